From an optimization exercise on the open Yosys and OpenROAD flow, aimed at a short achievable clock period and few clock cycles; shortcuts taken in it are not production practice.
In this exercise RTL edits were held to simulation tests only and were not proved equivalent to the original.
Order is by start time. A run may have started before the one above it ended, and the first run may already hold edits.
The series may have gaps, and a smaller design here may also do less where the tests do not look.
The clock port is modelled as an ideal driver; clocking choices that lean on that would not hold on a real chip.
Power is estimated from default activity; no workload was simulated.

==> flow/design.v <==
module alu
(
  input [4:0] opcode1,  
  input [2:0] opcode2,  
  input       opcode3,  
  input [31:0] operand1,
  input [31:0] operand2,
  output reg [31:0] result
);
always @*
  casez (opcode1)
    5'b01101:    result = operand1;
    5'b00101:  result = operand1 + operand2;
    5'b11011:    result = operand1 + operand2;
    5'b11001:   result = operand1 + operand2;
    5'b0?000:    result = operand1 + operand2;
    5'b11000: result = operand1 + operand2;
    5'b0?100:
      case (opcode2)
        3'b000:  result = (opcode3 == 1'b0 || opcode1 == 5'b00100) ? (operand1 + operand2) : (operand1 - operand2);
        3'b010:  result = ($signed(operand1) < $signed(operand2));
        3'b011: result = (operand1 < operand2);
        3'b100:  result = (operand1 ^ operand2);
        3'b110:   result = (operand1 | operand2);
        3'b111:  result = (operand1 & operand2);
        3'b001:   result = (operand1 << operand2[4:0]);
        3'b101:   if (opcode3 == 1'b0)
                  result = operand1 >> operand2[4:0];
               else
                  result = $signed(operand1) >>> operand2[4:0];
      endcase
    default: result = 32'bx;
  endcase
endmodule
module program_counter
(
  input clk,
  input rst,
  input  [29:0] jump_dest,
  input         jump,
  output [29:0] pc
);
reg [29:0] counter;
always @(posedge clk)
  if (rst)
    counter <= {28'hFF00000, 2'b00};  
  else if (jump)
    counter <= jump_dest;
  else
    counter <= counter + 1;
assign pc = counter;
endmodule
module register_file
(
  input clk,
  input [4:0] read_select_1,
  output reg [31:0] read_1,
  input [4:0] read_select_2,
  output reg [31:0] read_2,
  input [4:0] write_select,  
  input [31:0] write
);
reg [31:0] registers [31:1];
always @(posedge clk)
  if (write_select != 0)
    registers[write_select] <= write;
always @*
  if (read_select_1 == 0)
    read_1 = 0;
  else
    read_1 = registers[read_select_1];
always @*
  if (read_select_2 == 0)
    read_2 = 0;
  else
    read_2 = registers[read_select_2];
endmodule
module ad100_cpu
(
  input clk,
  input rst,  
  output     [29:0] addr_1,  
  input      [31:0] read_1,
  output     [29:0] addr_2,  
  input      [31:0] read_2,
  output reg [31:0] write_2,
  output reg        write_enable_1, write_enable_2, write_enable_3, write_enable_4
);
wire [29:0] program_counter;
assign addr_1 = program_counter;
wire [31:0] alu_result;
assign addr_2 = alu_result[31:2];
wire [31:0] instruction = read_1;
wire [4:0] opcode1 = instruction[6:2];
wire [2:0] opcode2 = instruction[14:12];
wire       opcode3 = instruction[30];
wire [4:0] dest_reg  = instruction[11:7];
wire [4:0] src_reg_1 = instruction[19:15];
wire [4:0] src_reg_2 = instruction[24:20];
wire [19:0] immed1 = instruction[31:12];  
wire [11:0] immed2 = instruction[31:20];  
wire [11:0] immed3 = {instruction[31:25], instruction[11:7]};  
wire [18:0] jal_immed = {immed1[19], immed1[7:0], immed1[8], immed1[18:10]};
wire [10:0] b_immed = {instruction[31], instruction[7], instruction[30:25], instruction[11:9]};
wire [31:0] reg1;  
wire [31:0] reg2;  
reg jump;
always @*
  case (opcode1)
    5'b11011: jump = 1;  
    5'b11001: jump = 1;  
    5'b11000:  
      case (opcode2)
        3'b000:    jump = (reg1 == reg2);
        3'b001:    jump = (reg1 != reg2);
        3'b100:    jump = ($signed(reg1) <  $signed(reg2));
        3'b101:    jump = ($signed(reg1) >= $signed(reg2));
        3'b110:   jump = (reg1 <  reg2);
        3'b111:   jump = (reg1 >= reg2);
        default: jump = 0;
      endcase
    default: jump = 0;
  endcase
function [29:0] drop_bottom_2_bits(input [31:0] val32);
  drop_bottom_2_bits = val32[31:2];
endfunction
reg [29:0] jump_dest;
always @*
  case (opcode1)
    5'b11011:  
      jump_dest = program_counter + {{11{jal_immed[18]}}, jal_immed};
    5'b11001:  
      jump_dest = drop_bottom_2_bits(reg1 + {{20{immed2[11]}}, immed2});
    5'b11000:  
      jump_dest = program_counter + {{19{b_immed[10]}}, b_immed};
    default:
      jump_dest = 0;
  endcase
always @* begin
  write_enable_1 = 0;
  write_enable_2 = 0;
  write_enable_3 = 0;
  write_enable_4 = 0;
  write_2 = reg2;
  if (opcode1 == 5'b01000)  
    case (opcode2)
      3'b000:  
        case (alu_result[1:0])
          2'b00: write_enable_1 = 1;
          2'b01: write_enable_2 = 1;
          2'b10: write_enable_3 = 1;
          2'b11: write_enable_4 = 1;
        endcase
      3'b001:  
        case (alu_result[1])
          1'b0: begin write_enable_1 = 1; write_enable_2 = 1; end
          1'b1: begin write_enable_3 = 1; write_enable_4 = 1; end
        endcase
      3'b010: begin  
        write_enable_1 = 1;
        write_enable_2 = 1;
        write_enable_3 = 1;
        write_enable_4 = 1;
      end
    endcase
end
reg [4:0] write_reg;
always @*
  case (opcode1)
    5'b01101: write_reg = dest_reg;  
    5'b00101: write_reg = dest_reg;  
    5'b11011: write_reg = dest_reg;  
    5'b11001: write_reg = dest_reg;  
    5'b00000: write_reg = dest_reg;  
    5'b00100: write_reg = dest_reg;  
    5'b01100: write_reg = dest_reg;  
    default:  write_reg = 0;
  endcase
reg [31:0] write_reg_val;
always @*
  case (opcode1)
    5'b00000:  
      case (opcode2)
        3'b000:
          case (alu_result[1:0])
            2'b00: write_reg_val = {{24{read_2[7]}},  read_2[7:0]};
            2'b01: write_reg_val = {{24{read_2[15]}}, read_2[15:8]};
            2'b10: write_reg_val = {{24{read_2[23]}}, read_2[23:16]};
            2'b11: write_reg_val = {{24{read_2[31]}}, read_2[31:24]};
          endcase
        3'b001:
          case (alu_result[1])
            1'b0: write_reg_val = {{16{read_2[15]}}, read_2[15:0]};
            1'b1: write_reg_val = {{16{read_2[31]}}, read_2[31:16]};
          endcase
        3'b100:
          case (alu_result[1:0])
            2'b00: write_reg_val = {24'b0, read_2[7:0]};
            2'b01: write_reg_val = {24'b0, read_2[15:8]};
            2'b10: write_reg_val = {24'b0, read_2[23:16]};
            2'b11: write_reg_val = {24'b0, read_2[31:24]};
          endcase
        3'b101:
          case (alu_result[1])
            1'b0: write_reg_val = {16'b0, read_2[15:0]};
            1'b1: write_reg_val = {16'b0, read_2[31:16]};
          endcase
        3'b010:     write_reg_val = read_2;  
        default: write_reg_val = 0;
      endcase
    default: write_reg_val = alu_result;
  endcase
reg [31:0] operand1;
reg [31:0] operand2;
always @* begin
  operand1 = 0;
  operand2 = 0;
  case (opcode1)
    5'b01101:  
      operand1 = {immed1, 12'b0};
    5'b00101: begin  
      operand1 = {immed1, 12'b0};
      operand2 = {program_counter, 2'b00};
    end
    5'b11011: begin  
      operand1 = 4;
      operand2 = {program_counter, 2'b00};
    end
    5'b11001: begin  
      operand1 = 4;
      operand2 = {program_counter, 2'b00};
    end
    5'b00000: begin  
      operand1 = reg1;
      operand2 = {{20{immed2[11]}}, immed2};
    end
    5'b01000: begin  
      operand1 = reg1;
      operand2 = {{20{immed3[11]}}, immed3};
    end
    5'b00100: begin  
      operand1 = reg1;
      operand2 = {{20{immed2[11]}}, immed2};
    end
    5'b01100: begin  
      operand1 = reg1;
      operand2 = reg2;
    end
  endcase
end
register_file regfile(
  .clk(clk),
  .read_select_1(src_reg_1),
  .read_1(reg1),
  .read_select_2(src_reg_2),
  .read_2(reg2),
  .write_select(write_reg),
  .write(write_reg_val));
program_counter prog_cnt(
  .clk(clk),
  .rst(rst),
  .jump_dest(jump_dest),
  .jump(jump),
  .pc(program_counter));
alu alu(
  .opcode1(opcode1),
  .opcode2(opcode2),
  .opcode3(opcode3),
  .operand1(operand1),
  .operand2(operand2),
  .result(alu_result));
endmodule
==> flow/run.sh <==
#!/bin/bash
# synth_recipe.tcl (not shown) runs the flow's synth.tcl, then flattens the netlist and writes it again
# the make line also repeats each setting of config.mk as NAME=value (left out here)
make -C /OpenROAD-flow-scripts/flow DESIGN_CONFIG=/design/flow/config.mk WORK_HOME=/design/flow/orfs CLKGATE_MAP_FILE= SYNTH_SCRIPT=/design/flow/synth_recipe.tcl finish
==> flow/config.mk <==
export PLATFORM = sky130hd
export DESIGN_NAME = ad100_cpu
export DESIGN_NICKNAME = ad100_cpu
export VERILOG_FILES = /design/flow/design.v
export SDC_FILE = /design/flow/constraint.sdc
export NUM_CORES = 4
export LEC_CHECK = 0
export CAP_MARGIN = 20
export CORE_MARGIN = 2
export CORE_UTILIZATION = 40
export SLEW_MARGIN = 20
==> flow/constraint.sdc <==
create_clock -name core_clock -period 20.0 [get_ports {clk}]
set_input_delay 4.0000 -clock core_clock [delete_from_list [all_inputs] [get_ports {clk}]]
set_output_delay 4.0000 -clock core_clock [all_outputs]
set_load 0.01 [all_outputs]
==> results of run 1 <==
metal layers:
layer	global-route usage	wire, µm	vias up
met5	0	27	-
met4	0.197	19300	4
met3	0.0767	30900	799
li1	-	-	21300
met2	0.496	120000	3437
met1	0.430	105000	25900
cells by family (layout without fill, tap and decap cells):
group,count (synthesis),after routing,synth area share
AO/OA/AOI/OAI,1559,1559,0.166
XOR/XNOR,135,135,0.0185
adder cells (fa/ha/maj),192,192,0.0380
buffers and inverters,555,722,0.0411
flip-flops,1022,1022,0.476
multiplexers,855,855,0.187
other,0,2,0
AND/OR/NAND/NOR,982,982,0.0738
cell usage in the layout (no fill, tap or decap), types with 22 or more instances in the layout:
cell / instances
a22oi_1: 91
nand2b_1: 25
ha_1: 189
o22ai_1: 116
dfxtp_1: 30
nor2_4: 32
clkdlybuf4s50_1: 145
clkinv_2: 26
nand4_1: 35
nor2b_1: 41
a211o_1: 29
edfxtp_1: 992
nor2_1: 248
nand2_1: 267
nand3_1: 83
a21boi_0: 27
and3_1: 31
o221ai_1: 89
o21a_1: 38
a221oi_1: 36
o211ai_1: 49
mux2_2: 57
a22o_1: 26
a31oi_1: 34
a21o_1: 49
clkbuf_16: 108
inv_1: 144
mux4_2: 258
a21oi_1: 377
xor2_1: 47
a211oi_1: 120
xnor2_1: 88
nor3_1: 54
buf_4: 198
o21ai_0: 228
mux2i_1: 531
clkbuf_1: 25
o31ai_1: 22
and2_1: 37
path summary, 6_finish.rpt:
check | from | to | slack (ps) | cells after the start
max | read_1[20] | addr_2[26] | 3160 | 23
min | prog_cnt.counter[29]$_SDFF_PP1_ | prog_cnt.counter[29]$_SDFF_PP1_ | 670 | 2
max reg2reg | regfile.registers[21][4]$_DFFE_PP_ | regfile.registers[9][19]$_DFFE_PP_ | 11530 | 21
min reg2reg | prog_cnt.counter[29]$_SDFF_PP1_ | prog_cnt.counter[29]$_SDFF_PP1_ | 670 | 2
final cells by class:
cell class | count | area (µm²)
multi-input combinational | 3723 | 31400
tap | 2072 | 2590
antenna | 2 | 5.00
fill | 14400 | 86800
clock buffer | 133 | 2800
clock inverter | 72 | 875
timing repair buffer | 361 | 3140
sequential | 1022 | 30400
inverter | 156 | 586
critical path, cell delays in order:
cell and delay, ps:
buf_8 620, buf_4 590, mux4_2 580, a22oi_1 260
o211ai_1 140, buf_4 210, a221oi_4 230, buf_4 260
buf_4 510, ha_1 370, inv_1 110, a21oi_1 430
o21ai_0 210, and4b_1 300, o2111a_1 310, o31ai_1 370
o21ai_0 250, a221oi_1 580, nor2b_1 230, xor2_1 220
a21oi_1 100, o31ai_1 990, clkdlybuf4s50_1 720
cell usage after synthesis, types with 32 or more instances:
cell | n | area (µm²)
mux2i_1 | 531 | 5320
a21o_1 | 49 | 368
o21ai_0 | 228 | 1140
a221oi_1 | 37 | 324
xnor2_1 | 88 | 771
inv_1 | 144 | 541
nand2_1 | 276 | 1040
o32ai_1 | 32 | 280
nor3_1 | 57 | 285
nand4_1 | 35 | 219
a22oi_1 | 91 | 683
mux2_2 | 57 | 642
clkbuf_1 | 218 | 818
xor2_1 | 47 | 412
ha_1 | 189 | 2360
o21a_1 | 38 | 285
o211ai_1 | 49 | 368
mux4_2 | 258 | 5810
a21oi_1 | 378 | 1890
buf_6 | 32 | 360
o221ai_1 | 89 | 780
and2_1 | 37 | 231
nor2b_1 | 44 | 275
buf_2 | 67 | 335
nor2_1 | 282 | 1060
edfxtp_1 | 992 | 29800
o22ai_1 | 116 | 726
a211oi_1 | 120 | 901
buf_1 | 47 | 176
a31oi_1 | 35 | 219
nand3_1 | 85 | 425
power breakdown:
| group | switching [mW] | internal, mW |
|---|---|---|
| Sequential | 0.0121 | 2.37 |
| Combinational | 0.675 | 0.345 |
| Clock | 0.884 | 1.20 |
| Total | 1.57 | 3.91 |
through the flow:
stage	cell area (µm²)	util	power, mW	std cells
final	71800	0.453	5.48	7541
after detailed placement	68100	0.429	3.41	7334
after CTS	71800	0.453	5.47	7539
after global routing	71800	0.453	5.62	7539
after floorplan	63900	-	3.01	5300
after global placement	68100	0.429	3.41	7334
==> results.txt, run 1 <==
Status - timing/DRC/antenna clean
Nets - 5,630
CP max FO - 75
Initial drt markers - 7,356
Sequential area share after synthesis - 0.476
Top achievable clock speed - 59.4 MHz
Vias in the first global route - 48.7k
H-tree Lvls - 3
P_leak - 25.7 nW
Port bufs - 159
Avg WL per Cell - 36.5 µm
Via count - 51.4k
Antenna violations before repair - 9
Final worst slack - 3160 ps
RSZ-0062 raised after global routing - no
Synth unique cells - 114
Clock buffer depth - 3
Root Buffer Master - clkbuf_16
Number of synthesized register bits - 1,022
Die Area - 0.163 mm²
PD cells - 76.3 mW/mm²
TNS Setup - 0 ps
Max IR drop VDD - 0.0925 mV
Total core area - 0.159 mm²
Global route overflow - 0
Netlist Area Pre-Place - 0.0639 mm²
Pre-antenna DRT Iters - 7
Syn_area_per_cell - 12.1 µm²
Post-DP HPWL - 182 mm
Post-synth ARST share - 0
Max reg flops - 992
DRC - 0
Clk latency of the worst-skew pair - 760 ps
Area growth, synth to finish - 12.4%
CTS resizes - 0
Cells after Synth - 5,300
CP required - 16,000 ps
CP Class - input pin to primary output
Synth warnings - 4
Crit path launch type - input pin
Final WL - 275 mm
Number of routed nets with antenna violations - 0
Hold crit path type - flop to flop
Max-Cap Viols - 0
CTS sink count - 1,022
Relative slew margins - 0.125
Num rows - 146
Layout cells sized above 1 - 0.157
Dominant synthesized flop cell - edfxtp_1
Slew Limit Fails - 0
Tot GR Track Use - 0.329
Global-route wire length before repair - 378 mm
CTS tree - done
Synthesized net count - 5,558
Reg with most FFs - regfile.registers
Largest registers - regfile.registers: 992 flops, prog_cnt.counter: 30 flops
Fin crit share - 0.842
CTS buffer count - 108
Clk slew on worst S/H paths - 60 ps
# setup viols final - 0
Initial Utilization - 0.403
Final Critical Period - 16,840 ps
# hold bufs at CTS - 0
Setup WS pre-CTS - 3600 ps
CP endpoint kind - primary output
Die Ht - 404 µm
Largest net degree at the start of global routing - 93
Clock Skew - 97.8 ps
Setup bufs post-CTS - 0
Post-synth EDFFs - 992
Final hold violations - 0
DR vias/cell - 6.82
Ports - 162
Critical path arrival - 12,840 ps
Routability cong. - 1.02
Worst hold slack - 666 ps
Chip width - 404 µm
Worst-Margin Slew - 1310 ps
Testbench counts, summed over its fixed seeds: cycles 83,414.
==> inputs of run 2 (changes only) <==
==> flow/design.v (replaced) <==
module alu
(
  input  [9:0]  op,         
  input  [31:0] operand1,
  input  [31:0] operand2,
  input  [4:0]  shift,      
  output [31:0] sum,        
  output        equal,      
  output        less_s,     
  output        less_u,     
  output [31:0] result
);
assign sum = operand1 + operand2;
wire [32:0] diff = {1'b0, operand1} - {1'b0, operand2};
assign equal  = operand1 == operand2;
assign less_u = diff[32];
assign less_s = (operand1[31] != operand2[31]) ? operand1[31] : diff[32];
wire [31:0] shift_left  = operand1 << shift;
wire [31:0] shift_right = {{32{op[9] & operand1[31]}}, operand1} >> shift;
assign result =
    ({32{op[0]}}  & sum)
  | ({32{op[1]}}  & diff[31:0])
  | ({32{op[2]}}  & {31'b0, less_s})
  | ({32{op[3]}} & {31'b0, less_u})
  | ({32{op[4]}}  & (operand1 ^ operand2))
  | ({32{op[5]}}   & (operand1 | operand2))
  | ({32{op[6]}}  & (operand1 & operand2))
  | ({32{op[7]}}  & shift_left)
  | ({32{op[8] | op[9]}} & shift_right);
endmodule
module program_counter
#(parameter ENTRIES = 8)
(
  input clk,
  input rst,
  input  [29:0] jump_dest,
  input         jump,
  output [29:0] pc,
  output                predicted,
  output [ENTRIES-1:0]  predicted_entry,   
  output [29:0]         predicted_dest,
  input                 insert,            
  input  [29:0]         insert_pc,
  input  [29:0]         insert_dest,
  input  [ENTRIES-1:0]  invalidate         
);
reg [29:0] counter;
reg [ENTRIES-1:0] valid;
reg [29:0]        tag  [0:ENTRIES-1];
reg [29:0]        dest [0:ENTRIES-1];
reg [ENTRIES-1:0] next_entry;  
genvar k;
generate
  for (k = 0; k < ENTRIES; k = k + 1) begin : e
    assign predicted_entry[k] = valid[k] && tag[k] == counter;
  end
endgenerate
reg [29:0] dest_sel;
integer i;
always @* begin
  dest_sel = 0;
  for (i = 0; i < ENTRIES; i = i + 1)
    dest_sel = dest_sel | ({30{predicted_entry[i]}} & dest[i]);
end
assign predicted      = |predicted_entry;
assign predicted_dest = dest_sel;
always @(posedge clk)
  if (rst)
    counter <= {28'hFF00000, 2'b00};  
  else if (jump)
    counter <= jump_dest;
  else if (predicted)
    counter <= predicted_dest;
  else
    counter <= counter + 1;
always @(posedge clk)
  if (rst) begin
    valid      <= 0;
    next_entry <= 1;
  end else begin
    valid <= (valid & ~invalidate) | ({ENTRIES{insert}} & next_entry);
    if (insert)
      next_entry <= {next_entry[ENTRIES-2:0], next_entry[ENTRIES-1]};
  end
always @(posedge clk)
  for (i = 0; i < ENTRIES; i = i + 1)
    if (insert && next_entry[i]) begin
      tag[i]  <= insert_pc;
      dest[i] <= insert_dest;
    end
assign pc = counter;
endmodule
module register_file
(
  input clk,
  input [4:0] read_select_1,
  output [127:0] read_1,  
  input [4:0] read_select_2,
  output [127:0] read_2,
  input        write_enable,
  input [4:0]  write_select,  
  input [31:0] write
);
wire [31:0] regs [0:31];
assign regs[0] = 32'b0;
genvar i, b;
generate
  for (i = 1; i < 32; i = i + 1) begin : r
    reg [31:0] q;
    always @(posedge clk)
      if (write_enable && write_select == i)
        q <= write;
    assign regs[i] = q;
  end
  for (b = 0; b < 4; b = b + 1) begin : bank
    reg [31:0] out_1, out_2;
    integer k;
    always @* begin
      out_1 = 0;
      out_2 = 0;
      for (k = 8*b; k < 8*b + 8; k = k + 1) begin
        out_1 = out_1 | ({32{read_select_1 == k}} & regs[k]);
        out_2 = out_2 | ({32{read_select_2 == k}} & regs[k]);
      end
    end
    assign read_1[32*b +: 32] = out_1;
    assign read_2[32*b +: 32] = out_2;
  end
endgenerate
endmodule
module ad100_cpu
(
  input clk,
  input rst,  
  output     [29:0] addr_1,  
  input      [31:0] read_1,
  output     [29:0] addr_2,  
  input      [31:0] read_2,
  output reg [31:0] write_2,
  output reg        write_enable_1, write_enable_2, write_enable_3, write_enable_4
);
wire [29:0] program_counter;
assign addr_1 = program_counter;
wire [31:0] instruction = read_1;
wire [4:0] opcode1 = instruction[6:2];
wire [2:0] opcode2 = instruction[14:12];
wire       opcode3 = instruction[30];
wire [4:0] dest_reg  = instruction[11:7];
wire [4:0] src_reg_1 = instruction[19:15];
wire [4:0] src_reg_2 = instruction[24:20];
wire [31:0] immed_u = {instruction[31:12], 12'b0};                              
wire [31:0] immed_i = {{20{instruction[31]}}, instruction[31:20]};              
wire [31:0] immed_s = {{20{instruction[31]}}, instruction[31:25], instruction[11:7]};  
wire [29:0] jal_immed = {{11{instruction[31]}}, instruction[31], instruction[19:12], instruction[20], instruction[30:22]};
wire [29:0] b_immed   = {{19{instruction[31]}}, instruction[31], instruction[7], instruction[30:25], instruction[11:9]};
wire is_lui    = opcode1 == 5'b01101;
wire is_auipc  = opcode1 == 5'b00101;
wire is_jal    = opcode1 == 5'b11011;
wire is_jalr   = opcode1 == 5'b11001;
wire is_branch = opcode1 == 5'b11000;
wire is_load   = opcode1 == 5'b00000;
wire is_store  = opcode1 == 5'b01000;
wire is_opimm  = opcode1 == 5'b00100;
wire is_op     = opcode1 == 5'b01100;
wire uses_src_1 = is_jalr | is_branch | is_load | is_store | is_opimm | is_op;
wire uses_src_2 = is_branch | is_store | is_op;
wire writes_reg = (is_lui | is_auipc | is_jal | is_jalr | is_opimm | is_op) && dest_reg != 0;
wire loads_reg  = is_load && dest_reg != 0;
wire is_shift   = (is_op || is_opimm) && opcode2[1:0] == 2'b01;
reg [9:0] alu_op;
always @* begin
  alu_op = 0;
  if (is_op || is_opimm)
    case (opcode2)
      3'b000: if (is_op && opcode3) alu_op[1] = 1; else alu_op[0] = 1;  
      3'b010: alu_op[2] = 1;  
      3'b011: alu_op[3] = 1;  
      3'b100: alu_op[4] = 1;  
      3'b110: alu_op[5] = 1;  
      3'b111: alu_op[6] = 1;  
      3'b001: alu_op[7] = 1;  
      3'b101: if (opcode3) alu_op[9] = 1; else alu_op[8] = 1;  
    endcase
  else if (is_lui || is_auipc)
    alu_op[0] = 1;  
end
wire        use_immed = !(is_op || is_branch);
wire [31:0] immed = (is_lui || is_auipc) ? immed_u : is_store ? immed_s : immed_i;
wire [127:0] bank1;  
wire [127:0] bank2;  
reg        ex_valid;
reg [29:0] ex_pc;
reg [29:0] ex_link;         
reg [4:0]  ex_dest_reg;
reg        ex_writes_reg;   
reg        ex_loads_reg;
reg        ex_store;
reg        ex_jal, ex_jalr, ex_branch;
reg [2:0]  ex_funct3;
reg [9:0]  ex_alu_op;
reg [29:0] ex_jump_offset;
reg [127:0] ex_bank1, ex_bank2;
reg [31:0] ex_immed;
reg [6:0]  ex_src1;
reg [6:0]  ex_src2;
reg [6:0]  ex_srcs;         
reg [5:0]  ex_srcd;         
reg        ex_replay;       
reg        ex_predicted;    
reg [7:0]  ex_predicted_entry;
reg [29:0] ex_predicted_dest;
reg        mem_load;        
reg        wb_result;       
reg [4:0]  mem_dest_reg;
reg [2:0]  mem_load_type;
reg [1:0]  mem_byte;
reg [29:0] mem_addr;
reg [31:0] last_result;     
reg [31:0] last_write;      
wire ex_execute    = ex_valid && !ex_replay;
wire ex_writes_now = ex_execute && ex_writes_reg;
wire ex_loads_now  = ex_execute && ex_loads_reg;
wire rf_write      = wb_result || mem_load;
wire fwd_ex1 = ex_writes_now && src_reg_1 == ex_dest_reg;
wire fwd_rf1 = !fwd_ex1 && rf_write && src_reg_1 == mem_dest_reg;
wire fwd_ex2 = ex_writes_now && src_reg_2 == ex_dest_reg;
wire fwd_rf2 = !fwd_ex2 && rf_write && src_reg_2 == mem_dest_reg;
wire [3:0] bank_sel1 = 4'b1 << src_reg_1[4:3];
wire [3:0] bank_sel2 = 4'b1 << src_reg_2[4:3];
wire        redirect;
wire [29:0] redirect_dest;
wire        predicted;
wire [7:0]  predicted_entry;
wire [29:0] predicted_dest;
always @(posedge clk) begin
  ex_valid       <= !rst && !redirect;
  ex_pc          <= program_counter;
  ex_link        <= program_counter + 1;
  ex_dest_reg    <= dest_reg;
  ex_writes_reg  <= writes_reg;
  ex_loads_reg   <= loads_reg;
  ex_store       <= is_store;
  ex_jal         <= is_jal;
  ex_jalr        <= is_jalr;
  ex_branch      <= is_branch;
  ex_funct3      <= opcode2;
  ex_alu_op      <= alu_op;
  ex_jump_offset <= is_jal ? jal_immed : b_immed;
  ex_bank1       <= bank1;
  ex_bank2       <= bank2;
  ex_immed       <= immed;
  ex_predicted       <= predicted;
  ex_predicted_entry <= predicted_entry;
  ex_predicted_dest  <= predicted_dest;
  ex_src1[3:0] <= {4{uses_src_1 && !fwd_ex1 && !fwd_rf1}} & bank_sel1;
  ex_src1[4]   <= uses_src_1 && fwd_ex1;
  ex_src1[5]   <= uses_src_1 && fwd_rf1;
  ex_src1[6]   <= is_auipc;
  ex_src2[3:0] <= {4{!use_immed && !fwd_ex2 && !fwd_rf2}} & bank_sel2;
  ex_src2[4]   <= !use_immed && fwd_ex2;
  ex_src2[5]   <= !use_immed && fwd_rf2;
  ex_src2[6]   <= use_immed;
  ex_srcs[3:0] <= {4{is_shift && !use_immed && !fwd_ex2 && !fwd_rf2}} & bank_sel2;
  ex_srcs[4]   <= is_shift && !use_immed && fwd_ex2;
  ex_srcs[5]   <= is_shift && !use_immed && fwd_rf2;
  ex_srcs[6]   <= is_shift && use_immed;
  ex_srcd[3:0] <= {4{!fwd_ex2 && !fwd_rf2}} & bank_sel2;
  ex_srcd[4]   <= fwd_ex2;
  ex_srcd[5]   <= fwd_rf2;
  ex_replay <= ex_loads_now &&
    ((uses_src_1 && src_reg_1 == ex_dest_reg) || (uses_src_2 && src_reg_2 == ex_dest_reg));
end
wire        btb_insert;
wire [29:0] btb_insert_dest;
wire [7:0]  btb_invalidate;
program_counter #(.ENTRIES(8)) prog_cnt(
  .clk(clk),
  .rst(rst),
  .jump_dest(redirect_dest),
  .jump(redirect),
  .pc(program_counter),
  .predicted(predicted),
  .predicted_entry(predicted_entry),
  .predicted_dest(predicted_dest),
  .insert(btb_insert),
  .insert_pc(ex_pc),
  .insert_dest(btb_insert_dest),
  .invalidate(btb_invalidate));
wire [31:0] operand1 =
    ({32{ex_src1[0]}} & ex_bank1[31:0])
  | ({32{ex_src1[1]}} & ex_bank1[63:32])
  | ({32{ex_src1[2]}} & ex_bank1[95:64])
  | ({32{ex_src1[3]}} & ex_bank1[127:96])
  | ({32{ex_src1[4]}} & last_result)
  | ({32{ex_src1[5]}} & last_write)
  | ({32{ex_src1[6]}} & {ex_pc, 2'b00});
wire [31:0] operand2 =
    ({32{ex_src2[0]}} & ex_bank2[31:0])
  | ({32{ex_src2[1]}} & ex_bank2[63:32])
  | ({32{ex_src2[2]}} & ex_bank2[95:64])
  | ({32{ex_src2[3]}} & ex_bank2[127:96])
  | ({32{ex_src2[4]}} & last_result)
  | ({32{ex_src2[5]}} & last_write)
  | ({32{ex_src2[6]}} & ex_immed);
wire [4:0] shift =
    ({5{ex_srcs[0]}} & ex_bank2[4:0])
  | ({5{ex_srcs[1]}} & ex_bank2[36:32])
  | ({5{ex_srcs[2]}} & ex_bank2[68:64])
  | ({5{ex_srcs[3]}} & ex_bank2[100:96])
  | ({5{ex_srcs[4]}} & last_result[4:0])
  | ({5{ex_srcs[5]}} & last_write[4:0])
  | ({5{ex_srcs[6]}} & ex_immed[4:0]);
wire [31:0] store_data =
    ({32{ex_srcd[0]}} & ex_bank2[31:0])
  | ({32{ex_srcd[1]}} & ex_bank2[63:32])
  | ({32{ex_srcd[2]}} & ex_bank2[95:64])
  | ({32{ex_srcd[3]}} & ex_bank2[127:96])
  | ({32{ex_srcd[4]}} & last_result)
  | ({32{ex_srcd[5]}} & last_write);
wire [31:0] sum;
wire        equal, less_s, less_u;
wire [31:0] alu_result;
alu alu(
  .op(ex_alu_op),
  .operand1(operand1),
  .operand2(operand2),
  .shift(shift),
  .sum(sum),
  .equal(equal),
  .less_s(less_s),
  .less_u(less_u),
  .result(alu_result));
reg branch_taken;
always @*
  case (ex_funct3)
    3'b000:    branch_taken = equal;
    3'b001:    branch_taken = !equal;
    3'b100:    branch_taken = less_s;
    3'b101:    branch_taken = !less_s;
    3'b110:   branch_taken = less_u;
    3'b111:   branch_taken = !less_u;
    default: branch_taken = 0;
  endcase
wire static_jump = ex_jal || (ex_branch && branch_taken);
wire [29:0] pc_jump_dest = ex_pc + ex_jump_offset;
wire predicted_right = ex_predicted && ex_predicted_dest == pc_jump_dest;
wire mispredict = ex_jalr || (static_jump ? !predicted_right : ex_predicted);
assign redirect      = ex_valid && (ex_replay || mispredict);
assign redirect_dest = ex_replay ? ex_pc
                     : ex_jalr ? sum[31:2]
                     : static_jump ? pc_jump_dest
                     : ex_link;
assign btb_insert      = ex_execute && static_jump && !predicted_right;
assign btb_insert_dest = pc_jump_dest;
assign btb_invalidate  = {8{ex_execute && ex_predicted && !(static_jump && predicted_right)}} & ex_predicted_entry;
wire [31:0] write_reg_val =
    alu_result
  | ({32{ex_jal || ex_jalr}}  & {ex_link, 2'b00});
always @(posedge clk)
  last_result <= write_reg_val;
always @(posedge clk) begin
  mem_addr      <= sum[31:2];
  mem_byte      <= sum[1:0];
  mem_load_type <= ex_funct3;
  mem_dest_reg  <= ex_dest_reg;
  write_2       <= store_data;
  if (rst) begin
    mem_load       <= 0;
    wb_result      <= 0;
    write_enable_1 <= 0;
    write_enable_2 <= 0;
    write_enable_3 <= 0;
    write_enable_4 <= 0;
  end else begin
    mem_load       <= ex_loads_now;
    wb_result      <= ex_writes_now;
    write_enable_1 <= 0;
    write_enable_2 <= 0;
    write_enable_3 <= 0;
    write_enable_4 <= 0;
    if (ex_execute && ex_store)
      case (ex_funct3)
        3'b000:  
          case (sum[1:0])
            2'b00: write_enable_1 <= 1;
            2'b01: write_enable_2 <= 1;
            2'b10: write_enable_3 <= 1;
            2'b11: write_enable_4 <= 1;
          endcase
        3'b001:  
          case (sum[1])
            1'b0: begin write_enable_1 <= 1; write_enable_2 <= 1; end
            1'b1: begin write_enable_3 <= 1; write_enable_4 <= 1; end
          endcase
        3'b010: begin  
          write_enable_1 <= 1;
          write_enable_2 <= 1;
          write_enable_3 <= 1;
          write_enable_4 <= 1;
        end
      endcase
  end
end
assign addr_2 = mem_addr;
reg [31:0] load_val;
always @*
  case (mem_load_type)
    3'b000:
      case (mem_byte)
        2'b00: load_val = {{24{read_2[7]}},  read_2[7:0]};
        2'b01: load_val = {{24{read_2[15]}}, read_2[15:8]};
        2'b10: load_val = {{24{read_2[23]}}, read_2[23:16]};
        2'b11: load_val = {{24{read_2[31]}}, read_2[31:24]};
      endcase
    3'b001:
      case (mem_byte[1])
        1'b0: load_val = {{16{read_2[15]}}, read_2[15:0]};
        1'b1: load_val = {{16{read_2[31]}}, read_2[31:16]};
      endcase
    3'b100:
      case (mem_byte)
        2'b00: load_val = {24'b0, read_2[7:0]};
        2'b01: load_val = {24'b0, read_2[15:8]};
        2'b10: load_val = {24'b0, read_2[23:16]};
        2'b11: load_val = {24'b0, read_2[31:24]};
      endcase
    3'b101:
      case (mem_byte[1])
        1'b0: load_val = {16'b0, read_2[15:0]};
        1'b1: load_val = {16'b0, read_2[31:16]};
      endcase
    3'b010:     load_val = read_2;  
    default: load_val = 0;
  endcase
wire [31:0] write_val = mem_load ? load_val : last_result;
always @(posedge clk)
  last_write <= write_val;
register_file regfile(
  .clk(clk),
  .read_select_1(src_reg_1),
  .read_1(bank1),
  .read_select_2(src_reg_2),
  .read_2(bank2),
  .write_enable(rf_write),
  .write_select(mem_dest_reg),
  .write(write_val));
endmodule
--- a/flow/config.mk
+++ b/flow/config.mk
@@ -5,7 +5,7 @@
 export SDC_FILE = /design/flow/constraint.sdc
 export NUM_CORES = 4
 export LEC_CHECK = 0
-export CAP_MARGIN = 20
+export CAP_MARGIN = 70
 export CORE_MARGIN = 2
 export CORE_UTILIZATION = 40
-export SLEW_MARGIN = 20
+export SLEW_MARGIN = 70
==> run 2 against run 1 <==
  * Sequential share of layout area increased by 11 points
  * Critical path depth decreased by 3
  * Flip-flop and latch count increased by 1096
  * Die area increased by 42%
  * Synthesized cell count increased by 37%
  * Highest routed layer unchanged
  * Wire length increased by 45%
  * Clock skew decreased by 7.0 ps
  * Critical endpoint is now prog_cnt.dest[7][8]$_DFFE_PP_
  * Final area increased by 50%
  * Register-to-register slack improved by 1900 ps
==> results.txt, run 2 <==
Leading area contributor after synthesis - edfxtp_1
Clk slew on worst S/H paths - 60 ps (about the same)
Int Power - 7.27 mW (+86%)
Routability cong. - 1.02 (+0.29%)
Met2 usage - 0.498 (+0.00188)
Sequential area share after synthesis - 0.630 (+0.154)
DRC - 0 (unchanged)
Hold Crit Depth - 1 (-1)
Global-route wire length before repair - 543 mm (+43%)
GR met3 Demand/Resource - 0.0884 (+0.0118)
CTS tree - done
R2r worst-path depth - 20 (-4.8%)
Avg WL per Cell - 37.3 µm (+2.0%)
Root Buffer Master - clkbuf_16
Clock buffer depth - 3 (unchanged)
Max reg flops - 992 (unchanged)
R2r setup slk - 13,430 ps (+1900 ps)
Reg2reg start - ex_src2[0]$_DFF_P_
CP required - 20,590 ps (+4590 ps)
Port bufs - 159 (unchanged)
Critical path arrival - 7160 ps (-5680 ps)
Top Usage Layer GRT - met2
H-tree Lvls - 4 (+1)
Number of routed nets with antenna violations - 0 (unchanged)
Worst Setup SP - ex_src2[0]$_DFF_P_
Worst Min Path Start - prog_cnt.counter[0]$_SDFF_PP0_
Synth unique cells - 94 (-18%)
Global route overflow - 0 (unchanged)
Number of synthesized register bits - 2,118 (+110%)
Via count - 71.8k (+40%)
TNS Setup - 0 ps (unchanged)
Initial drt markers - 12.9k (+76%)
Pre-antenna DRT Iters - 12 (+5)
Area growth, synth to finish - 18.7%
Ports - 162 (unchanged)
Synth cell count leaders - 1,472 x edfxtp_1, 1,057 x a22oi_1, 646 x dfxtp_1
Final WL - 401 mm (+45%)
# setup viols final - 0 (unchanged)
Commonest non-fill, non-tap cell in the layout - edfxtp_1
Status - timing/DRC/antenna clean
Net Sw Frac - 0.244 (-0.0429)
Synth top area cells - edfxtp_1 49%, dfxtp_1 14%, a22oi_1 8.7%
Relative slew margins - 0.637 (+0.512)
Setup bufs post-CTS - 0 (unchanged)
Final hold violations - 0 (unchanged)
Hold crit path type - flop to flop
Syn_area_per_cell - 12.5 µm² (+3.4%)
CTS resizes - 0 (unchanged)
Num rows - 174 (+19%)
Yosys top cell area share - 0.487 (+0.0210)
Clock Skew - 90.8 ps (-6.95 ps)
DR vias/cell - 6.68 (-2.0%)
Nets - 7,739 (+37%)
Layout cells sized above 1 - 0.161 (+0.00418)
Most common cell in the netlist - edfxtp_1
RSZ-0062 raised after global routing - no
Commonest non-fill, non-tap cells in the layout - 1,472 x edfxtp_1, 1,055 x a22oi_1, 597 x dfxtp_1, 318 x nand2_1, 289 x nand3_1
Fin crit share - 0.328 (-0.513)
Post-DP HPWL - 264 mm (+45%)
Final Critical Period - 6570 ps (-10,270 ps)
Antenna violations before repair - 53 (+44)
Worst-Margin Slew - 545 ps (-768 ps)
Worst Hold End - ex_link[0]$_DFF_P_
Combinational fraction of design power - 0.069 (-0.117)
Max IR drop VDD - 0.108 mV (+17%)
Clk latency of the worst-skew pair - 930 ps (+170 ps)
Clock share of power - 0.426 (+0.046)
Netlist Area Pre-Place - 0.0907 mm² (+42%)
Met1 usage - 0.442 (+0.0119)
Top achievable clock speed - 152 MHz (+160%)
CP max FO - 34 (-55%)
Cells after Synth - 7,276 (+37%)
Synthesized net count - 7,471 (+34%)
Switch Pwr - 2.35 mW (+49%)
FF-to-FF End - prog_cnt.dest[7][8]$_DFFE_PP_
Post-synth ARST share - 0 (unchanged)
Sequential share of power - 0.505 (+0.071)
Max-Cap Viols - 0 (unchanged)
PD cells - 89.3 mW/mm² (+17%)
Post-synth EDFFs - 1,472 (+48%)
Design Power - 9.62 mW (+76%)
Crit path launch type - flop
Synth warnings - 5 (+1)
CP Class - flop to flop
Chip width - 480 µm (+19%)
P_leak - 36.5 nW (+42%)
CTS sink count - 2,118 (+110%)
Dominant synthesized flop cell - edfxtp_1
Die Area - 0.231 mm² (+42%)
CTS buffer count - 214 (+98%)
Initial Utilization - 0.403 (about the same)
Die Ht - 480 µm (+19%)
Slew Limit Fails - 0 (unchanged)
Largest net degree at the start of global routing - 62 (-33%)
Total core area - 0.225 mm² (+42%)
Vias in the first global route - 66.3k (+36%)
# hold bufs at CTS - 0 (unchanged)
Tot GR Track Use - 0.336 (+0.00745)
CP endpoint kind - flop
## run 2: worst max-delay path by stage
stage,to,slack [ps],depth (start not counted)
finish,prog_cnt.dest[7][8]$_DFFE_PP_,13430,20
global route,prog_cnt.dest[7][8]$_DFFE_PP_,13440,20
CTS,prog_cnt.dest[7][8]$_DFFE_PP_,13380,19
detailed placement,regfile.r[26].q[31]$_DFFE_PP_,13280,8
global placement,prog_cnt.dest[7][28]$_DFFE_PP_,11630,14
floorplan,regfile.r[10].q[21]$_DFFE_PP_,13030,6
## run 2: layer usage
layer | vias up | share of wire
met2 | 5446 | 0.43
met5 | - | 0.00047
met3 | 981 | 0.12
met4 | 30 | 0.072
met1 | 36000 | 0.37
li1 | 29400 | -
## run 2: layout make-up
class,count,area [µm²]
Multi-Input combinational cell,4469,33200
Inverter,171,661
Clock buffer,287,5900
Sequential cell,2118,57200
Tap cell,2992,3740
Antenna cell,23,57.6
Timing Repair Buffer,570,5570
Clock inverter,121,1340
Fill cell,19800,117000
## run 2: cell families (layout without fill, tap and decap cells)
| family | after synthesis | in the layout | synth area share |
|---|---|---|---|
| flip-flops | 2118 | 2118 | 0.630 |
| other | 0 | 23 | 0 |
| AND/OR/NAND/NOR | 1550 | 1550 | 0.0833 |
| multiplexers | 152 | 152 | 0.0175 |
| buffers and inverters | 689 | 1149 | 0.0295 |
| adder cells (fa/ha/maj) | 129 | 129 | 0.0180 |
| AO/OA/AOI/OAI | 2262 | 2262 | 0.184 |
| XOR/XNOR | 376 | 376 | 0.0375 |
## run 2: metrics by stage
| step | worst slack (ps) | hold WS, ps | cells | utilization | instance area [µm²] |
|---|---|---|---|---|---|
| floorplan | 13030 | 372 | 7276 | - | 90700 |
| global placement | 11630 | 363 | 10200 | 0.431 | 96900 |
| detailed placement | 13280 | 364 | 10300 | 0.443 | 99700 |
| CTS | 13380 | 382 | 10700 | 0.475 | 107000 |
| global route | 13440 | 401 | 10700 | 0.478 | 108000 |
| finish | 13430 | 385 | 10800 | 0.479 | 108000 |
## run 2: power by group through the flow
stage | sequential [mW] | clock, mW | combinational, mW
6_report | 4.85 | 4.10 | 0.663
5_1_grt | 4.85 | 4.30 | 0.682
4_1_cts | 4.85 | 4.12 | 0.629
3_5_place_dp | 4.94 | 0 | 0.626
3_3_place_gp | 4.94 | 0 | 0.586
2_1_floorplan | 4.88 | 0 | 0.292
## run 2: worst max-delay path, stage by stage (launching register included)
cell,delay [ps]
dfxtp_1,310
buf_6,220
a222oi_1,360
clkdlybuf4s50_1,600
buf_2,160
nand3_1,360
ha_2,730
inv_1,120
a21oi_1,230
o31ai_4,150
o311ai_2,400
o211ai_1,240
buf_2,220
a21o_1,210
nand3_2,80
buf_6,310
and2_1,350
nand3_1,330
inv_6,350
buf_6,240
buf_12,220
Testbench counts for the RTL of run 2, summed over its fixed seeds: cycles 92,608.
==> inputs of run 3 (changes only) <==
--- a/flow/design.v
+++ b/flow/design.v
@@ -33,9 +33,9 @@
 (
   input clk,
   input rst,
-  input  [29:0] jump_dest,
-  input         jump,
+  input  [29:0] next_pc,       
   output [29:0] pc,
+  output [29:0] fetch_next,    
   output                predicted,
   output [ENTRIES-1:0]  predicted_entry,   
   output [29:0]         predicted_dest,
@@ -64,29 +64,37 @@
 end
 assign predicted      = |predicted_entry;
 assign predicted_dest = dest_sel;
+assign fetch_next = predicted ? predicted_dest : counter + 1;
 always @(posedge clk)
   if (rst)
     counter <= {28'hFF00000, 2'b00};  
-  else if (jump)
-    counter <= jump_dest;
-  else if (predicted)
-    counter <= predicted_dest;
   else
-    counter <= counter + 1;
+    counter <= next_pc;
+reg               insert_q;
+reg [29:0]        insert_pc_q, insert_dest_q;
+reg [ENTRIES-1:0] invalidate_q;
+always @(posedge clk) begin
+  insert_pc_q   <= insert_pc;
+  insert_dest_q <= insert_dest;
+end
 always @(posedge clk)
   if (rst) begin
-    valid      <= 0;
-    next_entry <= 1;
+    insert_q     <= 0;
+    invalidate_q <= 0;
+    valid        <= 0;
+    next_entry   <= 1;
   end else begin
-    valid <= (valid & ~invalidate) | ({ENTRIES{insert}} & next_entry);
-    if (insert)
+    insert_q     <= insert;
+    invalidate_q <= invalidate;
+    valid <= (valid & ~invalidate_q) | ({ENTRIES{insert_q}} & next_entry);
+    if (insert_q)
       next_entry <= {next_entry[ENTRIES-2:0], next_entry[ENTRIES-1]};
   end
 always @(posedge clk)
   for (i = 0; i < ENTRIES; i = i + 1)
-    if (insert && next_entry[i]) begin
-      tag[i]  <= insert_pc;
-      dest[i] <= insert_dest;
+    if (insert_q && next_entry[i]) begin
+      tag[i]  <= insert_pc_q;
+      dest[i] <= insert_dest_q;
     end
 assign pc = counter;
 endmodule
@@ -228,7 +236,8 @@
 wire [3:0] bank_sel1 = 4'b1 << src_reg_1[4:3];
 wire [3:0] bank_sel2 = 4'b1 << src_reg_2[4:3];
 wire        redirect;
-wire [29:0] redirect_dest;
+reg  [29:0] next_pc;
+wire [29:0] fetch_next;
 wire        predicted;
 wire [7:0]  predicted_entry;
 wire [29:0] predicted_dest;
@@ -276,8 +285,8 @@
 program_counter #(.ENTRIES(8)) prog_cnt(
   .clk(clk),
   .rst(rst),
-  .jump_dest(redirect_dest),
-  .jump(redirect),
+  .next_pc(next_pc),
+  .fetch_next(fetch_next),
   .pc(program_counter),
   .predicted(predicted),
   .predicted_entry(predicted_entry),
@@ -345,11 +354,22 @@
 wire [29:0] pc_jump_dest = ex_pc + ex_jump_offset;
 wire predicted_right = ex_predicted && ex_predicted_dest == pc_jump_dest;
 wire mispredict = ex_jalr || (static_jump ? !predicted_right : ex_predicted);
-assign redirect      = ex_valid && (ex_replay || mispredict);
-assign redirect_dest = ex_replay ? ex_pc
-                     : ex_jalr ? sum[31:2]
-                     : static_jump ? pc_jump_dest
-                     : ex_link;
+assign redirect = ex_valid && (ex_replay || mispredict);
+wire [29:0] next_if_taken = predicted_right ? fetch_next : pc_jump_dest;
+wire [29:0] next_if_not   = ex_predicted ? ex_link : fetch_next;
+always @*
+  if (!ex_valid)
+    next_pc = fetch_next;
+  else if (ex_replay)
+    next_pc = ex_pc;
+  else if (ex_jalr)
+    next_pc = sum[31:2];
+  else if (ex_jal)
+    next_pc = next_if_taken;
+  else if (ex_branch)
+    next_pc = branch_taken ? next_if_taken : next_if_not;
+  else
+    next_pc = next_if_not;
 assign btb_insert      = ex_execute && static_jump && !predicted_right;
 assign btb_insert_dest = pc_jump_dest;
 assign btb_invalidate  = {8{ex_execute && ex_predicted && !(static_jump && predicted_right)}} & ex_predicted_entry;
==> run 3 against run 2 <==
  * Highest routed layer unchanged
  * Wire length up 0.33%
  * Via count up 1.8%
  * Non-clock buffer count decreased by 14
  * Cell count increased by 1.9%
  * Area after synthesis up 2.1%
  * Combinational power is 26% higher
  * Critical endpoint is now prog_cnt.counter[22]$_SDFF_PP1_
  * Power up 6.7%
  * Sequential power up 5.8%
==> results.txt, run 3 <==
CTS sink count - 2,187 (+3.3%)
CP required - 20,780 ps (+190 ps)
Nets - 7,900 (+2.1%)
TNS Setup - 0 ps (unchanged)
Leading area contributor after synthesis - edfxtp_1
Number of synthesized register bits - 2,187 (+3.3%)
CTS tree - done
Global-route wire length before repair - 546 mm (+0.69%)
Worst-Margin Slew - 540 ps (-4.42 ps)
Synth warnings - 5 (unchanged)
Hold crit path type - flop to flop
H-tree Lvls - 4 (unchanged)
Worst Setup SP - ex_src2[3]$_DFF_P_
Num rows - 176 (+1.1%)
R2r setup slk - 13,480 ps (+40 ps)
Multi-input gate area - 0.0335 mm² (+0.76%)
Final worst slack - 13,480 ps (+42.6 ps)
CP endpoint kind - flop
Worst hold slack - 399 ps (+14.0 ps)
Pre-antenna DRT Iters - 12 (unchanged)
Clock buffer depth - 3 (unchanged)
Synth cell count leaders - 1,472 x edfxtp_1, 1,033 x a22oi_1, 715 x dfxtp_1
DR vias/cell - 6.67 (-0.13%)
Top achievable clock speed - 153 MHz (+0.65%)
PD cells - 93.3 mW/mm² (+4.5%)
Crit path launch type - flop
Setup bufs post-CTS - 0 (unchanged)
Sequential area share after synthesis - 0.632 (+0.00187)
Fin crit share - 0.326 (-0.00213)
Cells after Synth - 7,467 (+2.6%)
# setup viols final - 0 (unchanged)
# hold bufs at CTS - 0 (unchanged)
Post-DP HPWL - 265 mm (+0.40%)
Clk slew on worst S/H paths - 60 ps (about the same)
P_leak - 37.6 nW (+3.0%)
Initial drt markers - 12.4k (-3.8%)
Global route overflow - 0 (unchanged)
Commonest non-fill, non-tap cell in the layout - edfxtp_1
Routability cong. - 1.01 (-1.1%)
Die Ht - 485 µm (+1.0%)
Layout cells sized above 1 - 0.162 (+0.00152)
Netlist Area Pre-Place - 0.0926 mm² (+2.1%)
Reg2reg start - ex_src2[3]$_DFF_P_
Relative slew margins - 0.639 (+0.00251)
Clk latency of the worst-skew pair - 940 ps (about the same)
Core Util, Final - 0.478 (-0.000647)
Synthesized net count - 7,662 (+2.6%)
Max reg flops - 992 (unchanged)
Storage element area - 0.0587 mm² (+2.5%)
CTS resizes - 0 (unchanged)
Antenna violations before repair - 61 (+15%)
Chip width - 485 µm (+1.0%)
Yosys top cell area share - 0.477 (-0.0101)
DRC - 0 (unchanged)
Synth unique cells - 92 (-2.1%)
Avg WL per Cell - 36.7 µm (-1.6%)
Final WL - 402 mm (+0.33%)
Synth top area cells - edfxtp_1 48%, dfxtp_1 15%, a22oi_1 8.4%
Critical path arrival - 7300 ps (+140 ps)
Port bufs - 159 (unchanged)
Ports - 162 (unchanged)
Area growth, synth to finish - 18.7% (about the same)
CTS buffer count - 225 (+5.1%)
CP max FO - 19 (-44%)
Tot GR Track Use - 0.329 (-0.00679)
Post-synth EDFFs - 1,472 (unchanged)
Max IR drop VDD - 0.0898 mV (-17%)
Largest net degree at the start of global routing - 63 (+1.6%)
Final hold violations - 0 (unchanged)
Dominant synthesized flop cell - edfxtp_1
Clock Skew - 101 ps (+10.5 ps)
Max-Cap Viols - 0 (unchanged)
Final Critical Period - 6520 ps (-42.6 ps)
Syn_area_per_cell - 12.4 µm² (-0.50%)
RSZ-0062 raised after global routing - no
Post-synth ARST share - 0 (unchanged)
Number of routed nets with antenna violations - 0 (unchanged)
Setup WS pre-CTS - 13,310 ps (+30.4 ps)
Status - timing/DRC/antenna clean
Total core area - 0.230 mm² (+2.2%)
Initial Utilization - 0.403 (-0.000438)
Most common cell in the netlist - edfxtp_1
Die Area - 0.235 mm² (+2.1%)
Root Buffer Master - clkbuf_16
Commonest non-fill, non-tap cells in the layout - 1,472 x edfxtp_1, 1,030 x a22oi_1, 621 x dfxtp_1, 395 x nand2_1, 297 x nand3_1
Via count - 73.1k (+1.8%)
Vias in the first global route - 68.0k (+2.5%)
Worst Min Path Start - ex_dest_reg[1]$_DFF_P_
CP Class - flop to flop
Slew Limit Fails - 0 (unchanged)
Number of fill cells - 20.1k (+1.6%)
==> run 3: critical path, cell delays in order (launching register included) <==
cell             delay, ps
dfxtp_1                310
buf_4                  220
a222oi_1               330
clkdlybuf4s50_1        590
buf_1                  170
buf_2                  160
nand3_1                290
ha_2                   530
nor4_2                 490
nand4_1                150
buf_2                  220
a31o_2                 260
a31oi_2                290
o32ai_2                140
buf_4                  220
or4_1                  590
nor4_4                 160
clkdlybuf4s18_2        310
buf_4                  320
nor2_1                 180
o221a_2                310
o21ai_1                100
==> run 3: cell type report <==
type / instances / share of cell area
Timing Repair Buffer: 556 / 0.0508
Inverter: 182 / 0.00641
Clock buffer: 315 / 0.0584
Multi-Input combinational cell: 4553 / 0.305
Clock inverter: 117 / 0.0115
Antenna cell: 23 / 0.000523
Sequential cell: 2187 / 0.533
Tap cell: 3026 / 0.0344
==> run 3: worst paths after layout <==
path                                     endpoint  depth (start not counted)
setup / recovery  prog_cnt.counter[22]$_SDFF_PP1_                         21
hold / removal            mem_dest_reg[1]$_DFF_P_                          0
setup reg to reg  prog_cnt.counter[22]$_SDFF_PP1_                         21
hold reg to reg           mem_dest_reg[1]$_DFF_P_                          0
==> run 3: cell families after synthesis <==
kind of cell    Yosys count  synth area share
compound gates         2297             0.185
flops                  2187             0.632
fa+ha+maj               129            0.0177
mux                     103            0.0115
buf+inv                 727            0.0298
simple gates           1642            0.0865
xor+xnor                382            0.0381
==> run 3: report_power, final <==
group	total [mW]	switching, mW	internal [mW]
sequential	5.13	0.176	4.95
combinational	0.837	0.560	0.277
clock	4.30	1.86	2.44
==> run 3: layer usage <==
layer	wire length, µm	up-vias	GRT usage
met4	30900	22	0.206
met3	51400	1173	0.0996
met1	145000	36400	0.416
met2	174000	5590	0.492
li1	-	29900	-
met5	414	-	0.00837
==> run 3: per-stage QoR <==
step / power [mW] / instance area (µm²) / instances
4_1_cts: 10.2 / 109000 / 10900
3_3_place_gp: 5.95 / 98700 / 10400
3_5_place_dp: 6.01 / 101000 / 10500
5_1_grt: 10.5 / 110000 / 10900
6_report: 10.3 / 110000 / 11000
2_1_floorplan: 5.50 / 92600 / 7467
Testbench counts for the RTL of run 3, summed over its fixed seeds: cycles 92,608.
==> inputs of run 4 (changes only) <==
--- a/flow/design.v
+++ b/flow/design.v
@@ -148,7 +148,8 @@
   output reg        write_enable_1, write_enable_2, write_enable_3, write_enable_4
 );
 wire [29:0] program_counter;
-assign addr_1 = program_counter;
+reg  [29:0] fetch_address;
+assign addr_1 = fetch_address;
 wire [31:0] instruction = read_1;
 wire [4:0] opcode1 = instruction[6:2];
 wire [2:0] opcode2 = instruction[14:12];
@@ -370,6 +371,22 @@
     next_pc = branch_taken ? next_if_taken : next_if_not;
   else
     next_pc = next_if_not;
+wire next_fetch    = !ex_valid;
+wire next_replay   = ex_valid && ex_replay;
+wire next_jalr     = ex_valid && !ex_replay && ex_jalr;
+wire next_taken    = ex_valid && !ex_replay && !ex_jalr && (ex_jal || (ex_branch && branch_taken));
+wire next_not      = ex_valid && !ex_replay && !ex_jalr && !(ex_jal || (ex_branch && branch_taken));
+wire [29:0] next_fetch_address =
+    ({30{next_fetch}}  & fetch_next)
+  | ({30{next_replay}} & ex_pc)
+  | ({30{next_jalr}}   & sum[31:2])
+  | ({30{next_taken}}  & next_if_taken)
+  | ({30{next_not}}    & next_if_not);
+always @(posedge clk)
+  if (rst)
+    fetch_address <= {28'hFF00000, 2'b00};  
+  else
+    fetch_address <= next_fetch_address;
 assign btb_insert      = ex_execute && static_jump && !predicted_right;
 assign btb_insert_dest = pc_jump_dest;
 assign btb_invalidate  = {8{ex_execute && ex_predicted && !(static_jump && predicted_right)}} & ex_predicted_entry;
==> run 4 against run 3 <==
  * Synthesized cell count grew 0.71%
  * Largest power group unchanged
  * Utilization shrank 0.19 points
  * Via count shrank 0.28%
  * Worst setup slack gained 300 ps
  * Count of clock-buffer cells in the layout grew 6
  * Non-clock buffer count shrank 41
  * Global-route usage shrank 0.17 points
  * Critical path type unchanged
  * Largest cell class unchanged
  * Sequential share of layout area grew 0.26 points
  * Hold slack lost 31 ps
  * Critical endpoint is now fetch_address[16]$_SDFF_PP0_
  * Critical path depth shrank 4
  * Highest routed layer unchanged
  * Final area grew 0.56%
  * Clock skew grew 27 ps
==> results.txt, run 4 <==
P_leak - 37.4 nW (-0.45%)
Largest stage delay, worst path - 660 ps (+70 ps)
CTS buffer count - 222 (-1.3%)
Commonest non-fill, non-tap cell in the layout - edfxtp_1
Antenna violations before repair - 42 (-31%)
Final WL - 402 mm (about the same)
Commonest non-fill, non-tap cells in the layout - 1,472 x edfxtp_1, 998 x a22oi_1, 643 x dfxtp_1, 346 x nand2_1, 306 x nand3_1
Crit path launch type - flop
Crit path depth - 17 (-19%)
Tot GR Track Use - 0.328 (-0.00166)
R2r setup slk - 13,780 ps (+300 ps)
Chip width - 487 µm (+0.33%)
Slew Limit Fails - 0 (unchanged)
Final Non-Filler Cells - 11.0k (+0.35%)
Final Critical Period - 6220 ps (-300 ps)
Critical path arrival - 6910 ps (-390 ps)
Clk slew on worst S/H paths - 60 ps (about the same)
Synthesized net count - 7,715 (+0.69%)
Top achievable clock speed - 161 MHz (+4.8%)
Port bufs - 159 (unchanged)
Number of synthesized register bits - 2,217 (+1.4%)
WP buf/inv - 3 (-5)
H-tree Lvls - 4 (unchanged)
Area growth, synth to finish - 18.6%
Nets - 7,915 (+0.19%)
Initial Utilization - 0.401 (-0.00115)
Total core area - 0.232 mm² (+0.95%)
Global route overflow - 0 (unchanged)
RSZ-0062 raised after global routing - no
FF-to-FF End - fetch_address[16]$_SDFF_PP0_
Post-synth ARST share - 0 (unchanged)
Reg2reg start - ex_src1[6]$_DFF_P_
Post-DP HPWL - 266 mm (+0.59%)
Status - timing/DRC/antenna clean
Met2 usage - 0.481 (-0.0111)
Die Ht - 487 µm (+0.33%)
Worst-Margin Slew - 525 ps (-15.0 ps)
CP Cell Sequence - buf_4 -> a222oi_1 -> buf_1 -> nand3_2 -> ha_1 -> or2_2 -> nor4_2 -> and4_1 -> nand4_1 -> xnor2_1 -> o41ai_2 -> clkdlybuf4s15_2 -> nor4_2 -> or3_2 -> nor2_4 -> nand2_1 -> a31oi_1
Global-route wire length before repair - 545 mm (-0.29%)
Clk latency of the worst-skew pair - 940 ps (about the same)
CP top delay family - simple AND/OR/NAND/NOR gates
Setup bufs post-CTS - 0 (unchanged)
Cells after Synth - 7,520 (+0.71%)
Placed cells - 10.5k (+0.47%)
Hold crit path type - flop to flop
Max reg flops - 992 (unchanged)
Relative slew margins - 0.649 (+0.00951)
# setup viols final - 0 (unchanged)
CP Class - flop to flop
Fin crit share - 0.311 (-0.0150)
Routability cong. - 1.02 (+1.4%)
Ports - 162 (unchanged)
Synth warnings - 5 (unchanged)
Synth cell count leaders - 1,472 x edfxtp_1, 1,006 x a22oi_1, 745 x dfxtp_1
R2r worst-path depth - 17 (-19%)
Sequential area share after synthesis - 0.634 (+0.00226)
Number of routed nets with antenna violations - 0 (unchanged)
# hold bufs at CTS - 0 (unchanged)
CP endpoint kind - flop
Max IR drop VDD - 0.0835 mV (-7.1%)
CTS tree - done
Netlist Area Pre-Place - 0.0933 mm² (+0.67%)
TNS Setup - 0 ps (unchanged)
Pre-antenna DRT Iters - 10 (-2)
Most common cell in the netlist - edfxtp_1
Max-Cap Viols - 0 (unchanged)
Leading area contributor after synthesis - edfxtp_1
Root Buffer Master - clkbuf_16
Num rows - 177 (+0.57%)
Avg WL per Cell - 36.6 µm (-0.28%)
Final hold violations - 0 (unchanged)
DR vias/cell - 6.63 (-0.62%)
Most frequent CP cell - nor4_2
Layout cells sized above 1 - 0.162 (-0.000816)
DRC - 0 (unchanged)
Largest net degree at the start of global routing - 62 (-1.6%)
Worst Setup EP - fetch_address[16]$_SDFF_PP0_
Synth unique cells - 94 (+2.2%)
Die Area - 0.237 mm² (+0.66%)
Met1 usage - 0.426 (+0.00976)
Yosys top cell area share - 0.474 (-0.00316)
Dominant synthesized flop cell - edfxtp_1
CP max FO - 25 (+6)
Initial drt markers - 13.0k (+4.2%)
Clock Skew - 128 ps (+26.5 ps)
Clock buffer depth - 3 (unchanged)
CTS sink count - 2,217 (+1.4%)
PD cells - 93.0 mW/mm² (-0.40%)
GR met3 Demand/Resource - 0.101 (+0.00132)
Vias in the first global route - 67.6k (-0.63%)
CTS resizes - 0 (unchanged)
CP required - 20,680 ps (-100 ps)
Crit path max-delay cell type - or3_2
Hold Crit Depth - 0 (unchanged)
Post-synth EDFFs - 1,472 (unchanged)
Top Usage Layer GRT - met2
Syn_area_per_cell - 12.4 µm² (about the same)
Synth top area cells - edfxtp_1 47%, dfxtp_1 16%, a22oi_1 8.1%
Worst Setup SP - ex_src1[6]$_DFF_P_
Via count - 72.9k (-0.28%)
## run 4: changes by cell type after synthesis, sizes merged, moves of 29 or more
cell / previous run / this run
dfxtp: 715 / 745
inv: 179 / 212
nor2: 375 / 345
xnor2: 292 / 261
nand2: 402 / 356
a21oi: 243 / 303
nand4: 204 / 175
o21ai: 183 / 223
xor2: 77 / 108
a222oi: 131 / 162
## run 4: routing by layer
metal	vias up	routed length (µm)
met3	965	52400
met5	-	74
li1	30000	-
met1	36400	150000
met2	5477	171000
met4	10	29000
## run 4: how the worst min path moves through the flow
stage | from | slack (ps) | endpoint
floorplan | prog_cnt.counter[21]$_SDFF_PP0_ | 330 | ex_pc[21]$_DFF_P_
global placement | prog_cnt.counter[17]$_SDFF_PP0_ | 340 | ex_pc[17]$_DFF_P_
detailed placement | prog_cnt.counter[17]$_SDFF_PP0_ | 340 | ex_pc[17]$_DFF_P_
CTS | prog_cnt.counter[17]$_SDFF_PP0_ | 370 | ex_pc[17]$_DFF_P_
global route | prog_cnt.counter[17]$_SDFF_PP0_ | 380 | ex_pc[17]$_DFF_P_
finish | prog_cnt.counter[17]$_SDFF_PP0_ | 370 | ex_pc[17]$_DFF_P_
## run 4: metrics by stage
step	utilization	setup slack, ps	hold WS, ps	total power, mW	cell area [µm²]
after floorplan	-	13030	326	5.52	93300
after global placement	0.427	12690	340	5.95	99200
after detailed placement	0.440	13220	340	6.00	102000
after CTS	0.473	13990	368	10.3	110000
after global routing	0.476	13700	381	10.5	111000
final	0.476	13780	368	10.3	111000
## run 4: worst reg2reg max path: stages, from the launching register on
cell	delay [ps]
dfxtp_1	370
buf_4	300
a222oi_1	420
buf_1	230
nand3_2	350
ha_1	600
or2_2	390
nor4_2	300
and4_1	410
nand4_1	200
xnor2_1	190
o41ai_2	300
clkdlybuf4s15_2	300
nor4_2	60
or3_2	660
nor2_4	400
nand2_1	160
a31oi_1	370
## run 4: power breakdown
group	switching, mW	total, mW	internal [mW]
registers	0.167	5.17	5.00
clock network	1.85	4.32	2.47
logic	0.535	0.789	0.254
## run 4: logic make-up after synthesis
group / synth area share
AO/OA/AOI/OAI: 0.188
flip-flops: 0.634
AND/OR/NAND/NOR: 0.0810
buffers and inverters: 0.0307
XOR/XNOR: 0.0366
adder cells (fa/ha/maj): 0.0175
multiplexers: 0.0122
## run 4: cell type report
cell class	count	area, µm²
Sequential cell	2217	59300
Tap cell	3043	3810
Multi-Input combinational cell	4550	33700
Clock inverter	102	1370
Inverter	214	803
Fill cell	20300	122000
Antenna cell	35	87.6
Timing Repair Buffer	515	5210
Clock buffer	321	6370
Testbench counts for the RTL of run 4, summed over its fixed seeds: cycles 92,608.
==> inputs of run 5 (changes only) <==
--- a/flow/design.v
+++ b/flow/design.v
@@ -216,7 +216,7 @@
 reg [5:0]  ex_srcd;         
 reg        ex_replay;       
 reg        ex_predicted;    
-reg [7:0]  ex_predicted_entry;
+reg [3:0]  ex_predicted_entry;
 reg [29:0] ex_predicted_dest;
 reg        mem_load;        
 reg        wb_result;       
@@ -240,7 +240,7 @@
 reg  [29:0] next_pc;
 wire [29:0] fetch_next;
 wire        predicted;
-wire [7:0]  predicted_entry;
+wire [3:0]  predicted_entry;
 wire [29:0] predicted_dest;
 always @(posedge clk) begin
   ex_valid       <= !rst && !redirect;
@@ -282,8 +282,8 @@
 end
 wire        btb_insert;
 wire [29:0] btb_insert_dest;
-wire [7:0]  btb_invalidate;
-program_counter #(.ENTRIES(8)) prog_cnt(
+wire [3:0]  btb_invalidate;
+program_counter #(.ENTRIES(4)) prog_cnt(
   .clk(clk),
   .rst(rst),
   .next_pc(next_pc),
@@ -389,7 +389,7 @@
     fetch_address <= next_fetch_address;
 assign btb_insert      = ex_execute && static_jump && !predicted_right;
 assign btb_insert_dest = pc_jump_dest;
-assign btb_invalidate  = {8{ex_execute && ex_predicted && !(static_jump && predicted_right)}} & ex_predicted_entry;
+assign btb_invalidate  = {4{ex_execute && ex_predicted && !(static_jump && predicted_right)}} & ex_predicted_entry;
 wire [31:0] write_reg_val =
     alu_result
   | ({32{ex_jal || ex_jalr}}  & {ex_link, 2'b00});
--- a/flow/config.mk
+++ b/flow/config.mk
@@ -7,5 +7,6 @@
 export LEC_CHECK = 0
 export CAP_MARGIN = 70
 export CORE_MARGIN = 2
-export CORE_UTILIZATION = 40
+export CORE_UTILIZATION = 45
+export PLACE_DENSITY = 0.7
 export SLEW_MARGIN = 70
==> run 5 against run 4 <==
  * Cell count down 12%
  * Flip-flop and latch count down 256
  * Die area down 21%
  * Largest power group unchanged
==> results.txt, run 5 <==
CP top delay family - buffers and inverters
CP max FO - 28 (+12%)
Switch Pwr - 2.23 mW (-13%)
GR met3 Demand/Resource - 0.138 (+0.0372)
Clk latency of the worst-skew pair - 890 ps (-50 ps)
Syn_area_per_cell - 12.1 µm² (-2.0%)
Reg with most FFs - regfile.r.q
Vias in the first global route - 62.5k (-7.5%)
Final hold violations - 0 (unchanged)
Int Power - 6.74 mW (-13%)
Most common cell in the netlist - edfxtp_1
Reg2reg start - ex_src1[3]$_DFF_P_
Relative slew margins - 0.610 (-0.0392)
Initial drt markers - 13.2k (+1.4%)
Max-Cap Viols - 0 (unchanged)
Clock buffer depth - 3 (unchanged)
Port bufs - 159 (unchanged)
Met1 usage - 0.453 (+0.0271)
Number of synthesized register bits - 1,961 (-12%)
Global route overflow - 0 (unchanged)
Worst Setup SP - ex_src1[3]$_DFF_P_
Slew Limit Fails - 0 (unchanged)
DR vias/cell - 6.98 (+5.3%)
Synth warnings - 5 (unchanged)
Crit path depth - 22 (+5)
Post-synth EDFFs - 1,232 (-16%)
Nets - 7,191 (-9.1%)
Initial Utilization - 0.453 (+0.0512)
Root Buffer Master - clkbuf_16
PD cells - 91.7 mW/mm² (-1.3%)
Crit path launch type - flop
R2r worst-path depth - 22 (+5)
TNS Setup - 0 ps (unchanged)
Avg WL per Cell - 37.1 µm (+1.5%)
Crit path max-delay cell type - clkdlybuf4s50_1
Chip width - 433 µm (-11%)
CTS resizes - 0 (unchanged)
Antenna violations before repair - 38 (-9.5%)
Yosys top cell area share - 0.446 (-0.0276)
Num rows - 157 (-11%)
Final worst slack - 13,300 ps (-481 ps)
Clock Skew - 87.5 ps (-40.4 ps)
Ports - 162 (unchanged)
Via count - 67.4k (-7.5%)
Final Non-Filler Cells - 9,657 (-12%)
Netlist Area Pre-Place - 0.0829 mm² (-11%)
Final WL - 359 mm (-11%)
CTS buffer count - 195 (-12%)
P_leak - 33.8 nW (-9.7%)
FF-to-FF End - fetch_address[4]$_SDFF_PP0_
Setup WS pre-CTS - 13,230 ps (+11.3 ps)
Area growth, synth to finish - 18.0%
WP buf/inv - 9 (+6)
# setup viols final - 0 (unchanged)
Synthesized net count - 7,017 (-9.0%)
Sequential share of power - 0.506 (+0.003)
Top achievable clock speed - 149 MHz (-7.2%)
Number of routed nets with antenna violations - 0 (unchanged)
CP endpoint kind - flop
Tot GR Track Use - 0.372 (+0.0440)
Net Sw Frac - 0.249 (+0.000393)
CTS sink count - 1,961 (-12%)
Worst-Margin Slew - 586 ps (+60.1 ps)
H-tree Lvls - 4 (unchanged)
Max reg flops - 992 (unchanged)
Sequential area share after synthesis - 0.623 (-0.0114)
Final Critical Period - 6710 ps (+481 ps)
Layout cells sized above 1 - 0.161 (-0.00113)
Fin crit share - 0.335 (+0.0241)
CP Cell Sequence - buf_4 -> buf_16 -> a222oi_1 -> clkdlybuf4s50_1 -> buf_2 -> buf_2 -> and3_2 -> inv_1 -> ha_1 -> nor2b_1 -> a2111oi_1 -> a221oi_1 -> o211ai_1 -> buf_2 -> a31oi_1 -> or3_1 -> nor2_2 -> or3_1 -> buf_4 -> nor2_2 -> buf_4 -> a311o_1
RSZ-0062 raised after global routing - no
Largest net degree at the start of global routing - 60 (-3.2%)
Combinational fraction of design power - 0.076 (about the same)
Synth unique cells - 98 (+4.3%)
Met2 usage - 0.540 (+0.0593)
Design Power - 8.97 mW (-13%)
Post-synth ARST share - 0 (unchanged)
Largest registers - regfile.r.q: 992 flops, ex_bank1: 128 flops, ex_bank2: 128 flops
Top Usage Layer GRT - met2
CTS tree - done
Status - timing/DRC/antenna clean
Largest stage delay, worst path - 590 ps (-70 ps)
Hold crit path type - flop to flop
Dominant synthesized flop cell - edfxtp_1
R2r setup slk - 13,300 ps (-480 ps)
Worst Setup EP - fetch_address[4]$_SDFF_PP0_
Leading area contributor after synthesis - edfxtp_1
CP required - 20,720 ps (+40 ps)
Placed cells - 9,245 (-12%)
Die Area - 0.188 mm² (-21%)
Critical path arrival - 7420 ps (+510 ps)
Synth top area cells - edfxtp_1 45%, dfxtp_1 18%, a22oi_1 8.9%
Clock share of power - 0.419 (-0.002)
Post-DP HPWL - 238 mm (-11%)
Global-route wire length before repair - 489 mm (-10%)
Total core area - 0.183 mm² (-21%)
Pre-antenna DRT Iters - 14 (+4)
CP Class - flop to flop
Max IR drop VDD - 0.0851 mV (+1.9%)
Routability cong. - 1.03 (+1.1%)
Die Ht - 433 µm (-11%)
Synth cell count leaders - 1,232 x edfxtp_1, 986 x a22oi_1, 729 x dfxtp_1
# hold bufs at CTS - 0 (unchanged)
Commonest non-fill, non-tap cell in the layout - edfxtp_1
Clk slew on worst S/H paths - 60 ps (about the same)
Setup bufs post-CTS - 0 (unchanged)
Cells after Synth - 6,822 (-9.3%)
DRC - 0 (unchanged)
Commonest non-fill, non-tap cells in the layout - 1,232 x edfxtp_1, 976 x a22oi_1, 631 x dfxtp_1, 359 x nand2_1, 271 x nor2_1
==> run 5: cell types whose count changed after synthesis, moves of 28 or more <==
cell,previous run,this run
inv_1,211,159
edfxtp_1,1472,1232
nand3_1,341,275
nor2_1,344,372
a21oi_1,301,253
xnor2_1,261,165
==> run 5: cell type report <==
| cell class | instances | area (µm²) |
|---|---|---|
| fill | 15300 | 85300 |
| sequential | 1961 | 51700 |
| multi-input combinational | 4174 | 30600 |
| clock buffer | 271 | 5550 |
| timing repair buffer | 503 | 5020 |
| tap | 2464 | 3080 |
| clock inverter | 101 | 1100 |
| inverter | 161 | 622 |
| antenna | 22 | 55.1 |
==> run 5: stage by stage <==
| step | area (µm²) | util | hold WS [ps] |
|---|---|---|---|
| floorplan | 82900 | - | 329 |
| global placement | 87900 | 0.480 | 396 |
| detailed placement | 90400 | 0.494 | 379 |
| CTS | 97100 | 0.530 | 392 |
| global route | 97700 | 0.534 | 397 |
| finish | 97800 | 0.534 | 391 |
==> run 5: worst register-to-register path: stages, from the launching register on <==
cell and delay [ps]:
dfxtp_2 440, buf_4 270, buf_16 190, a222oi_1 320, clkdlybuf4s50_1 590, buf_2 180, buf_2 170, and3_2 340
inv_1 200, ha_1 300, nor2b_1 170, a2111oi_1 390, a221oi_1 160, o211ai_1 380, buf_2 260, a31oi_1 90
or3_1 510, nor2_2 330, or3_1 160, buf_4 330, nor2_2 60, buf_4 250, a311o_1 480
==> run 5: kinds of logic (layout without fill, tap and decap cells) <==
| logic type | Yosys count | count (layout) | synth area share |
|---|---|---|---|
| AOI/OAI and AO/OA | 2185 | 2185 | 0.197 |
| xor gates and xnor gates | 276 | 276 | 0.0303 |
| adders and majority gates | 129 | 129 | 0.0197 |
| buffers and inverters | 687 | 1036 | 0.0316 |
| DFF | 1961 | 1961 | 0.623 |
| muxes | 111 | 111 | 0.0138 |
| other | 0 | 22 | 0 |
| and+or+nand+nor | 1473 | 1473 | 0.0854 |
==> run 5: worst min path at each step <==
| stage | from | end | slack [ps] | cells past startpoint |
|---|---|---|---|---|
| detailed placement | ex_dest_reg[2]$_DFF_P_ | mem_dest_reg[2]$_DFF_P_ | 380 | 0 |
| global route | ex_dest_reg[2]$_DFF_P_ | mem_dest_reg[2]$_DFF_P_ | 400 | 0 |
| floorplan | prog_cnt.counter[11]$_SDFF_PP0_ | ex_pc[11]$_DFF_P_ | 330 | 0 |
| finish | ex_dest_reg[2]$_DFF_P_ | mem_dest_reg[2]$_DFF_P_ | 390 | 0 |
| CTS | ex_dest_reg[2]$_DFF_P_ | mem_dest_reg[2]$_DFF_P_ | 390 | 0 |
| global placement | ex_dest_reg[2]$_DFF_P_ | mem_dest_reg[2]$_DFF_P_ | 400 | 0 |
==> run 5: power by group through the flow <==
stage | Combinational, mW | Clock (mW) | Sequential (mW)
floorplan | 0.315 | 0 | 4.52
global placement | 0.589 | 0 | 4.61
detailed placement | 0.637 | 0 | 4.61
CTS | 0.640 | 3.77 | 4.52
global route | 0.693 | 3.92 | 4.53
finish | 0.678 | 3.75 | 4.54
==> run 5: layer usage <==
layer	vias up	part of all wire
li1	27200	-
met1	33000	0.34
met2	5876	0.42
met3	1274	0.15
met4	22	0.093
met5	-	0.00080
Testbench counts for the RTL of run 5, summed over its fixed seeds: cycles 92,608.
==> inputs of run 6 (changes only) <==
==> flow/config.mk (replaced) <==
export PLATFORM = sky130hd
export DESIGN_NAME = ad100_cpu
export DESIGN_NICKNAME = ad100_cpu
export VERILOG_FILES = /design/flow/design.v
export SDC_FILE = /design/flow/constraint.sdc
export NUM_CORES = 4
export LEC_CHECK = 0
export CAP_MARGIN = 50
export CORE_MARGIN = 2
export CORE_UTILIZATION = 40
export SLEW_MARGIN = 50
==> run 6 against run 5 <==
  * Count of clock-buffer cells in the layout stayed put
  * Wire length increased by 1.0%
  * Clock skew down 13 ps
  * Die area increased by 12%
  * Clock power grew 3%
  * Global-route usage fell by 4.0 points
  * Sequential share of layout area increased by 1.2 points
  * Area after synthesis unchanged
  * Fmax shrank 2.7%
  * Largest cell class unchanged
==> results.txt, run 6 <==
Vias in the first global route - 61.0k (-2.4%)
Int Power - 6.81 mW (+1.2%)
PD cells - 94.6 mW/mm² (+3.1%)
Commonest non-fill, non-tap cells in the layout - 1,232 x edfxtp_1, 984 x a22oi_1, 715 x dfxtp_1, 367 x nand2_1, 279 x nor2_1
Die Area - 0.211 mm² (+12%)
Via count - 65.7k (-2.5%)
P_leak - 32.9 nW (-2.8%)
Crit path max-delay cell type - a222oi_1
Max IR drop VDD - 0.0904 mV (+6.3%)
Synthesized net count - 7,017 (unchanged)
Clock Skew - 75.0 ps (-12.5 ps)
Synth unique cells - 98 (unchanged)
Clock share of power - 0.428 (+0.009)
Initial drt markers - 12.2k (-7.2%)
CP endpoint kind - flop
Sequential share of power - 0.503 (-0.003)
Largest stage delay, worst path - 730 ps (+140 ps)
Largest registers - regfile.r.q: 992 flops, ex_bank1: 128 flops, ex_bank2: 128 flops
Core Util, Final - 0.462 (-0.0722)
Pre-antenna DRT Iters - 12 (-2)
Worst Hold End - mem_dest_reg[2]$_DFF_P_
Final hold violations - 0 (unchanged)
Largest net degree at the start of global routing - 65 (+8.3%)
Worst Min Path Start - ex_dest_reg[2]$_DFF_P_
Fin crit share - 0.345 (+0.00937)
Routability cong. - 1.00 (-2.8%)
# hold bufs at CTS - 0 (unchanged)
Clk latency of the worst-skew pair - 880 ps (about the same)
Netlist Area Pre-Place - 0.0829 mm² (unchanged)
Reg with most FFs - regfile.r.q
Post-DP HPWL - 239 mm (+0.40%)
Worst-Margin Slew - 855 ps (+270 ps)
Global route overflow - 0 (unchanged)
Reg2reg start - ex_src1[3]$_DFF_P_
CTS resizes - 0 (unchanged)
TNS Setup - 0 ps (unchanged)
DRC - 0 (unchanged)
CTS tree - done
Switch Pwr - 2.21 mW (-1.2%)
CP Cell Sequence - buf_4 -> a222oi_1 -> and3_1 -> inv_1 -> ha_1 -> nor4_1 -> o311a_1 -> o311ai_2 -> a31o_1 -> and4_1 -> or3_1 -> nor2_2 -> nor3_2 -> buf_4 -> nand2b_1 -> nor3_1 -> a311o_1
Global-route wire length before repair - 491 mm (+0.47%)
Critical path arrival - 7610 ps (+190 ps)
Slew Limit Fails - 0 (unchanged)
CTS buffer count - 196 (+0.51%)
# setup viols final - 0 (unchanged)
Clock buffer depth - 3 (unchanged)
Hold Crit Depth - 0 (unchanged)
Final Critical Period - 6890 ps (+187 ps)
Post-synth EDFFs - 1,232 (unchanged)
Leading area contributor after synthesis - edfxtp_1
Top achievable clock speed - 145 MHz (-2.7%)
Syn_area_per_cell - 12.1 µm² (unchanged)
Net Sw Frac - 0.245 (-0.00443)
Hold crit path type - flop to flop
Number of routed nets with antenna violations - 0 (unchanged)
FF-to-FF End - fetch_address[4]$_SDFF_PP0_
RSZ-0062 raised after global routing - no
R2r setup slk - 13,110 ps (-190 ps)
CTS sink count - 1,961 (unchanged)
Synth top area cells - edfxtp_1 45%, dfxtp_1 18%, a22oi_1 8.9%
CP Class - flop to flop
Layout cells sized above 1 - 0.113 (-0.0470)
Crit path launch type - flop
Number of synthesized register bits - 1,961 (unchanged)
Post-synth ARST share - 0 (unchanged)
Tot GR Track Use - 0.332 (-0.0396)
Clk slew on worst S/H paths - 60 ps (about the same)
DR vias/cell - 6.71 (-3.9%)
Dominant synthesized flop cell - edfxtp_1
Cells after Synth - 6,822 (unchanged)
Synth cell count leaders - 1,232 x edfxtp_1, 986 x a22oi_1, 729 x dfxtp_1
Combinational fraction of design power - 0.069 (-0.007)
Chip width - 459 µm (+6.0%)
Root Buffer Master - clkbuf_16
Max reg flops - 992 (unchanged)
CP required - 20,720 ps (about the same)
CP max FO - 22 (-21%)
R2r worst-path depth - 17 (-23%)
Most frequent CP cell - buf_4
Die Ht - 459 µm (+6.0%)
Sequential area share after synthesis - 0.623 (unchanged)
Initial Utilization - 0.401 (-0.0512)
Total core area - 0.206 mm² (+13%)
Port bufs - 159 (unchanged)
Num rows - 167 (+6.4%)
Avg WL per Cell - 37.0 µm (-0.45%)
Synth warnings - 5 (unchanged)
Finished Cell Area - 0.0953 mm² (-2.5%)
Commonest non-fill, non-tap cell in the layout - edfxtp_1
Ports - 162 (unchanged)
Area growth, synth to finish - 15.0%
Status - timing/DRC/antenna clean
Relative slew margins - 0.428 (-0.182)
Antenna violations before repair - 31 (-18%)
H-tree Lvls - 4 (unchanged)
Nets - 7,095 (-1.3%)
Most common cell in the netlist - edfxtp_1
Setup bufs post-CTS - 0 (unchanged)
Placed Area - 0.0884 mm² (-2.3%)
Final WL - 362 mm (+1.0%)
Worst hold slack - 399 ps (+8.00 ps)
Max-Cap Viols - 0 (unchanged)
Yosys top cell area share - 0.446 (unchanged)
## run 6: cell types whose count changed in the layout (fill, tap and decap cells not counted), moves of 17 or more
| cell | before | now |
|---|---|---|
| buf_4 | 94 | 221 |
| nand3_1 | 243 | 270 |
| buf_2 | 49 | 12 |
| nand3_2 | 31 | 5 |
| xnor2_1 | 138 | 158 |
| dfxtp_1 | 631 | 715 |
| dfxtp_2 | 86 | 12 |
| buf_6 | 122 | 4 |
| o21ai_0 | 151 | 168 |
| buf_1 | 24 | 2 |
| buf_8 | 26 | 2 |
| xnor2_2 | 27 | 7 |
## run 6: cell families after synthesis
group	count (synthesis)	share of synthesized area
AOI/OAI and AO/OA	2185	0.197
xor gates and xnor gates	276	0.0303
adders and majority gates	129	0.0197
buffers and inverters	687	0.0316
DFF	1961	0.623
muxes	111	0.0138
and+or+nand+nor	1473	0.0854
## run 6: worst max path at each step
stage	start	to	cells after the start
floorplan	read_2[23]	regfile.r[10].q[21]$_DFFE_PP_	6
global placement	read_1[22]	ex_bank2[29]$_DFF_P_	6
detailed placement	read_2[31]	regfile.r[10].q[21]$_DFFE_PP_	8
CTS	ex_src1[3]$_DFF_P_	fetch_address[4]$_SDFF_PP0_	16
global route	ex_src1[3]$_DFF_P_	fetch_address[4]$_SDFF_PP0_	17
finish	ex_src1[3]$_DFF_P_	fetch_address[4]$_SDFF_PP0_	17
## run 6: worst max-delay path, delay by kind of cell (launching register included)
family                     cells  cell delay (ps)
DFF                            1              540
AOI/OAI and AO/OA              5             1980
buffers and inverters          3              850
adders and majority gates      1              490
and+or+nand+nor                8             2860
## run 6: power by group through the flow
stage,clock network (mW),registers [mW],logic (mW)
floorplan,0,4.52,0.315
global placement,0,4.60,0.595
detailed placement,0,4.61,0.601
CTS,3.88,4.52,0.604
global route,4.04,4.53,0.646
finish,3.86,4.53,0.627
## run 6: area by class of cell
cell class              instances  area [µm²]
clock buffers                 271        5460
fillers                     18400      111000
repair buffers                406        3430
flip-flops and latches       1961       51600
inverters                     161         609
multi-input cells            4174       29500
diodes                         21        52.6
clock inverters               103        1320
well taps                    2704        3380
## run 6: layer usage
| metal | routed length [µm] | global-route usage | vias up |
|---|---|---|---|
| met5 | 123 | 0 | - |
| met4 | 27800 | 0.201 | 18 |
| met3 | 47400 | 0.108 | 1028 |
| met2 | 156000 | 0.496 | 5089 |
| met1 | 131000 | 0.418 | 32600 |
| li1 | - | - | 27000 |
## run 6: metrics by stage
stage | setup WS [ps] | std cells | power, mW
CTS | 13380 | 9768 | 9.00
global route | 13110 | 9783 | 9.22
finish | 13110 | 9801 | 9.02
detailed placement | 13180 | 9394 | 5.21
floorplan | 13030 | 6822 | 4.84
global placement | 12700 | 9378 | 5.20
==> inputs of run 7 (changes only) <==
==> flow/flow/run.sh (new file) <==
#!/bin/bash
# Own layout flow: the standard flow, with ORFS's delay cells
# (clkdlybuf4s*, dlygate*, dlymetal*) kept out of the physical steps, so that
# port buffers and wire repeaters are plain buffers (buffer_ports picks its
# cell itself, so it is named).
# Synthesis runs unchanged first; the don't-use list is extended only after.
set -euo pipefail
bash standard.sh synth > synth.log 2>&1
DELAY_CELLS=""
for c in clkdlybuf4s15_1 clkdlybuf4s15_2 clkdlybuf4s18_1 clkdlybuf4s18_2 \
         clkdlybuf4s25_1 clkdlybuf4s25_2 clkdlybuf4s50_1 clkdlybuf4s50_2 \
         dlygate4sd1_1 dlygate4sd2_1 dlygate4sd3_1 \
         dlymetal6s2s_1 dlymetal6s4s_1 dlymetal6s6s_1; do
  DELAY_CELLS="$DELAY_CELLS sky130_fd_sc_hd__$c"
done
export DONT_USE_CELLS="$DELAY_CELLS"
export BUFFER_PORTS_ARGS="-buffer_cell sky130_fd_sc_hd__buf_4"
bash standard.sh finish > layout.log 2>&1
==> flow/standard.sh (new file) <==
#!/bin/bash
# synth_recipe.tcl (not shown) runs the flow's synth.tcl, then flattens the netlist and writes it again
# the make line also repeats each setting of config.mk as NAME=value (left out here)
make -C /OpenROAD-flow-scripts/flow DESIGN_CONFIG=/design/flow/config.mk WORK_HOME=/design/flow/orfs CLKGATE_MAP_FILE= SYNTH_SCRIPT=/design/flow/synth_recipe.tcl "${@:-finish}"
--- a/flow/config.mk
+++ b/flow/config.mk
@@ -5,7 +5,7 @@
 export SDC_FILE = /design/flow/constraint.sdc
 export NUM_CORES = 4
 export LEC_CHECK = 0
-export CAP_MARGIN = 50
+export CAP_MARGIN = 70
 export CORE_MARGIN = 2
 export CORE_UTILIZATION = 40
-export SLEW_MARGIN = 50
+export SLEW_MARGIN = 70
removed: flow/run.sh
==> run 7 against run 6 <==
  * Flip-flop and latch count is the same
  * First-iteration DRC count decreased by 7.3%
  * Clock power decreased by 1%
  * Synthesized cell count unchanged
  * Still clean on timing, DRC and antenna
  * Critical path type unchanged
  * Die area unchanged
  * Cell count increased by 0.46%
==> results.txt, run 7 <==
Clock buffer depth - 3 (unchanged)
Max reg flops - 992 (unchanged)
Switch Pwr - 2.22 mW (+0.50%)
Initial Utilization - 0.401 (unchanged)
# setup viols final - 0 (unchanged)
Largest stage delay, worst path - 590 ps (-140 ps)
Vias in the first global route - 61.1k (+0.26%)
Chip width - 459 µm (unchanged)
Critical path arrival - 7180 ps (-430 ps)
Relative slew margins - 0.661 (+0.233)
Number of fill cells - 18.2k (-1.0%)
Int Power - 6.78 mW (-0.53%)
CTS tree - done
Worst hold slack - 395 ps (-4.24 ps)
Combinational fraction of design power - 0.072 (+0.003)
Final hold violations - 0 (unchanged)
Slew Limit Fails - 0 (unchanged)
Worst-Margin Slew - 508 ps (-347 ps)
Synth unique cells - 98 (unchanged)
Setup WS pre-CTS - 13,720 ps (+543 ps)
Met2 routed WL - 153 mm (-1.5%)
WP buf/inv - 8 (+5)
Post-synth ARST share - 0 (unchanged)
Routed length on met1 - 129 mm (-2.0%)
Top achievable clock speed - 157 MHz (+8.1%)
Synth warnings - 5 (unchanged)
Post-synth EDFFs - 1,232 (unchanged)
Reg2reg start - ex_src1[0]$_DFF_P_
Layout cells sized above 1 - 0.171 (+0.0571)
RSZ-0062 raised after global routing - no
Most frequent CP cell - buf_2
CP required - 20,800 ps (+80 ps)
R2r setup slk - 13,620 ps (+520 ps)
FF-to-FF End - last_result[30]$_DFF_P_
Cells after Synth - 6,822 (unchanged)
Status - timing/DRC/antenna clean
CP max FO - 32 (+45%)
DR vias/cell - 6.71 (about the same)
Net Sw Frac - 0.246 (+0.00191)
Number of routed nets with antenna violations - 0 (unchanged)
Worst Hold End - mem_dest_reg[2]$_DFF_P_
CP endpoint kind - flop
Largest registers - regfile.r.q: 992 flops, ex_bank1: 128 flops, ex_bank2: 128 flops
P_leak - 33.7 nW (+2.5%)
Top routing layer in use - met5
Root Buffer Master - clkbuf_16
Global route overflow - 0 (unchanged)
Worst Min Path Start - ex_dest_reg[2]$_DFF_P_
R2r worst-path depth - 22 (+5)
CTS buffer count - 196 (unchanged)
Synth cell count leaders - 1,232 x edfxtp_1, 986 x a22oi_1, 729 x dfxtp_1
Most common cell in the netlist - edfxtp_1
Sequential area share after synthesis - 0.623 (unchanged)
CP Class - flop to flop
CP top delay family - compound AO/OA/AOI/OAI gates
Tot GR Track Use - 0.329 (-0.00315)
Commonest non-fill, non-tap cells in the layout - 1,232 x edfxtp_1, 976 x a22oi_1, 625 x dfxtp_1, 361 x nand2_1, 271 x nor2_1
DRC - 0 (unchanged)
Global-route wire length before repair - 487 mm (-0.77%)
Area growth, synth to finish - 17.1%
Via count - 66.1k (+0.51%)
Num rows - 167 (unchanged)
Clock share of power - 0.424 (-0.004)
Initial drt markers - 11.3k (-7.3%)
Number of synthesized register bits - 1,961 (unchanged)
Nets - 7,144 (+0.69%)
Total core area - 0.206 mm² (unchanged)
CTS resizes - 0 (unchanged)
H-tree Lvls - 4 (unchanged)
Max-Cap Viols - 0 (unchanged)
Synthesized net count - 7,017 (unchanged)
Final WL - 359 mm (-0.79%)
Ports - 162 (unchanged)
Crit path launch type - flop
Avg WL per Cell - 36.5 µm (-1.2%)
TNS Setup - 0 ps (unchanged)
Clock Skew - 85.1 ps (+10.2 ps)
Largest net degree at the start of global routing - 65 (unchanged)
PD cells - 92.7 mW/mm² (-2.0%)
Post-DP HPWL - 237 mm (-0.73%)
Final Critical Period - 6380 ps (-517 ps)
Hold Crit Depth - 0 (unchanged)
CP Cell Sequence - buf_6 -> a222oi_1 -> clkdlybuf4s50_1 -> buf_2 -> buf_2 -> and3_2 -> inv_1 -> ha_2 -> and3_1 -> nand2_1 -> a21oi_1 -> a22oi_1 -> clkbuf_2 -> a31oi_2 -> a211o_1 -> a311o_1 -> o311ai_2 -> o21ai_1 -> mux2_1 -> o211ai_1 -> buf_1 -> buf_2
Routability cong. - 1.03 (+2.6%)
Crit path max-delay cell type - clkdlybuf4s50_1
Netlist Area Pre-Place - 0.0829 mm² (unchanged)
Fin crit share - 0.319 (-0.0259)
Clk slew on worst S/H paths - 60 ps (about the same)
Syn_area_per_cell - 12.1 µm² (unchanged)
Met3 WL - 48.9 mm (+3.1%)
Reg with most FFs - regfile.r.q
Commonest non-fill, non-tap cell in the layout - edfxtp_1
Dominant synthesized flop cell - edfxtp_1
Yosys top cell area share - 0.446 (unchanged)
Antenna violations before repair - 38 (+23%)
Pre-antenna DRT Iters - 17 (+5)
Max IR drop VDD - 0.0947 mV (+4.7%)
Die Area - 0.211 mm² (unchanged)
Port bufs - 159 (unchanged)
Synth top area cells - edfxtp_1 45%, dfxtp_1 18%, a22oi_1 8.9%
Leading area contributor after synthesis - edfxtp_1
Clk latency of the worst-skew pair - 890 ps (about the same)
Setup bufs post-CTS - 0 (unchanged)
CTS sink count - 1,961 (unchanged)
Hold crit path type - flop to flop
Die Ht - 459 µm (unchanged)
Sequential share of power - 0.505 (+0.002)
# hold bufs at CTS - 0 (unchanged)
Final worst slack - 13,620 ps (+517 ps)
run 7: cell counts after synthesis:
No cell type changed its count.
run 7: kinds of logic (layout without fill, tap and decap cells):
family / count (synthesis) / after routing / share of synthesized area
AND/OR/NAND/NOR: 1473 / 1473 / 0.0854
multiplexers: 111 / 111 / 0.0138
adder cells (fa/ha/maj): 129 / 129 / 0.0197
flip-flops: 1961 / 1961 / 0.623
XOR/XNOR: 276 / 276 / 0.0303
buffers and inverters: 687 / 987 / 0.0316
AO/OA/AOI/OAI: 2185 / 2185 / 0.197
other: 0 / 20 / 0
run 7: per-layer routing:
layer  track usage  vias to the layer above
met5       0.00781                        -
met4         0.209                       20
met3         0.121                     1097
met2         0.484                     5060
met1         0.407                    32800
li1              -                    27100
run 7: cell type report:
type                            count  area [µm²]  share of cell area
Sequential cell                  1961       51700               0.533
Multi-Input combinational cell   4174       30400               0.314
Antenna cell                       20        50.0            0.000516
Inverter                          161         622             0.00641
Tap cell                         2704        3380              0.0349
Clock inverter                     93        1140              0.0118
Clock buffer                      278        5530              0.0570
Timing Repair Buffer              455        4140              0.0427
run 7: how the worst max path moves through the flow:
stage,from,to,slack (ps),cells after the start
finish,ex_src1[0]$_DFF_P_,last_result[30]$_DFF_P_,13620,22
global route,ex_src1[0]$_DFF_P_,last_result[30]$_DFF_P_,13560,22
CTS,ex_src1[0]$_DFF_P_,last_result[30]$_DFF_P_,13690,21
detailed placement,ex_src1[0]$_DFF_P_,last_result[30]$_DFF_P_,13720,21
global placement,ex_src1[3]$_DFF_P_,last_result[30]$_DFF_P_,13000,16
floorplan,read_2[23],regfile.r[10].q[21]$_DFFE_PP_,13030,6
run 7: worst register-to-register path: cells and delay by family (launching register included):
| kind | cells | cell delay [ps] |
|---|---|---|
| muxes | 1 | 340 |
| AOI/OAI and AO/OA | 9 | 2400 |
| buffers and inverters | 8 | 2010 |
| adders and majority gates | 1 | 470 |
| DFF | 1 | 310 |
| and+or+nand+nor | 3 | 770 |
run 7: stage by stage:
| step | util | instance area [µm²] | std cells | power, mW |
|---|---|---|---|---|
| floorplan | - | 82900 | 6822 | 4.84 |
| global placement | 0.424 | 87600 | 9359 | 5.19 |
| detailed placement | 0.436 | 89900 | 9448 | 5.22 |
| CTS | 0.468 | 96600 | 9819 | 8.98 |
| global route | 0.470 | 97000 | 9832 | 9.19 |
| finish | 0.470 | 97000 | 9846 | 8.99 |
run 7: power groups by stage:
stage	Combinational [mW]	Clock (mW)	Sequential, mW
after global routing	0.667	3.99	4.53
after CTS	0.615	3.84	4.52
after floorplan	0.315	0	4.52
after global placement	0.578	0	4.61
after detailed placement	0.613	0	4.61
final	0.645	3.81	4.54
==> inputs of run 8 (changes only) <==
==> flow/flow/run.sh (replaced) <==
#!/bin/bash
# Own layout flow: the standard flow (standard.sh), with ORFS's delay
# cells (clkdlybuf4s*, dlygate*, dlymetal*) kept out of the physical steps,
# so that port buffers and wire repeaters are plain buffers:
#  - they are on the don't-use list of the steps after synthesis,
#  - buffer_ports is told to use buf_4 (it picks its cell itself),
#  - after the resize and CTS steps, any delay cell repair inserted anyway
#    is replaced by a plain buffer (swap_delay*.tcl).
# Synthesis runs unchanged first.
set -euo pipefail
HERE=$(pwd)
bash standard.sh synth > synth.log 2>&1
DELAY_CELLS=""
for c in clkdlybuf4s15_1 clkdlybuf4s15_2 clkdlybuf4s18_1 clkdlybuf4s18_2 \
         clkdlybuf4s25_1 clkdlybuf4s25_2 clkdlybuf4s50_1 clkdlybuf4s50_2 \
         dlygate4sd1_1 dlygate4sd2_1 dlygate4sd3_1 \
         dlymetal6s2s_1 dlymetal6s4s_1 dlymetal6s6s_1; do
  DELAY_CELLS="$DELAY_CELLS sky130_fd_sc_hd__$c"
done
export DONT_USE_CELLS="$DELAY_CELLS"
export BUFFER_PORTS_ARGS="-buffer_cell sky130_fd_sc_hd__buf_4"
export POST_RESIZE_TCL="$HERE/flow/swap_delay.tcl"
export POST_CTS_TCL="$HERE/flow/swap_delay_dp.tcl"
bash standard.sh finish > layout.log 2>&1
==> flow/flow/swap_delay.tcl (new file) <==
# Replace any delay cell that repair left in the design by a plain buffer of
# similar drive (the don't-use list does not reach every buffering step).
set swapped 0
foreach inst [[ord::get_db_block] getInsts] {
  set m [[$inst getMaster] getName]
  if {[regexp {^sky130_fd_sc_hd__(clkdlybuf4s[0-9]+|dlygate4sd[0-9]|dlymetal6s[0-9]s)_([0-9]+)$} $m -> kind size]} {
    set new [expr {$size >= 2 ? "sky130_fd_sc_hd__buf_4" : "sky130_fd_sc_hd__buf_2"}]
    replace_cell [$inst getName] $new
    incr swapped
  }
}
puts "swap_delay: replaced $swapped delay cells"
==> flow/flow/swap_delay_dp.tcl (new file) <==
# As swap_delay.tcl, for a step that has already legalized the placement:
# legalize again if anything changed.
source [file join [file dirname [info script]] swap_delay.tcl]
if {$swapped > 0} {
  detailed_placement
  check_placement -verbose
}
==> run 8 against run 7 <==
  * Still clean
  * Via count down 0.40%
  * Hold slack better by 2.6 ps
  * Synthesized cell count unchanged
  * Non-clock buffer count up 1
  * Power down 1.3%
  * Area after synthesis unchanged
  * Flip-flop and latch count unchanged
==> results.txt, run 8 <==
Status - timing/DRC/antenna clean
Cells after Synth - 6,822 (unchanged)
Max-Cap Viols - 0 (unchanged)
R2r setup slk - 13,930 ps (+300 ps)
TNS Setup - 0 ps (unchanged)
Setup WS pre-CTS - 13,850 ps (+127 ps)
Initial drt markers - 11.6k (+2.5%)
Final hold violations - 0 (unchanged)
CP Cell Sequence - buf_4 -> a222oi_1 -> and3_1 -> inv_1 -> ha_2 -> o21a_1 -> o21ai_1 -> a21oi_1 -> a22oi_1 -> clkbuf_2 -> a31oi_2 -> a211o_1 -> a311o_1 -> o311ai_2 -> o21ai_1 -> mux2_1 -> o211ai_1 -> buf_1 -> buf_2
Pre-antenna DRT Iters - 13 (-4)
Leading area contributor after synthesis - edfxtp_1
Worst Setup EP - last_result[30]$_DFF_P_
PD cells - 91.7 mW/mm² (-1.0%)
Post-DP HPWL - 237 mm (about the same)
Crit path depth - 19 (-14%)
Int Power - 6.69 mW (-1.3%)
Reg2reg start - ex_src1[3]$_DFF_P_
Largest net degree at the start of global routing - 65 (unchanged)
CP required - 20,790 ps (about the same)
Syn_area_per_cell - 12.1 µm² (unchanged)
Max IR drop VDD - 0.0917 mV (-3.1%)
Net Sw Frac - 0.247 (+0.000298)
Die Area - 0.211 mm² (unchanged)
CP Class - flop to flop
Number of fill cells - 18.2k (+0.21%)
Port bufs - 159 (unchanged)
Clock Skew - 65.0 ps (-20.1 ps)
Routability cong. - 1.03 (unchanged)
Largest registers - regfile.r.q: 992 flops, ex_bank1: 128 flops, ex_bank2: 128 flops
Worst Setup SP - ex_src1[3]$_DFF_P_
Global route overflow - 0 (unchanged)
Fin crit share - 0.304 (-0.0151)
CP top delay family - compound AO/OA/AOI/OAI gates
Top achievable clock speed - 165 MHz (+5.0%)
Number of synthesized register bits - 1,961 (unchanged)
Clock share of power - 0.417 (-0.007)
Post-synth EDFFs - 1,232 (unchanged)
Worst-Margin Slew - 504 ps (-3.52 ps)
Global-route wire length before repair - 487 mm (-0.16%)
Via count - 65.8k (-0.40%)
Total core area - 0.206 mm² (unchanged)
DR vias/cell - 6.69 (-0.36%)
Synth unique cells - 98 (unchanged)
CP endpoint kind - flop
# setup viols final - 0 (unchanged)
Avg WL per Cell - 36.4 µm (-0.26%)
Commonest non-fill, non-tap cells in the layout - 1,232 x edfxtp_1, 975 x a22oi_1, 626 x dfxtp_1, 360 x nand2_1, 270 x nor2_1
Hold crit path type - flop to flop
Ports - 162 (unchanged)
Layout cells sized above 1 - 0.173 (+0.00277)
Largest stage delay, worst path - 530 ps (-60 ps)
Final worst slack - 13,930 ps (+302 ps)
Sequential area share after synthesis - 0.623 (unchanged)
Slew Limit Fails - 0 (unchanged)
Design Power - 8.88 mW (-1.3%)
R2r worst-path depth - 19 (-14%)
Clk slew on worst S/H paths - 60 ps (about the same)
Finished Cell Area - 0.0968 mm² (-0.23%)
Synth warnings - 5 (unchanged)
Die Ht - 459 µm (unchanged)
Synth top area cells - edfxtp_1 45%, dfxtp_1 18%, a22oi_1 8.9%
Combinational fraction of design power - 0.073 (about the same)
Worst hold slack - 398 ps (+2.58 ps)
Tot GR Track Use - 0.328 (-0.000607)
Yosys top cell area share - 0.446 (unchanged)
Synth cell count leaders - 1,232 x edfxtp_1, 986 x a22oi_1, 729 x dfxtp_1
Commonest non-fill, non-tap cell in the layout - edfxtp_1
CP max FO - 22 (-31%)
Reg with most FFs - regfile.r.q
Chip width - 459 µm (unchanged)
RSZ-0062 raised after global routing - no
Nets - 7,143 (-0.014%)
CTS sink count - 1,961 (unchanged)
Netlist Area Pre-Place - 0.0829 mm² (unchanged)
Switch Pwr - 2.19 mW (-1.1%)
Max reg flops - 992 (unchanged)
Most frequent CP cell - o21ai_1
CTS tree - done
Final WL - 358 mm (-0.31%)
Most common cell in the netlist - edfxtp_1
Crit path max-delay cell type - and3_1
Relative slew margins - 0.660 (-0.000743)
Post-synth ARST share - 0 (unchanged)
Vias in the first global route - 61.3k (+0.27%)
Number of routed nets with antenna violations - 0 (unchanged)
Crit path launch type - flop
Antenna violations before repair - 40 (+5.3%)
WP buf/inv - 5 (-3)
Initial Utilization - 0.401 (unchanged)
P_leak - 33.6 nW (-0.36%)
Synthesized net count - 7,017 (unchanged)
Area growth, synth to finish - 16.8%
Dominant synthesized flop cell - edfxtp_1
FF-to-FF End - last_result[30]$_DFF_P_
Num rows - 167 (unchanged)
Clk latency of the worst-skew pair - 870 ps (-20 ps)
Sequential share of power - 0.511 (+0.006)
Final Critical Period - 6070 ps (-302 ps)
DRC - 0 (unchanged)
Placed Area - 0.0899 mm² (about the same)
Critical path arrival - 6870 ps (-310 ps)
run 8: cell counts after synthesis:
Identical to the previous run, type by type.
run 8: worst register-to-register path, delay by kind of cell (launching register included):
kind / cells / cell delay, ps
flip-flops: 1 / 430
multiplexers: 1 / 350
AO/OA/AOI/OAI: 11 / 3060
buffers and inverters: 5 / 1190
adder cells (fa/ha/maj): 1 / 450
AND/OR/NAND/NOR: 1 / 530
run 8: power by group through the flow:
stage                     Clock [mW]  Sequential, mW  Combinational (mW)
after floorplan                    0            4.52               0.315
after global placement             0            4.61               0.578
after detailed placement           0            4.61               0.613
after global routing            3.89            4.53               0.667
final                           3.70            4.54               0.645
run 8: cells by family after synthesis:
kind of cell,Yosys count,share of synthesized area
DFF,1961,0.623
xor gates and xnor gates,276,0.0303
buffers and inverters,687,0.0316
adders and majority gates,129,0.0197
and+or+nand+nor,1473,0.0854
muxes,111,0.0138
AOI/OAI and AO/OA,2185,0.197
run 8: metrics by stage:
stage / utilization / std cells
2_1_floorplan: - / 6822
3_3_place_gp: 0.424 / 9359
3_5_place_dp: 0.435 / 9448
5_1_grt: 0.469 / 9828
6_report: 0.469 / 9842
run 8: worst min path at each step:
stage                                         start                       to  slack, ps  cells after the start
detailed placement           ex_dest_reg[4]$_DFF_P_  mem_dest_reg[4]$_DFF_P_        380                      0
floorplan           prog_cnt.counter[11]$_SDFF_PP0_        ex_pc[11]$_DFF_P_        330                      0
finish                       ex_dest_reg[4]$_DFF_P_  mem_dest_reg[4]$_DFF_P_        400                      0
global placement             ex_dest_reg[2]$_DFF_P_  mem_dest_reg[2]$_DFF_P_        390                      0
global route                 ex_dest_reg[3]$_DFF_P_  mem_dest_reg[3]$_DFF_P_        410                      0
run 8: final cells by class:
| type | instances | area, µm² | area share |
|---|---|---|---|
| tap | 2704 | 3380 | 0.0349 |
| multi-input combinational | 4174 | 30500 | 0.315 |
| timing repair buffer | 456 | 4110 | 0.0424 |
| sequential | 1961 | 51700 | 0.534 |
| antenna | 20 | 50.0 | 0.000517 |
| clock inverter | 91 | 938 | 0.00969 |
| clock buffer | 275 | 5520 | 0.0570 |
| inverter | 161 | 622 | 0.00642 |
run 8: routing by layer:
layer / global-route usage / wire length [µm] / share of wire / up-vias
met4: 0.214 / 27900 / 0.078 / 18
met5: 0 / 124 / 0.00035 / -
met3: 0.118 / 48800 / 0.14 / 1013
met2: 0.484 / 153000 / 0.43 / 4964
met1: 0.405 / 128000 / 0.36 / 32700
li1: - / - / - / 27100
==> inputs of run 9 (changes only) <==
--- a/flow/design.v
+++ b/flow/design.v
@@ -10,8 +10,11 @@
   output        less_u,     
   output [31:0] result
 );
-assign sum = operand1 + operand2;
-wire [32:0] diff = {1'b0, operand1} - {1'b0, operand2};
+wire        sum_carry, diff_carry;
+wire [31:0] diff_low;
+prefix_adder add(.a(operand1), .b(operand2),  .carry_in(1'b0), .sum(sum),      .carry_out(sum_carry));
+prefix_adder sub(.a(operand1), .b(~operand2), .carry_in(1'b1), .sum(diff_low), .carry_out(diff_carry));
+wire [32:0] diff = {!diff_carry, diff_low};
 assign equal  = operand1 == operand2;
 assign less_u = diff[32];
 assign less_s = (operand1[31] != operand2[31]) ? operand1[31] : diff[32];
@@ -28,6 +31,38 @@
   | ({32{op[7]}}  & shift_left)
   | ({32{op[8] | op[9]}} & shift_right);
 endmodule
+module prefix_adder
+(
+  input  [31:0] a,
+  input  [31:0] b,
+  input         carry_in,
+  output [31:0] sum,
+  output        carry_out
+);
+wire [31:0] p = a ^ b;
+wire [31:0] g0 = a & b;
+wire [31:0] gen  [0:5];
+wire [31:0] prop [0:5];
+assign gen[0]  = {g0[31:1], g0[0] | (p[0] & carry_in)};
+assign prop[0] = p;
+genvar l, i;
+generate
+  for (l = 0; l < 5; l = l + 1) begin : level
+    for (i = 0; i < 32; i = i + 1) begin : column
+      if (i >= (1 << l)) begin : merge
+        assign gen[l+1][i]  = gen[l][i] | (prop[l][i] & gen[l][i - (1 << l)]);
+        assign prop[l+1][i] = prop[l][i] & prop[l][i - (1 << l)];
+      end else begin : pass
+        assign gen[l+1][i]  = gen[l][i];
+        assign prop[l+1][i] = prop[l][i];
+      end
+    end
+  end
+endgenerate
+wire [31:0] carry = {gen[5][30:0], carry_in};
+assign sum = p ^ carry;
+assign carry_out = gen[5][31];
+endmodule
 module program_counter
 #(parameter ENTRIES = 8)
 (
==> run 9 against run 8 <==
  * Power up 3.5%
  * Count of clock-buffer cells in the layout down 10
  * Final area up 1.5%
  * Largest power group unchanged
==> results.txt, run 9 <==
Status - timing/DRC/antenna clean
# setup viols final - 0 (unchanged)
Synth top area cells - edfxtp_1 45%, dfxtp_1 18%, a22oi_1 9.2%
Netlist Area Pre-Place - 0.0830 mm² (+0.22%)
Synthesized net count - 7,043 (+0.37%)
FF-to-FF End - fetch_address[3]$_SDFF_PP0_
Leading area contributor after synthesis - edfxtp_1
Vias in the first global route - 61.9k (+1.0%)
Die Ht - 460 µm (+0.11%)
Syn_area_per_cell - 12.1 µm² (-0.16%)
GR met3 Demand/Resource - 0.123 (+0.00506)
Final worst slack - 13,780 ps (-149 ps)
Die Area - 0.211 mm² (+0.21%)
CP endpoint kind - flop
Avg WL per Cell - 37.0 µm (+1.6%)
Antenna violations before repair - 42 (+5.0%)
Sequential share of power - 0.498 (-0.013)
Nets - 7,232 (+1.2%)
Pre-antenna DRT Iters - 17 (+4)
Yosys top cell area share - 0.445 (-0.000962)
R2r setup slk - 13,780 ps (-150 ps)
Initial Utilization - 0.402 (+0.000460)
Worst Hold End - mem_dest_reg[4]$_DFF_P_
Worst-Margin Slew - 490 ps (-14.7 ps)
Worst Min Path Start - ex_dest_reg[4]$_DFF_P_
Top Usage Layer GRT - met2
Commonest non-fill, non-tap cells in the layout - 1,232 x edfxtp_1, 1,002 x a22oi_1, 642 x dfxtp_1, 351 x nand2_1, 256 x a21oi_1
Chip width - 460 µm (+0.11%)
Met1 usage - 0.418 (+0.0128)
Post-synth EDFFs - 1,232 (unchanged)
Final hold violations - 0 (unchanged)
Post-synth ARST share - 0 (unchanged)
Reg with most FFs - regfile.r.q
PD cells - 93.5 mW/mm² (+2.0%)
R2r worst-path depth - 20 (+1)
Hold crit path type - flop to flop
Int Power - 6.86 mW (+2.6%)
Number of synthesized register bits - 1,961 (unchanged)
Layout cells sized above 1 - 0.180 (+0.00702)
Top achievable clock speed - 161 MHz (-2.4%)
Switch Pwr - 2.33 mW (+6.3%)
Largest net degree at the start of global routing - 59 (-9.2%)
Critical path arrival - 6920 ps (+50 ps)
Final WL - 368 mm (+2.6%)
Post-DP HPWL - 244 mm (+3.0%)
CP required - 20,700 ps (-90 ps)
Most common cell in the netlist - edfxtp_1
Net Sw Frac - 0.253 (+0.00665)
Fin crit share - 0.311 (+0.00745)
Number of routed nets with antenna violations - 0 (unchanged)
Cells after Synth - 6,848 (+0.38%)
Worst Setup SP - ex_src1[0]$_DFF_P_
CP Class - flop to flop
DR vias/cell - 6.71 (+0.38%)
Ports - 162 (unchanged)
Combinational fraction of design power - 0.086 (+0.013)
Reg2reg start - ex_src1[0]$_DFF_P_
Num rows - 167 (unchanged)
Clk latency of the worst-skew pair - 900 ps (+30 ps)
Max IR drop VDD - 0.0991 mV (+8.0%)
Final Critical Period - 6220 ps (+149 ps)
Routability cong. - 1.01 (-1.5%)
Via count - 66.7k (+1.4%)
Port bufs - 159 (unchanged)
Commonest non-fill, non-tap cell in the layout - edfxtp_1
Crit path launch type - flop
Total core area - 0.207 mm² (+0.10%)
Synth warnings - 6 (+1)
Area growth, synth to finish - 18.3%
Core Util, Final - 0.476 (+0.00655)
Met2 usage - 0.496 (+0.0117)
Clock share of power - 0.416 (about the same)
Slew Limit Fails - 0 (unchanged)
Relative slew margins - 0.664 (+0.00399)
Global-route wire length before repair - 498 mm (+2.3%)
Initial drt markers - 12.0k (+3.5%)
Clock Skew - 77.5 ps (+12.5 ps)
TNS Setup - 0 ps (unchanged)
Max reg flops - 992 (unchanged)
RSZ-0062 raised after global routing - no
CP max FO - 38 (+73%)
Synth cell count leaders - 1,232 x edfxtp_1, 1,014 x a22oi_1, 729 x dfxtp_1
Setup WS pre-CTS - 13,610 ps (-236 ps)
Hold Crit Depth - 0 (unchanged)
Synth unique cells - 88 (-10%)
Sequential area share after synthesis - 0.621 (-0.00134)
CTS tree - done
DRC - 0 (unchanged)
CTS sink count - 1,961 (unchanged)
Tot GR Track Use - 0.337 (+0.00877)
Max-Cap Viols - 0 (unchanged)
Largest registers - regfile.r.q: 992 flops, ex_bank1: 128 flops, ex_bank2: 128 flops
Dominant synthesized flop cell - edfxtp_1
P_leak - 34.1 nW (+1.5%)
Global route overflow - 0 (unchanged)
Clk slew on worst S/H paths - 60 ps (about the same)
-- run 9: area by class of cell --
cell class                 count  area, µm²
multi-input combinational   4190      31100
antenna                       32       80.1
inverter                     192        724
timing repair buffer         497       4560
clock buffer                 265       5540
sequential                  1961      51700
fill                       18100     108000
clock inverter               102       1180
tap                         2704       3380
-- run 9: how the worst max path moves through the flow --
stage	end	slack, ps	cells past startpoint
2_1_floorplan	regfile.r[10].q[21]$_DFFE_PP_	13030	6
3_3_place_gp	fetch_address[7]$_SDFF_PP0_	12410	15
3_5_place_dp	regfile.r[25].q[14]$_DFFE_PP_	13610	9
5_1_grt	fetch_address[3]$_SDFF_PP0_	13650	20
6_report	fetch_address[3]$_SDFF_PP0_	13780	20
-- run 9: critical path, cell delays in order (launching register included) --
cell      delay, ps
dfxtp_1         310
buf_6           230
a222oi_1        360
buf_1           200
buf_1           200
buf_2           180
and3_2          340
inv_1           130
ha_1            450
or4_1           660
nor4_2          380
buf_2           230
buf_1           140
and2_1          190
xnor2_1          70
or4b_1          490
o21ai_1         240
nor2_2          160
or3_1           370
buf_4           270
o21ai_1         410
-- run 9: routing by layer --
metal  wire length [µm]  part of all wire  vias up
met5                134           0.00036        -
met4              28200             0.077       22
met3              50400              0.14     1037
met2             157000              0.43     5102
met1             132000              0.36    33200
li1                   -                 -    27400
-- run 9: cell families (layout without fill, tap and decap cells) --
kind of cell / count (synthesis) / in the layout / share of synthesized area
XOR/XNOR: 277 / 277 / 0.0311
adder cells (fa/ha/maj): 129 / 129 / 0.0197
other: 0 / 32 / 0
buffers and inverters: 697 / 1056 / 0.0319
AND/OR/NAND/NOR: 1439 / 1439 / 0.0830
multiplexers: 123 / 123 / 0.0152
AO/OA/AOI/OAI: 2222 / 2222 / 0.198
flip-flops: 1961 / 1961 / 0.621
-- run 9: through the flow --
step                area [µm²]  cells  hold slack, ps  total power [mW]
floorplan                83000   6848             329              4.93
global route             98200   9923             401              9.39
global placement         87900   9414             393              5.34
finish                   98300   9943             390              9.19
detailed placement       90800   9527             384              5.39
-- run 9: power groups by stage --
| stage | sequential [mW] | clock, mW | combinational (mW) |
|---|---|---|---|
| 2_1_floorplan | 4.55 | 0 | 0.373 |
| 3_3_place_gp | 4.65 | 0 | 0.689 |
| 3_5_place_dp | 4.65 | 0 | 0.746 |
| 5_1_grt | 4.57 | 4.01 | 0.817 |
| 6_report | 4.58 | 3.82 | 0.792 |
Testbench counts for the RTL of run 9, summed over its fixed seeds: cycles 92,608.
==> inputs of run 10 (changes only) <==
--- a/flow/design.v
+++ b/flow/design.v
@@ -10,11 +10,8 @@
   output        less_u,     
   output [31:0] result
 );
-wire        sum_carry, diff_carry;
-wire [31:0] diff_low;
-prefix_adder add(.a(operand1), .b(operand2),  .carry_in(1'b0), .sum(sum),      .carry_out(sum_carry));
-prefix_adder sub(.a(operand1), .b(~operand2), .carry_in(1'b1), .sum(diff_low), .carry_out(diff_carry));
-wire [32:0] diff = {!diff_carry, diff_low};
+assign sum = operand1 + operand2;
+wire [32:0] diff = {1'b0, operand1} - {1'b0, operand2};
 assign equal  = operand1 == operand2;
 assign less_u = diff[32];
 assign less_s = (operand1[31] != operand2[31]) ? operand1[31] : diff[32];
@@ -31,38 +28,6 @@
   | ({32{op[7]}}  & shift_left)
   | ({32{op[8] | op[9]}} & shift_right);
 endmodule
-module prefix_adder
-(
-  input  [31:0] a,
-  input  [31:0] b,
-  input         carry_in,
-  output [31:0] sum,
-  output        carry_out
-);
-wire [31:0] p = a ^ b;
-wire [31:0] g0 = a & b;
-wire [31:0] gen  [0:5];
-wire [31:0] prop [0:5];
-assign gen[0]  = {g0[31:1], g0[0] | (p[0] & carry_in)};
-assign prop[0] = p;
-genvar l, i;
-generate
-  for (l = 0; l < 5; l = l + 1) begin : level
-    for (i = 0; i < 32; i = i + 1) begin : column
-      if (i >= (1 << l)) begin : merge
-        assign gen[l+1][i]  = gen[l][i] | (prop[l][i] & gen[l][i - (1 << l)]);
-        assign prop[l+1][i] = prop[l][i] & prop[l][i - (1 << l)];
-      end else begin : pass
-        assign gen[l+1][i]  = gen[l][i];
-        assign prop[l+1][i] = prop[l][i];
-      end
-    end
-  end
-endgenerate
-wire [31:0] carry = {gen[5][30:0], carry_in};
-assign sum = p ^ carry;
-assign carry_out = gen[5][31];
-endmodule
 module program_counter
 #(parameter ENTRIES = 8)
 (
--- a/flow/flow/run.sh
+++ b/flow/flow/run.sh
@@ -4,8 +4,8 @@
 # so that port buffers and wire repeaters are plain buffers:
 #  - they are on the don't-use list of the steps after synthesis,
 #  - buffer_ports is told to use buf_4 (it picks its cell itself),
-#  - after the resize and CTS steps, any delay cell repair inserted anyway
-#    is replaced by a plain buffer (swap_delay*.tcl).
+#  - after the resize, CTS and global route steps, any delay cell repair
+#    inserted anyway is replaced by a plain buffer (swap_delay*.tcl).
 # Synthesis runs unchanged first.
 set -euo pipefail
 HERE=$(pwd)
@@ -21,4 +21,5 @@
 export BUFFER_PORTS_ARGS="-buffer_cell sky130_fd_sc_hd__buf_4"
 export POST_RESIZE_TCL="$HERE/flow/swap_delay.tcl"
 export POST_CTS_TCL="$HERE/flow/swap_delay_dp.tcl"
+export POST_GLOBAL_ROUTE_TCL="$HERE/flow/swap_delay_grt.tcl"
 bash standard.sh finish > layout.log 2>&1
==> flow/flow/swap_delay_grt.tcl (new file) <==
# After global routing (whose repair step may insert delay cells as wire
# repeaters): replace them by plain buffers, legalize, reroute the changed
# nets incrementally and write the route guides again.
set delay_insts {}
foreach inst [[ord::get_db_block] getInsts] {
  if {[regexp {^sky130_fd_sc_hd__(clkdlybuf4s[0-9]+|dlygate4sd[0-9]|dlymetal6s[0-9]s)_([0-9]+)$} \
         [[$inst getMaster] getName]]} {
    lappend delay_insts $inst
  }
}
puts "swap_delay_grt: [llength $delay_insts] delay cells"
if {[llength $delay_insts] > 0} {
  global_route -start_incremental
  source [file join [file dirname [info script]] swap_delay.tcl]
  detailed_placement
  check_placement -verbose
  global_route -end_incremental
  estimate_parasitics -global_routing
  write_guides $::env(RESULTS_DIR)/route.guide
}
==> run 10 against run 9 <==
  * Still clean
  * Utilization shrank 0.66 points
  * Final area is 1.5% lower
  * Fmax is 2.5% higher
  * First-iteration DRC count shrank 3.4%
  * Critical path depth down 1
  * Critical path type unchanged
  * Largest cell class unchanged
==> results.txt, run 10 <==
Status - timing/DRC/antenna clean
Syn_area_per_cell - 12.1 µm² (+0.16%)
Worst hold slack - 398 ps (+8.32 ps)
Pre-antenna DRT Iters - 10 (-7)
Nets - 7,143 (-1.2%)
Post-synth ARST share - 0 (unchanged)
Number of fill cells - 18.2k (+0.71%)
Dominant synthesized flop cell - edfxtp_1
Total core area - 0.206 mm² (-0.10%)
Yosys top cell area share - 0.446 (+0.000962)
Most frequent CP cell - o21ai_1
Port bufs - 159 (unchanged)
Synth unique cells - 98 (+11%)
Sequential area share after synthesis - 0.623 (+0.00134)
Commonest non-fill, non-tap cells in the layout - 1,232 x edfxtp_1, 975 x a22oi_1, 626 x dfxtp_1, 360 x nand2_1, 270 x nor2_1
Leading area contributor after synthesis - edfxtp_1
Final hold violations - 0 (unchanged)
Die Area - 0.211 mm² (-0.21%)
Chip width - 459 µm (-0.11%)
Synth top area cells - edfxtp_1 45%, dfxtp_1 18%, a22oi_1 8.9%
Slew Limit Fails - 0 (unchanged)
Hold crit path type - flop to flop
Core Util, Final - 0.469 (-0.00659)
CP endpoint kind - flop
Critical path arrival - 6860 ps (-60 ps)
Commonest non-fill, non-tap cell in the layout - edfxtp_1
Number of routed nets with antenna violations - 0 (unchanged)
Synth warnings - 5 (-1)
Post-DP HPWL - 237 mm (-3.0%)
CP Class - flop to flop
CP max FO - 22 (-42%)
Largest registers - regfile.r.q: 992 flops, ex_bank1: 128 flops, ex_bank2: 128 flops
Cells after Synth - 6,822 (-0.38%)
Crit path depth - 19 (-5.0%)
Vias in the first global route - 61.3k (-1.0%)
Synth cell count leaders - 1,232 x edfxtp_1, 986 x a22oi_1, 729 x dfxtp_1
Area growth, synth to finish - 16.8%
R2r worst-path depth - 19 (-5.0%)
Largest net degree at the start of global routing - 65 (+10%)
Most common cell in the netlist - edfxtp_1
Reg with most FFs - regfile.r.q
Number of synthesized register bits - 1,961 (unchanged)
Tot GR Track Use - 0.328 (-0.00877)
Initial Utilization - 0.401 (-0.000460)
Finished Cell Area - 0.0968 mm² (-1.5%)
Fin crit share - 0.303 (-0.00772)
Clk latency of the worst-skew pair - 870 ps (-30 ps)
Top achievable clock speed - 165 MHz (+2.5%)
Post-synth EDFFs - 1,232 (unchanged)
Final WL - 358 mm (-2.5%)
R2r setup slk - 13,930 ps (+150 ps)
Final Critical Period - 6070 ps (-154 ps)
Via count - 65.9k (-1.3%)
FF-to-FF End - last_result[30]$_DFF_P_
DRC - 0 (unchanged)
TNS Setup - 0 ps (unchanged)
Worst Setup SP - ex_src1[3]$_DFF_P_
Layout cells sized above 1 - 0.174 (-0.00674)
Crit path max-delay cell type - and3_1
CP Cell Sequence - buf_4 -> a222oi_1 -> and3_1 -> inv_1 -> ha_2 -> o21a_1 -> o21ai_1 -> a21oi_1 -> a22oi_1 -> clkbuf_2 -> a31oi_2 -> a211o_1 -> a311o_1 -> o311ai_2 -> o21ai_1 -> mux2_1 -> o211ai_1 -> buf_1 -> buf_2
Max-Cap Viols - 0 (unchanged)
Placed Area - 0.0899 mm² (-1.0%)
Relative slew margins - 0.637 (-0.0276)
CTS tree - done
Die Ht - 459 µm (-0.11%)
WP buf/inv - 5 (-3)
Netlist Area Pre-Place - 0.0829 mm² (-0.22%)
Antenna violations before repair - 40 (-4.8%)
DR vias/cell - 6.69 (-0.26%)
# setup viols final - 0 (unchanged)
Clock Skew - 62.6 ps (-14.9 ps)
CP top delay family - compound AO/OA/AOI/OAI gates
P_leak - 33.6 nW (-1.5%)
Largest stage delay, worst path - 530 ps (-130 ps)
Routability cong. - 1.03 (+1.5%)
Clk slew on worst S/H paths - 60 ps (about the same)
Global-route wire length before repair - 487 mm (-2.3%)
Reg2reg start - ex_src1[3]$_DFF_P_
Avg WL per Cell - 36.4 µm (-1.5%)
Worst Setup EP - last_result[30]$_DFF_P_
Design Power - 8.88 mW (-3.4%)
CTS sink count - 1,961 (unchanged)
CP required - 20,800 ps (+100 ps)
Worst-Margin Slew - 544 ps (+54.6 ps)
Synthesized net count - 7,017 (-0.37%)
Crit path launch type - flop
Num rows - 167 (unchanged)
PD cells - 91.7 mW/mm² (-1.9%)
Ports - 162 (unchanged)
Max reg flops - 992 (unchanged)
Initial drt markers - 11.6k (-3.4%)
Global route overflow - 0 (unchanged)
Max IR drop VDD - 0.0921 mV (-7.0%)
==> run 10: changes by cell type after synthesis, moves of 21 or more <==
| cell | delta |
|---|---|
| xor2_1 | +49 |
| xnor2_1 | -46 |
| a22oi_1 | -28 |
| a222oi_1 | -22 |
| and3_1 | +24 |
| a221oi_1 | +34 |
| inv_1 | -32 |
| a22o_1 | +21 |
==> run 10: per-layer routing <==
layer / up-vias / track usage / wire (µm) / part of all wire
met1: 32700 / 0.405 / 128000 / 0.36
met3: 1024 / 0.118 / 48700 / 0.14
li1: 27100 / - / - / -
met2: 5006 / 0.484 / 153000 / 0.43
met5: - / 0 / 124 / 0.00035
met4: 18 / 0.214 / 28300 / 0.079
==> run 10: worst min-delay path by stage <==
stage                               startpoint                 endpoint  slack, ps  cells after the start
2_1_floorplan  prog_cnt.counter[11]$_SDFF_PP0_        ex_pc[11]$_DFF_P_        330                      0
3_3_place_gp            ex_dest_reg[2]$_DFF_P_  mem_dest_reg[2]$_DFF_P_        390                      0
3_5_place_dp            ex_dest_reg[4]$_DFF_P_  mem_dest_reg[4]$_DFF_P_        380                      0
6_report                ex_dest_reg[4]$_DFF_P_  mem_dest_reg[4]$_DFF_P_        400                      0
==> run 10: kinds of logic after synthesis <==
group,Yosys count,share of synthesized area
compound gates,2185,0.197
xor+xnor,276,0.0303
flops,1961,0.623
fa+ha+maj,129,0.0197
simple gates,1473,0.0854
buf+inv,687,0.0316
mux,111,0.0138
==> run 10: per-stage QoR <==
stage | instances | worst slack, ps
2_1_floorplan | 6822 | 13030
3_3_place_gp | 9359 | 13000
3_5_place_dp | 9448 | 13850
6_report | 9843 | 13930
==> run 10: final cells by class <==
cell class / instances / area (µm²) / share of cell area
multi-input cells: 4174 / 30500 / 0.315
flip-flops and latches: 1961 / 51700 / 0.534
clock buffers: 275 / 5520 / 0.0570
repair buffers: 456 / 4100 / 0.0423
clock inverters: 91 / 938 / 0.00969
diodes: 21 / 52.6 / 0.000543
inverters: 161 / 622 / 0.00642
well taps: 2704 / 3380 / 0.0349
==> run 10: where the power goes <==
group          leakage, nW  switching [mW]  internal (mW)
sequential            17.3           0.143           4.39
combinational         13.1           0.437          0.207
clock                 3.16            1.61           2.09
total                 33.6            2.19           6.69
Testbench counts for the RTL of run 10, summed over its fixed seeds: cycles 92,608.
==> inputs of run 11 (changes only) <==
--- a/flow/design.v
+++ b/flow/design.v
@@ -10,8 +10,11 @@
   output        less_u,     
   output [31:0] result
 );
-assign sum = operand1 + operand2;
-wire [32:0] diff = {1'b0, operand1} - {1'b0, operand2};
+wire        sum_carry, diff_carry;
+wire [31:0] diff_low;
+prefix_adder add(.a(operand1), .b(operand2),  .carry_in(1'b0), .sum(sum),      .carry_out(sum_carry));
+prefix_adder sub(.a(operand1), .b(~operand2), .carry_in(1'b1), .sum(diff_low), .carry_out(diff_carry));
+wire [32:0] diff = {!diff_carry, diff_low};
 assign equal  = operand1 == operand2;
 assign less_u = diff[32];
 assign less_s = (operand1[31] != operand2[31]) ? operand1[31] : diff[32];
@@ -28,6 +31,38 @@
   | ({32{op[7]}}  & shift_left)
   | ({32{op[8] | op[9]}} & shift_right);
 endmodule
+module prefix_adder
+(
+  input  [31:0] a,
+  input  [31:0] b,
+  input         carry_in,
+  output [31:0] sum,
+  output        carry_out
+);
+wire [31:0] p = a ^ b;
+wire [31:0] g0 = a & b;
+wire [31:0] gen  [0:5];
+wire [31:0] prop [0:5];
+assign gen[0]  = {g0[31:1], g0[0] | (p[0] & carry_in)};
+assign prop[0] = p;
+genvar l, i;
+generate
+  for (l = 0; l < 5; l = l + 1) begin : level
+    for (i = 0; i < 32; i = i + 1) begin : column
+      if (i >= (1 << l)) begin : merge
+        assign gen[l+1][i]  = gen[l][i] | (prop[l][i] & gen[l][i - (1 << l)]);
+        assign prop[l+1][i] = prop[l][i] & prop[l][i - (1 << l)];
+      end else begin : pass
+        assign gen[l+1][i]  = gen[l][i];
+        assign prop[l+1][i] = prop[l][i];
+      end
+    end
+  end
+endgenerate
+wire [31:0] carry = {gen[5][30:0], carry_in};
+assign sum = p ^ carry;
+assign carry_out = gen[5][31];
+endmodule
 module program_counter
 #(parameter ENTRIES = 8)
 (
==> run 11 against run 10 <==
  * Register-to-register slack got worse by 170 ps
  * Critical endpoint is now fetch_address[3]$_SDFF_PP0_
  * Flip-flop and latch count unchanged
  * Die area grew 0.21%
  * Count of clock-buffer cells in the layout fell by 10
  * Clock power grew 3%
==> results.txt, run 11 <==
Num rows - 167 (unchanged)
Tot GR Track Use - 0.337 (+0.00877)
CTS tree - done
Total core area - 0.207 mm² (+0.10%)
DR vias/cell - 6.72 (+0.37%)
Top achievable clock speed - 160 MHz (-2.7%)
Final Critical Period - 6240 ps (+171 ps)
Routability cong. - 1.01 (-1.5%)
Post-DP HPWL - 244 mm (+3.0%)
Antenna violations before repair - 42 (+5.0%)
Number of routed nets with antenna violations - 0 (unchanged)
Pre-antenna DRT Iters - 11 (+1)
Largest family of logic cells by synthesized area - compound AO/OA/AOI/OAI gates
Sequential area share after synthesis - 0.621 (-0.00134)
CP required - 20,700 ps (-100 ps)
Clock Skew - 77.9 ps (+15.3 ps)
P_leak - 34.1 nW (+1.4%)
Synth cell count leaders - 1,232 x edfxtp_1, 1,014 x a22oi_1, 729 x dfxtp_1
# setup viols final - 0 (unchanged)
Post-Synth Adder-Cell Area - 0.0197 (-0.0000425)
Met2 usage - 0.496 (+0.0117)
Avg WL per Cell - 37.0 µm (+1.6%)
Relative slew margins - 0.641 (+0.00476)
Post-synth ARST share - 0 (unchanged)
Via count - 66.8k (+1.4%)
Synth top area cells - edfxtp_1 45%, dfxtp_1 18%, a22oi_1 9.2%
Clk slew on worst S/H paths - 60 ps (about the same)
TNS Setup - 0 ps (unchanged)
Status - timing/DRC/antenna clean
Chip width - 460 µm (+0.11%)
Syn_area_per_cell - 12.1 µm² (-0.16%)
Port bufs - 159 (unchanged)
CP max FO - 38 (+73%)
Number of synthesized register bits - 1,961 (unchanged)
Final WL - 368 mm (+2.6%)
Commonest non-fill, non-tap cell in the layout - edfxtp_1
Synth Area in Compound Gates - 0.198 (+0.00129)
Clk latency of the worst-skew pair - 910 ps (+40 ps)
Layout cells sized above 1 - 0.181 (+0.00757)
Leading area contributor after synthesis - edfxtp_1
Area growth, synth to finish - 18.3%
Met1 usage - 0.418 (+0.0128)
Cells after Synth - 6,848 (+0.38%)
Initial drt markers - 11.9k (+2.1%)
Synthesized net count - 7,043 (+0.37%)
CP endpoint kind - flop
CP Class - flop to flop
Most common cell in the netlist - edfxtp_1
Max reg flops - 992 (unchanged)
Commonest non-fill, non-tap cells in the layout - 1,232 x edfxtp_1, 1,002 x a22oi_1, 642 x dfxtp_1, 351 x nand2_1, 256 x a21oi_1
Ports - 162 (unchanged)
Netlist Area Pre-Place - 0.0830 mm² (+0.22%)
Post-Synth Simple-Gate Area - 0.0830 (-0.00241)
Dominant synthesized flop cell - edfxtp_1
Fin crit share - 0.312 (+0.00856)
CTS sink count - 1,961 (unchanged)
Synth warnings - 6 (+1)
Post-Synth XOR/XNOR Area - 0.0311 (+0.000748)
Global-route wire length before repair - 498 mm (+2.3%)
DRC - 0 (unchanged)
Post-synth EDFFs - 1,232 (unchanged)
Nets - 7,232 (+1.2%)
Worst-Margin Slew - 537 ps (-7.13 ps)
Initial Utilization - 0.402 (+0.000460)
Vias in the first global route - 61.9k (+1.0%)
Slew Limit Fails - 0 (unchanged)
Reg with most FFs - regfile.r.q
Largest registers - regfile.r.q: 992 flops, ex_bank1: 128 flops, ex_bank2: 128 flops
Worst hold slack - 388 ps (-9.88 ps)
GR met3 Demand/Resource - 0.123 (+0.00506)
Largest net degree at the start of global routing - 59 (-9.2%)
Critical path arrival - 6940 ps (+80 ps)
Yosys top cell area share - 0.445 (-0.000962)
Die Area - 0.211 mm² (+0.21%)
Mux contribution to synthesized area - 0.0152 (+0.00140)
Max-Cap Viols - 0 (unchanged)
Top Usage Layer GRT - met2
Max IR drop VDD - 0.0995 mV (+8.1%)
Final hold violations - 0 (unchanged)
PD cells - 93.6 mW/mm² (+2.0%)
Global route overflow - 0 (unchanged)
Die Ht - 460 µm (+0.11%)
Hold crit path type - flop to flop
Crit path launch type - flop
Core Util, Final - 0.475 (+0.00648)
Synth unique cells - 88 (-10%)
## run 11: cell count changes in the layout (fill, tap and decap cells not counted), sizes merged, moves of 21 or more
cell and delta:
and3 -24, inv +31, a22o -21, xnor2 +46, a222oi +22, buf +36
xor2 -49, a22oi +28, a221oi -34
## run 11: final cells by class
type | count | area, µm²
fillers | 18100 | 108000
diodes | 35 | 87.6
repair buffers | 497 | 4530
well taps | 2704 | 3380
clock inverters | 102 | 1180
inverters | 192 | 724
flip-flops and latches | 1961 | 51700
clock buffers | 265 | 5540
multi-input cells | 4190 | 31100
## run 11: through the flow
step	cells	power, mW	area (µm²)	setup WS, ps
2_1_floorplan	6848	4.93	83000	13030
3_3_place_gp	9414	5.34	87900	12410
3_5_place_dp	9527	5.39	90800	13610
6_report	9946	9.19	98200	13760
## run 11: report_power, final
| part | total, mW | switching (mW) | internal, mW |
|---|---|---|---|
| logic | 0.792 | 0.536 | 0.256 |
| registers | 4.58 | 0.159 | 4.42 |
| clock network | 3.82 | 1.64 | 2.19 |
| total | 9.19 | 2.33 | 6.86 |
## run 11: critical path: stages (launching register included)
cell      delay [ps]
dfxtp_1          310
buf_6            230
a222oi_1         360
buf_1            200
buf_1            200
buf_2            180
and3_2           330
inv_1            120
ha_1             450
or4_1            660
nor4_2           400
buf_2            240
buf_1            150
and2_1           190
xnor2_1           70
or4b_1           490
o21ai_1          240
nor2_2           160
or3_1            370
buf_4            270
o21ai_1          410
## run 11: metal layers
layer  share of wire  vias up  wire [µm]
met1            0.36    33400     133000
met5         0.00042        -        153
li1                -    27400          -
met3            0.13     1040      49300
met2            0.43     4995     157000
met4           0.076       24      28000
## run 11: worst paths after layout
check	startpoint	end	slack [ps]	cells after the start
setup / recovery	ex_src1[0]$_DFF_P_	fetch_address[3]$_SDFF_PP0_	13760	20
hold / removal	ex_dest_reg[4]$_DFF_P_	mem_dest_reg[4]$_DFF_P_	390	0
setup reg to reg	ex_src1[0]$_DFF_P_	fetch_address[3]$_SDFF_PP0_	13760	20
hold reg to reg	ex_dest_reg[4]$_DFF_P_	mem_dest_reg[4]$_DFF_P_	390	0
## run 11: cells by family after synthesis
kind of cell             Yosys count
adder cells (fa/ha/maj)          129
AO/OA/AOI/OAI                   2222
multiplexers                     123
XOR/XNOR                         277
buffers and inverters            697
AND/OR/NAND/NOR                 1439
flip-flops                      1961
Testbench counts for the RTL of run 11, summed over its fixed seeds: cycles 92,608.
==> inputs of run 12 (changes only) <==
--- a/flow/flow/run.sh
+++ b/flow/flow/run.sh
@@ -4,8 +4,8 @@
 # so that port buffers and wire repeaters are plain buffers:
 #  - they are on the don't-use list of the steps after synthesis,
 #  - buffer_ports is told to use buf_4 (it picks its cell itself),
-#  - after the resize, CTS and global route steps, any delay cell repair
-#    inserted anyway is replaced by a plain buffer (swap_delay*.tcl).
+#  - after the resize and CTS steps, any delay cell repair inserted anyway
+#    is replaced by a plain buffer (swap_delay*.tcl).
 # Synthesis runs unchanged first.
 set -euo pipefail
 HERE=$(pwd)
@@ -21,5 +21,4 @@
 export BUFFER_PORTS_ARGS="-buffer_cell sky130_fd_sc_hd__buf_4"
 export POST_RESIZE_TCL="$HERE/flow/swap_delay.tcl"
 export POST_CTS_TCL="$HERE/flow/swap_delay_dp.tcl"
-export POST_GLOBAL_ROUTE_TCL="$HERE/flow/swap_delay_grt.tcl"
 bash standard.sh finish > layout.log 2>&1
--- a/flow/config.mk
+++ b/flow/config.mk
@@ -7,5 +7,5 @@
 export LEC_CHECK = 0
 export CAP_MARGIN = 70
 export CORE_MARGIN = 2
-export CORE_UTILIZATION = 40
+export CORE_UTILIZATION = 45
 export SLEW_MARGIN = 70
removed: flow/flow/swap_delay_grt.tcl
==> run 12 against run 11 <==
  * Critical path type unchanged
  * Worst setup slack improved by 130 ps
  * Count of clock-buffer cells in the layout shrank 2
  * Still clean
  * Final area increased by 0.10%
  * First-iteration DRC count is 2.5% higher
  * Synthesized cell count unchanged
  * Largest power group unchanged
  * Global-route usage increased by 4.4 points
==> results.txt, run 12 <==
Status - timing/DRC/antenna clean
Post-Synth Adder-Cell Area - 0.0197 (unchanged)
FF-to-FF End - fetch_address[1]$_SDFF_PP0_
Number of routed nets with antenna violations - 0 (unchanged)
Global-route wire length before repair - 496 mm (-0.37%)
Synth unique cells - 88 (unchanged)
Synth Area in Compound Gates - 0.198 (unchanged)
Most frequent CP cell - buf_4
Hold Crit Depth - 0 (unchanged)
Worst Min Path Start - ex_dest_reg[3]$_DFF_P_
Synth top area cells - edfxtp_1 45%, dfxtp_1 18%, a22oi_1 9.2%
Sequential share of power - 0.490 (-0.008)
CTS sink count - 1,961 (unchanged)
Worst-Margin Slew - 522 ps (-15.7 ps)
Post-Synth XOR/XNOR Area - 0.0311 (unchanged)
CP required - 20,710 ps (about the same)
DRC - 0 (unchanged)
Ports - 162 (unchanged)
Num rows - 157 (-6.0%)
Routed length on met1 - 131 mm (-1.8%)
Initial Utilization - 0.453 (+0.0513)
Multi-input gate area - 0.0310 mm² (-0.23%)
DR vias/cell - 6.91 (+2.8%)
Layout cells sized above 1 - 0.183 (+0.00195)
Antenna violations before repair - 37 (-12%)
Switch Pwr - 2.36 mW (+1.2%)
Initial drt markers - 12.2k (+2.5%)
Synth cell count leaders - 1,232 x edfxtp_1, 1,014 x a22oi_1, 729 x dfxtp_1
P_leak - 34.2 nW (+0.37%)
Top routing layer in use - met5
Tot GR Track Use - 0.381 (+0.0437)
Netlist Area Pre-Place - 0.0830 mm² (unchanged)
Nets - 7,242 (+0.14%)
R2r setup slk - 13,890 ps (+130 ps)
Cells after Synth - 6,848 (unchanged)
Commonest non-fill, non-tap cell in the layout - edfxtp_1
Largest stage delay, worst path - 600 ps (-60 ps)
Final worst slack - 13,890 ps (+132 ps)
Post-synth EDFFs - 1,232 (unchanged)
Largest net degree at the start of global routing - 70 (+19%)
RSZ-0062 raised after global routing - no
Clock Skew - 74.0 ps (-3.98 ps)
Synth warnings - 6 (unchanged)
R2r worst-path depth - 20 (unchanged)
Commonest non-fill, non-tap cells in the layout - 1,232 x edfxtp_1, 1,002 x a22oi_1, 635 x dfxtp_1, 352 x nand2_1, 256 x nor2_1
Reg with most FFs - regfile.r.q
Syn_area_per_cell - 12.1 µm² (unchanged)
Met3 WL - 48.0 mm (-2.7%)
CTS tree - done
Mux contribution to synthesized area - 0.0152 (unchanged)
Relative slew margins - 0.651 (+0.0101)
CP Class - flop to flop
Final WL - 367 mm (-0.12%)
Pre-antenna DRT Iters - 12 (+1)
Die Area - 0.188 mm² (-11%)
Vias in the first global route - 61.6k (-0.54%)
Max-Cap Viols - 0 (unchanged)
Via count - 67.1k (+0.45%)
Slew Limit Fails - 0 (unchanged)
CP Cell Sequence - buf_4 -> buf_4 -> a222oi_1 -> buf_1 -> and3_1 -> buf_4 -> inv_1 -> ha_1 -> or4_1 -> nor4_2 -> buf_1 -> buf_2 -> and2_1 -> xnor2_1 -> or4b_1 -> o21ai_1 -> nor2_2 -> or3_1 -> buf_6 -> o21ai_0
Chip width - 434 µm (-5.7%)
Routability cong. - 1.04 (+2.8%)
Largest registers - regfile.r.q: 992 flops, ex_bank1: 128 flops, ex_bank2: 128 flops
Setup WS pre-CTS - 13,720 ps (+107 ps)
Dominant synthesized flop cell - edfxtp_1
PD cells - 95.0 mW/mm² (+1.6%)
Worst hold slack - 392 ps (+4.30 ps)
Clock share of power - 0.425 (+0.009)
Total core area - 0.183 mm² (-11%)
Number of synthesized register bits - 1,961 (unchanged)
CP endpoint kind - flop
Number of fill cells - 15.4k (-15%)
Area growth, synth to finish - 18.4%
Top achievable clock speed - 164 MHz (+2.2%)
Leading area contributor after synthesis - edfxtp_1
Largest family of logic cells by synthesized area - compound AO/OA/AOI/OAI gates
Int Power - 6.99 mW (+1.8%)
Worst Hold End - mem_dest_reg[3]$_DFF_P_
Port bufs - 159 (unchanged)
Yosys top cell area share - 0.445 (unchanged)
Max reg flops - 992 (unchanged)
Net Sw Frac - 0.252 (-0.00126)
Synthesized net count - 7,043 (unchanged)
Clk slew on worst S/H paths - 60 ps (about the same)
Final Critical Period - 6110 ps (-132 ps)
Design Power - 9.35 mW (+1.7%)
Avg WL per Cell - 37.8 µm (+2.2%)
Most common cell in the netlist - edfxtp_1
Global route overflow - 0 (unchanged)
Critical path arrival - 6820 ps (-120 ps)
Core Util, Final - 0.537 (+0.0612)
TNS Setup - 0 ps (unchanged)
Post-synth ARST share - 0 (unchanged)
Storage element area - 0.0517 mm² (about the same)
Hold crit path type - flop to flop
Sequential area share after synthesis - 0.621 (unchanged)
Die Ht - 434 µm (-5.7%)
# setup viols final - 0 (unchanged)
Crit path max-delay cell type - or4_1
CP max FO - 38 (unchanged)
Combinational fraction of design power - 0.085 (about the same)
Met2 routed WL - 158 mm (+0.64%)
Clk latency of the worst-skew pair - 880 ps (-30 ps)
Crit path launch type - flop
Fin crit share - 0.305 (-0.00662)
Reg2reg start - ex_src1[2]$_DFF_P_
Post-DP HPWL - 241 mm (-1.3%)
Max IR drop VDD - 0.0745 mV (-25%)
Post-Synth Simple-Gate Area - 0.0830 (unchanged)
Final hold violations - 0 (unchanged)
## run 12: cell families (layout without fill, tap and decap cells)
logic type,Yosys count,after routing
AO/OA/AOI/OAI,2222,2222
other,0,32
XOR/XNOR,277,277
flip-flops,1961,1961
buffers and inverters,697,1072
multiplexers,123,123
AND/OR/NAND/NOR,1439,1439
adder cells (fa/ha/maj),129,129
## run 12: power groups by stage
stage,sequential [mW],clock [mW],combinational [mW]
3_3_place_gp,4.64,0,0.691
5_1_grt,4.57,4.16,0.815
6_report,4.58,3.98,0.793
2_1_floorplan,4.55,0,0.373
3_5_place_dp,4.65,0,0.748
## run 12: worst max path at each step
stage / slack [ps] / endpoint / startpoint
2_1_floorplan: 13030 / regfile.r[10].q[21]$_DFFE_PP_ / read_2[23]
3_3_place_gp: 12380 / fetch_address[14]$_SDFF_PP0_ / ex_src1[0]$_DFF_P_
3_5_place_dp: 13720 / regfile.r[27].q[14]$_DFFE_PP_ / read_2[31]
5_1_grt: 13900 / fetch_address[1]$_SDFF_PP0_ / ex_src1[5]$_DFF_P_
6_report: 13890 / fetch_address[1]$_SDFF_PP0_ / ex_src1[2]$_DFF_P_
## run 12: final cells by class
type                    count  share of cell area
diodes                     32            0.000814
clock buffers             263              0.0561
clock inverters           113              0.0158
inverters                 192             0.00747
multi-input cells        4190               0.315
flip-flops and latches   1961               0.526
well taps                2464              0.0313
repair buffers            504              0.0473
## run 12: layer usage
layer | up-vias | GRT usage
met2 | 5237 | 0.562
met3 | 1135 | 0.127
met5 | - | 0.0104
met1 | 33300 | 0.471
met4 | 22 | 0.260
li1 | 27400 | -
## run 12: metrics by stage
| step | cells | area [µm²] |
|---|---|---|
| final | 9719 | 98300 |
| after global routing | 9700 | 98300 |
| after detailed placement | 9290 | 90600 |
| after global placement | 9185 | 87700 |
| after floorplan | 6848 | 83000 |
## run 12: critical path, delay by kind of cell, from the launching register on
family / cells / cell delay [ps]
compound gates: 3 / 1100
flops: 1 / 300
buf+inv: 8 / 1700
xor+xnor: 1 / 80
simple gates: 7 / 2340
fa+ha+maj: 1 / 400
==> inputs of run 13 (changes only) <==
==> flow/config.mk (replaced) <==
export PLATFORM = sky130hd
export DESIGN_NAME = ad100_cpu
export DESIGN_NICKNAME = ad100_cpu
export VERILOG_FILES = /design/flow/design.v
export SDC_FILE = /design/flow/constraint.sdc
export NUM_CORES = 4
export LEC_CHECK = 0
export CAP_MARGIN = 80
export CORE_MARGIN = 2
export CORE_UTILIZATION = 40
export SLEW_MARGIN = 80
==> run 13 against run 12 <==
  * Sequential share of layout area is 4.2 points lower
  * Die area is 12% higher
  * Combinational power is 16% higher
  * Still clean
  * Largest power group unchanged
  * Worst setup slack better by 11 ps
  * Critical endpoint is now fetch_address[29]$_SDFF_PP1_
==> results.txt, run 13 <==
Worst-Margin Slew - 480 ps (-41.1 ps)
Global route overflow - 0 (unchanged)
Synth unique cells - 88 (unchanged)
Post-synth ARST share - 0 (unchanged)
Dominant synthesized flop cell - edfxtp_1
Via count - 69.4k (+3.4%)
Reg with most FFs - regfile.r.q
Clk slew on worst S/H paths - 60 ps (about the same)
Placed Area - 0.0988 mm² (+9.1%)
CTS tree - done
Leading area contributor after synthesis - edfxtp_1
Clock share of power - 0.404 (-0.021)
Layout cells sized above 1 - 0.265 (+0.0818)
Pre-antenna DRT Iters - 12 (unchanged)
Synth top area cells - edfxtp_1 45%, dfxtp_1 18%, a22oi_1 9.2%
Max IR drop VDD - 0.0908 mV (+22%)
Sequential area share after synthesis - 0.621 (unchanged)
Cells after Synth - 6,848 (unchanged)
Netlist Area Pre-Place - 0.0830 mm² (unchanged)
Sequential share of power - 0.496 (+0.006)
Slew Limit Fails - 0 (unchanged)
Top achievable clock speed - 164 MHz (+0.19%)
WP buf/inv - 13 (+5)
Crit path launch type - flop
Max-Cap Viols - 0 (unchanged)
Die Area - 0.211 mm² (+12%)
Num rows - 167 (+6.4%)
Port bufs - 159 (unchanged)
Critical path arrival - 6880 ps (+60 ps)
TNS Setup - 0 ps (unchanged)
Die Ht - 460 µm (+6.0%)
Fin crit share - 0.305 (-0.000565)
CP top delay family - buffers and inverters
Switch Pwr - 2.36 mW (about the same)
Max reg flops - 992 (unchanged)
Final WL - 377 mm (+2.6%)
CP max FO - 18 (-53%)
Finished Cell Area - 0.107 mm² (+9.3%)
Number of synthesized register bits - 1,961 (unchanged)
Final Critical Period - 6100 ps (-11.3 ps)
Yosys top cell area share - 0.445 (unchanged)
P_leak - 37.4 nW (+9.5%)
Relative slew margins - 0.680 (+0.0282)
Post-synth EDFFs - 1,232 (unchanged)
Worst hold slack - 391 ps (-0.934 ps)
Chip width - 460 µm (+6.0%)
Number of fill cells - 17.1k (+11%)
Int Power - 6.88 mW (-1.6%)
Synth warnings - 6 (unchanged)
Most frequent CP cell - buf_1
Vias in the first global route - 64.6k (+4.9%)
Tot GR Track Use - 0.346 (-0.0348)
Clock Skew - 83.0 ps (+8.99 ps)
Clk latency of the worst-skew pair - 870 ps (about the same)
PD cells - 85.9 mW/mm² (-9.6%)
Nets - 7,706 (+6.4%)
Combinational fraction of design power - 0.100 (+0.015)
Antenna violations before repair - 47 (+27%)
CTS sink count - 1,961 (unchanged)
Most common cell in the netlist - edfxtp_1
Area growth, synth to finish - 29.4%
Total core area - 0.207 mm² (+13%)
Initial Utilization - 0.402 (-0.0513)
Avg WL per Cell - 36.2 µm (-4.3%)
CP endpoint kind - flop
Commonest non-fill, non-tap cell in the layout - edfxtp_1
Routability cong. - 1.01 (-2.7%)
Synth cell count leaders - 1,232 x edfxtp_1, 1,014 x a22oi_1, 729 x dfxtp_1
DR vias/cell - 6.66 (-3.6%)
Initial drt markers - 12.3k (+1.1%)
Largest net degree at the start of global routing - 39 (-44%)
Net Sw Frac - 0.255 (+0.00302)
DRC - 0 (unchanged)
Largest stage delay, worst path - 610 ps (about the same)
Post-DP HPWL - 272 mm (+13%)
Final hold violations - 0 (unchanged)
Number of routed nets with antenna violations - 0 (unchanged)
Ports - 162 (unchanged)
Largest registers - regfile.r.q: 992 flops, ex_bank1: 128 flops, ex_bank2: 128 flops
CP Class - flop to flop
Status - timing/DRC/antenna clean
Commonest non-fill, non-tap cells in the layout - 1,232 x edfxtp_1, 987 x a22oi_1, 547 x dfxtp_1, 334 x nand2_1, 231 x nor2_1
RSZ-0062 raised after global routing - no
Synthesized net count - 7,043 (unchanged)
Crit path max-delay cell type - or4_1
Syn_area_per_cell - 12.1 µm² (unchanged)
CP required - 20,780 ps (+70 ps)
Hold crit path type - flop to flop
Global-route wire length before repair - 513 mm (+3.4%)
# setup viols final - 0 (unchanged)
## run 13: cell counts after synthesis
No cell type changed its count.
## run 13: metrics by stage
step	cells	setup WS, ps	utilization	power [mW]
finish	10400	13900	0.520	9.24
detailed placement	9924	13770	0.478	5.50
floorplan	6848	13030	-	4.93
global route	10400	13920	0.520	9.43
global placement	9414	12410	0.425	5.34
## run 13: cell type report
class | instances | area, µm² | area share
repair buffers | 971 | 11000 | 0.103
flip-flops and latches | 1961 | 52000 | 0.483
diodes | 31 | 77.6 | 0.000722
clock buffers | 288 | 5650 | 0.0526
clock inverters | 83 | 906 | 0.00843
inverters | 192 | 734 | 0.00683
multi-input cells | 4190 | 33700 | 0.314
well taps | 2704 | 3380 | 0.0315
## run 13: power by group through the flow
stage	logic [mW]	clock network [mW]	registers, mW
after global routing	0.944	3.91	4.58
after floorplan	0.373	0	4.55
final	0.919	3.73	4.58
after detailed placement	0.845	0	4.65
after global placement	0.689	0	4.65
## run 13: cell families after synthesis
family,share of synthesized area
AOI/OAI and AO/OA,0.198
DFF,0.621
and+or+nand+nor,0.0830
buffers and inverters,0.0319
xor gates and xnor gates,0.0311
adders and majority gates,0.0197
muxes,0.0152
## run 13: final timing paths
path                                        startpoint                            to  slack, ps  depth (start not counted)
worst min-delay path            ex_dest_reg[2]$_DFF_P_       mem_dest_reg[2]$_DFF_P_        390                          0
worst max-delay path                ex_src1[3]$_DFF_P_  fetch_address[29]$_SDFF_PP1_      13900                         25
worst min register to register  ex_dest_reg[2]$_DFF_P_       mem_dest_reg[2]$_DFF_P_        390                          0
worst max register to register      ex_src1[3]$_DFF_P_  fetch_address[29]$_SDFF_PP1_      13900                         25
## run 13: routing by layer
layer	wire length (µm)	track usage	part of all wire
met1	133000	0.423	0.35
met2	162000	0.512	0.43
met3	51000	0.127	0.14
met4	30500	0.227	0.081
met5	158	0	0.00042
==> inputs of run 14 (changes only) <==
--- a/flow/design.v
+++ b/flow/design.v
@@ -10,11 +10,8 @@
   output        less_u,     
   output [31:0] result
 );
-wire        sum_carry, diff_carry;
-wire [31:0] diff_low;
-prefix_adder add(.a(operand1), .b(operand2),  .carry_in(1'b0), .sum(sum),      .carry_out(sum_carry));
-prefix_adder sub(.a(operand1), .b(~operand2), .carry_in(1'b1), .sum(diff_low), .carry_out(diff_carry));
-wire [32:0] diff = {!diff_carry, diff_low};
+assign sum = operand1 + operand2;
+wire [32:0] diff = {1'b0, operand1} - {1'b0, operand2};
 assign equal  = operand1 == operand2;
 assign less_u = diff[32];
 assign less_s = (operand1[31] != operand2[31]) ? operand1[31] : diff[32];
@@ -31,38 +28,6 @@
   | ({32{op[7]}}  & shift_left)
   | ({32{op[8] | op[9]}} & shift_right);
 endmodule
-module prefix_adder
-(
-  input  [31:0] a,
-  input  [31:0] b,
-  input         carry_in,
-  output [31:0] sum,
-  output        carry_out
-);
-wire [31:0] p = a ^ b;
-wire [31:0] g0 = a & b;
-wire [31:0] gen  [0:5];
-wire [31:0] prop [0:5];
-assign gen[0]  = {g0[31:1], g0[0] | (p[0] & carry_in)};
-assign prop[0] = p;
-genvar l, i;
-generate
-  for (l = 0; l < 5; l = l + 1) begin : level
-    for (i = 0; i < 32; i = i + 1) begin : column
-      if (i >= (1 << l)) begin : merge
-        assign gen[l+1][i]  = gen[l][i] | (prop[l][i] & gen[l][i - (1 << l)]);
-        assign prop[l+1][i] = prop[l][i] & prop[l][i - (1 << l)];
-      end else begin : pass
-        assign gen[l+1][i]  = gen[l][i];
-        assign prop[l+1][i] = prop[l][i];
-      end
-    end
-  end
-endgenerate
-wire [31:0] carry = {gen[5][30:0], carry_in};
-assign sum = p ^ carry;
-assign carry_out = gen[5][31];
-endmodule
 module program_counter
 #(parameter ENTRIES = 8)
 (
==> flow/config.mk (replaced) <==
export PLATFORM = sky130hd
export DESIGN_NAME = ad100_cpu
export DESIGN_NICKNAME = ad100_cpu
export VERILOG_FILES = /design/flow/design.v
export SDC_FILE = /design/flow/constraint.sdc
export NUM_CORES = 4
export LEC_CHECK = 0
export CAP_MARGIN = 70
export CORE_MARGIN = 2
export CORE_UTILIZATION = 45
export SLEW_MARGIN = 70
==> run 14 against run 13 <==
  * Count of clock-buffer cells in the layout is 17 lower
  * Sequential power is 1% lower
  * Utilization is 1.4 points higher
  * Wire length is 5.3% lower
  * Final area is 9.1% lower
==> results.txt, run 14 <==
Status - timing/DRC/antenna clean
Fin crit share - 0.324 (+0.0191)
Number of routed nets with antenna violations - 0 (unchanged)
Port bufs - 159 (unchanged)
Critical path arrival - 7200 ps (+320 ps)
Setup WS pre-CTS - 13,720 ps (-50.4 ps)
Worst-Margin Slew - 501 ps (+20.7 ps)
Max-Cap Viols - 0 (unchanged)
Reg with most FFs - regfile.r.q
Initial Utilization - 0.453 (+0.0508)
Total core area - 0.183 mm² (-11%)
Initial drt markers - 12.2k (-0.83%)
Area growth, synth to finish - 17.9%
Avg WL per Cell - 37.0 µm (+2.1%)
Design Power - 9.12 mW (-1.2%)
DR vias/cell - 6.90 (+3.6%)
Layout cells sized above 1 - 0.178 (-0.0865)
Post-synth EDFFs - 1,232 (unchanged)
Hold Crit Depth - 0 (unchanged)
Synthesized net count - 7,017 (-0.37%)
TNS Setup - 0 ps (unchanged)
Largest registers - regfile.r.q: 992 flops, ex_bank1: 128 flops, ex_bank2: 128 flops
Storage element area - 0.0517 mm² (-0.43%)
Via count - 66.7k (-3.9%)
Finished Cell Area - 0.0977 mm² (-9.1%)
Antenna violations before repair - 43 (-8.5%)
Ports - 162 (unchanged)
Largest net degree at the start of global routing - 65 (+67%)
Vias in the first global route - 61.3k (-5.2%)
Crit path max-delay cell type - a222oi_1
Post-DP HPWL - 236 mm (-13%)
P_leak - 34.1 nW (-8.8%)
Synth cell count leaders - 1,232 x edfxtp_1, 986 x a22oi_1, 729 x dfxtp_1
CP required - 20,720 ps (-60 ps)
Netlist Area Pre-Place - 0.0829 mm² (-0.22%)
Sequential area share after synthesis - 0.623 (+0.00134)
Multi-input gate area - 0.0307 mm² (-9.1%)
Num rows - 157 (-6.0%)
# setup viols final - 0 (unchanged)
Max IR drop VDD - 0.0935 mV (+2.9%)
CTS tree - done
Worst hold slack - 358 ps (-33.1 ps)
Slew Limit Fails - 0 (unchanged)
Tot GR Track Use - 0.370 (+0.0244)
Synth warnings - 5 (-1)
Syn_area_per_cell - 12.1 µm² (+0.16%)
Top achievable clock speed - 154 MHz (-5.9%)
DRC - 0 (unchanged)
Hold crit path type - flop to flop
Most frequent CP cell - buf_4
Final WL - 357 mm (-5.3%)
Largest stage delay, worst path - 540 ps (-70 ps)
Final worst slack - 13,520 ps (-382 ps)
Number of fill cells - 15.3k (-10%)
RSZ-0062 raised after global routing - no
Yosys top cell area share - 0.446 (+0.000962)
Clk slew on worst S/H paths - 60 ps (about the same)
CP Cell Sequence - buf_4 -> a222oi_1 -> buf_2 -> and3_2 -> inv_1 -> ha_1 -> nor4_2 -> buf_1 -> buf_1 -> nand3_1 -> or2_1 -> a31o_1 -> and4_1 -> or3_1 -> nor2_2 -> or3_1 -> buf_4 -> nor2_4 -> buf_4 -> a311o_1
Cells after Synth - 6,822 (-0.38%)
Crit path launch type - flop
CP max FO - 21 (+3)
Leading area contributor after synthesis - edfxtp_1
Commonest non-fill, non-tap cell in the layout - edfxtp_1
PD cells - 93.4 mW/mm² (+8.7%)
Relative slew margins - 0.663 (-0.0169)
Pre-antenna DRT Iters - 11 (-1)
Clk latency of the worst-skew pair - 900 ps (+30 ps)
Synth top area cells - edfxtp_1 45%, dfxtp_1 18%, a22oi_1 8.9%
CP endpoint kind - flop
Clock Skew - 89.0 ps (+6.03 ps)
Placed Area - 0.0900 mm² (-8.9%)
Post-synth ARST share - 0 (unchanged)
R2r worst-path depth - 20 (-20%)
CP Class - flop to flop
Global route overflow - 0 (unchanged)
Final hold violations - 0 (unchanged)
CTS sink count - 1,961 (unchanged)
Dominant synthesized flop cell - edfxtp_1
Final Critical Period - 6480 ps (+382 ps)
Die Area - 0.188 mm² (-11%)
Routability cong. - 1.08 (+6.1%)
Synth unique cells - 98 (+11%)
Die Ht - 433 µm (-5.8%)
Most common cell in the netlist - edfxtp_1
Chip width - 433 µm (-5.8%)
Commonest non-fill, non-tap cells in the layout - 1,232 x edfxtp_1, 977 x a22oi_1, 637 x dfxtp_1, 360 x nand2_1, 273 x nor2_1
Nets - 7,190 (-6.7%)
Max reg flops - 992 (unchanged)
Global-route wire length before repair - 485 mm (-5.5%)
Number of synthesized register bits - 1,961 (unchanged)
run 14: cell count changes in the layout (fill, tap and decap cells not counted), sizes merged, moves of 22 or more:
cell,change
a221oi,+34
a222oi,-22
a22oi,-28
and3,+24
buf,-416
clkbuf,-26
clkdlybuf4s50,-29
inv,-28
xnor2,-46
xor2,+49
run 14: stage by stage:
step           cells   util
6_report        9662  0.534
2_1_floorplan   6822      -
3_5_place_dp    9237  0.492
3_3_place_gp    9131  0.478
5_1_grt         9645  0.533
run 14: cell type report:
cell class                      count  area share
Antenna cell                       24    0.000615
Clock buffer                      271      0.0577
Clock inverter                    110      0.0139
Inverter                          161     0.00629
Multi-Input combinational cell   4174       0.314
Sequential cell                  1961       0.530
Tap cell                         2464      0.0316
Timing Repair Buffer              497      0.0464
run 14: critical path: cells and delay by family (launching register included):
family | cells | cell delay [ps]
AO/OA/AOI/OAI | 3 | 1270
adder cells (fa/ha/maj) | 1 | 490
buffers and inverters | 7 | 1740
flip-flops | 1 | 450
AND/OR/NAND/NOR | 9 | 2310
run 14: worst paths after layout:
check | startpoint | end | slack, ps
worst max register to register | ex_src1[0]$_DFF_P_ | fetch_address[5]$_SDFF_PP0_ | 13520
worst min-delay path | ex_pc[4]$_DFF_P_ | prog_cnt.insert_pc_q[4]$_DFF_P_ | 360
worst min register to register | ex_pc[4]$_DFF_P_ | prog_cnt.insert_pc_q[4]$_DFF_P_ | 360
worst max-delay path | ex_src1[0]$_DFF_P_ | fetch_address[5]$_SDFF_PP0_ | 13520
run 14: metal layers:
metal | up-vias | share of wire | track usage
li1 | 27300 | - | -
met1 | 32800 | 0.35 | 0.461
met2 | 5480 | 0.42 | 0.538
met3 | 1142 | 0.14 | 0.132
met4 | 22 | 0.084 | 0.254
met5 | - | 0.00038 | 0
run 14: power breakdown:
group / leakage [nW] / total [mW] / switching (mW) / internal (mW)
combinational: 13.4 / 0.664 / 0.450 / 0.213
sequential: 17.3 / 4.53 / 0.137 / 4.39
clock: 3.41 / 3.93 / 1.67 / 2.26
run 14: cell families (layout without fill, tap and decap cells):
family	Yosys count	after routing	share of synthesized area
AO/OA/AOI/OAI	2185	2185	0.197
flip-flops	1961	1961	0.623
AND/OR/NAND/NOR	1473	1473	0.0854
buffers and inverters	687	1039	0.0316
XOR/XNOR	276	276	0.0303
adder cells (fa/ha/maj)	129	129	0.0197
multiplexers	111	111	0.0138
other	0	24	0
Testbench counts for the RTL of run 14, summed over its fixed seeds: cycles 92,608.
==> inputs of run 15 (changes only) <==
--- a/flow/design.v
+++ b/flow/design.v
@@ -10,8 +10,11 @@
   output        less_u,     
   output [31:0] result
 );
-assign sum = operand1 + operand2;
-wire [32:0] diff = {1'b0, operand1} - {1'b0, operand2};
+wire        sum_carry, diff_carry;
+wire [31:0] diff_low;
+prefix_adder add(.a(operand1), .b(operand2),  .carry_in(1'b0), .sum(sum),      .carry_out(sum_carry));
+prefix_adder sub(.a(operand1), .b(~operand2), .carry_in(1'b1), .sum(diff_low), .carry_out(diff_carry));
+wire [32:0] diff = {!diff_carry, diff_low};
 assign equal  = operand1 == operand2;
 assign less_u = diff[32];
 assign less_s = (operand1[31] != operand2[31]) ? operand1[31] : diff[32];
@@ -28,6 +31,38 @@
   | ({32{op[7]}}  & shift_left)
   | ({32{op[8] | op[9]}} & shift_right);
 endmodule
+module prefix_adder
+(
+  input  [31:0] a,
+  input  [31:0] b,
+  input         carry_in,
+  output [31:0] sum,
+  output        carry_out
+);
+wire [31:0] p = a ^ b;
+wire [31:0] g0 = a & b;
+wire [31:0] gen  [0:5];
+wire [31:0] prop [0:5];
+assign gen[0]  = {g0[31:1], g0[0] | (p[0] & carry_in)};
+assign prop[0] = p;
+genvar l, i;
+generate
+  for (l = 0; l < 5; l = l + 1) begin : level
+    for (i = 0; i < 32; i = i + 1) begin : column
+      if (i >= (1 << l)) begin : merge
+        assign gen[l+1][i]  = gen[l][i] | (prop[l][i] & gen[l][i - (1 << l)]);
+        assign prop[l+1][i] = prop[l][i] & prop[l][i - (1 << l)];
+      end else begin : pass
+        assign gen[l+1][i]  = gen[l][i];
+        assign prop[l+1][i] = prop[l][i];
+      end
+    end
+  end
+endgenerate
+wire [31:0] carry = {gen[5][30:0], carry_in};
+assign sum = p ^ carry;
+assign carry_out = gen[5][31];
+endmodule
 module program_counter
 #(parameter ENTRIES = 8)
 (
--- a/flow/config.mk
+++ b/flow/config.mk
@@ -5,7 +5,7 @@
 export SDC_FILE = /design/flow/constraint.sdc
 export NUM_CORES = 4
 export LEC_CHECK = 0
-export CAP_MARGIN = 70
+export CAP_MARGIN = 80
 export CORE_MARGIN = 2
 export CORE_UTILIZATION = 45
-export SLEW_MARGIN = 70
+export SLEW_MARGIN = 80
==> run 15 against run 14 <==
  * Utilization grew 5.3 points
  * Sequential power grew 1%
  * Combinational power grew 39%
  * Clock power shrank 4%
  * Die area grew 0.21%
  * Critical endpoint is now fetch_address[25]$_SDFF_PP1_
  * Non-clock buffer count grew 451
  * Flip-flop and latch count is the same
  * Via count grew 3.8%
==> results.txt, run 15 <==
Die Ht - 434 µm (+0.11%)
Crit path launch type - flop
CP required - 20,710 ps (about the same)
Dominant synthesized flop cell - edfxtp_1
Global route overflow - 0 (unchanged)
Reg with most FFs - regfile.r.q
CP Cell Sequence - buf_8 -> buf_16 -> buf_8 -> a222oi_1 -> buf_2 -> buf_1 -> buf_1 -> buf_1 -> buf_1 -> nand3_4 -> ha_2 -> a2111oi_2 -> o21a_2 -> o21ai_0 -> a21o_1 -> o41a_1 -> and3_1 -> o41ai_4 -> buf_2 -> xnor2_2 -> buf_1 -> buf_1 -> a221oi_1 -> o21ai_1
Post-synth ARST share - 0 (unchanged)
Ports - 162 (unchanged)
Post-DP HPWL - 268 mm (+13%)
Finished Cell Area - 0.107 mm² (+10%)
Syn_area_per_cell - 12.1 µm² (-0.16%)
Netlist Area Pre-Place - 0.0830 mm² (+0.22%)
Initial drt markers - 12.5k (+2.5%)
Routability cong. - 1.04 (-3.1%)
Placed cells - 9,678 (+4.8%)
Num rows - 157 (unchanged)
Cells after Synth - 6,848 (+0.38%)
Via count - 69.2k (+3.8%)
CP max FO - 13 (-38%)
Design Power - 9.29 mW (+1.9%)
RSZ-0062 raised after global routing - no
FF-to-FF End - fetch_address[25]$_SDFF_PP1_
Vias in the first global route - 64.3k (+4.9%)
Synthesized net count - 7,043 (+0.37%)
Number of routed nets with antenna violations - 0 (unchanged)
Total core area - 0.183 mm² (+0.11%)
Tot GR Track Use - 0.390 (+0.0194)
Largest registers - regfile.r.q: 992 flops, ex_bank1: 128 flops, ex_bank2: 128 flops
Largest stage delay, worst path - 440 ps (-100 ps)
Initial Utilization - 0.453 (+0.000491)
Sequential area share after synthesis - 0.621 (-0.00134)
Nets - 7,685 (+6.9%)
Layout cells sized above 1 - 0.268 (+0.0895)
Antenna violations before repair - 35 (-19%)
Largest net degree at the start of global routing - 44 (-32%)
Slew Limit Fails - 0 (unchanged)
Final Non-Filler Cells - 10.2k (+5.1%)
Most frequent CP cell - buf_1
Clk latency of the worst-skew pair - 900 ps (about the same)
Final Critical Period - 5870 ps (-612 ps)
Hold crit path type - flop to flop
CTS tree - done
R2r setup slk - 14,130 ps (+610 ps)
Worst-Margin Slew - 479 ps (-21.8 ps)
Worst Setup SP - ex_src1[6]$_DFF_P_
DR vias/cell - 6.81 (-1.3%)
Top achievable clock speed - 170 MHz (+10%)
Die Area - 0.188 mm² (+0.21%)
Chip width - 434 µm (+0.11%)
Avg WL per Cell - 37.0 µm (about the same)
Yosys top cell area share - 0.445 (-0.000962)
Synth top area cells - edfxtp_1 45%, dfxtp_1 18%, a22oi_1 9.2%
Clk slew on worst S/H paths - 60 ps (about the same)
Clock Skew - 83.1 ps (-5.84 ps)
Reg2reg start - ex_src1[6]$_DFF_P_
Placed Area - 0.0989 mm² (+9.9%)
CP endpoint kind - flop
Status - timing/DRC/antenna clean
Most common cell in the netlist - edfxtp_1
CP Class - flop to flop
Leading area contributor after synthesis - edfxtp_1
Pre-antenna DRT Iters - 12 (+1)
Critical path arrival - 6570 ps (-630 ps)
Synth unique cells - 88 (-10%)
P_leak - 37.5 nW (+9.8%)
DRC - 0 (unchanged)
Max reg flops - 992 (unchanged)
Commonest non-fill, non-tap cell in the layout - edfxtp_1
Number of fill cells - 14.5k (-5.7%)
Max-Cap Viols - 0 (unchanged)
TNS Setup - 0 ps (unchanged)
Final WL - 375 mm (+5.1%)
Synth cell count leaders - 1,232 x edfxtp_1, 1,014 x a22oi_1, 729 x dfxtp_1
Synth warnings - 6 (+1)
CTS sink count - 1,961 (unchanged)
# setup viols final - 0 (unchanged)
Post-synth EDFFs - 1,232 (unchanged)
Crit path max-delay cell type - o41a_1
Number of synthesized register bits - 1,961 (unchanged)
Max IR drop VDD - 0.0877 mV (-6.2%)
Commonest non-fill, non-tap cells in the layout - 1,232 x edfxtp_1, 989 x a22oi_1, 542 x dfxtp_1, 327 x nand2_1, 229 x nor2_1
Global-route wire length before repair - 509 mm (+5.0%)
Port bufs - 159 (unchanged)
Relative slew margins - 0.680 (+0.0176)
Worst Setup EP - fetch_address[25]$_SDFF_PP1_
Fin crit share - 0.293 (-0.0306)
Worst hold slack - 382 ps (+23.3 ps)
Area growth, synth to finish - 29.4%
R2r worst-path depth - 24 (+20%)
PD cells - 86.5 mW/mm² (-7.4%)
Final hold violations - 0 (unchanged)
==> run 15: cell count changes in the layout (fill, tap and decap cells not counted), moves of 73 or more <==
cell / change
buf_16: +109
buf_6: -73
dfxtp_1: -95
buf_1: +97
buf_2: +95
buf_8: +143
==> run 15: cells by family (layout without fill, tap and decap cells) <==
kind of cell	Yosys count	after routing	share of synthesized area
AO/OA/AOI/OAI	2222	2222	0.198
XOR/XNOR	277	277	0.0311
adder cells (fa/ha/maj)	129	129	0.0197
buffers and inverters	697	1516	0.0319
flip-flops	1961	1961	0.621
multiplexers	123	123	0.0152
other	0	27	0
AND/OR/NAND/NOR	1439	1439	0.0830
==> run 15: area by class of cell <==
type | count | area [µm²] | area share
clock inverters | 96 | 1110 | 0.0104
diodes | 27 | 67.6 | 0.000629
well taps | 2464 | 3080 | 0.0287
repair buffers | 948 | 11000 | 0.103
multi-input cells | 4190 | 33800 | 0.315
inverters | 192 | 752 | 0.00700
clock buffers | 280 | 5630 | 0.0524
flip-flops and latches | 1961 | 52000 | 0.484
==> run 15: how the worst min path moves through the flow <==
stage	slack (ps)	depth (start not counted)	from	end
after global placement	380	0	ex_dest_reg[3]$_DFF_P_	mem_dest_reg[3]$_DFF_P_
after floorplan	330	0	prog_cnt.counter[10]$_SDFF_PP0_	ex_pc[10]$_DFF_P_
after detailed placement	370	0	ex_dest_reg[3]$_DFF_P_	mem_dest_reg[3]$_DFF_P_
after global routing	390	0	ex_dest_reg[2]$_DFF_P_	mem_dest_reg[2]$_DFF_P_
final	380	0	ex_dest_reg[2]$_DFF_P_	mem_dest_reg[2]$_DFF_P_
==> run 15: critical path: cells and delay by family, from the launching register on <==
kind | cells | cell delay, ps
compound gates | 9 | 2550
buf+inv | 11 | 1840
simple gates | 2 | 480
fa+ha+maj | 1 | 410
flops | 1 | 320
xor+xnor | 1 | 100
==> run 15: stage by stage <==
stage | setup slack [ps] | util
after floorplan | 13030 | -
after global placement | 12380 | 0.479
after detailed placement | 13630 | 0.540
after global routing | 13940 | 0.586
final | 14130 | 0.586
==> run 15: power by group <==
group | internal, mW | switching, mW
Clock | 2.15 | 1.65
Combinational | 0.335 | 0.585
Sequential | 4.42 | 0.163
Total | 6.90 | 2.39
==> run 15: per-layer routing <==
metal,track usage,wire [µm]
met1,0.472,130000
met2,0.576,160000
met3,0.137,51300
met4,0.278,34000
met5,0.0112,272
Testbench counts for the RTL of run 15, summed over its fixed seeds: cycles 92,608.
==> inputs of run 16 (changes only) <==
--- a/flow/config.mk
+++ b/flow/config.mk
@@ -7,5 +7,5 @@
 export LEC_CHECK = 0
 export CAP_MARGIN = 80
 export CORE_MARGIN = 2
-export CORE_UTILIZATION = 45
+export CORE_UTILIZATION = 50
 export SLEW_MARGIN = 80
==> run 16 against run 15 <==
  * Now fails the layout checks on antenna violations
  * Via count fell by 0.17%
  * Sequential power barely moved
  * First-iteration DRC count rose by 1.2%
==> results.txt, run 16 <==
CTS tree - done
Fin crit share - 0.304 (+0.0108)
Die Ht - 412 µm (-5.1%)
Worst hold slack - 394 ps (+12.9 ps)
Syn_area_per_cell - 12.1 µm² (unchanged)
Sequential share of power - 0.492 (about the same)
Worst-Margin Slew - 379 ps (-100 ps)
Port bufs - 159 (unchanged)
Net Sw Frac - 0.253 (-0.00479)
Largest registers - regfile.r.q: 992 flops, ex_bank1: 128 flops, ex_bank2: 128 flops
Most common cell in the netlist - edfxtp_1
Total core area - 0.165 mm² (-10%)
Global-route wire length before repair - 507 mm (-0.41%)
P_leak - 37.5 nW (+0.11%)
Nets - 7,701 (+0.21%)
Synthesized net count - 7,043 (unchanged)
Crit path launch type - flop
Largest net degree at the start of global routing - 39 (-11%)
Synth cell count leaders - 1,232 x edfxtp_1, 1,014 x a22oi_1, 729 x dfxtp_1
Initial Utilization - 0.503 (+0.0502)
Cells after Synth - 6,848 (unchanged)
Tot GR Track Use - 0.431 (+0.0413)
Clk slew on worst S/H paths - 60 ps (about the same)
Clk latency of the worst-skew pair - 880 ps (-20 ps)
CP max FO - 18 (+5)
Final hold violations - 0 (unchanged)
PD cells - 86.9 mW/mm² (+0.45%)
CTS sink count - 1,961 (unchanged)
Critical path arrival - 6820 ps (+250 ps)
CP Class - flop to flop
Worst Setup SP - ex_src1[1]$_DFF_P_
Commonest non-fill, non-tap cell in the layout - edfxtp_1
Synth unique cells - 88 (unchanged)
Post-synth EDFFs - 1,232 (unchanged)
CP endpoint kind - flop
CP required - 20,740 ps (+30 ps)
TNS Setup - 0 ps (unchanged)
Leading area contributor after synthesis - edfxtp_1
Vias in the first global route - 64.0k (-0.53%)
Routability cong. - 1.03 (-1.2%)
Die Area - 0.169 mm² (-9.9%)
Top achievable clock speed - 164 MHz (-3.5%)
Avg WL per Cell - 37.9 µm (+2.5%)
Clock Skew - 31.3 ps (-51.9 ps)
Clock share of power - 0.409 (about the same)
Sequential area share after synthesis - 0.621 (unchanged)
Status - finished with violations
Final Critical Period - 6080 ps (+215 ps)
Combinational fraction of design power - 0.098 (about the same)
Area growth, synth to finish - 28.5%
RSZ-0062 raised after global routing - no
DR vias/cell - 6.98 (+2.5%)
Reg with most FFs - regfile.r.q
Number of fill cells - 12.3k (-15%)
Number of synthesized register bits - 1,961 (unchanged)
Relative slew margins - 0.747 (+0.0666)
Layout cells sized above 1 - 0.261 (-0.00716)
Fail Reasons - antenna violations
Netlist Area Pre-Place - 0.0830 mm² (unchanged)
Dominant synthesized flop cell - edfxtp_1
Synth warnings - 6 (unchanged)
Initial drt markers - 12.6k (+1.2%)
Reg2reg start - ex_src1[1]$_DFF_P_
Commonest non-fill, non-tap cells in the layout - 1,232 x edfxtp_1, 996 x a22oi_1, 569 x dfxtp_1, 336 x nand2_1, 257 x buf_4
# setup viols final - 0 (unchanged)
Synth top area cells - edfxtp_1 45%, dfxtp_1 18%, a22oi_1 9.2%
Hold crit path type - flop to flop
Yosys top cell area share - 0.445 (unchanged)
Int Power - 6.93 mW (+0.41%)
Antenna violations before repair - 25 (-29%)
Number of routed nets with antenna violations - 1 (+1)
Num rows - 149 (-5.1%)
Max reg flops - 992 (unchanged)
Pre-antenna DRT Iters - 31 (+19)
Post-synth ARST share - 0 (unchanged)
Switch Pwr - 2.34 mW (-2.1%)
Worst Min Path Start - ex_dest_reg[1]$_DFF_P_
Ports - 162 (unchanged)
Slew Limit Fails - 0 (unchanged)
Via count - 69.1k (-0.17%)
Max-Cap Viols - 0 (unchanged)
Post-DP HPWL - 271 mm (+1.3%)
Global route overflow - 0 (unchanged)
Chip width - 412 µm (-5.1%)
DRC - 0 (unchanged)
Final WL - 375 mm (-0.17%)
Max IR drop VDD - 0.102 mV (+17%)
## run 16: power by group through the flow
stage | sequential [mW] | clock, mW | combinational (mW)
after floorplan | 4.55 | 0 | 0.373
final | 4.56 | 3.80 | 0.913
after global routing | 4.56 | 3.96 | 0.942
after global placement | 4.63 | 0 | 0.700
after detailed placement | 4.63 | 0 | 0.854
## run 16: cell families (layout without fill, tap and decap cells)
kind of cell / count (synthesis) / in the layout / share of synthesized area
flip-flops: 1961 / 1961 / 0.621
adder cells (fa/ha/maj): 129 / 129 / 0.0197
AO/OA/AOI/OAI: 2222 / 2222 / 0.198
multiplexers: 123 / 123 / 0.0152
other: 0 / 23 / 0
AND/OR/NAND/NOR: 1439 / 1439 / 0.0830
XOR/XNOR: 277 / 277 / 0.0311
buffers and inverters: 697 / 1531 / 0.0319
## run 16: layout make-up
| class | count | area, µm² | share of cell area |
|---|---|---|---|
| sequential | 1961 | 51900 | 0.486 |
| clock inverter | 81 | 945 | 0.00885 |
| multi-input combinational | 4190 | 33600 | 0.315 |
| tap | 2189 | 2740 | 0.0257 |
| timing repair buffer | 965 | 10900 | 0.103 |
| antenna | 23 | 57.6 | 0.000539 |
| inverter | 192 | 741 | 0.00694 |
| clock buffer | 293 | 5740 | 0.0538 |
## run 16: path summary, 6_finish.rpt
kind                                     endpoint  slack, ps  cells past startpoint
setup reg to reg  prog_cnt.counter[26]$_SDFF_PP1_      13920                     24
hold reg to reg           mem_dest_reg[1]$_DFF_P_        390                      0
setup / recovery  prog_cnt.counter[26]$_SDFF_PP1_      13920                     24
hold / removal            mem_dest_reg[1]$_DFF_P_        390                      0
## run 16: layer usage
metal  share of wire  global-route usage
met2            0.43               0.646
met5         0.00036             0.00113
met4           0.086               0.285
met3            0.13               0.141
met1            0.35               0.533
## run 16: per-stage QoR
stage               cells  cell area (µm²)  utilization  setup WS [ps]  power (mW)
global route         9871           107000        0.647          13930        9.47
detailed placement   9431            98500        0.597          13310        5.49
finish               9894           107000        0.647          13920        9.27
global placement     8926            87600        0.531          12550        5.33
floorplan            6848            83000            -          13030        4.93
## run 16: critical path, cell delays in order, from the launching register on
cell	delay [ps]
dfxtp_1	310
buf_6	190
buf_8	230
a22oi_2	200
buf_1	260
buf_4	210
nand3_2	170
ha_1	310
fa_1	550
a21oi_1	270
o21bai_2	150
a2111oi_2	360
buf_1	230
buf_2	150
o21bai_2	100
a311o_2	460
a211oi_4	250
buf_4	170
nor2_4	60
a21o_1	180
a21oi_1	250
xnor2_2	130
buf_1	200
buf_1	180
a221o_1	350

-- port drivers added, routing unchanged --
Ports are ideal in the flow. The routed layouts listed here were re-timed in OpenROAD.
Step 1 assumes that a clkbuf_16 drives the clock port and a buf_2 every other input.
Step 2 adds t to the input delays and takes it off the output delays; t is the mean of the earliest and latest rising clock arrival at the registers after step 1. Input paths then give back, and output paths get back, about the clock's delay inside the block.
a / b / c = ideal ports / drivers / drivers and shift; a / b = the first two.
run	t, ns	setup slack, ns	hold slack, ns
run 1	0.791	3.163 / 3.075 / 3.075	0.666 / 0.666 / 0.666
run 2	0.971	13.433 / 13.433 / 13.010	0.385 / 0.385 / 0.385
run 3	0.972	13.476 / 13.476 / 13.197	0.399 / 0.399 / 0.399
run 4	0.967	13.776 / 13.776 / 13.048	0.368 / 0.368 / 0.368
run 5	0.930	13.295 / 13.295 / 13.194	0.391 / 0.391 / 0.391
run 6	0.933	13.108 / 13.108 / 12.917	0.399 / 0.399 / 0.399
run 7	0.935	13.625 / 13.625 / 13.625	0.395 / 0.395 / 0.395
run 8	0.928	13.927 / 13.927 / 13.623	0.398 / 0.398 / 0.398
run 9	0.956	13.778 / 13.778 / 13.571	0.390 / 0.390 / 0.390
run 10	0.930	13.932 / 13.932 / 13.810	0.398 / 0.398 / 0.398
run 11	0.959	13.761 / 13.761 / 13.569	0.388 / 0.388 / 0.388
run 12	0.934	13.893 / 13.893 / 13.614	0.392 / 0.392 / 0.392
run 13	0.921	13.904 / 13.904 / 13.602	0.391 / 0.391 / 0.391
run 14	0.942	13.523 / 13.523 / 13.523	0.358 / 0.358 / 0.358
run 15	0.947	14.135 / 14.135 / 13.523	0.382 / 0.382 / 0.382
run 16	0.958	13.919 / 13.919 / 13.158	0.394 / 0.394 / 0.394
For run 16, which loses most, drivers alone change the setup slack by 0.000 ns; drivers and shift together by -0.761 ns.
